This design comes from an exercise in tuning for small area, a short achievable clock period and few clock cycles per item on the open sky130 flow, not from production work.
At most, simulation tests tie the RTL to the original design; equivalence was not proved.
Order is by start time. A run may have started before the one above it ended, and the first run may already hold edits.
Not every run is shown, and edits may drop behaviour that the tests do not exercise.
Function not checked in runs 2 to 4, 7 and 16: the RTL went through the layout flow alone.
Power and IR drop assume default switching activity.

`design.v`:
```
`timescale 1ns / 1ps
module summator(
input [16:0] a1,
input [16:0] b1,
output [16:0] res1
);
    assign res1 = a1 + b1;
endmodule
`timescale 1ns / 1ps
module multer (
    input clk_i ,
    input rst_i ,
    input [7:0] a_bi ,
    input [7:0] b_bi ,
    input start_i ,
    output wire ready,
    output busy_o ,
    output reg [15:0] y_bo
);
    localparam IDLE = 1'b0 ;
    localparam WORK = 1'b1 ;
    reg [2:0] ctr ;
    wire [2:0] end_step ;
    wire [7:0] part_sum ;
    wire [15:0] shifted_part_sum ;
    reg [7:0] a , b ;
    reg [15:0] part_res ;
    reg state ;
    reg ready_in ; 
    assign part_sum = a & { 8{ b [ ctr ] } } ;
    assign shifted_part_sum = part_sum << ctr ;
    assign end_step = ( ctr == 3'h7 ) ;
    assign busy_o = state ;
    assign ready = ready_in ;
    always @(posedge clk_i)
        if (rst_i) begin
            ctr <= 0 ;
            part_res <= 0 ;
            y_bo <= 0 ;
            state <= IDLE ;
            ready_in <= 1 ;
        end else begin
            case ( state )
                IDLE :
                    if (start_i) begin
                        state <= WORK;
                        a <= a_bi ;
                        b <= b_bi ;
                        ctr <= 0 ;
                        part_res <= 0 ;
                        ready_in <= 0 ;
                    end
                WORK:
                begin
                    if ( end_step ) begin
                        state <= IDLE ;
                        y_bo <= part_res + shifted_part_sum ;
                    end
                    part_res <= part_res + shifted_part_sum ;
                    ctr <= ctr + 1 ;
                end
            endcase
        end
endmodule
`timescale 1ns / 1ps
module sqrt (
    input clk_i ,
    input rst_i ,
    input [16:0] a_bi ,
    input start_i ,
    output wire ready,
    output busy_o ,
    output reg [8:0] y_bo,
    output wire [16:0] summator_reg1_sqrt,
    output wire [16:0] summator_reg2_sqrt,
    input wire [16:0] summator_result_sqrt
);
    localparam IDLE = 1'b0 ;
    localparam WORK = 1'b1 ;
    wire [2:0] end_step ;
    reg [16:0] a ;
    reg state ;
    reg ready_in ; 
    reg [16:0] m ;
    reg [16:0] y_or_m, y ;
    reg[16:0] y_temp, yw, mw;
    reg [16:0] aw, bw;
    assign busy_o = state ;
    assign end_step = (m == 0) ;
    assign ready = ready_in ;
    assign summator_reg1_sqrt = a;
    assign summator_reg2_sqrt = -bw;
    always @(posedge clk_i)
        if (rst_i) begin
            m <= 1 << 16 ;
            y_bo <= 0 ;
            y <= 0 ;
            state <= IDLE ;
            ready_in <= 1 ;
        end else begin
            case ( state )
                IDLE :
                    if (ready && start_i) begin
                        m <= 1 << 16 ;
                        y <= 0 ;
                        state <= WORK;
                        a <= a_bi ;
                        ready_in <= 0 ;
                    end
                WORK:
                begin
                    if (end_step) begin
                        state <= IDLE ;
                        ready_in <= 1 ;
                        y_bo <= y ;
                    end else begin
                        y_or_m <= bw;
                        a <= aw;
                        y <= yw;
                        m <= mw;
                    end
                end
            endcase
        end
        always @*
            begin
                bw = y | m ;
                yw = y >> 1 ;
                if (a >= bw) begin
                    aw = summator_result_sqrt ;  
                    yw = yw | m ;
                end else begin
                    aw = a;
                end
                mw = m >> 2 ;
            end
endmodule
`timescale 1ns / 1ps
module evaluator(
    input clk_i ,
    input rst_i ,
    input [7:0] a_bi ,
    input [7:0] b_bi ,
    input start_i ,
    output ready,
    output busy_o ,
    output reg [8:0] y_bo
);
    localparam IDLE = 2'h0 ;
    localparam WORK_MULT = 2'h1 ;
    localparam WORK_SQRT = 2'h2 ;
    reg [1:0] state ;
    reg ready_in;
    reg start_mult;
    reg start_sqrt;
    reg [15:0] a_res, b_res;
    wire [15:0] a_sq, b_sq;
    wire a_busy, b_busy, sqrt_busy;
    wire a_ready, b_ready, sqrt_ready;
    reg [16:0] sum;
    wire [8:0] res;
    reg a_rst;
    reg b_rst;
    reg sum_rst;
    assign ready = ready_in;
    assign busy_o = state > 0 ;
    wire [16:0] summator_reg1;
    wire [16:0] summator_reg2;
    wire [16:0] summator_result;
    wire [16:0] sqrt_operand1;
    wire [16:0] sqrt_operand2;
    assign summator_reg1 = (state == WORK_MULT) ? a_sq : sqrt_operand1;
    assign summator_reg2 = (state == WORK_MULT) ? b_sq : sqrt_operand2;
    summator main_summator(
        .a1(summator_reg1), .b1(summator_reg2),
        .res1(summator_result)
    );
    multer a_square(.clk_i(clk_i), .rst_i(a_rst), .ready(a_ready), 
                    .a_bi(a_bi), .b_bi(a_bi), .start_i(start_mult), 
                    .busy_o(a_busy), .y_bo(a_sq));
    multer b_square(.clk_i(clk_i), .rst_i(b_rst), .ready(b_ready), 
                    .a_bi(b_bi), .b_bi(b_bi), .start_i(start_mult), 
                    .busy_o(b_busy), .y_bo(b_sq));
    reg [16:0] sqrt_input;
    sqrt sqrt_res(.clk_i(clk_i), .rst_i(sum_rst), .ready(sqrt_ready),
                  .a_bi(sqrt_input), .start_i(start_sqrt), 
                  .busy_o(sqrt_busy), .y_bo(res), 
                  .summator_reg1_sqrt(sqrt_operand1), .summator_reg2_sqrt(sqrt_operand2), 
                  .summator_result_sqrt(summator_result)
                  );
    always @(posedge clk_i)
        if (rst_i) begin
            y_bo <= 0 ;
            state <= IDLE ;
            a_rst <= 1;
            b_rst <= 1;
            sum_rst <= 1;
            start_mult <= 0;
            start_sqrt <= 0;
            sum <= 0;
            ready_in <= 1;
        end else begin
            case ( state )
                IDLE :
                    if (start_i) begin
                        a_rst <= 0;
                        b_rst <= 0;
                        sum_rst <= 0;
                        state <= WORK_MULT ;
                        ready_in <= 0 ;
                        start_mult <= 1 ;
                    end
                WORK_MULT:
                    begin
                        if (start_mult) begin
                            start_mult <= 0;         
                        end else if (!a_busy && !b_busy) begin
                            a_res <= a_sq;
                            b_res <= b_sq;
                            sqrt_input <= summator_result;
                            start_sqrt <= 1;
                            state <= WORK_SQRT;
                        end
                    end
                WORK_SQRT:
                    begin
                        if (start_sqrt) begin
                            start_sqrt <= 0;
                        end else if (!sqrt_busy) begin
                            y_bo <= res;                        
                            ready_in <= 1 ;
                            state <= IDLE;
                        end
                    end
            endcase
        end
endmodule
```
`run.sh`:
```
#!/bin/bash
# synth_recipe.tcl (not shown) runs the flow's synth.tcl, then flattens the netlist and writes it again
# the make line also repeats each setting of config.mk as NAME=value (left out here)
make -C /OpenROAD-flow-scripts/flow DESIGN_CONFIG=/design/flow/config.mk WORK_HOME=/design/flow/orfs CLKGATE_MAP_FILE= SYNTH_SCRIPT=/design/flow/synth_recipe.tcl finish
```
`constraint.sdc`:
```
create_clock -name core_clock -period 4.0 [get_ports {clk_i}]
set_input_delay 0.8000 -clock core_clock [delete_from_list [all_inputs] [get_ports {clk_i}]]
set_output_delay 0.8000 -clock core_clock [all_outputs]
set_load 0.01 [all_outputs]
```
`config.mk`:
```
export PLATFORM = sky130hd
export DESIGN_NAME = evaluator
export DESIGN_NICKNAME = evaluator
export VERILOG_FILES = /design/flow/design.v
export SDC_FILE = /design/flow/constraint.sdc
export NUM_CORES = 4
export LEC_CHECK = 0
export CAP_MARGIN = 20
export CORE_MARGIN = 2
export CORE_UTILIZATION = 40
export SLEW_MARGIN = 20
```
==> summary.txt, run 1 <==
crit path from b_square.ctr[0]; critical path class register to register; Worst Clk Skew 0.0119 ns; synth cell count leaders nor2_1 (164), nand2_1 (147), dfxtp_1 (124); Fin. Hold Viols 0; HPWL Detailed 18300 µm; power density over the cells 422 mW/mm²; Post-synth top flop dfxtp_1; drt wl/cell 16.0 µm; maximum clock rate 271 MHz; part of the cycle the worst path needs 0.924; post-synthesis cell area 0.0103 mm²; Synth cell types 65; syn_nets 1291; die height 165 µm; Slew @ Worst Pin 0.814 ns; Post-Route WL 24600 µm; FILL cells 2517; TritonCTS clock tree yes; DP Area 0.0109 mm²; Clock Tree Root clkbuf_16; largest net degree at the start of global routing 71; I/O pins 30; cts repair resizes 0; layout cells sized above 1 0.0899; Max VDD drop 278 µV; crit path launch type register; Hold Startpoint y_bo[2]; WP data arrival 3.98 ns; Yosys warning total 3; Rows 58; CTS Buf Count 17; Final ANT Viol Nets 0; first-pass GRT wire length 40800 µm; Detailed Route Iter0 Violations 557; register area 0.00399 mm²; CP Capture Type register; Placeable Area 0.0253 mm²; Post-synth EDFFs 50; Post-Synthesis Cells 1196; routed vias 8345; die width 165 µm; Final Cell Area 0.0114 mm²; Tot GR Track Use 0.190; drt first pass iters 7; Setup TNS Final 0 ns; Max-slew headroom 0.456; Max Buffers Root-to-Sink 2; GRT overflow 0; Sink Count 174; Worst Hold Class register to register; postcts setup bufs 0; Vias/cell 5.41; Max Cap Viol 0; register area share after synthesis 0.387; top cells by area, synth dfxtp_1 (24%), edfxtp_1 (15%), ha_1 (8.9%); Yosys top cell area share 0.241; Tmin final 3.70 ns; unrepaired setup endpoints after global routing false; Synth async-reset ratio 0; Critical Path RT 4.28 ns; gpl congestion 0.870; final setup vio count 0; Nets 1295; Critical R2R Launch b_square.ctr[0]; initial antenna violation count 0; LEAKAGE 4.34 nW; PortBufs 29; most common cell in the synthesized netlist nor2_1; # H-tree levels 4; Die ar. 0.0271 mm²; #FFs+latches synth 174; # diodes 0; Initial Utilization 0.408; Post-route DRC 0; CTS clk-pin slew, worst paths 0.07 ns; clock latency at the later pin of the worst-skew pair 0.43 ns; Hold Buf Count CTS 0; Max FO, Critical Path 10; number of global-route vias before repair 7944; max-slew violation count 0; Yosys top cell by area dfxtp_1; Avg Cell Area, Syn 8.62 µm²; area grow syn2layout 11.1%; outcome timing/DRC/antenna clean; area of the multi-input gates 0.00594 mm²
==> logic make-up (layout without fill, tap and decap cells) <==
logic type      after synthesis  after routing  share of synthesized area
compound gates              293            293                      0.170
buf+inv                      98            115                     0.0382
simple gates                438            438                      0.194
xor+xnor                     52             52                     0.0442
mux                          65             65                     0.0731
flops                       174            174                      0.387
fa+ha+maj                    76             76                     0.0944
==> sequential cells by signal (all words and copies together) (netlist names), 2 cells and up <==
signal / flops
sqrt_res.y_bo: 9
sqrt_res.a: 17
a_square.part_res: 16
b_square.part_res: 16
a_square.ctr: 3
sqrt_input: 17
y_bo: 9
sqrt_res.m: 9
b_square.ctr: 3
b_square.y_bo: 16
b_square.a: 8
a_square.y_bo: 16
a_square.a: 8
state: 2
sqrt_res.y: 17
==> area by class of cell <==
| class | count | share of cell area |
|---|---|---|
| Timing Repair Buffer | 46 | 0.0365 |
| Multi-Input combinational cell | 924 | 0.519 |
| Clock inverter | 14 | 0.0101 |
| Sequential cell | 174 | 0.348 |
| Tap cell | 330 | 0.0361 |
| Inverter | 37 | 0.0121 |
| Clock buffer | 18 | 0.0384 |
==> where the power goes <==
part | switching (mW) | leakage (nW) | total [mW] | internal [mW]
registers | 0.123 | 1.46 | 2.08 | 1.96
logic | 0.724 | 2.60 | 1.14 | 0.418
clock network | 0.774 | 0.283 | 1.61 | 0.836
==> metal layers <==
| layer | part of all wire | global-route usage |
|---|---|---|
| met1 | 0.50 | 0.263 |
| met2 | 0.46 | 0.308 |
| met3 | 0.032 | 0.0334 |
| met4 | 0.016 | 0.0498 |
| met5 | 0 | 0 |
==> layout by cell type (no fill, tap or decap), drive strengths merged, types with 17 or more instances in the layout <==
| cell type | synthesis | final |
|---|---|---|
| clkdlybuf4s50 | 0 | 29 |
| mux2i | 19 | 19 |
| a21o | 18 | 18 |
| nand3 | 24 | 24 |
| a21oi | 123 | 123 |
| inv | 37 | 51 |
| a211oi | 18 | 18 |
| xor2 | 24 | 24 |
| o21ai | 66 | 66 |
| a22oi | 24 | 24 |
| dfxtp | 124 | 124 |
| mux2 | 42 | 42 |
| xnor2 | 28 | 28 |
| ha | 73 | 73 |
| nand2 | 148 | 148 |
| clkbuf | 42 | 18 |
| nor3b | 26 | 26 |
| edfxtp | 50 | 50 |
| buf | 19 | 17 |
| nor2 | 165 | 165 |
==> final timing paths <==
kind / endpoint / slack, ns / depth (start not counted)
hold / removal: y_bo[2] / 0.45 / 2
hold reg to reg: y_bo[2] / 0.45 / 2
setup reg to reg: b_square.y_bo[15] / 0.30 / 12
setup / recovery: b_square.y_bo[15] / 0.30 / 12
==> worst max-delay path, stage by stage, from the launching register on <==
cell	delay, ns
dfxtp_1	0.55
mux4_2	0.54
nand2_1	0.14
and2_1	0.27
a211oi_1	0.08
ha_1	0.35
a211oi_1	0.25
nor2_1	0.10
o41ai_1	0.56
o221ai_1	0.33
xor2_1	0.21
nand2_1	0.08
a21oi_1	0.07
==> metrics by stage <==
| step | power [mW] | hold WS, ns | util | std cells | setup slack (ns) |
|---|---|---|---|---|---|
| 6_report | 4.84 | 0.454 | 0.453 | 1543 | 0.303 |
| 5_1_grt | 5.09 | 0.475 | 0.453 | 1543 | 0.0340 |
| 4_1_cts | 4.87 | 0.458 | 0.453 | 1543 | 0.331 |
| 3_5_place_dp | 3.26 | 0.448 | 0.431 | 1511 | 0.394 |
| 3_3_place_gp | 3.25 | 0.443 | 0.431 | 1511 | 0.432 |
| 2_1_floorplan | 2.93 | 0.425 | - | 1196 | 0.362 |
Testbench counts, summed over its fixed seeds: cycles 36,808, items 1,600.
==> run 2: changes to the inputs <==
==> design.v (replaced) <==
module summator(
    input  [7:0]  a1,
    input  [7:0]  b1,
    output [16:0] res1
);
    wire t1, t2, t3, t4, t5, t6, t7, t8, t9, t10, t11, t12, t13, t14, t15, t16, t17, t18, t19, t20, t21, t22, t23, t24, t25, t26, t27, t28, t29, t30, t31, t32, t33, t34, t35, t36, t37, t38, t39, t40, t41, t42, t43, t44, t45, t46, t47, t48, t49, t50, t51, t52, t53, t54, t55, t56, t57, t58, t59, t60, t61, t62, t63, t64, t65, t66, t67, t68, t69, t70, t71, t72, t73, t74, t75, t76, t77, t78, t79, t80, t81, t82, t83, t84, t85, t86, t87, t88, t89, t90, t91, t92, t93, t94, t95, t96, t97, t98, t99, t100, t101, t102, t103, t104, t105, t106, t107, t108, t109, t110, t111, t112, t113, t114, t115, t116, t117, t118, t119, t120, t121, t122, t123, t124, t125, t126, t127, t128, t129, t130, t131, t132, t133, t134, t135, t136, t137, t138, t139, t140, t141, t142, t143, t144, t145, t146, t147, t148, t149, t150, t151, t152, t153, t154, t155, t156, t157, t158, t159, t160, t161, t162, t163, t164, t165, t166, t167, t168;
    wire [16:0] r0 = {t168, t166, t164, t162, t160, t158, t156, t154, t152, t150, t148, t146, t144, t119, t3, 1'b0, t1};
    wire [16:0] r1 = {1'b0, t167, t165, t163, t161, t159, t157, t155, t153, t151, t149, t147, t145, t143, t4, 1'b0, t2};
    assign t1 = a1[0];
    assign t2 = b1[0];
    assign t3 = (a1[1] & ~a1[0]);
    assign t4 = (b1[1] & ~b1[0]);
    assign t5 = (a1[0] & a1[1]);
    assign t6 = (a1[0] & a1[2]);
    assign t7 = (b1[0] & b1[1]);
    assign t8 = (b1[0] & b1[2]);
    assign t9 = (a1[2] & ~a1[1]);
    assign t10 = (a1[0] & a1[3]);
    assign t11 = (b1[2] & ~b1[1]);
    assign t12 = (b1[0] & b1[3]);
    assign t13 = (a1[1] & a1[2]);
    assign t14 = (a1[0] & a1[4]);
    assign t15 = (a1[1] & a1[3]);
    assign t16 = (b1[1] & b1[2]);
    assign t17 = (b1[0] & b1[4]);
    assign t18 = (b1[1] & b1[3]);
    assign t19 = (a1[3] & ~a1[2]);
    assign t20 = (a1[0] & a1[5]);
    assign t21 = (a1[1] & a1[4]);
    assign t22 = (b1[3] & ~b1[2]);
    assign t23 = (b1[0] & b1[5]);
    assign t24 = (b1[1] & b1[4]);
    assign t25 = (a1[2] & a1[3]);
    assign t26 = (a1[0] & a1[6]);
    assign t27 = (a1[1] & a1[5]);
    assign t28 = (a1[2] & a1[4]);
    assign t29 = (b1[2] & b1[3]);
    assign t30 = (b1[0] & b1[6]);
    assign t31 = (b1[1] & b1[5]);
    assign t32 = (b1[2] & b1[4]);
    assign t33 = (a1[4] & ~a1[3]);
    assign t34 = (a1[0] & a1[7]);
    assign t35 = (a1[1] & a1[6]);
    assign t36 = (a1[2] & a1[5]);
    assign t37 = (b1[4] & ~b1[3]);
    assign t38 = (b1[0] & b1[7]);
    assign t39 = (b1[1] & b1[6]);
    assign t40 = (b1[2] & b1[5]);
    assign t41 = (a1[3] & a1[4]);
    assign t42 = (a1[1] & a1[7]);
    assign t43 = (a1[2] & a1[6]);
    assign t44 = (a1[3] & a1[5]);
    assign t45 = (b1[3] & b1[4]);
    assign t46 = (b1[1] & b1[7]);
    assign t47 = (b1[2] & b1[6]);
    assign t48 = (b1[3] & b1[5]);
    assign t49 = (a1[5] & ~a1[4]);
    assign t50 = (a1[2] & a1[7]);
    assign t51 = (a1[3] & a1[6]);
    assign t52 = (b1[5] & ~b1[4]);
    assign t53 = (b1[2] & b1[7]);
    assign t54 = (b1[3] & b1[6]);
    assign t55 = (a1[4] & a1[5]);
    assign t56 = (a1[3] & a1[7]);
    assign t57 = (a1[4] & a1[6]);
    assign t58 = (b1[4] & b1[5]);
    assign t59 = (b1[3] & b1[7]);
    assign t60 = (b1[4] & b1[6]);
    assign t61 = (a1[6] & ~a1[5]);
    assign t62 = (a1[4] & a1[7]);
    assign t63 = (b1[6] & ~b1[5]);
    assign t64 = (b1[4] & b1[7]);
    assign t65 = (a1[5] & a1[6]);
    assign t66 = (a1[5] & a1[7]);
    assign t67 = (b1[5] & b1[6]);
    assign t68 = (b1[5] & b1[7]);
    assign t69 = (a1[7] & ~a1[6]);
    assign t70 = (b1[7] & ~b1[6]);
    assign t71 = (a1[6] & a1[7]);
    assign t72 = (b1[6] & b1[7]);
    assign t73 = t25 ^ t26 ^ t27;
    assign t74 = (t25 & t26) | (t25 & t27) | (t26 & t27);
    assign t75 = t33 ^ t34 ^ t35;
    assign t76 = (t33 & t34) | (t33 & t35) | (t34 & t35);
    assign t77 = t36 ^ t37;
    assign t78 = t36 & t37;
    assign t79 = t41 ^ t42 ^ t43;
    assign t80 = (t41 & t42) | (t41 & t43) | (t42 & t43);
    assign t81 = t44 ^ t45 ^ t46;
    assign t82 = (t44 & t45) | (t44 & t46) | (t45 & t46);
    assign t83 = t49 ^ t50 ^ t51;
    assign t84 = (t49 & t50) | (t49 & t51) | (t50 & t51);
    assign t85 = t55 ^ t56;
    assign t86 = t55 & t56;
    assign t87 = t13 ^ t14 ^ t15;
    assign t88 = (t13 & t14) | (t13 & t15) | (t14 & t15);
    assign t89 = t19 ^ t20 ^ t21;
    assign t90 = (t19 & t20) | (t19 & t21) | (t20 & t21);
    assign t91 = t22 ^ t23;
    assign t92 = t22 & t23;
    assign t93 = t28 ^ t29 ^ t30;
    assign t94 = (t28 & t29) | (t28 & t30) | (t29 & t30);
    assign t95 = t31 ^ t32 ^ t73;
    assign t96 = (t31 & t32) | (t31 & t73) | (t32 & t73);
    assign t97 = t38 ^ t39 ^ t40;
    assign t98 = (t38 & t39) | (t38 & t40) | (t39 & t40);
    assign t99 = t74 ^ t75 ^ t77;
    assign t100 = (t74 & t75) | (t74 & t77) | (t75 & t77);
    assign t101 = t47 ^ t48 ^ t76;
    assign t102 = (t47 & t48) | (t47 & t76) | (t48 & t76);
    assign t103 = t78 ^ t79 ^ t81;
    assign t104 = (t78 & t79) | (t78 & t81) | (t79 & t81);
    assign t105 = t52 ^ t53 ^ t54;
    assign t106 = (t52 & t53) | (t52 & t54) | (t53 & t54);
    assign t107 = t80 ^ t82 ^ t83;
    assign t108 = (t80 & t82) | (t80 & t83) | (t82 & t83);
    assign t109 = t57 ^ t58 ^ t59;
    assign t110 = (t57 & t58) | (t57 & t59) | (t58 & t59);
    assign t111 = t60 ^ t84 ^ t85;
    assign t112 = (t60 & t84) | (t60 & t85) | (t84 & t85);
    assign t113 = t61 ^ t62 ^ t63;
    assign t114 = (t61 & t62) | (t61 & t63) | (t62 & t63);
    assign t115 = t64 ^ t86;
    assign t116 = t64 & t86;
    assign t117 = t65 ^ t66 ^ t67;
    assign t118 = (t65 & t66) | (t65 & t67) | (t66 & t67);
    assign t119 = t5 ^ t6;
    assign t120 = t5 & t6;
    assign t121 = t9 ^ t10 ^ t11;
    assign t122 = (t9 & t10) | (t9 & t11) | (t10 & t11);
    assign t123 = t16 ^ t17 ^ t18;
    assign t124 = (t16 & t17) | (t16 & t18) | (t17 & t18);
    assign t125 = t24 ^ t88 ^ t89;
    assign t126 = (t24 & t88) | (t24 & t89) | (t88 & t89);
    assign t127 = t90 ^ t92 ^ t93;
    assign t128 = (t90 & t92) | (t90 & t93) | (t92 & t93);
    assign t129 = t94 ^ t96 ^ t97;
    assign t130 = (t94 & t96) | (t94 & t97) | (t96 & t97);
    assign t131 = t98 ^ t100 ^ t101;
    assign t132 = (t98 & t100) | (t98 & t101) | (t100 & t101);
    assign t133 = t102 ^ t104 ^ t105;
    assign t134 = (t102 & t104) | (t102 & t105) | (t104 & t105);
    assign t135 = t106 ^ t108 ^ t109;
    assign t136 = (t106 & t108) | (t106 & t109) | (t108 & t109);
    assign t137 = t110 ^ t112 ^ t113;
    assign t138 = (t110 & t112) | (t110 & t113) | (t112 & t113);
    assign t139 = t68 ^ t114 ^ t116;
    assign t140 = (t68 & t114) | (t68 & t116) | (t114 & t116);
    assign t141 = t69 ^ t70;
    assign t142 = t69 & t70;
    assign t143 = t7 ^ t8;
    assign t144 = t7 & t8;
    assign t145 = t12 ^ t120 ^ t121;
    assign t146 = (t12 & t120) | (t12 & t121) | (t120 & t121);
    assign t147 = t87 ^ t122 ^ t123;
    assign t148 = (t87 & t122) | (t87 & t123) | (t122 & t123);
    assign t149 = t91 ^ t124 ^ t125;
    assign t150 = (t91 & t124) | (t91 & t125) | (t124 & t125);
    assign t151 = t95 ^ t126 ^ t127;
    assign t152 = (t95 & t126) | (t95 & t127) | (t126 & t127);
    assign t153 = t99 ^ t128 ^ t129;
    assign t154 = (t99 & t128) | (t99 & t129) | (t128 & t129);
    assign t155 = t103 ^ t130 ^ t131;
    assign t156 = (t103 & t130) | (t103 & t131) | (t130 & t131);
    assign t157 = t107 ^ t132 ^ t133;
    assign t158 = (t107 & t132) | (t107 & t133) | (t132 & t133);
    assign t159 = t111 ^ t134 ^ t135;
    assign t160 = (t111 & t134) | (t111 & t135) | (t134 & t135);
    assign t161 = t115 ^ t136 ^ t137;
    assign t162 = (t115 & t136) | (t115 & t137) | (t136 & t137);
    assign t163 = t117 ^ t138 ^ t139;
    assign t164 = (t117 & t138) | (t117 & t139) | (t138 & t139);
    assign t165 = t118 ^ t140 ^ t141;
    assign t166 = (t118 & t140) | (t118 & t141) | (t140 & t141);
    assign t167 = t71 ^ t72 ^ t142;
    assign t168 = (t71 & t72) | (t71 & t142) | (t72 & t142);
    assign res1 = r0 + r1;
endmodule
module sqrt(
    input  [6:0] rem_i,
    input  [5:0] y_i,
    input  [5:0] x_i,
    output [6:0] rem_o,
    output [2:0] bits_o
);
    wire [8:0]  r1 = {rem_i, x_i[5:4]};
    wire [9:0]  t1 = {1'b0, r1} - {2'b00, y_i, 2'b01};
    wire        b1 = ~t1[9];
    wire [7:0]  q1 = b1 ? t1[7:0] : r1[7:0];
    wire [6:0]  y1 = {y_i, b1};
    wire [9:0]  r2 = {q1, x_i[3:2]};
    wire [10:0] t2 = {1'b0, r2} - {2'b00, y1, 2'b01};
    wire        b2 = ~t2[10];
    wire [8:0]  q2 = b2 ? t2[8:0] : r2[8:0];
    wire [7:0]  y2 = {y1, b2};
    wire [10:0] r3 = {q2, x_i[1:0]};
    wire [11:0] t3 = {1'b0, r3} - {2'b00, y2, 2'b01};
    wire        b3 = ~t3[11];
    wire [9:0]  q3 = b3 ? t3[9:0] : r3[9:0];
    assign rem_o  = q3[6:0];
    assign bits_o = {b1, b2, b3};
endmodule
module evaluator(
    input clk_i ,
    input rst_i ,
    input [7:0] a_bi ,
    input [7:0] b_bi ,
    input start_i ,
    output ready,
    output busy_o ,
    output reg [8:0] y_bo
);
    reg        busy;
    reg [1:0]  cnt;      
    reg [16:0] x;        
    reg [6:0]  rem;      
    wire [16:0] n;
    wire [6:0]  rem_nx;
    wire [2:0]  bits;
    wire        first = (cnt == 2'd0);
    wire [5:0]  x_sel = first          ? {1'b0, x[16:12]} :
                        (cnt == 2'd1)  ? x[11:6] : x[5:0];
    summator sq_sum(.a1(a_bi), .b1(b_bi), .res1(n));
    sqrt     rows(.rem_i(first ? 7'd0 : rem), .y_i(y_bo[5:0]),
                  .x_i(x_sel), .rem_o(rem_nx), .bits_o(bits));
    assign busy_o = busy;
    assign ready  = ~busy;
    always @(posedge clk_i) begin
        x   <= n;
        rem <= rem_nx;
    end
    always @(posedge clk_i)
        if (rst_i) begin
            busy <= 1'b0;
            cnt  <= 2'd0;
            y_bo <= 9'd0;
        end else if (busy) begin
            y_bo <= {y_bo[5:0], bits};
            cnt  <= (cnt == 2'd2) ? 2'd0 : cnt + 2'd1;
            if (cnt == 2'd2)
                busy <= 1'b0;
        end else if (start_i) begin
            busy <= 1'b1;
            y_bo <= 9'd0;
        end
endmodule
==> run 2 against run 1 <==
  * The layout now fails its checks (setup timing)
  * Die area shrank 55%
  * Sequential cell count down 138
  * Clock skew fell by 0.0054 ns
  * Sequential share of layout area shrank 24 points
  * Synthesized cell count shrank 56%
==> summary.txt, run 2 <==
outcome failed layout checks; violated checks setup timing; area grow syn2layout 50.3%; Final Cell Area 0.00673 mm² (-41%); clock latency at the later pin of the worst-skew pair 0.28 ns (-0.15 ns); CTS clk-pin slew, worst paths 0.07 ns (about the same); die height 110 µm (-33%); crit path launch type register; Tmin final 4.86 ns (+1.16 ns); drt wl/cell 14.3 µm (-10%); WP data arrival 5.04 ns (+1.06 ns); Final ANT Viol Nets 0 (unchanged); number of global-route vias before repair 4213 (-47%); Biggest register x; Initial Utilization 0.411 (+0.00314); Largest register FFs 17; Placed Cells incl. Taps 811 (-46%); Post-Route WL 12100 µm (-51%); Max Cap Viol 0 (unchanged); Max-slew headroom 0.629 (+0.173); FILL cells 887 (-65%); register area share after synthesis 0.161 (-0.226); most frequent cells in the layout buf_4 (143), inv_1 (73), nand2_1 (34), dfxtp_1 (34); Max FO, Critical Path 6 (-4); I/O pins 30 (unchanged); final setup vio count 8 (+8); cells on worst reg2reg path 24 (+12); # H-tree levels 2 (-2); Fin. Hold Viols 0 (unchanged); Worst Clk Skew 0.00652 ns (-0.00540 ns); first-pass GRT wire length 20200 µm (-50%); Worst Hold Class register to register; dpl ws -1.01 ns (-1.41 ns); most common cell in the synthesized netlist inv_1; drt first pass iters 4 (-3); top cells by area, synth fa_1 (19%), dfxtp_1 (16%), ha_1 (13%); layout cells sized above 1 0.413 (+0.323); register area 726 µm² (-82%); HPWL Detailed 9730 µm (-47%); Yosys warning total 1 (-2); Yosys top cell by area fa_1; syn_nets 633 (-51%); part of the cycle the worst path needs 1.21 (+0.291); synth cell count leaders inv_1 (82), ha_1 (46), and2_1 (43); RR Endpoint rem[6]; met2 usage 0.362 (+0.0542); area of the multi-input gates 0.00398 mm² (-33%); critical path endpoint rem[6]; Slew @ Worst Pin 0.550 ns (-0.264 ns); routed vias 4187 (-50%); post-synthesis cell area 0.00448 mm² (-57%); Sink Count 36 (-79%); PortBufs 29 (unchanged); crit path from cnt[0]; Critical Path RT 4.18 ns (-0.10 ns); maximum clock rate 206 MHz (-24%); max-slew violation count 0 (unchanged); met1 Track Usage GR 0.296 (+0.0328); DP Area 0.00609 mm² (-44%); Detailed Route Iter0 Violations 105 (-81%); GR peak layer met2; Vias/cell 4.96 (-8.3%); Tot GR Track Use 0.214 (+0.0237); commonest non-fill, non-tap cell in the layout buf_4; r2r setup slk -0.86 ns (-1.16 ns); Die ar. 0.0121 mm² (-55%); Post-Synthesis Cells 526 (-56%); Post-route DRC 0 (unchanged); initial antenna violation count 0 (unchanged); Top Registers x x17, y_bo x9, rem x7; Synth cell types 55 (-15%); Avg Cell Area, Syn 8.51 µm² (-1.2%); Max Buffers Root-to-Sink 2 (unchanged); #FFs+latches synth 36 (-79%); unrepaired setup endpoints after global routing true; GRT overflow 0 (unchanged); gpl congestion 0.882 (+1.3%); CTS Buf Count 5 (-12); Synth async-reset ratio 0 (unchanged); critical path class register to register; CP Capture Type register; # diodes 0 (unchanged); Critical R2R Launch cnt[0]; setup ws final -0.860 ns (-1.16 ns); Placeable Area 0.0109 mm² (-57%); Yosys top cell area share 0.188 (-0.0531); Rows 38 (-34%); worst hold stages 3 (+1); die width 110 µm (-33%); Nets 811 (-37%); Post-synth EDFFs 0 (-100%); global-route met3 utilization 0.0267 (-0.00673); largest net degree at the start of global routing 16 (-77%); post-route insts no fill 844 (-45%); Clock Tree Root clkbuf_8; TritonCTS clock tree yes; Post-synth top flop dfxtp_1
run 2: logic make-up (layout without fill, tap and decap cells):
kind of cell | after synthesis | in the layout | share of synthesized area
AND/OR/NAND/NOR | 172 | 172 | 0.205
flip-flops | 36 | 36 | 0.161
adder cells (fa/ha/maj) | 88 | 88 | 0.316
buffers and inverters | 92 | 270 | 0.0813
multiplexers | 20 | 20 | 0.0511
AO/OA/AOI/OAI | 87 | 87 | 0.125
XOR/XNOR | 31 | 31 | 0.0606
run 2: metal layers:
layer,wire [µm],part of all wire,up-vias
met3,277,0.023,13
met2,6040,0.50,37
met5,0,0,-
li1,-,-,2080
met4,131,0.011,0
met1,5630,0.47,2057
run 2: final cells by class:
class                           instances  share of cell area
Tap cell                              140              0.0260
Multi-Input combinational cell        398               0.591
Sequential cell                        36               0.108
Clock buffer                            7              0.0143
Inverter                               82              0.0457
Timing Repair Buffer                  181               0.215
run 2: worst max-delay path, stage by stage (launching register included):
cell and delay (ns):
dfxtp_4 0.37, or2_4 0.26, and2_4 0.18, ha_4 0.24
a21o_1 0.17, nand2_2 0.08, nand2_2 0.07, a21oi_4 0.16
buf_6 0.16, mux2i_4 0.28, ha_4 0.16, or4b_4 0.49
nand3b_4 0.10, nand4_1 0.16, nand2b_4 0.19, buf_6 0.15
mux2i_2 0.23, ha_1 0.30, buf_4 0.16, o21ai_0 0.07
nand2b_1 0.10, a21o_1 0.20, a21oi_2 0.13, xnor2_1 0.07
mux2_4 0.26
run 2: per-stage QoR:
step	TNS, ns	hold slack [ns]	util
2_1_floorplan	-5.14	0.516	-
3_3_place_gp	-12.53	0.566	0.560
3_5_place_dp	-13.57	0.592	0.560
4_1_cts	-6.21	0.615	0.598
5_1_grt	-8.28	0.632	0.618
6_report	-6.69	0.603	0.618
run 2: repair_timing:
action / in CTS / in global routing
buffers inserted: 19 / 7
pin swaps: 40 / 53
endpoints found under the setup margin: 16 / 11
hold buffers: 0 / 0
endpoints found under the hold margin: 0 / 0
gates cloned: 1 / 0
gates resized for setup: 105 / 61
run 2: how the worst min path moves through the flow:
stage / to / slack [ns] / startpoint
2_1_floorplan: rem[1] / 0.52 / x[1]
3_3_place_gp: rem[1] / 0.57 / x[1]
3_5_place_dp: y_bo[8] / 0.59 / y_bo[5]
4_1_cts: y_bo[3] / 0.62 / y_bo[0]
5_1_grt: y_bo[8] / 0.63 / y_bo[5]
6_report: y_bo[3] / 0.60 / y_bo[0]
Power of run 2 is not shown: the default activity estimate is doubtful for this run.
==> run 3: changes to the inputs <==
--- a/design.v
+++ b/design.v
@@ -177,27 +177,15 @@
     assign res1 = r0 + r1;
 endmodule
-module sqrt(
-    input  [6:0] rem_i,
-    input  [5:0] y_i,
-    input  [5:0] x_i,
-    output [6:0] rem_o,
-    output [2:0] bits_o
+module sqrt #(parameter RW = 4, parameter YW = 3) (
+    input  [RW-1:0] rem_i,
+    input  [YW-1:0] y_i,
+    input  [1:0]    x_i,
+    output [RW:0]   rem_o,
+    output          bit_o
 );
-    wire [8:0]  r1 = {rem_i, x_i[5:4]};
-    wire [9:0]  t1 = {1'b0, r1} - {2'b00, y_i, 2'b01};
-    wire        b1 = ~t1[9];
-    wire [7:0]  q1 = b1 ? t1[7:0] : r1[7:0];
-    wire [6:0]  y1 = {y_i, b1};
-    wire [9:0]  r2 = {q1, x_i[3:2]};
-    wire [10:0] t2 = {1'b0, r2} - {2'b00, y1, 2'b01};
-    wire        b2 = ~t2[10];
-    wire [8:0]  q2 = b2 ? t2[8:0] : r2[8:0];
-    wire [7:0]  y2 = {y1, b2};
-    wire [10:0] r3 = {q2, x_i[1:0]};
-    wire [11:0] t3 = {1'b0, r3} - {2'b00, y2, 2'b01};
-    wire        b3 = ~t3[11];
-    wire [9:0]  q3 = b3 ? t3[9:0] : r3[9:0];
-    assign rem_o  = q3[6:0];
-    assign bits_o = {b1, b2, b3};
+    wire [RW+1:0] r = {rem_i, x_i};
+    wire [RW+2:0] t = {1'b0, r} - {{(RW-YW+1){1'b0}}, y_i, 2'b01};
+    assign bit_o = ~t[RW+2];
+    assign rem_o = bit_o ? t[RW:0] : r[RW:0];
 endmodule
 module evaluator(
@@ -212,35 +200,47 @@
 );
     reg        busy;
-    reg [1:0]  cnt;      
+    reg [1:0]  ph;       
     reg [16:0] x;        
-    reg [6:0]  rem;      
+    reg [7:0]  rem;      
     wire [16:0] n;
-    wire [6:0]  rem_nx;
-    wire [2:0]  bits;
-    wire        first = (cnt == 2'd0);
-    wire [5:0]  x_sel = first          ? {1'b0, x[16:12]} :
-                        (cnt == 2'd1)  ? x[11:6] : x[5:0];
     summator sq_sum(.a1(a_bi), .b1(b_bi), .res1(n));
-    sqrt     rows(.rem_i(first ? 7'd0 : rem), .y_i(y_bo[5:0]),
-                  .x_i(x_sel), .rem_o(rem_nx), .bits_o(bits));
+    reg [2:0] yt;
+    reg [3:0] rt;
+    always @* begin
+        if      (x[16:12] >= 5'd25) yt = 3'd5;
+        else if (x[16:12] >= 5'd16) yt = 3'd4;
+        else if (x[16:12] >= 5'd9)  yt = 3'd3;
+        else if (x[16:12] >= 5'd4)  yt = 3'd2;
+        else if (x[16:12] >= 5'd1)  yt = 3'd1;
+        else                        yt = 3'd0;
+        rt = x[16:12] - yt * yt;
+    end
+    wire       p0 = (ph == 2'd0);
+    wire [7:0] rem_in = p0 ? {4'd0, rt} : rem;
+    wire [6:0] y_in   = p0 ? {4'd0, yt} : y_bo[6:0];
+    wire [3:0] x_in   = p0 ? x[11:8] : (ph == 2'd1) ? x[7:4] : x[3:0];
+    wire [8:0] r1; wire b1;
+    wire [9:0] r2; wire b2;
+    sqrt #(8, 7) row1(.rem_i(rem_in), .y_i(y_in), .x_i(x_in[3:2]), .rem_o(r1), .bit_o(b1));
+    sqrt #(9, 8) row2(.rem_i(r1), .y_i({y_in, b1}), .x_i(x_in[1:0]), .rem_o(r2), .bit_o(b2));
     assign busy_o = busy;
     assign ready  = ~busy;
     always @(posedge clk_i) begin
         x   <= n;
-        rem <= rem_nx;
+        rem <= r2[7:0];
     end
     always @(posedge clk_i)
         if (rst_i) begin
             busy <= 1'b0;
-            cnt  <= 2'd0;
+            ph   <= 2'd0;
             y_bo <= 9'd0;
         end else if (busy) begin
-            y_bo <= {y_bo[5:0], bits};
-            cnt  <= (cnt == 2'd2) ? 2'd0 : cnt + 2'd1;
-            if (cnt == 2'd2)
+            y_bo <= {y_in, b1, b2};
+            if (ph == 2'd2) begin
+                ph   <= 2'd0;
                 busy <= 1'b0;
-        end else if (start_i) begin
+            end else
+                ph <= ph + 2'd1;
+        end else if (start_i)
             busy <= 1'b1;
-            y_bo <= 9'd0;
-        end
 endmodule
==> run 3 against run 2 <==
  * Still fails the layout checks on setup timing
  * Hold slack worse by 0.14 ns
  * Via count decreased by 7.2%
  * Clock skew is 0.0021 ns lower
  * Global-route usage fell by 3.8 points
  * Cell count decreased by 5.7%
  * Fmax is 4.6% higher
==> summary.txt, run 3 <==
worst path bufs/invs 1 (-2); I/O pins 30 (unchanged); Tmin final 4.65 ns (-0.215 ns); die height 109 µm (-1.1%); Placed Cells incl. Taps 772 (-4.8%); synth cell count leaders inv_1 (77), nand2_1 (46), and2_1 (45); violated checks setup timing; Yosys top cell by area fa_1; Sink Count 37 (+2.8%); CTS clk-pin slew, worst paths 0.07 ns (about the same); Critical Path RT 4.18 ns (about the same); Worst Clk Skew 0.00440 ns (-0.00211 ns); Max Cap Viol 0 (unchanged); Rows 38 (unchanged); gpl congestion 0.807 (-8.5%); syn_nets 614 (-3.0%); met2 usage 0.367 (+0.00500); critical path class register to register; part of the cycle the worst path needs 1.16 (-0.0537); drt first pass iters 4 (unchanged); commonest non-fill, non-tap cell in the layout buf_4; Top Registers x x17, y_bo x9, rem x8; Post-Synthesis Cells 510 (-3.0%); Final ANT Viol Nets 0 (unchanged); Critical R2R Launch x[14]; Hold Startpoint y_bo[8]; post-route insts no fill 796 (-5.7%); final setup vio count 13 (+5); clock latency at the later pin of the worst-skew pair 0.29 ns (about the same); critical path's slowest cell a211o_4; Initial Utilization 0.407 (-0.00421); drt wl/cell 12.8 µm (-11%); Die ar. 0.0118 mm² (-2.2%); most frequent cells in the layout buf_4 (115), inv_1 (69), nand2_1 (42); PortBufs 29 (unchanged); Biggest register x; critical path, cell by cell nor2_4 -> nor2_1 -> ha_1 -> inv_2 -> ha_4 -> nor4bb_4 -> nor3_2 -> xnor2_1 -> o21ai_2 -> ha_4 -> a221oi_4 -> a31oi_4 -> nor2_4 -> mux2i_2 -> ha_1 -> and3_4 -> a32o_1 -> o31a_1 -> a211o_4 -> mux2_4; r2r setup slk -0.65 ns (+0.21 ns); post-synthesis cell area 0.00437 mm² (-2.3%); HPWL Detailed 8440 µm (-13%); Post-synth EDFFs 0 (unchanged); crit path launch type register; Post-Route WL 10200 µm (-16%); Max Buffers Root-to-Sink 2 (unchanged); GR peak layer met2; WP data arrival 4.83 ns (-0.21 ns); Post-synth top flop dfxtp_1; crit path from x[14]; Yosys warning total 1 (unchanged); Fin. Hold Viols 0 (unchanged); slowest stage delay, CP 0.39 ns (-0.10 ns); setup ws final -0.645 ns (+0.215 ns); largest net degree at the start of global routing 18 (+2); GRT overflow 0 (unchanged); first-pass GRT wire length 16700 µm (-18%); number of global-route vias before repair 3983 (-5.5%); Final Cell Area 0.00619 mm² (-8.0%); Nets 759 (-6.4%); #FFs+latches synth 37 (+2.8%); Tot GR Track Use 0.176 (-0.0375); # diodes 0 (unchanged); CTS Buf Count 5 (unchanged); Worst Hold Class register to register; maximum clock rate 215 MHz (+4.6%); Synth cell types 55 (unchanged); TritonCTS clock tree yes; Synth async-reset ratio 0 (unchanged); met1 Track Usage GR 0.180 (-0.115); Yosys top cell area share 0.192 (+0.00446); max-slew violation count 0 (unchanged); most common cell in the synthesized netlist inv_1; routed vias 3886 (-7.2%); Post-route DRC 0 (unchanged); Clock Tree Root clkbuf_8; top cells by area, synth fa_1 (19%), dfxtp_1 (17%), ha_1 (12%); # H-tree levels 2 (unchanged); Detailed Route Iter0 Violations 144 (+37%); global-route met3 utilization 0.0151 (-0.0116); die width 109 µm (-1.1%); unrepaired setup endpoints after global routing true; outcome failed layout checks; Largest register FFs 17 (unchanged); Slew @ Worst Pin 0.545 ns (-0.00483 ns); Max-slew headroom 0.636 (+0.00660); Max FO, Critical Path 6 (unchanged); Placeable Area 0.0107 mm² (-1.3%); Avg Cell Area, Syn 8.58 µm² (+0.75%); Vias/cell 4.88 (-1.6%); CP top delay family compound AO/OA/AOI/OAI gates; area grow syn2layout 41.5%; DP Area 0.00572 mm² (-6.1%); register area share after synthesis 0.169 (+0.00840); layout cells sized above 1 0.332 (-0.0810); CP Capture Type register; initial antenna violation count 0 (unchanged)
==> run 3: cell count changes after synthesis, sizes merged, moves of 3 or more <==
cell | before | now
a211oi | 0 | 6
ha | 46 | 43
mux2 | 11 | 7
nand2 | 42 | 46
xor2 | 12 | 8
or3b | 0 | 3
a21oi | 30 | 21
a31oi | 4 | 1
o211ai | 4 | 1
nor3 | 11 | 6
inv | 82 | 77
==> run 3: final cells by class <==
class                   instances  area [µm²]
clock buffers                   6        82.6
clock inverters                 2        36.3
fillers                       968        4560
inverters                      79         297
multi-input cells             384        3630
flip-flops and latches         37         756
well taps                     140         175
repair buffers                148        1210
==> run 3: repair_timing <==
item                                   in CTS  in global routing
hold buffers                                0                  0
endpoints found under the hold margin       0                  0
pin swaps                                  39                 34
gates resized for setup                   105                 17
setup endpoints to repair                  18                 15
buffers inserted                           10                  6
==> run 3: worst paths after layout <==
path,to,cells after the start
min reg2reg,y_bo[8],2
max,rem[5],20
min,y_bo[8],2
max reg2reg,rem[5],20
==> run 3: cell families (layout without fill, tap and decap cells) <==
logic type,Yosys count,count (layout),synth area share
AOI/OAI and AO/OA,81,81,0.119
xor gates and xnor gates,29,29,0.0581
adders and majority gates,85,85,0.315
buffers and inverters,89,235,0.0801
DFF,37,37,0.169
muxes,16,16,0.0495
and+or+nand+nor,173,173,0.209
==> run 3: routing by layer <==
layer | vias up | wire [µm]
met1 | 1860 | 3950
met2 | 56 | 5780
met4 | 0 | 229
met3 | 19 | 209
met5 | - | 0
li1 | 1951 | -
==> run 3: worst register-to-register path: cells and delay by family (launching register included) <==
kind                     cells  cell delay (ns)
AO/OA/AOI/OAI                6             1.50
adder cells (fa/ha/maj)      4             0.91
AND/OR/NAND/NOR              6             0.91
multiplexers                 2             0.59
flip-flops                   1             0.37
XOR/XNOR                     1             0.20
buffers and inverters        1             0.04
==> run 3: per-stage QoR <==
step / util / setup WS (ns) / hold WS [ns] / TNS (ns)
after floorplan: - / -0.593 / 0.490 / -4.85
after global placement: 0.532 / -0.907 / 0.454 / -12.32
after detailed placement: 0.532 / -0.960 / 0.457 / -13.36
after CTS: 0.565 / -0.570 / 0.469 / -5.35
after global routing: 0.576 / -0.884 / 0.498 / -8.70
final: 0.576 / -0.645 / 0.468 / -5.88
Power of run 3 is left out: the tool's default activity adds up to more than one toggle a clock period on the data nets, which glitch-free logic cannot reach.
==> run 4: changes to the inputs <==
--- a/design.v
+++ b/design.v
@@ -2,9 +2,10 @@
     input  [7:0]  a1,
     input  [7:0]  b1,
+    output [16:0] res0,
     output [16:0] res1
 );
     wire t1, t2, t3, t4, t5, t6, t7, t8, t9, t10, t11, t12, t13, t14, t15, t16, t17, t18, t19, t20, t21, t22, t23, t24, t25, t26, t27, t28, t29, t30, t31, t32, t33, t34, t35, t36, t37, t38, t39, t40, t41, t42, t43, t44, t45, t46, t47, t48, t49, t50, t51, t52, t53, t54, t55, t56, t57, t58, t59, t60, t61, t62, t63, t64, t65, t66, t67, t68, t69, t70, t71, t72, t73, t74, t75, t76, t77, t78, t79, t80, t81, t82, t83, t84, t85, t86, t87, t88, t89, t90, t91, t92, t93, t94, t95, t96, t97, t98, t99, t100, t101, t102, t103, t104, t105, t106, t107, t108, t109, t110, t111, t112, t113, t114, t115, t116, t117, t118, t119, t120, t121, t122, t123, t124, t125, t126, t127, t128, t129, t130, t131, t132, t133, t134, t135, t136, t137, t138, t139, t140, t141, t142, t143, t144, t145, t146, t147, t148, t149, t150, t151, t152, t153, t154, t155, t156, t157, t158, t159, t160, t161, t162, t163, t164, t165, t166, t167, t168;
-    wire [16:0] r0 = {t168, t166, t164, t162, t160, t158, t156, t154, t152, t150, t148, t146, t144, t119, t3, 1'b0, t1};
-    wire [16:0] r1 = {1'b0, t167, t165, t163, t161, t159, t157, t155, t153, t151, t149, t147, t145, t143, t4, 1'b0, t2};
+    assign res0 = {t168, t166, t164, t162, t160, t158, t156, t154, t152, t150, t148, t146, t144, t119, t3, 1'b0, t1};
+    assign res1 = {1'b0, t167, t165, t163, t161, t159, t157, t155, t153, t151, t149, t147, t145, t143, t4, 1'b0, t2};
     assign t1 = a1[0];
     assign t2 = b1[0];
@@ -175,5 +176,4 @@
     assign t167 = t71 ^ t72 ^ t142;
     assign t168 = (t71 & t72) | (t71 & t142) | (t72 & t142);
-    assign res1 = r0 + r1;
 endmodule
 module sqrt #(parameter RW = 4, parameter YW = 3) (
@@ -201,33 +201,33 @@
     reg        busy;
     reg [1:0]  ph;       
-    reg [16:0] x;        
+    reg [4:0]  top;      
+    reg        c12;      
+    reg [11:0] nlo;      
     reg [7:0]  rem;      
-    wire [16:0] n;
-    summator sq_sum(.a1(a_bi), .b1(b_bi), .res1(n));
-    reg [2:0] yt;
-    reg [3:0] rt;
-    always @* begin
-        if      (x[16:12] >= 5'd25) yt = 3'd5;
-        else if (x[16:12] >= 5'd16) yt = 3'd4;
-        else if (x[16:12] >= 5'd9)  yt = 3'd3;
-        else if (x[16:12] >= 5'd4)  yt = 3'd2;
-        else if (x[16:12] >= 5'd1)  yt = 3'd1;
-        else                        yt = 3'd0;
-        rt = x[16:12] - yt * yt;
+    wire [16:0] t0, t1;
+    summator sq_sum(.a1(a_bi), .b1(b_bi), .res0(t0), .res1(t1));
+    wire [12:0] lo_sum = t0[11:0] + t1[11:0];
+    always @(posedge clk_i) begin
+        top <= t0[16:12] + t1[16:12];
+        c12 <= lo_sum[12];
+        nlo <= lo_sum[11:0];
     end
-    wire       p0 = (ph == 2'd0);
-    wire [7:0] rem_in = p0 ? {4'd0, rt} : rem;
-    wire [6:0] y_in   = p0 ? {4'd0, yt} : y_bo[6:0];
-    wire [3:0] x_in   = p0 ? x[11:8] : (ph == 2'd1) ? x[7:4] : x[3:0];
-    wire [8:0] r1; wire b1;
-    wire [9:0] r2; wire b2;
-    sqrt #(8, 7) row1(.rem_i(rem_in), .y_i(y_in), .x_i(x_in[3:2]), .rem_o(r1), .bit_o(b1));
-    sqrt #(9, 8) row2(.rem_i(r1), .y_i({y_in, b1}), .x_i(x_in[1:0]), .rem_o(r2), .bit_o(b2));
+    reg  [2:0] yt;
+    reg  [3:0] rt;
+    localparam [447:0] ROOT_TABLE = 448'h015ab55ab52a53a74a951a342848911e3c68d162c4890e1c285060c080d9b356ad1a3366c993162c1824488d1a244850a040489112240800;
+    always @* {yt, rt} = ROOT_TABLE[{top, c12} * 7 +: 7];
+    wire [4:0] ra5; wire b5;
+    wire [5:0] ra4; wire b4;
+    sqrt #(4, 3) row5(.rem_i(rt), .y_i(yt), .x_i(nlo[11:10]), .rem_o(ra5), .bit_o(b5));
+    sqrt #(5, 4) row4(.rem_i(ra5), .y_i({yt, b5}), .x_i(nlo[9:8]), .rem_o(ra4), .bit_o(b4));
+    wire [3:0] xq = ph[0] ? nlo[7:4] : nlo[3:0];
+    wire [8:0] rb1; wire bb1;
+    wire [9:0] rb2; wire bb2;
+    sqrt #(8, 7) rowb1(.rem_i(rem), .y_i(y_bo[6:0]), .x_i(xq[3:2]), .rem_o(rb1), .bit_o(bb1));
+    sqrt #(9, 8) rowb2(.rem_i(rb1), .y_i({y_bo[6:0], bb1}), .x_i(xq[1:0]), .rem_o(rb2), .bit_o(bb2));
     assign busy_o = busy;
     assign ready  = ~busy;
-    always @(posedge clk_i) begin
-        x   <= n;
-        rem <= r2[7:0];
-    end
+    always @(posedge clk_i)
+        rem <= (ph == 2'd0) ? {2'b00, ra4} : rb2[7:0];
     always @(posedge clk_i)
         if (rst_i) begin
@@ -236,5 +236,8 @@
             y_bo <= 9'd0;
         end else if (busy) begin
-            y_bo <= {y_in, b1, b2};
+            if (ph == 2'd0)
+                y_bo <= {4'd0, yt, b5, b4};
+            else
+                y_bo <= {y_bo[6:0], bb1, bb2};
             if (ph == 2'd2) begin
                 ph   <= 2'd0;
==> run 4 against run 3 <==
  * Still fails the layout checks on setup timing
  * First-iteration DRC count is 33% higher
  * Utilization is 2.6 points lower
  * Synthesized cell count is 9.0% higher
  * Cell count is 2.3% higher
  * Sequential cell count is 1 higher
  * Count of clock-buffer cells in the layout is 1 lower
==> summary.txt, run 4 <==
Fin. Hold Viols 0 (unchanged); largest net degree at the start of global routing 18 (unchanged); post-synthesis cell area 0.00474 mm² (+8.4%); Setup TNS Final -0.453 ns (+5.42 ns); CP top delay family compound AO/OA/AOI/OAI gates; dpl ws -0.631 ns (+0.329 ns); Synth async-reset ratio 0 (unchanged); area grow syn2layout 33.5%; Die ar. 0.0127 mm² (+8.1%); drt wl/cell 14.3 µm (+12%); critical path, cell by cell inv_4 -> ha_4 -> mux2_2 -> a21oi_2 -> o21ai_1 -> ha_1 -> o21a_1 -> o31a_1 -> or3_4 -> mux2_4 -> ha_4 -> a21oi_4 -> o31ai_4 -> o21ai_2 -> nand2_2 -> buf_6 -> xnor2_2 -> o211ai_1; Synth cell types 67 (+22%); commonest non-fill, non-tap cell in the layout buf_4; Vias/cell 5.28 (+8.1%); routed vias 4297 (+11%); violated checks setup timing; die width 113 µm (+4.0%); final setup vio count 7 (-6); part of the cycle the worst path needs 1.04 (-0.122); Critical Path RT 4.19 ns (about the same); Initial Utilization 0.412 (+0.00459); slowest stage delay, CP 0.42 ns (+0.03 ns); Nets 784 (+3.3%); # H-tree levels 2 (unchanged); unrepaired setup endpoints after global routing true; worst hold stages 2 (unchanged); Post-synth top flop dfxtp_1; Post-synth EDFFs 0 (unchanged); synth cell count leaders inv_1 (71), ha_1 (52), nand2_1 (49); Avg Cell Area, Syn 8.53 µm² (-0.59%); Post-route DRC 0 (unchanged); Worst Hold Class register to register; Clock Tree Root clkbuf_16; Yosys top cell area share 0.182 (-0.0106); die height 113 µm (+4.0%); HPWL Detailed 8810 µm (+4.4%); final core occ 0.550 (-0.0263); CP Capture Type register; Sink Count 38 (+2.7%); critical path's slowest cell or3_4; syn_nets 670 (+9.1%); Hold Buf Count CTS 0 (unchanged); Yosys top cell by area fa_1; Max FO, Critical Path 5 (-1); hold slack 0.459 ns (-0.00821 ns); WP data arrival 4.35 ns (-0.48 ns); number of global-route vias before repair 4352 (+9.3%); Crit path depth 18 (-10%); CTS clk-pin slew, worst paths 0.06 ns (about the same); Worst Clk Skew 0.00613 ns (+0.00172 ns); crit path launch type register; # diodes 0 (unchanged); CP most frequent cell ha_4; Placeable Area 0.0115 mm² (+7.2%); initial antenna violation count 0 (unchanged); Max Cap Viol 0 (unchanged); critical path class register to register; Critical R2R Launch c12; Slew @ Worst Pin 0.870 ns (+0.325 ns); Detailed Route Iter0 Violations 192 (+33%); Largest register FFs 12 (-5); layout cells sized above 1 0.252 (-0.0805); Tot GR Track Use 0.182 (+0.00535); Max-slew headroom 0.418 (-0.218); RR Endpoint rem[0]; FILL cells 1032 (+6.6%); r2r setup slk -0.16 ns (+0.49 ns); #FFs+latches synth 38 (+2.7%); Yosys warning total 1 (unchanged); Hold Startpoint y_bo[8]; top cells by area, synth fa_1 (18%), dfxtp_1 (16%), ha_1 (14%); setup ws final -0.157 ns (+0.488 ns); GRT overflow 0 (unchanged); I/O pins 30 (unchanged); Post-Route WL 11600 µm (+14%); drt first pass iters 21 (+17); Final ANT Viol Nets 0 (unchanged); cells on worst reg2reg path 18 (-10%); most common cell in the synthesized netlist inv_1; max-slew violation count 0 (unchanged); clock latency at the later pin of the worst-skew pair 0.28 ns (about the same); first-pass GRT wire length 19200 µm (+15%); register area share after synthesis 0.160 (-0.00887); maximum clock rate 241 MHz (+12%); Rows 39 (+2.6%); Top Registers nlo x12, y_bo x9, rem x8; outcome failed layout checks; Tmin final 4.16 ns (-0.488 ns); gpl congestion 0.856 (+6.1%); Post-Synthesis Cells 556 (+9.0%); CTS Buf Count 5 (unchanged); hold endpoint y_bo[8]; Max Buffers Root-to-Sink 2 (unchanged); Biggest register nlo; TritonCTS clock tree yes; worst path bufs/invs 2 (+1); PortBufs 29 (unchanged); most frequent cells in the layout buf_4 (91), inv_1 (68), nand2_1 (45)
==> run 4: metrics by stage <==
step                cell area, µm²  instances
finish                        6330        814
global route                  6330        814
CTS                           6210        810
detailed placement            5660        778
global placement              5660        778
floorplan                     4770        556
==> run 4: timing repair <==
action                                  4_1_cts  5_1_grt
endpoints found under the setup margin       14       13
pin swaps                                    18       21
cloned                                        0        0
gates resized for setup                      50       42
setup buffers                                25        4
==> run 4: worst min-delay path, cell delays in order, from the launching register on <==
cell	delay (ns)
dfxtp_1	0.30
nand2_1	0.06
a21oi_1	0.05
==> run 4: how the worst max path moves through the flow <==
stage | from | end | slack [ns]
after floorplan | a_bi[4] | nlo[11] | 0.06
after global placement | a_bi[4] | nlo[11] | -0.53
after detailed placement | a_bi[4] | nlo[11] | -0.63
after CTS | c12 | rem[4] | -0.02
after global routing | c12 | rem[0] | -0.32
final | c12 | rem[0] | -0.16
==> run 4: kinds of logic after synthesis <==
logic type / share of synthesized area
fa+ha+maj: 0.319
buf+inv: 0.0702
mux: 0.0333
compound gates: 0.179
simple gates: 0.187
flops: 0.160
xor+xnor: 0.0517
==> run 4: layout make-up <==
cell class,count,area [µm²],share of cell area
Multi-Input combinational cell,431,3930,0.621
Timing Repair Buffer,121,975,0.154
Sequential cell,38,771,0.122
Inverter,73,279,0.0441
Tap cell,143,179,0.0283
Clock buffer,5,125,0.0198
Clock inverter,3,68.8,0.0109
==> run 4: metal layers <==
metal | part of all wire | wire length [µm] | up-vias | GRT usage
met2 | 0.52 | 5980 | 128 | 0.349
met3 | 0.046 | 532 | 22 | 0.0204
met1 | 0.42 | 4830 | 2039 | 0.208
met4 | 0.022 | 255 | 0 | 0.0618
met5 | 0 | 0 | - | 0
li1 | - | - | 2108 | -
Power of run 4 is left out for the same reason.
==> run 5: changes to the inputs <==
--- a/design.v
+++ b/design.v
@@ -213,12 +213,10 @@
         nlo <= lo_sum[11:0];
     end
-    reg  [2:0] yt;
-    reg  [3:0] rt;
-    localparam [447:0] ROOT_TABLE = 448'h015ab55ab52a53a74a951a342848911e3c68d162c4890e1c285060c080d9b356ad1a3366c993162c1824488d1a244850a040489112240800;
-    always @* {yt, rt} = ROOT_TABLE[{top, c12} * 7 +: 7];
-    wire [4:0] ra5; wire b5;
+    reg  [3:0] yt;
+    reg  [4:0] rt;
+    localparam [2303:0] ROOT_TABLE = 2304'h110844000b3596c963b3596c963b1586c154b1586c154a9d4aa350a9d4aa350a7d3a9b4ca7d3a9b4ca5d2a9348a5d2a9348a3d1a8b44a3d1a8b44a1d0a8340a1d0a8340994c6612f994c6612f974b6592b974b6592b954a65127954a6512793496492393496492391486411091486411087c3a1b0c87c3a1b0c85c2a130885c2a130883c1a0b0483c1a0b0481c0a030081c0a0300773b5d8eb773b5d8eb753a5d0e7753a5d0e773395c8e373395c8e371385c0cc71385c0cc65b2992c865b2992c863b198ac463b198ac461b0982c061b0982c0552a550a7552a550a75329548a35329548a351285408851285408843a190a8443a190a8441a09028041a09028033194c86333194c86331184c04431184c044219088240219088240110844000;
+    always @* {yt, rt} = ROOT_TABLE[{top, c12, nlo[11:10]} * 9 +: 9];
     wire [5:0] ra4; wire b4;
-    sqrt #(4, 3) row5(.rem_i(rt), .y_i(yt), .x_i(nlo[11:10]), .rem_o(ra5), .bit_o(b5));
-    sqrt #(5, 4) row4(.rem_i(ra5), .y_i({yt, b5}), .x_i(nlo[9:8]), .rem_o(ra4), .bit_o(b4));
+    sqrt #(5, 4) row4(.rem_i(rt), .y_i(yt), .x_i(nlo[9:8]), .rem_o(ra4), .bit_o(b4));
     wire [3:0] xq = ph[0] ? nlo[7:4] : nlo[3:0];
     wire [8:0] rb1; wire bb1;
@@ -237,5 +235,5 @@
         end else if (busy) begin
             if (ph == 2'd0)
-                y_bo <= {4'd0, yt, b5, b4};
+                y_bo <= {4'd0, yt, b4};
             else
                 y_bo <= {y_bo[6:0], bb1, bb2};
==> run 5 against run 4 <==
  * Now clean on timing, DRC and antenna
  * Setup slack better by 0.28 ns
  * Hold slack gained 0.0080 ns
  * Sequential share of layout area shrank 0.91 points
  * Final area increased by 7.4%
  * Critical endpoint is now nlo[11]
  * Via count increased by 24%
  * Cell count rose by 19%
  * Sequential cell count stayed put
  * Die area grew 17%
  * Synthesized area grew 18%
  * Critical path type is now input port to register
==> summary.txt, run 5 <==
outcome timing/DRC/antenna clean; Max Buffers Root-to-Sink 2 (unchanged); Setup TNS Final 0 ns (+0.453 ns); PortBufs 29 (unchanged); Worst Hold Class register to register; Post-synth top flop dfxtp_1; TritonCTS clock tree yes; synth cell count leaders inv_1 (74), nand2_1 (57), a21oi_1 (53); Detailed Route Iter0 Violations 348 (+81%); CTS clk-pin slew, worst paths 0.05 ns (about the same); CP Capture Type register; Clock Tree Root clkbuf_16; Sink Count 38 (unchanged); register area share after synthesis 0.136 (-0.0240); Post-route DRC 0 (unchanged); Worst Clk Skew 0.00461 ns (-0.00152 ns); Final Cell Area 0.00680 mm² (+7.4%); Vias/cell 5.50 (+4.1%); largest net degree at the start of global routing 52 (+34); Yosys warning total 1 (unchanged); Max FO, Critical Path 5 (unchanged); Post-synth EDFFs 0 (unchanged); Tmin final 3.88 ns (-0.275 ns); DP Area 0.00658 mm² (+16%); Max-slew headroom 0.543 (+0.126); r2r setup slk 0.23 ns (+0.39 ns); setup ws final 0.118 ns (+0.275 ns); Synth cell types 71 (+6.0%); Synth async-reset ratio 0 (unchanged); syn_nets 819 (+22%); first-pass GRT wire length 24600 µm (+28%); hold endpoint y_bo[7]; Max Cap Viol 0 (unchanged); drt wl/cell 15.0 µm (+5.6%); Avg Cell Area, Syn 7.88 µm² (-7.5%); worst hold stages 2 (unchanged); routed vias 5321 (+24%); part of the cycle the worst path needs 0.970 (-0.0688); Slew @ Worst Pin 0.684 ns (-0.186 ns); unrepaired setup endpoints after global routing false; gpl congestion 0.921 (+7.7%); Tot GR Track Use 0.202 (+0.0201); post-synthesis cell area 0.00557 mm² (+18%); Placeable Area 0.0137 mm² (+19%); Fin. Hold Viols 0 (unchanged); Final ANT Viol Nets 0 (unchanged); most common cell in the synthesized netlist inv_1; #FFs+latches synth 38 (unchanged); top cells by area, synth fa_1 (15%), dfxtp_1 (14%), ha_1 (11%); area grow syn2layout 21.9%; cells on worst reg2reg path 15 (-3); layout cells sized above 1 0.174 (-0.0780); critical path class input port to register; dpl ws -0.609 ns (+0.0216 ns); initial antenna violation count 0 (unchanged); Initial Utilization 0.406 (-0.00538); Top Registers nlo x12, y_bo x9, rem x8; Nets 899 (+15%); Yosys top cell area share 0.154 (-0.0271); Post-Route WL 14600 µm (+26%); crit path launch type input port; Die ar. 0.0149 mm² (+17%); max-slew violation count 0 (unchanged); Post-Synthesis Cells 707 (+27%); GRT overflow 0 (unchanged); Critical Path RT 4.23 ns (+0.04 ns); Largest register FFs 12 (unchanged); die height 122 µm (+8.1%); clock latency at the later pin of the worst-skew pair 0.29 ns (about the same); maximum clock rate 258 MHz (+7.1%); # H-tree levels 2 (unchanged); WP data arrival 4.11 ns (-0.24 ns); HPWL Detailed 11700 µm (+32%); # diodes 0 (unchanged); final setup vio count 0 (-7); Hold Buf Count CTS 0 (unchanged); Hold Startpoint y_bo[7]; Biggest register nlo; I/O pins 30 (unchanged); number of global-route vias before repair 5378 (+24%); Critical R2R Launch y_bo[0]; most frequent cells in the layout buf_4 (79), inv_1 (70), nand2_1 (57); commonest non-fill, non-tap cell in the layout buf_4; drt first pass iters 7 (-67%); Yosys top cell by area fa_1; crit path from a_bi[6]; RR Endpoint rem[3]; Rows 43 (+10%); CTS Buf Count 5 (unchanged); die width 122 µm (+8.1%)
[run 5: cell types whose count changed after synthesis, moves of 9 or more]
cell      previous run  this run
nor2_1              22        39
nand2b_1             6        15
a21oi_1             31        53
nand3_1             10        23
buf_2                2        14
[run 5: worst max-delay path: stages]
cell	delay (ns)
buf_4	0.13
and2_4	0.13
fa_1	0.55
inv_2	0.05
fa_2	0.36
inv_2	0.07
fa_1	0.43
fa_1	0.56
ha_4	0.22
a21oi_2	0.14
o21ai_2	0.07
or4b_4	0.53
nand3_2	0.08
[run 5: worst max path at each step]
stage / to / slack (ns) / cells after the start
2_1_floorplan: nlo[11] / 0.009 / 12
3_3_place_gp: nlo[11] / -0.53 / 13
3_5_place_dp: nlo[11] / -0.61 / 13
4_1_cts: nlo[11] / 0.0004 / 13
5_1_grt: nlo[11] / 0.001 / 13
6_report: nlo[11] / 0.12 / 13
[run 5: metrics by stage]
step | hold WS (ns) | std cells | util
after floorplan | 0.480 | 707 | -
after global placement | 0.449 | 959 | 0.479
after detailed placement | 0.465 | 959 | 0.479
after CTS | 0.474 | 968 | 0.491
after global routing | 0.492 | 968 | 0.495
final | 0.467 | 968 | 0.495
[run 5: metal layers]
metal | global-route usage | vias to the layer above | wire length [µm]
met5 | 0 | - | 0
met4 | 0.0654 | 0 | 255
met3 | 0.0239 | 25 | 761
met2 | 0.357 | 173 | 7330
met1 | 0.255 | 2489 | 6220
li1 | - | 2634 | -
[run 5: final cells by class]
| class | count | area, µm² |
|---|---|---|
| Multi-Input combinational cell | 556 | 4480 |
| Timing Repair Buffer | 109 | 892 |
| Sequential cell | 38 | 766 |
| Clock inverter | 1 | 5.00 |
| Clock buffer | 7 | 143 |
| Inverter | 77 | 289 |
| Fill cell | 1325 | 6920 |
| Tap cell | 180 | 225 |
[run 5: cell families after synthesis]
kind of cell    Yosys count  synth area share
buf+inv                 113            0.0806
simple gates            228             0.212
fa+ha+maj                93             0.267
mux                      16            0.0316
xor+xnor                 25            0.0393
compound gates          194             0.233
flops                    38             0.136
[run 5: repair_timing]
| action | 4_1_cts | 5_1_grt |
|---|---|---|
| pin swaps | 2 | 14 |
| endpoints found under the setup margin | 6 | 14 |
| resized for setup | 22 | 40 |
| setup buffers | 1 | 0 |
| hold endpoints to repair | 0 | 0 |
Testbench counts for the RTL of run 5, summed over its fixed seeds: cycles 6,408, items 1,600.
Power of run 5 is not shown: the default activity estimate is doubtful for this run.
==> run 6: changes to the inputs <==
--- a/design.v
+++ b/design.v
@@ -205,4 +205,5 @@
     reg [11:0] nlo;      
     reg [7:0]  rem;      
+    reg [3:0]  xq;       
     wire [16:0] t0, t1;
     summator sq_sum(.a1(a_bi), .b1(b_bi), .res0(t0), .res1(t1));
@@ -213,11 +214,16 @@
         nlo <= lo_sum[11:0];
     end
-    reg  [3:0] yt;
-    reg  [4:0] rt;
-    localparam [2303:0] ROOT_TABLE = 2304'h110844000b3596c963b3596c963b1586c154b1586c154a9d4aa350a9d4aa350a7d3a9b4ca7d3a9b4ca5d2a9348a5d2a9348a3d1a8b44a3d1a8b44a1d0a8340a1d0a8340994c6612f994c6612f974b6592b974b6592b954a65127954a6512793496492393496492391486411091486411087c3a1b0c87c3a1b0c85c2a130885c2a130883c1a0b0483c1a0b0481c0a030081c0a0300773b5d8eb773b5d8eb753a5d0e7753a5d0e773395c8e373395c8e371385c0cc71385c0cc65b2992c865b2992c863b198ac463b198ac461b0982c061b0982c0552a550a7552a550a75329548a35329548a351285408851285408843a190a8443a190a8441a09028041a09028033194c86333194c86331184c04431184c044219088240219088240110844000;
-    always @* {yt, rt} = ROOT_TABLE[{top, c12, nlo[11:10]} * 9 +: 9];
+    reg  [2:0] yt;
+    reg  [3:0] rt;
+    reg        pos, zero;
+    reg  [2:0] e1, e0;
+    localparam [959:0] ROOT_TABLE = 960'h00815a22b445540aa815002a005300a60148029005100a201400280048a391471e6a3cd46918d2316222c4444088810c0218042008401040208040008000da69b4d35916b22d221a4433406680c80190031006200c001800249149228e211c4224044808401080200040004a209441140228040008000040;
+    always @* {yt, rt, pos, zero, e1, e0} = ROOT_TABLE[{top, c12} * 15 +: 15];
+    wire [1:0] n5 = nlo[11:10];
+    wire       b5 = pos | (zero & (n5 != 2'd0));
+    wire [4:0] ra5 = !b5          ? {rt[2:0], n5} :
+                     (n5 != 2'd0) ? {e1, n5 - 2'd1} : {e0, 2'b11};
     wire [5:0] ra4; wire b4;
-    sqrt #(5, 4) row4(.rem_i(rt), .y_i(yt), .x_i(nlo[9:8]), .rem_o(ra4), .bit_o(b4));
-    wire [3:0] xq = ph[0] ? nlo[7:4] : nlo[3:0];
+    sqrt #(5, 4) row4(.rem_i(ra5), .y_i({yt, b5}), .x_i(nlo[9:8]), .rem_o(ra4), .bit_o(b4));
     wire [8:0] rb1; wire bb1;
     wire [9:0] rb2; wire bb2;
@@ -226,6 +232,8 @@
     assign busy_o = busy;
     assign ready  = ~busy;
-    always @(posedge clk_i)
+    always @(posedge clk_i) begin
         rem <= (ph == 2'd0) ? {2'b00, ra4} : rb2[7:0];
+        xq  <= (ph == 2'd0) ? nlo[7:4] : nlo[3:0];
+    end
     always @(posedge clk_i)
         if (rst_i) begin
@@ -235,5 +243,5 @@
         end else if (busy) begin
             if (ph == 2'd0)
-                y_bo <= {4'd0, yt, b4};
+                y_bo <= {4'd0, yt, b5, b4};
             else
                 y_bo <= {y_bo[6:0], bb1, bb2};
==> run 6 against run 5 <==
  * Still clean on timing, DRC and antenna
  * Sequential cell count is 4 higher
  * Setup slack gained 0.020 ns
  * Utilization increased by 1.9 points
  * Clock skew is 0.0019 ns higher
  * Count of clock-buffer cells in the layout decreased by 1
  * Sequential share of layout area up 2.4 points
  * Wire length fell by 24%
  * Cell count is 11% lower
  * Global-route usage fell by 2.5 points
  * Via count down 18%
  * Critical path type is now register to register
  * Critical endpoint is now rem[5]
==> summary.txt, run 6 <==
Synth async-reset ratio 0 (unchanged); Top Registers nlo x12, y_bo x9, rem x8; critical path's slowest cell dfxtp_2; commonest non-fill, non-tap cell in the layout inv_1; Sink Count 42 (+11%); Max Cap Viol 0 (unchanged); slowest stage delay, CP 0.50 ns (-0.06 ns); HPWL Detailed 9180 µm (-21%); GRT overflow 0 (unchanged); RR Endpoint rem[5]; Hold Buf Count CTS 0 (unchanged); area grow syn2layout 25.5%; Biggest register nlo; register area share after synthesis 0.171 (+0.0342); TritonCTS clock tree yes; Initial Utilization 0.410 (+0.00392); Post-synth EDFFs 0 (unchanged); Yosys top cell area share 0.175 (+0.0203); # diodes 0 (unchanged); CTS Buf Count 5 (unchanged); critical path endpoint rem[5]; Post-Synthesis Cells 618 (-13%); post-synthesis cell area 0.00493 mm² (-12%); Tmin final 3.86 ns (-0.0199 ns); drt wl/cell 12.9 µm (-15%); Final ANT Viol Nets 0 (unchanged); Largest register FFs 12 (unchanged); initial antenna violation count 0 (unchanged); final setup vio count 0 (unchanged); I/O pins 30 (unchanged); Avg Cell Area, Syn 7.97 µm² (+1.1%); r2r setup slk 0.14 ns (-0.09 ns); max-slew violation count 0 (unchanged); Rows 40 (-7.0%); outcome timing/DRC/antenna clean; largest net degree at the start of global routing 25 (-52%); Critical Path RT 4.24 ns (about the same); Tot GR Track Use 0.177 (-0.0250); Worst Clk Skew 0.00651 ns (+0.00191 ns); Clock Tree Root clkbuf_16; Crit path depth 14 (+1); CTS clk-pin slew, worst paths 0.06 ns (about the same); Post-synth top flop dfxtp_1; crit path from top[4]; most frequent cells in the layout inv_1 (87), buf_4 (83), nand2_1 (71); PortBufs 29 (unchanged); critical path class register to register; FILL cells 1150 (-13%); Post-route DRC 0 (unchanged); Vias/cell 5.06 (-8.0%); Synth cell types 65 (-8.5%); Yosys top cell by area fa_1; critical path, cell by cell nand2b_1 -> a32o_1 -> a2111o_1 -> nand2_1 -> nand2_1 -> buf_4 -> mux2i_1 -> ha_1 -> a221o_1 -> a31o_1 -> buf_4 -> a21o_2 -> a221oi_1 -> o21a_1; Detailed Route Iter0 Violations 207 (-41%); CP Capture Type register; first-pass GRT wire length 19300 µm (-22%); cells on worst reg2reg path 14 (-1); Worst Hold Class register to register; Yosys warning total 1 (unchanged); number of global-route vias before repair 4363 (-19%); Fin. Hold Viols 0 (unchanged); worst path bufs/invs 2 (-1); routed vias 4369 (-18%); part of the cycle the worst path needs 0.965 (-0.00497); top cells by area, synth fa_1 (17%), dfxtp_1 (17%), ha_1 (12%); Die ar. 0.0132 mm² (-11%); Max-slew headroom 0.604 (+0.0610); crit path launch type register; Max FO, Critical Path 13 (+8); synth cell count leaders inv_1 (88), nand2_1 (71), ha_1 (46); drt first pass iters 4 (-3); syn_nets 726 (-11%); CP top delay family compound AO/OA/AOI/OAI gates; Critical R2R Launch top[4]; gpl congestion 0.884 (-4.0%); Hold Startpoint nlo[4]; die height 115 µm (-5.8%); WP data arrival 4.10 ns (about the same); # H-tree levels 2 (unchanged); Max Buffers Root-to-Sink 2 (unchanged); Post-Route WL 11100 µm (-24%); Slew @ Worst Pin 0.593 ns (-0.0916 ns); hold slack 0.414 ns (-0.0537 ns); layout cells sized above 1 0.173 (-0.000915); #FFs+latches synth 42 (+11%); Nets 824 (-8.3%); most common cell in the synthesized netlist inv_1; maximum clock rate 259 MHz (+0.52%); die width 115 µm (-5.8%); clock latency at the later pin of the worst-skew pair 0.29 ns (about the same); Placeable Area 0.0120 mm² (-12%)
-- run 6: layout make-up --
cell class | count | area [µm²] | share of cell area
clock buffers | 6 | 129 | 0.0208
multi-input cells | 464 | 3750 | 0.606
repair buffers | 112 | 900 | 0.146
inverters | 91 | 342 | 0.0553
well taps | 147 | 184 | 0.0298
flip-flops and latches | 42 | 843 | 0.136
clock inverters | 2 | 37.5 | 0.00607
-- run 6: worst min-delay path by stage --
| stage | endpoint | slack [ns] | cells past startpoint |
|---|---|---|---|
| finish | xq[0] | 0.41 | 2 |
| global route | xq[0] | 0.44 | 2 |
| CTS | xq[0] | 0.42 | 2 |
| detailed placement | xq[0] | 0.40 | 2 |
| global placement | xq[3] | 0.40 | 2 |
| floorplan | xq[0] | 0.39 | 2 |
-- run 6: worst register-to-register path, cell delays in order, from the launching register on --
cell,delay [ns]
dfxtp_2,0.50
nand2b_1,0.15
a32o_1,0.28
a2111o_1,0.44
nand2_1,0.11
nand2_1,0.09
buf_4,0.18
mux2i_1,0.22
ha_1,0.33
a221o_1,0.34
a31o_1,0.21
buf_4,0.14
a21o_2,0.20
a221oi_1,0.45
o21a_1,0.17
-- run 6: cell families after synthesis --
group / count (synthesis) / share of synthesized area
buffers and inverters: 112 / 0.0881
multiplexers: 12 / 0.0259
AND/OR/NAND/NOR: 213 / 0.211
flip-flops: 42 / 0.171
XOR/XNOR: 26 / 0.0462
AO/OA/AOI/OAI: 124 / 0.167
adder cells (fa/ha/maj): 89 / 0.292
-- run 6: through the flow --
step	area, µm²	std cells	TNS, ns	utilization	setup slack (ns)
after global routing	6180	864	-0.0141	0.515	-0.0133
after floorplan	4930	618	0	-	0.0453
after global placement	5920	855	-2.13	0.493	-0.368
final	6180	864	0	0.515	0.138
after detailed placement	5920	855	-2.60	0.493	-0.442
after CTS	6090	863	0	0.507	0.0124
-- run 6: layer usage --
layer | track usage | up-vias | routed length [µm]
met4 | 0.0410 | 0 | 125
met3 | 0.0169 | 8 | 338
met2 | 0.328 | 83 | 5600
met5 | 0 | - | 0
li1 | - | 2242 | -
met1 | 0.221 | 2036 | 5040
-- run 6: timing repair --
action / in CTS / in global routing
pin swaps: 6 / 4
endpoints found under the setup margin: 5 / 13
gates resized for setup: 15 / 22
setup buffers: 0 / 1
Testbench counts for the RTL of run 6, summed over its fixed seeds: cycles 6,408, items 1,600.
Power of run 6 is not shown: the default activity estimate is doubtful for this run.
==> run 7: changes to the inputs <==
--- a/design.v
+++ b/design.v
@@ -199,9 +199,10 @@
     output reg [8:0] y_bo
 );
-    reg        busy;
-    reg [1:0]  ph;       
+    reg [1:0]  st;       
+    wire       busy = (st != 2'd0);
+    wire       p1   = (st == 2'd1);
     reg [4:0]  top;      
     reg        c12;      
-    reg [11:0] nlo;      
+    reg [11:8] nlo;      
     reg [7:0]  rem;      
     reg [3:0]  xq;       
@@ -212,5 +213,5 @@
         top <= t0[16:12] + t1[16:12];
         c12 <= lo_sum[12];
-        nlo <= lo_sum[11:0];
+        nlo <= lo_sum[11:8];
     end
     reg  [2:0] yt;
@@ -233,23 +234,18 @@
     assign ready  = ~busy;
     always @(posedge clk_i) begin
-        rem <= (ph == 2'd0) ? {2'b00, ra4} : rb2[7:0];
-        xq  <= (ph == 2'd0) ? nlo[7:4] : nlo[3:0];
+        rem <= p1 ? {2'b00, ra4} : rb2[7:0];
+        xq  <= p1 ? lo_sum[7:4] : lo_sum[3:0];
     end
     always @(posedge clk_i)
         if (rst_i) begin
-            busy <= 1'b0;
-            ph   <= 2'd0;
+            st   <= 2'd0;
             y_bo <= 9'd0;
         end else if (busy) begin
-            if (ph == 2'd0)
-                y_bo <= {4'd0, yt, b5, b4};
+            if (p1)
+                y_bo <= {3'd0, yt, b5, b4};
             else
                 y_bo <= {y_bo[6:0], bb1, bb2};
-            if (ph == 2'd2) begin
-                ph   <= 2'd0;
-                busy <= 1'b0;
-            end else
-                ph <= ph + 2'd1;
+            st <= st + 2'd1;
         end else if (start_i)
-            busy <= 1'b1;
+            st <= 2'd1;
 endmodule
==> run 7 against run 6 <==
  * Hold slack improved by 0.074 ns
  * Synthesized area fell by 0.48%
  * Wire length rose by 0.81%
  * Non-clock buffer count fell by 10
  * Critical endpoint is now nlo[11]
  * Still clean
  * Register-to-register slack improved by 0.03 ns
  * Count of clock-buffer cells in the layout rose by 2
==> summary.txt, run 7 <==
syn_nets 706 (-2.8%); largest net degree at the start of global routing 29 (+16%); Fin. Hold Viols 0 (unchanged); Post-Synthesis Cells 596 (-3.6%); Yosys top cell by area fa_1; Post-route DRC 0 (unchanged); WP data arrival 4.04 ns (-0.06 ns); critical path class input port to register; commonest non-fill, non-tap cell in the layout inv_1; Largest register FFs 9 (-3); post-synthesis cell area 0.00490 mm² (-0.48%); Tmin final 3.89 ns (+0.0313 ns); Critical Path RT 4.15 ns (-0.09 ns); outcome timing/DRC/antenna clean; Slew @ Worst Pin 0.574 ns (-0.0183 ns); HPWL Detailed 8940 µm (-2.6%); die height 115 µm (-0.23%); maximum clock rate 257 MHz (-0.80%); synth cell count leaders inv_1 (84), ha_1 (48), nand2_1 (46); Detailed Route Iter0 Violations 150 (-28%); top cells by area, synth fa_1 (18%), dfxtp_1 (13%), ha_1 (12%); clock latency at the later pin of the worst-skew pair 0.28 ns (about the same); area grow syn2layout 25.3%; Top Registers y_bo x9, rem x8, top x5; Initial Utilization 0.408 (-0.00198); Rows 40 (unchanged); Final ANT Viol Nets 0 (unchanged); #FFs+latches synth 33 (-21%); CTS Buf Count 5 (unchanged); Worst Hold Class register to register; drt wl/cell 13.5 µm (+4.7%); number of global-route vias before repair 4318 (-1.0%); CP Capture Type register; FILL cells 1130 (-1.7%); Setup TNS Final 0 ns (unchanged); initial antenna violation count 0 (unchanged); register area 663 µm² (-21%); Sink Count 33 (-21%); area of the multi-input gates 0.00402 mm² (+7.2%); Max-slew headroom 0.614 (+0.00944); Max Buffers Root-to-Sink 2 (unchanged); most common cell in the synthesized netlist inv_1; gpl congestion 0.845 (-4.5%); Tot GR Track Use 0.173 (-0.00419); Nets 794 (-3.6%); Post-synth top flop dfxtp_1; PortBufs 29 (unchanged); routed vias 4310 (-1.4%); max-slew violation count 0 (unchanged); final setup vio count 0 (unchanged); Max FO, Critical Path 4 (-9); I/O pins 30 (unchanged); Worst Clk Skew 0.00215 ns (-0.00436 ns); final core occ 0.511 (-0.00333); Clock Tree Root clkbuf_16; crit path launch type input port; part of the cycle the worst path needs 0.973 (+0.00783); Hold Buf Count CTS 0 (unchanged); # H-tree levels 2 (unchanged); drt first pass iters 4 (unchanged); Yosys top cell area share 0.176 (+0.000847); Placeable Area 0.0120 mm² (unchanged); Synth async-reset ratio 0 (unchanged); Avg Cell Area, Syn 8.23 µm² (+3.2%); layout cells sized above 1 0.191 (+0.0183); # diodes 0 (unchanged); most frequent cells in the layout inv_1 (80), buf_4 (70), nand2_1 (46); CTS clk-pin slew, worst paths 0.05 ns (about the same); TritonCTS clock tree yes; Post-synth EDFFs 0 (unchanged); Max Cap Viol 0 (unchanged); Post-Route WL 11200 µm (+0.81%); GRT overflow 0 (unchanged); Synth cell types 64 (-1.5%); Vias/cell 5.18 (+2.4%); Die ar. 0.0132 mm² (-0.46%); first-pass GRT wire length 18900 µm (-2.3%); Biggest register y_bo; register area share after synthesis 0.135 (-0.0359); Yosys warning total 1 (unchanged); die width 115 µm (-0.23%)
## run 7: path summary, 6_finish.rpt
path	endpoint	slack, ns	from	depth (start not counted)
max	nlo[11]	0.11	b_bi[3]	13
min	y_bo[7]	0.49	y_bo[7]	2
max reg2reg	rem[2]	0.17	top[0]	16
min reg2reg	y_bo[7]	0.49	y_bo[7]	2
## run 7: critical path, stage by stage
cell	delay (ns)
clkdlybuf4s50_1	0.42
and2_4	0.17
fa_1	0.46
fa_1	0.37
inv_1	0.07
fa_1	0.42
fa_1	0.45
inv_2	0.08
ha_4	0.15
nand2b_1	0.14
nor3_1	0.08
a2111oi_4	0.31
o211ai_1	0.12
## run 7: cell type report
cell class / count / area share
flip-flops and latches: 33 / 0.108
multi-input cells: 458 / 0.654
repair buffers: 102 / 0.135
clock buffers: 8 / 0.0222
well taps: 147 / 0.0299
inverters: 84 / 0.0513
## run 7: repair_timing
action                                  in CTS  in global routing
setup buffers                                0                 11
gates cloned                                 0                  1
pin swaps                                    4                 14
resized for setup                           14                 46
endpoints found under the setup margin       6                 12
## run 7: stage by stage
| step | instance area (µm²) | std cells | setup WS (ns) | hold slack, ns |
|---|---|---|---|---|
| floorplan | 4920 | 596 | 0.0316 | 0.474 |
| global placement | 5750 | 812 | -0.430 | 0.470 |
| detailed placement | 5750 | 812 | -0.505 | 0.483 |
| CTS | 5880 | 820 | 0.0173 | 0.495 |
| global route | 6140 | 832 | -0.0206 | 0.522 |
| finish | 6140 | 832 | 0.107 | 0.488 |
## run 7: routing by layer
layer  routed length [µm]  global-route usage  share of wire  up-vias
li1                     -                   -              -     2200
met1                 4910               0.207           0.44     2005
met2                 5680               0.321           0.51       87
met3                  358              0.0201          0.032       18
met4                  244              0.0538          0.022        0
met5                    0                   0              0        -
## run 7: logic make-up (layout without fill, tap and decap cells)
family / count (synthesis) / in the layout / synth area share
AOI/OAI and AO/OA: 124 / 124 / 0.180
and+or+nand+nor: 198 / 198 / 0.213
muxes: 21 / 21 / 0.0467
xor gates and xnor gates: 24 / 24 / 0.0429
buffers and inverters: 105 / 194 / 0.0852
adders and majority gates: 91 / 91 / 0.298
DFF: 33 / 33 / 0.135
Power of run 7 is not shown: the default activity estimate is doubtful for this run.
==> run 8: changes to the inputs <==
--- a/design.v
+++ b/design.v
@@ -199,10 +199,9 @@
     output reg [8:0] y_bo
 );
-    reg [1:0]  st;       
-    wire       busy = (st != 2'd0);
-    wire       p1   = (st == 2'd1);
+    reg        busy;
+    reg [1:0]  ph;       
     reg [4:0]  top;      
     reg        c12;      
-    reg [11:8] nlo;      
+    reg [11:0] nlo;      
     reg [7:0]  rem;      
     reg [3:0]  xq;       
@@ -213,5 +212,5 @@
         top <= t0[16:12] + t1[16:12];
         c12 <= lo_sum[12];
-        nlo <= lo_sum[11:8];
+        nlo <= lo_sum[11:0];
     end
     reg  [2:0] yt;
@@ -234,18 +233,23 @@
     assign ready  = ~busy;
     always @(posedge clk_i) begin
-        rem <= p1 ? {2'b00, ra4} : rb2[7:0];
-        xq  <= p1 ? lo_sum[7:4] : lo_sum[3:0];
+        rem <= (ph == 2'd0) ? {2'b00, ra4} : rb2[7:0];
+        xq  <= (ph == 2'd0) ? nlo[7:4] : nlo[3:0];
     end
     always @(posedge clk_i)
         if (rst_i) begin
-            st   <= 2'd0;
+            busy <= 1'b0;
+            ph   <= 2'd0;
             y_bo <= 9'd0;
         end else if (busy) begin
-            if (p1)
-                y_bo <= {3'd0, yt, b5, b4};
+            if (ph == 2'd0)
+                y_bo <= {4'd0, yt, b5, b4};
             else
                 y_bo <= {y_bo[6:0], bb1, bb2};
-            st <= st + 2'd1;
+            if (ph == 2'd2) begin
+                ph   <= 2'd0;
+                busy <= 1'b0;
+            end else
+                ph <= ph + 2'd1;
         end else if (start_i)
-            st <= 2'd1;
+            busy <= 1'b1;
 endmodule
--- a/config.mk
+++ b/config.mk
@@ -9,3 +9,4 @@
 export CORE_MARGIN = 2
 export CORE_UTILIZATION = 40
+export GPL_TIMING_DRIVEN = 0
 export SLEW_MARGIN = 20
==> run 8 against run 7 <==
  * Global-route usage shrank 0.095 points
  * First-iteration DRC count is 4.0% higher
  * Cell count shrank 2.6%
  * Utilization is 3.0 points lower
  * Count of clock-buffer cells in the layout shrank 3
  * Clock skew increased by 0.0068 ns
  * Register-to-register slack worse by 0.02 ns
  * Wire length fell by 2.6%
  * Setup slack better by 0.041 ns
  * Fmax is 1.1% higher
  * Critical endpoint is now rem[2]
==> summary.txt, run 8 <==
outcome timing/DRC/antenna clean; Critical Path RT 4.18 ns (+0.03 ns); CP most frequent cell a31o_1; Hold Startpoint nlo[7]; most frequent cells in the layout inv_1 (88), nand2_1 (68), nor2_1 (43); FILL cells 1195 (+5.8%); Synth cell types 65 (+1.6%); Worst Clk Skew 0.00890 ns (+0.00675 ns); Placeable Area 0.0120 mm² (unchanged); RR Endpoint rem[2]; Post-synth EDFFs 0 (unchanged); #FFs+latches synth 42 (+27%); final setup vio count 0 (unchanged); slowest stage delay, CP 0.41 ns (-0.05 ns); area grow syn2layout 17.3%; PortBufs 26 (-10%); crit path launch type register; Biggest register nlo; critical path, cell by cell buf_2 -> nand2_2 -> o22ai_1 -> a21boi_2 -> a31o_1 -> nand2_4 -> mux2i_4 -> ha_4 -> a21oi_1 -> inv_1 -> a221o_1 -> a31o_4 -> a21oi_4 -> mux2_4 -> o32a_1 -> a31o_1; Post-Synthesis Cells 618 (+3.7%); gpl congestion 0.883 (+4.5%); Max FO, Critical Path 10 (+6); largest net degree at the start of global routing 16 (-45%); GRT overflow 0 (unchanged); critical path class register to register; Hold Buf Count CTS 0 (unchanged); Synth async-reset ratio 0 (unchanged); most common cell in the synthesized netlist inv_1; Die ar. 0.0132 mm² (+0.46%); number of global-route vias before repair 4119 (-4.6%); post-synthesis cell area 0.00493 mm² (+0.48%); Avg Cell Area, Syn 7.97 µm² (-3.1%); Yosys warning total 1 (unchanged); Tmin final 3.85 ns (-0.0413 ns); Worst Hold Class register to register; Post-route DRC 0 (unchanged); top cells by area, synth fa_1 (17%), dfxtp_1 (17%), ha_1 (12%); Max Cap Viol 0 (unchanged); r2r setup slk 0.15 ns (-0.02 ns); drt wl/cell 13.5 µm (about the same); TritonCTS clock tree yes; Largest register FFs 12 (+3); initial antenna violation count 0 (unchanged); # diodes 0 (unchanged); Top Registers nlo x12, y_bo x9, rem x8; worst hold stages 2 (unchanged); CTS clk-pin slew, worst paths 0.06 ns (about the same); crit path from top[1]; layout cells sized above 1 0.115 (-0.0766); maximum clock rate 260 MHz (+1.1%); Nets 770 (-3.0%); register area share after synthesis 0.171 (+0.0359); critical path's slowest cell dfxtp_1; clock latency at the later pin of the worst-skew pair 0.29 ns (about the same); HPWL Detailed 8600 µm (-3.9%); Max-slew headroom 0.575 (-0.0386); Final ANT Viol Nets 0 (unchanged); commonest non-fill, non-tap cell in the layout inv_1; # H-tree levels 2 (unchanged); hold endpoint xq[3]; Detailed Route Iter0 Violations 156 (+4.0%); Slew @ Worst Pin 0.635 ns (+0.0605 ns); hold slack 0.418 ns (-0.0695 ns); Fin. Hold Viols 0 (unchanged); WP data arrival 4.03 ns (about the same); Vias/cell 5.27 (+1.7%); die width 115 µm (+0.23%); synth cell count leaders inv_1 (88), nand2_1 (71), ha_1 (46); Initial Utilization 0.410 (+0.00198); Rows 40 (unchanged); routed vias 4269 (-0.95%); part of the cycle the worst path needs 0.963 (-0.0103); Post-synth top flop dfxtp_1; max-slew violation count 0 (unchanged); I/O pins 30 (unchanged); Tot GR Track Use 0.172 (-0.000947); Sink Count 42 (+27%); Yosys top cell area share 0.175 (-0.000847); Post-Route WL 10900 µm (-2.6%); first-pass GRT wire length 18800 µm (-0.55%); CP Capture Type register; die height 115 µm (+0.23%); drt first pass iters 4 (unchanged); Critical R2R Launch top[1]; Clock Tree Root clkbuf_16; Yosys top cell by area fa_1; syn_nets 726 (+2.8%); cells on worst reg2reg path 16 (unchanged); Max Buffers Root-to-Sink 2 (unchanged); CTS Buf Count 5 (unchanged)
## run 8: cell types whose count changed after synthesis, moves of 6 or more
cell     before  now
nand2_1      46   71
dfxtp_1      33   42
a21oi_1      27   35
a21o_1       15    8
nand3_1       5   11
nor2_1       37   43
## run 8: layout make-up
class                      instances  area, µm²  share of cell area
clock inverter                     3       23.8             0.00411
sequential                        42        843               0.146
buffer                            21        104              0.0180
inverter                          91        347              0.0600
multi-input combinational        464       3830               0.664
tap                              147        184              0.0318
timing repair buffer              37        317              0.0548
clock buffer                       5        125              0.0217
## run 8: metrics by stage
stage | util | setup WS, ns | cells | instance area, µm² | setup TNS, ns
6_report | 0.481 | 0.148 | 810 | 5780 | 0
5_1_grt | 0.481 | -0.0364 | 810 | 5780 | -0.107
4_1_cts | 0.469 | 0.00324 | 801 | 5640 | 0
3_5_place_dp | 0.447 | -0.799 | 791 | 5370 | -9.12
3_3_place_gp | 0.447 | -0.800 | 791 | 5370 | -8.73
2_1_floorplan | - | 0.0453 | 618 | 4930 | 0
## run 8: critical path, delay by kind of cell (launching register included)
kind	cells	cell delay (ns)
compound gates	9	1.85
mux	2	0.60
flops	1	0.41
buf+inv	2	0.32
simple gates	2	0.32
fa+ha+maj	1	0.23
## run 8: cell families after synthesis
| logic type | count (synthesis) | synth area share |
|---|---|---|
| muxes | 12 | 0.0259 |
| DFF | 42 | 0.171 |
| buffers and inverters | 112 | 0.0881 |
| xor gates and xnor gates | 26 | 0.0462 |
| and+or+nand+nor | 213 | 0.211 |
| adders and majority gates | 89 | 0.292 |
| AOI/OAI and AO/OA | 124 | 0.167 |
## run 8: per-layer routing
layer / up-vias / global-route usage / routed length [µm]
li1: 2128 / - / -
met1: 2021 / 0.223 / 5140
met2: 94 / 0.301 / 5110
met3: 26 / 0.0200 / 332
met4: 0 / 0.0498 / 318
met5: - / 0 / 0
## run 8: timing repair
action                     CTS  global route
buffers inserted             2             9
pin swaps                    3             5
gates resized for setup     37            37
setup endpoints to repair   14            13
## run 8: worst max-delay path by stage
stage          endpoint  slack (ns)  cells past startpoint
5_1_grt          rem[3]       -0.04                     17
6_report         rem[2]        0.15                     16
3_5_place_dp     rem[1]       -0.80                     19
4_1_cts          rem[3]       0.003                     17
2_1_floorplan    rem[2]        0.05                     17
3_3_place_gp     rem[1]       -0.80                     19
Testbench counts for the RTL of run 8, summed over its fixed seeds: cycles 6,408, items 1,600.
Power of run 8 is not shown: the default activity estimate is doubtful for this run.
==> run 9: changes to the inputs <==
--- a/design.v
+++ b/design.v
@@ -214,10 +214,23 @@
         nlo <= lo_sum[11:0];
     end
-    reg  [2:0] yt;
-    reg  [3:0] rt;
-    reg        pos, zero;
-    reg  [2:0] e1, e0;
-    localparam [959:0] ROOT_TABLE = 960'h00815a22b445540aa815002a005300a60148029005100a201400280048a391471e6a3cd46918d2316222c4444088810c0218042008401040208040008000da69b4d35916b22d221a4433406680c80190031006200c001800249149228e211c4224044808401080200040004a209441140228040008000040;
-    always @* {yt, rt, pos, zero, e1, e0} = ROOT_TABLE[{top, c12} * 15 +: 15];
+    wire [2:0] yt;
+    wire [3:0] rt;
+    wire       pos, zero;
+    wire [2:0] e1, e0;
+    assign yt[0] = (c12 & ~top[2] & top[3]) | (~c12 & top[0] & top[3]) | (~top[0] & top[2] & top[3]) | (~c12 & top[1] & ~top[2] & ~top[4]) | (top[0] & ~top[1] & top[3]) | (c12 & ~top[0] & ~top[2] & ~top[4]) | (top[0] & ~top[1] & ~top[2] & ~top[4]) | (top[1] & ~top[2] & top[3]);
+    assign yt[1] = (~top[2] & top[3] & ~top[4]) | (top[2] & ~top[3] & ~top[4]) | (~top[0] & top[3] & ~top[4]) | (~top[1] & top[2] & ~top[4]) | (~c12 & top[2] & ~top[4]) | (c12 & top[0] & top[1] & ~top[2] & ~top[4]);
+    assign yt[2] = (~top[3] & top[4]) | (~top[1] & top[4]) | (~top[0] & top[4]) | (~c12 & top[4]) | (~top[2] & top[4]) | (c12 & top[0] & top[1] & top[2] & top[3] & ~top[4]);
+    assign rt[0] = (~c12 & ~top[0] & top[1] & top[3]) | (c12 & top[0] & ~top[2] & top[3]) | (~c12 & top[0] & top[2] & ~top[3]) | (c12 & ~top[0] & ~top[3] & top[4]) | (~c12 & ~top[0] & top[2] & top[3]) | (~c12 & top[0] & ~top[3] & top[4]) | (c12 & ~top[0] & top[2] & ~top[3]) | (c12 & top[0] & ~top[1] & top[3]) | (~c12 & ~top[0] & top[1] & ~top[2] & ~top[4]) | (c12 & top[0] & ~top[1] & ~top[2] & ~top[4]);
+    assign rt[1] = (c12 & ~top[0] & top[1]) | (~c12 & top[0] & top[1]) | (~top[0] & top[1] & top[2] & ~top[3]) | (top[0] & top[1] & ~top[2] & top[3]) | (c12 & top[0] & ~top[1] & ~top[3] & top[4]) | (~c12 & ~top[0] & ~top[1] & top[2] & top[3]) | (~c12 & top[1] & ~top[3] & top[4]) | (c12 & top[0] & ~top[1] & top[2] & ~top[3]);
+    assign rt[2] = (c12 & ~top[0] & top[2] & top[4]) | (top[0] & ~top[1] & top[2] & top[3]) | (~c12 & top[2] & ~top[3] & top[4]) | (~c12 & top[1] & top[2] & top[3]) | (c12 & ~top[0] & top[2] & top[3]) | (~top[1] & top[2] & ~top[3] & top[4]) | (~c12 & ~top[0] & ~top[1] & ~top[2] & top[3] & ~top[4]) | (c12 & top[0] & top[1] & top[2] & ~top[3] & ~top[4]) | (c12 & top[0] & top[1] & ~top[2] & ~top[3] & top[4]);
+    assign rt[3] = (c12 & top[0] & top[1] & top[2] & ~top[3] & top[4]) | (~c12 & ~top[0] & ~top[1] & ~top[2] & top[3] & top[4]);
+    assign pos = (top[0] & top[1] & top[2] & ~top[3]) | (c12 & ~top[0] & top[1] & top[2]) | (c12 & top[2] & ~top[3] & top[4]) | (~c12 & top[0] & top[1] & top[2]) | (top[0] & ~top[1] & top[2] & top[3] & ~top[4]) | (~c12 & ~top[0] & ~top[1] & ~top[2] & top[3]) | (top[1] & top[2] & ~top[3] & top[4]) | (top[0] & top[2] & ~top[3] & top[4]) | (~top[0] & top[1] & top[2] & top[3] & ~top[4]) | (c12 & ~top[0] & top[1] & ~top[3] & ~top[4]) | (~c12 & top[0] & top[1] & ~top[3] & ~top[4]) | (c12 & ~top[1] & top[2] & top[3] & ~top[4]);
+    assign zero = (c12 & top[0] & ~top[1] & ~top[3] & ~top[4]) | (~c12 & ~top[0] & ~top[2] & ~top[3] & ~top[4]) | (c12 & top[0] & top[2] & top[3] & top[4]) | (~c12 & ~top[0] & top[1] & ~top[3] & ~top[4]) | (c12 & top[0] & top[1] & ~top[2] & top[3] & ~top[4]) | (~c12 & ~top[0] & ~top[1] & top[2] & ~top[3] & top[4]) | (~c12 & ~top[0] & ~top[1] & top[2] & top[3] & ~top[4]) | (~c12 & ~top[0] & top[1] & top[2] & top[3] & top[4]) | (c12 & top[0] & top[1] & ~top[2] & ~top[3] & top[4]);
+    assign e1[0] = (c12 & ~top[0] & top[1] & top[2]) | (~c12 & top[0] & top[1] & top[2]) | (c12 & ~top[0] & top[2] & ~top[3] & top[4]) | (c12 & ~top[0] & top[1] & ~top[3] & ~top[4]) | (~c12 & top[0] & top[2] & top[3] & ~top[4]) | (~c12 & top[0] & top[2] & ~top[3] & top[4]) | (~c12 & top[0] & top[1] & ~top[3] & ~top[4]) | (c12 & ~top[0] & top[2] & top[3] & ~top[4]);
+    assign e1[1] = (~top[0] & top[1] & top[2] & ~top[3] & top[4]) | (~top[0] & top[1] & top[2] & top[3] & ~top[4]) | (~c12 & top[1] & top[2] & ~top[3] & top[4]) | (~c12 & top[1] & top[2] & top[3] & ~top[4]) | (~c12 & ~top[0] & ~top[1] & ~top[2] & top[3] & ~top[4]) | (c12 & top[0] & top[1] & top[2] & ~top[3] & ~top[4]) | (c12 & top[0] & ~top[1] & top[2] & ~top[3] & top[4]) | (c12 & top[0] & ~top[1] & top[2] & top[3] & ~top[4]);
+    assign e1[2] = (c12 & top[0] & top[1] & top[2] & ~top[3] & top[4]) | (~c12 & ~top[0] & ~top[1] & ~top[2] & top[3] & top[4]);
+    assign e0[0] = (c12 & top[0] & top[1] & top[2] & ~top[3]) | (~c12 & ~top[0] & ~top[1] & ~top[2] & top[3]) | (c12 & top[0] & top[2] & ~top[3] & top[4]) | (c12 & top[0] & ~top[1] & top[2] & top[3] & ~top[4]) | (~c12 & ~top[0] & top[1] & top[2] & ~top[3] & top[4]) | (~c12 & ~top[0] & top[1] & top[2] & top[3] & ~top[4]);
+    assign e0[1] = (c12 & top[1] & top[2] & ~top[3] & top[4]) | (top[0] & top[1] & top[2] & ~top[3] & top[4]) | (~c12 & ~top[0] & ~top[1] & ~top[2] & top[3] & top[4]) | (c12 & ~top[0] & top[1] & top[2] & top[3] & ~top[4]) | (~c12 & top[0] & top[1] & top[2] & top[3] & ~top[4]);
+    assign e0[2] = 1'b0;
     wire [1:0] n5 = nlo[11:10];
     wire       b5 = pos | (zero & (n5 != 2'd0));
--- a/config.mk
+++ b/config.mk
@@ -9,4 +9,3 @@
 export CORE_MARGIN = 2
 export CORE_UTILIZATION = 40
-export GPL_TIMING_DRIVEN = 0
 export SLEW_MARGIN = 20
==> run 9 against run 8 <==
  * Largest cell class unchanged
  * Utilization is 0.78 points higher
  * Synthesized cell count decreased by 1.8%
  * First-iteration DRC count increased by 25%
  * Still clean
  * Via count decreased by 3.2%
  * Highest routed layer unchanged
  * Register-to-register slack improved by 0.09 ns
  * Non-clock buffer count rose by 17
  * Sequential share of layout area decreased by 0.31 points
==> summary.txt, run 9 <==
Synth async-reset ratio 0 (unchanged); critical path's slowest cell fa_2; Setup TNS Final 0 ns (unchanged); Avg Cell Area, Syn 8.15 µm² (+2.3%); Critical Path RT 4.20 ns (+0.02 ns); max-slew violation count 0 (unchanged); Vias/cell 4.94 (-6.3%); post-synthesis cell area 0.00495 mm² (+0.43%); routed vias 4133 (-3.2%); Post-Synthesis Cells 607 (-1.8%); layout cells sized above 1 0.127 (+0.0124); maximum clock rate 258 MHz (-0.61%); PortBufs 29 (+12%); Final Cell Area 0.00590 mm² (+2.0%); HPWL Detailed 8580 µm (-0.17%); drt first pass iters 4 (unchanged); Tot GR Track Use 0.167 (-0.00487); worst path bufs/invs 5 (+3); Post-synth top flop dfxtp_1; Slew @ Worst Pin 0.602 ns (-0.0329 ns); Tmin final 3.88 ns (+0.0237 ns); area of the multi-input gates 0.00371 mm² (-3.4%); Max Cap Viol 0 (unchanged); part of the cycle the worst path needs 0.969 (+0.00592); die height 115 µm (+0.21%); crit path launch type input port; Max-slew headroom 0.598 (+0.0229); WP data arrival 4.08 ns (+0.05 ns); critical path class input port to register; CP Capture Type register; CTS clk-pin slew, worst paths 0.06 ns (about the same); number of global-route vias before repair 4085 (-0.83%); Placeable Area 0.0121 mm² (+0.42%); top cells by area, synth fa_1 (17%), dfxtp_1 (17%), ha_1 (11%); slowest stage delay, CP 0.56 ns (+0.15 ns); I/O pins 30 (unchanged); Initial Utilization 0.410 (about the same); # H-tree levels 2 (unchanged); Clock Tree Root clkbuf_16; Detailed Route Iter0 Violations 195 (+25%); DP Area 0.00566 mm² (+5.4%); register area share after synthesis 0.170 (-0.000733); Rows 40 (unchanged); critical path, cell by cell dlygate4sd2_1 -> nor2b_2 -> fa_2 -> inv_1 -> fa_2 -> fa_2 -> fa_1 -> inv_1 -> ha_1 -> inv_1 -> fa_2 -> inv_1 -> a21o_1 -> a21oi_1 -> xnor2_1; Worst Hold Class register to register; clock latency at the later pin of the worst-skew pair 0.28 ns (about the same); register area 842 µm² (-0.15%); Final ANT Viol Nets 0 (unchanged); GRT overflow 0 (unchanged); Yosys top cell by area fa_1; Max Buffers Root-to-Sink 2 (unchanged); largest net degree at the start of global routing 21 (+5); final setup vio count 0 (unchanged); TritonCTS clock tree yes; outcome timing/DRC/antenna clean; Post-Route WL 10400 µm (-4.8%); first-pass GRT wire length 18400 µm (-2.0%); dpl ws -0.656 ns (+0.143 ns); die width 115 µm (+0.21%); gpl congestion 0.899 (+1.8%); Max FO, Critical Path 4 (-6); drt wl/cell 12.4 µm (-7.9%); commonest non-fill, non-tap cell in the layout inv_1; Post-route DRC 0 (unchanged); CP top delay family adder cells; most common cell in the synthesized netlist inv_1; most frequent cells in the layout inv_1 (81), nand2_1 (69), buf_4 (45); syn_nets 713 (-1.8%); area grow syn2layout 19.1%; Post-synth EDFFs 0 (unchanged); # diodes 0 (unchanged); #FFs+latches synth 42 (unchanged); final core occ 0.489 (+0.00775); Die ar. 0.0133 mm² (+0.42%); synth cell count leaders inv_1 (82), nand2_1 (69), ha_1 (44); Yosys top cell area share 0.174 (-0.000751); CTS Buf Count 5 (unchanged); Biggest register nlo; initial antenna violation count 0 (unchanged); Top Registers nlo x12, y_bo x9, rem x8; Yosys warning total 1 (unchanged); Largest register FFs 12 (unchanged); Synth cell types 66 (+1.5%); setup ws final 0.125 ns (-0.0237 ns); Worst Clk Skew 0.00334 ns (-0.00556 ns); Fin. Hold Viols 0 (unchanged); Sink Count 42 (unchanged); FILL cells 1211 (+1.3%); Nets 774 (+0.52%)
## run 9: cells by family after synthesis
group | Yosys count | synth area share
simple gates | 211 | 0.216
compound gates | 125 | 0.171
buf+inv | 104 | 0.0880
fa+ha+maj | 87 | 0.285
flops | 42 | 0.170
xor+xnor | 27 | 0.0478
mux | 11 | 0.0228
## run 9: timing repair
item,in CTS,in global routing
pin swaps,0,4
hold buffers,0,0
endpoints found under the hold margin,0,0
resized for setup,17,31
buffers inserted,0,1
endpoints found under the setup margin,7,13
## run 9: layout make-up
| class | instances | share of cell area |
|---|---|---|
| clock buffers | 6 | 0.0236 |
| clock inverters | 2 | 0.0102 |
| inverters | 83 | 0.0528 |
| multi-input cells | 461 | 0.629 |
| flip-flops and latches | 42 | 0.143 |
| well taps | 168 | 0.0357 |
| repair buffers | 75 | 0.106 |
## run 9: worst reg2reg max path: stages (launching register included)
cell,delay [ns]
dfxtp_2,0.36
inv_1,0.08
ha_1,0.33
nor2b_1,0.16
o31a_1,0.28
o211ai_1,0.27
and2_1,0.19
buf_4,0.18
buf_4,0.14
nand2_1,0.04
o21ai_0,0.10
ha_1,0.29
a21o_1,0.16
a21oi_1,0.14
o21ai_0,0.09
a21oi_1,0.15
o211ai_2,0.15
buf_4,0.20
a211o_1,0.28
o21ai_0,0.09
## run 9: layer usage
metal / global-route usage / share of wire / wire, µm
met1: 0.215 / 0.46 / 4780
met2: 0.305 / 0.50 / 5150
met3: 0.0169 / 0.032 / 327
met4: 0.0305 / 0.011 / 112
met5: 0 / 0 / 0
## run 9: worst paths after layout
| check | endpoint | startpoint | slack (ns) | cells after the start |
|---|---|---|---|---|
| setup / recovery | top[4] | a_bi[5] | 0.12 | 15 |
| setup reg to reg | rem[3] | y_bo[0] | 0.24 | 19 |
| hold / removal | xq[0] | nlo[4] | 0.41 | 2 |
| hold reg to reg | xq[0] | nlo[4] | 0.41 | 2 |
## run 9: through the flow
step	hold WS, ns	std cells
6_report	0.415	837
5_1_grt	0.434	837
4_1_cts	0.414	836
3_5_place_dp	0.398	828
3_3_place_gp	0.401	828
2_1_floorplan	0.392	607
Testbench counts for the RTL of run 9, summed over its fixed seeds: cycles 6,408, items 1,600.
Power of run 9 is not shown: the default activity estimate is doubtful for this run.
==> run 10: changes to the inputs <==
--- a/design.v
+++ b/design.v
@@ -177,15 +177,21 @@
     assign t168 = (t71 & t72) | (t71 & t142) | (t72 & t142);
 endmodule
-module sqrt #(parameter RW = 4, parameter YW = 3) (
+module sqrt #(parameter RW = 5, parameter YW = 4, parameter UW = 6, parameter W = 10) (
     input  [RW-1:0] rem_i,
     input  [YW-1:0] y_i,
-    input  [1:0]    x_i,
-    output [RW:0]   rem_o,
-    output          bit_o
+    input  [UW-1:0] u_i,
+    input  [3:0]    q_i,
+    output [1:0]    d_o,
+    output [W-2:0]  rem_o
 );
-    wire [RW+1:0] r = {rem_i, x_i};
-    wire [RW+2:0] t = {1'b0, r} - {{(RW-YW+1){1'b0}}, y_i, 2'b01};
-    assign bit_o = ~t[RW+2];
-    assign rem_o = bit_o ? t[RW:0] : r[RW:0];
+    wire [W-1:0] r  = {{(W-RW-4){1'b0}}, rem_i, q_i};
+    wire [W-1:0] d1 = r - {{(W-YW-3){1'b0}}, y_i, 3'b001};
+    wire [W-1:0] d2 = r - {{(W-YW-4){1'b0}}, y_i, 4'b0100};
+    wire [W-1:0] d3 = r - {{(W-UW-3){1'b0}}, u_i, 3'b001};
+    wire ge1 = ~d1[W-1];
+    wire ge2 = ~d2[W-1];
+    wire ge3 = ~d3[W-1];
+    assign d_o   = ge3 ? 2'd3 : ge2 ? 2'd2 : ge1 ? 2'd1 : 2'd0;
+    assign rem_o = ge3 ? d3[W-2:0] : ge2 ? d2[W-2:0] : ge1 ? d1[W-2:0] : r[W-2:0];
 endmodule
 module evaluator(
@@ -199,11 +205,11 @@
     output reg [8:0] y_bo
 );
-    reg        busy;
-    reg [1:0]  ph;       
+    reg [1:0]  st;       
+    wire       busy = st[0] | st[1];
     reg [4:0]  top;      
     reg        c12;      
     reg [11:0] nlo;      
-    reg [7:0]  rem;      
-    reg [3:0]  xq;       
+    reg [6:0]  rem;      
+    reg [7:0]  u;        
     wire [16:0] t0, t1;
     summator sq_sum(.a1(a_bi), .b1(b_bi), .res0(t0), .res1(t1));
@@ -218,4 +224,5 @@
     wire       pos, zero;
     wire [2:0] e1, e0;
+    wire [5:0] u0m, u0, u0p, u1m, u1, u1p;
     assign yt[0] = (c12 & ~top[2] & top[3]) | (~c12 & top[0] & top[3]) | (~top[0] & top[2] & top[3]) | (~c12 & top[1] & ~top[2] & ~top[4]) | (top[0] & ~top[1] & top[3]) | (c12 & ~top[0] & ~top[2] & ~top[4]) | (top[0] & ~top[1] & ~top[2] & ~top[4]) | (top[1] & ~top[2] & top[3]);
     assign yt[1] = (~top[2] & top[3] & ~top[4]) | (top[2] & ~top[3] & ~top[4]) | (~top[0] & top[3] & ~top[4]) | (~top[1] & top[2] & ~top[4]) | (~c12 & top[2] & ~top[4]) | (c12 & top[0] & top[1] & ~top[2] & ~top[4]);
@@ -233,36 +240,82 @@
     assign e0[1] = (c12 & top[1] & top[2] & ~top[3] & top[4]) | (top[0] & top[1] & top[2] & ~top[3] & top[4]) | (~c12 & ~top[0] & ~top[1] & ~top[2] & top[3] & top[4]) | (c12 & ~top[0] & top[1] & top[2] & top[3] & ~top[4]) | (~c12 & top[0] & top[1] & top[2] & top[3] & ~top[4]);
     assign e0[2] = 1'b0;
+    assign u0m[0] = 1'b0;
+    assign u0m[1] = (c12 & ~top[2] & top[3]) | (~c12 & top[0] & top[3]) | (~top[0] & top[2] & top[3]) | (~c12 & top[1] & ~top[2] & ~top[4]) | (top[0] & ~top[1] & top[3]) | (c12 & ~top[0] & ~top[2] & ~top[4]) | (top[0] & ~top[1] & ~top[2] & ~top[4]) | (top[1] & ~top[2] & top[3]);
+    assign u0m[2] = (top[2] & ~top[3] & ~top[4]) | (c12 & ~top[3] & ~top[4]) | (c12 & ~top[1] & top[3] & top[4]) | (~c12 & top[2] & top[3] & top[4]) | (top[1] & ~top[2] & top[3] & top[4]) | (top[0] & ~top[3] & ~top[4]) | (top[1] & ~top[3] & ~top[4]) | (top[0] & ~top[1] & top[3] & top[4]) | (c12 & ~top[0] & top[3] & top[4]) | (~c12 & ~top[0] & ~top[1] & ~top[2] & top[3] & ~top[4]);
+    assign u0m[3] = (~top[3] & top[4]) | (~top[1] & top[4]) | (top[2] & ~top[3]) | (~c12 & top[4]) | (~top[2] & top[4]) | (~top[0] & top[4]) | (c12 & top[0] & top[1] & ~top[3]) | (~c12 & ~top[0] & ~top[1] & ~top[2] & top[3]) | (c12 & top[0] & top[1] & top[2] & ~top[4]);
+    assign u0m[4] = (~top[2] & top[4]) | (~top[0] & top[4]) | (top[1] & top[3] & ~top[4]) | (top[0] & ~top[1] & top[3]) | (~top[3] & top[4]) | (top[2] & top[3] & ~top[4]) | (~c12 & top[4]) | (c12 & ~top[2] & top[3]);
+    assign u0m[5] = 1'b0;
+    assign u0[0] = 1'b1;
+    assign u0[1] = (c12 & ~top[2] & top[3]) | (~c12 & top[0] & top[3]) | (~top[0] & top[2] & top[3]) | (~c12 & top[1] & ~top[2] & ~top[4]) | (top[0] & ~top[1] & top[3]) | (c12 & ~top[0] & ~top[2] & ~top[4]) | (top[0] & ~top[1] & ~top[2] & ~top[4]) | (top[1] & ~top[2] & top[3]);
+    assign u0[2] = (top[2] & ~top[3] & ~top[4]) | (c12 & ~top[3] & ~top[4]) | (c12 & ~top[1] & top[3] & top[4]) | (~c12 & top[2] & top[3] & top[4]) | (top[1] & ~top[2] & top[3] & top[4]) | (top[0] & ~top[3] & ~top[4]) | (top[1] & ~top[3] & ~top[4]) | (top[0] & ~top[1] & top[3] & top[4]) | (c12 & ~top[0] & top[3] & top[4]) | (~c12 & ~top[0] & ~top[1] & ~top[2] & top[3] & ~top[4]);
+    assign u0[3] = (~top[3] & top[4]) | (~top[1] & top[4]) | (top[2] & ~top[3]) | (~c12 & top[4]) | (~top[2] & top[4]) | (~top[0] & top[4]) | (c12 & top[0] & top[1] & ~top[3]) | (~c12 & ~top[0] & ~top[1] & ~top[2] & top[3]) | (c12 & top[0] & top[1] & top[2] & ~top[4]);
+    assign u0[4] = (~top[2] & top[4]) | (~top[0] & top[4]) | (top[1] & top[3] & ~top[4]) | (top[0] & ~top[1] & top[3]) | (~top[3] & top[4]) | (top[2] & top[3] & ~top[4]) | (~c12 & top[4]) | (c12 & ~top[2] & top[3]);
+    assign u0[5] = 1'b0;
+    assign u0p[0] = 1'b0;
+    assign u0p[1] = (~top[3] & top[4]) | (top[2] & ~top[3]) | (~c12 & ~top[0] & ~top[1] & ~top[2]) | (c12 & top[0] & top[1] & top[2]) | (c12 & top[0] & top[1] & ~top[3]);
+    assign u0p[2] = (~top[2] & top[3] & ~top[4]) | (top[2] & ~top[3] & ~top[4]) | (~top[0] & top[3] & ~top[4]) | (~top[1] & top[2] & ~top[4]) | (~c12 & top[2] & ~top[4]) | (c12 & top[0] & top[1] & ~top[2] & ~top[4]);
+    assign u0p[3] = (~top[3] & top[4]) | (c12 & ~top[3]) | (top[0] & ~top[3]) | (top[2] & ~top[3]) | (~c12 & ~top[0] & ~top[1] & ~top[2] & top[3]) | (top[1] & ~top[3]) | (c12 & top[0] & top[1] & top[2] & ~top[4]);
+    assign u0p[4] = (~top[3] & top[4]) | (top[1] & top[3] & ~top[4]) | (top[2] & top[3] & ~top[4]) | (c12 & top[3] & ~top[4]) | (top[0] & top[3] & ~top[4]) | (~c12 & ~top[0] & ~top[1] & ~top[2] & top[4]);
+    assign u0p[5] = (c12 & ~top[1] & top[3] & top[4]) | (~c12 & top[2] & top[3] & top[4]) | (top[1] & ~top[2] & top[3] & top[4]) | (c12 & ~top[0] & top[3] & top[4]) | (top[0] & ~top[1] & top[3] & top[4]);
+    assign u1m[0] = 1'b1;
+    assign u1m[1] = (~top[3] & top[4]) | (top[2] & ~top[3]) | (~c12 & ~top[0] & ~top[1] & ~top[2]) | (c12 & top[0] & top[1] & top[2]) | (c12 & top[0] & top[1] & ~top[3]);
+    assign u1m[2] = (~top[2] & top[3] & ~top[4]) | (top[2] & ~top[3] & ~top[4]) | (~top[0] & top[3] & ~top[4]) | (~top[1] & top[2] & ~top[4]) | (~c12 & top[2] & ~top[4]) | (c12 & top[0] & top[1] & ~top[2] & ~top[4]);
+    assign u1m[3] = (~top[3] & top[4]) | (c12 & ~top[3]) | (top[0] & ~top[3]) | (top[2] & ~top[3]) | (~c12 & ~top[0] & ~top[1] & ~top[2] & top[3]) | (top[1] & ~top[3]) | (c12 & top[0] & top[1] & top[2] & ~top[4]);
+    assign u1m[4] = (~top[3] & top[4]) | (top[1] & top[3] & ~top[4]) | (top[2] & top[3] & ~top[4]) | (c12 & top[3] & ~top[4]) | (top[0] & top[3] & ~top[4]) | (~c12 & ~top[0] & ~top[1] & ~top[2] & top[4]);
+    assign u1m[5] = (c12 & ~top[1] & top[3] & top[4]) | (~c12 & top[2] & top[3] & top[4]) | (top[1] & ~top[2] & top[3] & top[4]) | (c12 & ~top[0] & top[3] & top[4]) | (top[0] & ~top[1] & top[3] & top[4]);
+    assign u1[0] = 1'b0;
+    assign u1[1] = (c12 & ~top[2] & top[3]) | (~c12 & top[0] & top[3]) | (~top[0] & top[2] & top[3]) | (~c12 & top[1] & ~top[2] & ~top[4]) | (top[0] & ~top[1] & top[3]) | (c12 & ~top[0] & ~top[2] & ~top[4]) | (top[0] & ~top[1] & ~top[2] & ~top[4]) | (top[1] & ~top[2] & top[3]);
+    assign u1[2] = (~top[3] & top[4]) | (top[1] & top[3] & ~top[4]) | (top[2] & top[3] & ~top[4]) | (top[0] & top[3] & ~top[4]) | (c12 & top[3] & ~top[4]) | (~c12 & ~top[0] & ~top[1] & ~top[2] & ~top[3]) | (c12 & top[0] & top[1] & top[2] & top[4]) | (~c12 & ~top[0] & ~top[1] & ~top[2] & top[4]);
+    assign u1[3] = (~top[3] & top[4]) | (top[0] & ~top[1] & ~top[2] & ~top[3]) | (c12 & ~top[0] & ~top[2] & ~top[3]) | (~c12 & top[1] & ~top[2] & ~top[3]) | (~c12 & ~top[0] & ~top[1] & ~top[2] & top[4]) | (c12 & top[0] & top[1] & top[2] & top[3] & ~top[4]);
+    assign u1[4] = (~top[3] & top[4]) | (top[2] & ~top[4]) | (top[3] & ~top[4]) | (c12 & top[0] & top[1] & ~top[3]) | (~c12 & ~top[0] & ~top[1] & ~top[2] & top[3]);
+    assign u1[5] = (c12 & ~top[1] & top[3] & top[4]) | (~c12 & top[2] & top[3] & top[4]) | (top[1] & ~top[2] & top[3] & top[4]) | (c12 & ~top[0] & top[3] & top[4]) | (top[0] & ~top[1] & top[3] & top[4]);
+    assign u1p[0] = 1'b1;
+    assign u1p[1] = (c12 & ~top[2] & top[3]) | (~c12 & top[0] & top[3]) | (~top[0] & top[2] & top[3]) | (~c12 & top[1] & ~top[2] & ~top[4]) | (top[0] & ~top[1] & top[3]) | (c12 & ~top[0] & ~top[2] & ~top[4]) | (top[0] & ~top[1] & ~top[2] & ~top[4]) | (top[1] & ~top[2] & top[3]);
+    assign u1p[2] = (~top[3] & top[4]) | (top[1] & top[3] & ~top[4]) | (top[2] & top[3] & ~top[4]) | (top[0] & top[3] & ~top[4]) | (c12 & top[3] & ~top[4]) | (~c12 & ~top[0] & ~top[1] & ~top[2] & ~top[3]) | (c12 & top[0] & top[1] & top[2] & top[4]) | (~c12 & ~top[0] & ~top[1] & ~top[2] & top[4]);
+    assign u1p[3] = (~top[3] & top[4]) | (top[0] & ~top[1] & ~top[2] & ~top[3]) | (c12 & ~top[0] & ~top[2] & ~top[3]) | (~c12 & top[1] & ~top[2] & ~top[3]) | (~c12 & ~top[0] & ~top[1] & ~top[2] & top[4]) | (c12 & top[0] & top[1] & top[2] & top[3] & ~top[4]);
+    assign u1p[4] = (~top[3] & top[4]) | (top[2] & ~top[4]) | (top[3] & ~top[4]) | (c12 & top[0] & top[1] & ~top[3]) | (~c12 & ~top[0] & ~top[1] & ~top[2] & top[3]);
+    assign u1p[5] = (c12 & ~top[1] & top[3] & top[4]) | (~c12 & top[2] & top[3] & top[4]) | (top[1] & ~top[2] & top[3] & top[4]) | (c12 & ~top[0] & top[3] & top[4]) | (top[0] & ~top[1] & top[3] & top[4]);
     wire [1:0] n5 = nlo[11:10];
     wire       b5 = pos | (zero & (n5 != 2'd0));
     wire [4:0] ra5 = !b5          ? {rt[2:0], n5} :
                      (n5 != 2'd0) ? {e1, n5 - 2'd1} : {e0, 2'b11};
-    wire [5:0] ra4; wire b4;
-    sqrt #(5, 4) row4(.rem_i(ra5), .y_i({yt, b5}), .x_i(nlo[9:8]), .rem_o(ra4), .bit_o(b4));
-    wire [8:0] rb1; wire bb1;
-    wire [9:0] rb2; wire bb2;
-    sqrt #(8, 7) rowb1(.rem_i(rem), .y_i(y_bo[6:0]), .x_i(xq[3:2]), .rem_o(rb1), .bit_o(bb1));
-    sqrt #(9, 8) rowb2(.rem_i(rb1), .y_i({y_bo[6:0], bb1}), .x_i(xq[1:0]), .rem_o(rb2), .bit_o(bb2));
+    wire [3:0] y5 = {yt, b5};
+    wire [5:0] u5 = b5 ? u1 : u0;
+    wire [1:0] da; wire [8:0] ra;
+    sqrt #(5, 4, 6, 10) step_a(.rem_i(ra5), .y_i(y5), .u_i(u5), .q_i(nlo[9:6]),
+                               .d_o(da), .rem_o(ra));
+    wire [5:0] u5m = b5 ? u1m : u0m;
+    wire [5:0] u5p = b5 ? u1p : u0p;
+    reg  [7:0] ua;
+    always @*
+        case (da)
+            2'd0: ua = {u5m, 2'b01};
+            2'd1: ua = {u5, 2'b00};
+            2'd2: ua = {u5, 2'b11};
+            default: ua = {u5p, 2'b10};
+        endcase
+    wire [1:0] db; wire [10:0] rb;
+    sqrt #(7, 6, 8, 12) step_b(.rem_i(rem), .y_i(y_bo[5:0]), .u_i(u), .q_i(nlo[5:2]),
+                               .d_o(db), .rem_o(rb));
+    wire [7:0]  yb = {y_bo[5:0], db};
+    wire [11:0] r0 = {rb[9:0], nlo[1:0]} - {2'b00, yb, 2'b01};
+    wire        b0 = ~r0[11];
     assign busy_o = busy;
     assign ready  = ~busy;
     always @(posedge clk_i) begin
-        rem <= (ph == 2'd0) ? {2'b00, ra4} : rb2[7:0];
-        xq  <= (ph == 2'd0) ? nlo[7:4] : nlo[3:0];
+        rem <= ra[6:0];
+        u   <= ua;
     end
     always @(posedge clk_i)
         if (rst_i) begin
-            busy <= 1'b0;
-            ph   <= 2'd0;
+            st   <= 2'd0;
             y_bo <= 9'd0;
-        end else if (busy) begin
-            if (ph == 2'd0)
-                y_bo <= {4'd0, yt, b5, b4};
-            else
-                y_bo <= {y_bo[6:0], bb1, bb2};
-            if (ph == 2'd2) begin
-                ph   <= 2'd0;
-                busy <= 1'b0;
-            end else
-                ph <= ph + 2'd1;
+        end else if (st[0]) begin
+            y_bo <= {3'd0, y5, da};
+            st   <= 2'd2;
+        end else if (st[1]) begin
+            y_bo <= {yb, b0};
+            st   <= 2'd0;
         end else if (start_i)
-            busy <= 1'b1;
+            st <= 2'd1;
 endmodule
--- a/config.mk
+++ b/config.mk
@@ -9,3 +9,4 @@
 export CORE_MARGIN = 2
 export CORE_UTILIZATION = 40
+export GPL_TIMING_DRIVEN = 0
 export SLEW_MARGIN = 20
==> run 10 against run 9 <==
  * Sequential share of layout area is 2.2 points lower
  * Critical endpoint is now u[4]
  * Wire length increased by 57%
  * Still clean on timing, DRC and antenna
  * Via count increased by 40%
  * Fmax increased by 0.40%
  * Largest cell class unchanged
  * Register-to-register slack worse by 0.10 ns
  * Highest routed layer unchanged
  * Critical path depth up 1
  * Die area grew 26%
==> summary.txt, run 10 <==
outcome timing/DRC/antenna clean; Top Registers nlo x12, y_bo x9, u x8; # H-tree levels 2 (unchanged); hold endpoint rem[1]; area of the multi-input gates 0.00529 mm² (+43%); Die ar. 0.0167 mm² (+26%); Largest register FFs 12 (unchanged); met2 usage 0.353 (+0.0482); synth cell count leaders inv_1 (92), ha_1 (66), nand2_1 (64); first-pass GRT wire length 27000 µm (+47%); syn_nets 920 (+29%); Placed Cells incl. Taps 1031 (+25%); Synth cell types 79 (+20%); post-synthesis cell area 0.00628 mm² (+27%); Final ANT Viol Nets 0 (unchanged); unrepaired setup endpoints after global routing true; CP Capture Type register; drt first pass iters 5 (+1); Slew @ Worst Pin 0.769 ns (+0.167 ns); Max-slew headroom 0.474 (-0.124); Yosys top cell area share 0.140 (-0.0337); die width 129 µm (+12%); worst hold stages 2 (unchanged); Biggest register nlo; PortBufs 28 (-3.4%); Fin. Hold Viols 0 (unchanged); Critical Path RT 4.18 ns (-0.02 ns); global-route met3 utilization 0.0161 (-0.000766); Setup TNS Final 0 ns (unchanged); area grow syn2layout 19.9%; Hold Buf Count CTS 0 (unchanged); RR Endpoint u[4]; # diodes 0 (unchanged); GR peak layer met2; FILL cells 1535 (+27%); Hold Startpoint nlo[7]; commonest non-fill, non-tap cell in the layout inv_1; register area share after synthesis 0.140 (-0.0296); Post-route DRC 0 (unchanged); slowest stage delay, CP 0.40 ns (-0.16 ns); CTS Buf Count 5 (unchanged); drt wl/cell 15.5 µm (+25%); Post-Route WL 16300 µm (+57%); CTS clk-pin slew, worst paths 0.06 ns (about the same); Yosys top cell by area dfxtp_1; routed vias 5787 (+40%); GRT overflow 0 (unchanged); Detailed Route Iter0 Violations 528 (+170%); Worst Hold Class register to register; Post-synth top flop dfxtp_1; critical path class register to register; cells on worst reg2reg path 16 (-3); WP data arrival 4.04 ns (-0.04 ns); Clock Tree Root clkbuf_16; layout cells sized above 1 0.168 (+0.0410); critical path, cell by cell buf_6 -> nor4bb_2 -> o21ai_1 -> a31oi_2 -> a21o_4 -> inv_2 -> a221o_1 -> ha_1 -> o21a_1 -> o21ai_0 -> a31oi_1 -> nor2_2 -> nand2_1 -> or3_4 -> o211a_1 -> a311oi_1; Worst Clk Skew 0.00293 ns (-0.000412 ns); Initial Utilization 0.411 (+0.00121); Max Buffers Root-to-Sink 2 (unchanged); Critical R2R Launch c12; r2r setup slk 0.14 ns (-0.10 ns); max-slew violation count 0 (unchanged); register area 911 µm² (+8.2%); Synth async-reset ratio 0 (unchanged); Vias/cell 5.51 (+12%); maximum clock rate 259 MHz (+0.40%); HPWL Detailed 12800 µm (+49%); gpl congestion 0.918 (+2.1%); largest net degree at the start of global routing 14 (-33%); clock latency at the later pin of the worst-skew pair 0.28 ns (about the same); Tmin final 3.86 ns (-0.0154 ns); top cells by area, synth dfxtp_1 (14%), fa_1 (14%), ha_1 (13%); Post-synth EDFFs 0 (unchanged); Nets 967 (+25%); Max FO, Critical Path 10 (+6); Placeable Area 0.0153 mm² (+27%); #FFs+latches synth 44 (+4.8%); Tot GR Track Use 0.198 (+0.0314); Max Cap Viol 0 (unchanged); part of the cycle the worst path needs 0.965 (-0.00386); Rows 45 (+13%); post-route insts no fill 1050 (+25%); met1 Track Usage GR 0.266 (+0.0508); critical path's slowest cell nor4bb_2; TritonCTS clock tree yes; I/O pins 30 (unchanged); hold slack 0.491 ns (+0.0757 ns); crit path launch type register; Post-Synthesis Cells 792 (+30%); initial antenna violation count 0 (unchanged); worst path bufs/invs 2 (-3); most frequent cells in the layout inv_1 (86), nand2_1 (64), ha_1 (50); Yosys warning total 1 (unchanged); Avg Cell Area, Syn 7.93 µm² (-2.8%); CP top delay family compound AO/OA/AOI/OAI gates; final setup vio count 0 (unchanged); number of global-route vias before repair 5526 (+35%); most common cell in the synthesized netlist inv_1; die height 129 µm (+12%); Sink Count 44 (+4.8%)
==> run 10: changes by cell type in the layout (fill, tap and decap cells not counted), sizes merged, moves of 7 or more <==
| cell | delta |
|---|---|
| clkbuf | +19 |
| inv | +11 |
| o21ai | +11 |
| xnor2 | +20 |
| nor3 | +11 |
| nor2 | +18 |
| xor2 | -7 |
| a21oi | +14 |
| nand3 | -7 |
| a211oi | +13 |
| ha | +22 |
| buf | -21 |
==> run 10: metal layers <==
| metal | up-vias | wire [µm] |
|---|---|---|
| met3 | 24 | 459 |
| li1 | 2892 | - |
| met4 | 0 | 270 |
| met1 | 2759 | 7550 |
| met5 | - | 0 |
| met2 | 112 | 8000 |
==> run 10: metrics by stage <==
step	area [µm²]	worst slack, ns	util
after floorplan	6280	0.124	-
after global placement	6830	-0.714	0.448
after detailed placement	6830	-0.691	0.448
after CTS	7160	-0.0129	0.469
after global routing	7530	-0.0645	0.493
final	7530	0.140	0.493
==> run 10: cell type report <==
class,instances,share of cell area
Multi-Input combinational cell,625,0.703
Inverter,93,0.0464
Clock buffer,5,0.0166
Sequential cell,44,0.121
Clock inverter,2,0.00798
Tap cell,211,0.0351
Buffer,27,0.0209
Timing Repair Buffer,43,0.0494
==> run 10: worst max-delay path by stage <==
stage                     startpoint       to  slack, ns  cells past startpoint
after floorplan              y_bo[5]  y_bo[0]       0.12                     19
final                            c12     u[4]       0.14                     16
after global placement        top[4]     u[4]      -0.71                     19
after global routing          rem[4]  y_bo[0]      -0.06                     18
after CTS                    y_bo[1]  y_bo[0]      -0.01                     18
after detailed placement     a_bi[5]   top[4]      -0.69                     15
==> run 10: timing repair <==
| action | 4_1_cts | 5_1_grt |
|---|---|---|
| setup buffers | 4 | 11 |
| gates resized for setup | 68 | 98 |
| pin swaps | 4 | 25 |
| endpoints found under the setup margin | 25 | 21 |
==> run 10: worst reg2reg max path: cells and delay by family (launching register included) <==
kind	cells	cell delay, ns
compound gates	9	1.85
simple gates	4	1.00
fa+ha+maj	1	0.35
flops	1	0.34
buf+inv	2	0.21
==> run 10: logic make-up (layout without fill, tap and decap cells) <==
family	count (synthesis)	after routing	synth area share
AOI/OAI and AO/OA	210	210	0.231
xor gates and xnor gates	40	40	0.0558
adders and majority gates	109	109	0.269
buffers and inverters	123	170	0.0759
DFF	44	44	0.140
muxes	11	11	0.0183
and+or+nand+nor	255	255	0.210
Power of run 10 is left out: the tool's default activity adds up to more than one toggle a clock period on the data nets, which glitch-free logic cannot reach.
==> run 11: changes to the inputs <==
==> design.v: back to that of run 9 <==
--- a/config.mk
+++ b/config.mk
@@ -8,5 +8,6 @@
 export CAP_MARGIN = 20
 export CORE_MARGIN = 2
-export CORE_UTILIZATION = 40
+export CORE_UTILIZATION = 60
 export GPL_TIMING_DRIVEN = 0
+export SETUP_SLACK_MARGIN = 0.3
 export SLEW_MARGIN = 20
==> run 11 against run 10 <==
  * Wire length shrank 33%
  * Count of clock-buffer cells in the layout is the same
  * Critical path type is now input port to register
  * Hold slack lost 0.069 ns
  * Setup slack gained 0.21 ns
  * Largest cell class unchanged
  * Synthesized area shrank 21%
  * Die area shrank 46%
  * Still clean
  * Critical endpoint is now top[4]
  * Final area shrank 23%
  * Clock skew grew 0.0091 ns
  * Sequential share of layout area grew 2.5 points
  * Utilization grew 22 points
  * Synthesized cell count shrank 23%
  * Critical path depth shrank 1
==> summary.txt, run 11 <==
Post-synth EDFFs 0 (unchanged); Tmin final 3.65 ns (-0.205 ns); Worst Clk Skew 0.0120 ns (+0.00908 ns); die height 94.8 µm (-27%); most common cell in the synthesized netlist inv_1; Clock Tree Root clkbuf_8; most frequent cells in the layout inv_1 (78), nand2_1 (69), fa_1 (37), dfxtp_1 (37); CTS clk-pin slew, worst paths 0.09 ns (+0.03 ns); Nets 763 (-21%); gpl congestion 0.922 (+0.46%); HPWL Detailed 8400 µm (-34%); Final Cell Area 0.00581 mm² (-23%); Worst Hold Class register to register; global-route met3 utilization 0.0208 (+0.00465); part of the cycle the worst path needs 0.914 (-0.0513); Yosys top cell by area fa_1; final setup vio count 0 (unchanged); Critical Path RT 4.20 ns (+0.02 ns); Critical R2R Launch y_bo[0]; Post-Route WL 10900 µm (-33%); Die ar. 0.00899 mm² (-46%); Max Buffers Root-to-Sink 2 (unchanged); Biggest register nlo; largest net degree at the start of global routing 16 (+2); Yosys warning total 1 (unchanged); critical path class input port to register; met2 usage 0.466 (+0.113); commonest non-fill, non-tap cell in the layout inv_1; maximum clock rate 274 MHz (+5.6%); simple-gate share of the synthesized area 0.216 (+0.00523); GRT overflow 0 (unchanged); routed vias 4329 (-25%); crit path launch type input port; Detailed Route Iter0 Violations 197 (-63%); Fin. Hold Viols 0 (unchanged); register area share after synthesis 0.170 (+0.0296); Post-Synthesis Cells 607 (-23%); WP data arrival 3.85 ns (-0.19 ns); #FFs+latches synth 42 (-4.5%); top cells by area, synth fa_1 (17%), dfxtp_1 (17%), ha_1 (11%); # diodes 0 (unchanged); Initial Utilization 0.611 (+0.200); post-synthesis compound-gate area fraction 0.171 (-0.0599); Max Cap Viol 0 (unchanged); Slew @ Worst Pin 0.689 ns (-0.0807 ns); unrepaired setup endpoints after global routing true; drt first pass iters 5 (unchanged); PortBufs 29 (+3.6%); Rows 33 (-27%); crit path from a_bi[2]; Yosys top cell area share 0.174 (+0.0337); Sink Count 42 (-4.5%); largest family of logic cells by synthesized area adder cells; Tot GR Track Use 0.251 (+0.0529); first-pass GRT wire length 18200 µm (-33%); Placeable Area 0.00809 mm² (-47%); Vias/cell 5.67 (+2.9%); Max FO, Critical Path 8 (-2); CTS Buf Count 5 (unchanged); max-slew violation count 0 (unchanged); Avg Cell Area, Syn 8.15 µm² (+2.8%); post-synthesis cell area 0.00495 mm² (-21%); Adder-Cell Fraction of Synth Area 0.285 (+0.0166); CP Capture Type register; DP Area 0.00540 mm² (-21%); Synth async-reset ratio 0 (unchanged); initial antenna violation count 0 (unchanged); area grow syn2layout 17.5%; drt wl/cell 14.3 µm (-8.1%); number of global-route vias before repair 4131 (-25%); GR peak layer met2; I/O pins 30 (unchanged); Synth cell types 66 (-16%); die width 94.8 µm (-27%); # H-tree levels 2 (unchanged); Post-route DRC 0 (unchanged); layout cells sized above 1 0.167 (-0.000884); TritonCTS clock tree yes; met1 Track Usage GR 0.313 (+0.0465); multiplexer share of the synthesized area 0.0228 (+0.00442); outcome timing/DRC/antenna clean; Post-synth top flop dfxtp_1; Top Registers nlo x12, y_bo x9, rem x8; Largest register FFs 12 (unchanged); syn_nets 713 (-23%); Max-slew headroom 0.539 (+0.0654); clock latency at the later pin of the worst-skew pair 0.31 ns (+0.03 ns); Final ANT Viol Nets 0 (unchanged); Hold Buf Count CTS 0 (unchanged); Hold Startpoint nlo[7]; synth cell count leaders inv_1 (82), nand2_1 (69), ha_1 (44); Synth Area in XOR/XNOR 0.0478 (-0.00801)
-- run 11: what timing repair did --
item,CTS,global route
buffers inserted,6,7
gates resized for setup,83,63
pin swaps,17,23
setup endpoints to repair,18,13
cloned,1,0
-- run 11: worst paths after layout --
| kind | slack, ns | endpoint | depth (start not counted) |
|---|---|---|---|
| worst max-delay path | 0.35 | top[4] | 15 |
| worst min-delay path | 0.42 | xq[3] | 2 |
| worst max register to register | 0.38 | rem[7] | 17 |
| worst min register to register | 0.42 | xq[3] | 2 |
-- run 11: critical path, stage by stage --
cell and delay, ns:
buf_12 0.11, and2_4 0.15, fa_2 0.39, fa_2 0.36
fa_1 0.56, inv_1 0.06, fa_1 0.44, inv_1 0.07
ha_2 0.18, inv_2 0.04, fa_2 0.36, inv_2 0.05
a21o_1 0.11, a21oi_2 0.05, xnor2_1 0.11
-- run 11: cell families (layout without fill, tap and decap cells) --
logic type                 after synthesis  count (layout)
and+or+nand+nor                        211             211
AOI/OAI and AO/OA                      125             125
buffers and inverters                  104             155
adders and majority gates               87              87
DFF                                     42              42
xor gates and xnor gates                27              27
muxes                                   11              11
-- run 11: cell type report --
cell class / count / area (µm²)
sequential: 42 / 850
fill: 645 / 2280
multi-input combinational: 461 / 3910
timing repair buffer: 43 / 369
tap: 105 / 131
buffer: 21 / 144
clock buffer: 5 / 68.8
clock inverter: 3 / 25.0
inverter: 83 / 314
-- run 11: through the flow --
step / setup TNS, ns / utilization / instances / hold WS [ns] / worst slack (ns)
2_1_floorplan: 0 / - / 607 / 0.392 / 0.287
3_3_place_gp: -3.63 / 0.667 / 741 / 0.398 / -0.523
3_5_place_dp: -4.99 / 0.667 / 741 / 0.404 / -0.542
4_1_cts: 0 / 0.693 / 756 / 0.427 / 0.305
5_1_grt: 0 / 0.718 / 763 / 0.440 / 0.184
6_report: 0 / 0.718 / 763 / 0.422 / 0.345
-- run 11: metal layers --
metal | vias up | wire length (µm) | share of wire
met5 | - | 0 | 0
met4 | 0 | 160 | 0.015
met3 | 12 | 414 | 0.038
met2 | 114 | 5630 | 0.52
met1 | 2088 | 4670 | 0.43
li1 | 2115 | - | -
Testbench counts for the RTL of run 11, summed over its fixed seeds: cycles 6,408, items 1,600.
Power of run 11 is not shown: the default activity estimate is doubtful for this run.
==> run 12: changes to the inputs <==
--- a/config.mk
+++ b/config.mk
@@ -10,4 +10,3 @@
 export CORE_UTILIZATION = 60
 export GPL_TIMING_DRIVEN = 0
-export SETUP_SLACK_MARGIN = 0.3
 export SLEW_MARGIN = 20
==> run 12 against run 11 <==
  * Sequential share of layout area up 0.70 points
  * Clock skew down 0.0022 ns
  * Critical endpoint is now c12
  * Synthesized cell count is the same
  * Still clean
==> summary.txt, run 12 <==
GRT overflow 0 (unchanged); drt first pass iters 5 (unchanged); gpl congestion 0.945 (+2.4%); area grow syn2layout 11.1%; register area share after synthesis 0.170 (unchanged); FILL cells 715 (+11%); Max FO, Critical Path 9 (+1); routed vias 4179 (-3.5%); met1 Track Usage GR 0.311 (-0.00196); Critical Path RT 4.19 ns (about the same); DP Area 0.00537 mm² (-0.58%); WP data arrival 4.06 ns (+0.21 ns); TritonCTS clock tree yes; Top Registers nlo x12, y_bo x9, rem x8; most frequent cells in the layout inv_1 (82), nand2_1 (69), ha_1 (44); largest net degree at the start of global routing 16 (unchanged); Max-slew headroom 0.587 (+0.0478); HPWL Detailed 8360 µm (-0.42%); I/O pins 30 (unchanged); Max Buffers Root-to-Sink 2 (unchanged); layout cells sized above 1 0.0929 (-0.0743); Synth async-reset ratio 0 (unchanged); cells on worst reg2reg path 18 (+1); Post-route DRC 0 (unchanged); maximum clock rate 259 MHz (-5.5%); setup ws final 0.133 ns (-0.213 ns); worst hold stages 2 (unchanged); dpl ws -0.691 ns (-0.149 ns); CTS clk-pin slew, worst paths 0.09 ns (about the same); Yosys warning total 1 (unchanged); initial antenna violation count 0 (unchanged); Synth cell types 66 (unchanged); final setup vio count 0 (unchanged); Avg Cell Area, Syn 8.15 µm² (unchanged); CP Capture Type register; Tot GR Track Use 0.246 (-0.00481); commonest non-fill, non-tap cell in the layout inv_1; Yosys top cell area share 0.174 (unchanged); first-pass GRT wire length 18000 µm (-1.2%); synth cell count leaders inv_1 (82), nand2_1 (69), ha_1 (44); Detailed Route Iter0 Violations 163 (-17%); Yosys top cell by area fa_1; global-route met3 utilization 0.0295 (+0.00878); # H-tree levels 2 (unchanged); Post-Synthesis Cells 607 (unchanged); Clock Tree Root clkbuf_8; # diodes 0 (unchanged); Initial Utilization 0.611 (unchanged); Rows 33 (unchanged); #FFs+latches synth 42 (unchanged); unrepaired setup endpoints after global routing false; part of the cycle the worst path needs 0.967 (+0.0532); Worst Hold Class register to register; max-slew violation count 0 (unchanged); die height 94.8 µm (unchanged); Nets 751 (-1.6%); Fin. Hold Viols 0 (unchanged); Worst Clk Skew 0.00982 ns (-0.00218 ns); number of global-route vias before repair 4015 (-2.8%); outcome timing/DRC/antenna clean; Post-synth top flop dfxtp_1; Final Cell Area 0.00550 mm² (-5.4%); drt wl/cell 13.6 µm (-4.6%); Final ANT Viol Nets 0 (unchanged); die width 94.8 µm (unchanged); Sink Count 42 (unchanged); Max Cap Viol 0 (unchanged); CTS Buf Count 5 (unchanged); syn_nets 713 (unchanged); critical path class input port to register; Post-synth EDFFs 0 (unchanged); Hold Buf Count CTS 0 (unchanged); top cells by area, synth fa_1 (17%), dfxtp_1 (17%), ha_1 (11%); PortBufs 29 (unchanged); Biggest register nlo; GR peak layer met2; met2 usage 0.441 (-0.0248); Die ar. 0.00899 mm² (unchanged); most common cell in the synthesized netlist inv_1; Placeable Area 0.00809 mm² (unchanged); crit path launch type input port; Slew @ Worst Pin 0.620 ns (-0.0691 ns); Tmin final 3.87 ns (+0.213 ns); Vias/cell 5.56 (-1.9%); clock latency at the later pin of the worst-skew pair 0.30 ns (about the same); Largest register FFs 12 (unchanged); post-synthesis cell area 0.00495 mm² (unchanged); Post-Route WL 10200 µm (-6.1%)
-- run 12: kinds of logic after synthesis --
group                      count (synthesis)  synth area share
AOI/OAI and AO/OA                        125             0.171
xor gates and xnor gates                  27            0.0478
adders and majority gates                 87             0.285
buffers and inverters                    104            0.0880
DFF                                       42             0.170
muxes                                     11            0.0228
and+or+nand+nor                          211             0.216
-- run 12: routing by layer --
metal / routed length [µm] / vias up
li1: - / 2101
met1: 4450 / 1953
met2: 5130 / 109
met3: 449 / 16
met4: 186 / 0
met5: 0 / -
-- run 12: layout make-up --
| cell class | count | area (µm²) | area share |
|---|---|---|---|
| Multi-Input combinational cell | 461 | 3720 | 0.676 |
| Sequential cell | 42 | 842 | 0.153 |
| Inverter | 83 | 312 | 0.0567 |
| Timing Repair Buffer | 32 | 278 | 0.0505 |
| Tap cell | 105 | 131 | 0.0239 |
| Buffer | 20 | 125 | 0.0228 |
| Clock buffer | 5 | 68.8 | 0.0125 |
| Clock inverter | 3 | 25.0 | 0.00455 |
-- run 12: per-stage QoR --
| stage | hold slack [ns] | setup TNS, ns | std cells | util |
|---|---|---|---|---|
| finish | 0.425 | 0 | 751 | 0.679 |
| global route | 0.454 | 0 | 751 | 0.679 |
| CTS | 0.427 | 0 | 749 | 0.677 |
| detailed placement | 0.404 | -5.94 | 741 | 0.664 |
| global placement | 0.397 | -4.69 | 741 | 0.664 |
| floorplan | 0.392 | 0 | 607 | - |
-- run 12: what timing repair did --
action | in CTS | in global routing
resized for setup | 31 | 36
setup buffers | 0 | 3
endpoints found under the hold margin | 0 | 0
pin swaps | 0 | 3
setup endpoints to repair | 16 | 13
-- run 12: worst paths after layout --
kind                            endpoint  slack [ns]  startpoint
worst max register to register    rem[2]        0.32     y_bo[0]
worst min-delay path               xq[1]        0.42      nlo[5]
worst min register to register     xq[1]        0.42      nlo[5]
worst max-delay path                 c12        0.13     a_bi[3]
-- run 12: worst max-delay path, stage by stage --
cell             delay, ns
clkdlybuf4s15_2       0.26
nand2_1               0.10
fa_1                  0.50
fa_1                  0.37
inv_1                 0.08
fa_1                  0.43
fa_1                  0.45
ha_1                  0.32
a21boi_1              0.16
o21ai_1               0.13
nand2b_1              0.10
a21o_1                0.19
a21o_1                0.16
Power of run 12 is not shown: the default activity estimate is doubtful for this run.
==> run 13: changes to the inputs <==
--- a/design.v
+++ b/design.v
@@ -199,9 +199,10 @@
     output reg [8:0] y_bo
 );
-    reg        busy;
-    reg [1:0]  ph;       
+    reg [1:0]  st;       
+    wire       busy = (st != 2'd0);
+    wire       p1   = (st == 2'd1);
     reg [4:0]  top;      
     reg        c12;      
-    reg [11:0] nlo;      
+    reg [11:8] nlo;      
     reg [7:0]  rem;      
     reg [3:0]  xq;       
@@ -212,5 +213,5 @@
         top <= t0[16:12] + t1[16:12];
         c12 <= lo_sum[12];
-        nlo <= lo_sum[11:0];
+        nlo <= lo_sum[11:8];
     end
     wire [2:0] yt;
@@ -246,23 +247,18 @@
     assign ready  = ~busy;
     always @(posedge clk_i) begin
-        rem <= (ph == 2'd0) ? {2'b00, ra4} : rb2[7:0];
-        xq  <= (ph == 2'd0) ? nlo[7:4] : nlo[3:0];
+        rem <= p1 ? {2'b00, ra4} : rb2[7:0];
+        xq  <= p1 ? lo_sum[7:4] : lo_sum[3:0];
     end
     always @(posedge clk_i)
         if (rst_i) begin
-            busy <= 1'b0;
-            ph   <= 2'd0;
+            st   <= 2'd0;
             y_bo <= 9'd0;
         end else if (busy) begin
-            if (ph == 2'd0)
-                y_bo <= {4'd0, yt, b5, b4};
+            if (p1)
+                y_bo <= {3'd0, yt, b5, b4};
             else
                 y_bo <= {y_bo[6:0], bb1, bb2};
-            if (ph == 2'd2) begin
-                ph   <= 2'd0;
-                busy <= 1'b0;
-            end else
-                ph <= ph + 2'd1;
+            st <= st + 2'd1;
         end else if (start_i)
-            busy <= 1'b1;
+            st <= 2'd1;
 endmodule
==> run 13 against run 12 <==
  * Critical endpoint is now top[4]
  * Final area fell by 1.3%
  * Fmax is 0.52% higher
  * Critical path depth increased by 2
  * Still clean
  * Largest cell class unchanged
  * Critical path type unchanged
==> summary.txt, run 13 <==
Slew @ Worst Pin 0.599 ns (-0.0211 ns); Placeable Area 0.00773 mm² (-4.5%); gpl congestion 0.880 (-6.9%); Detailed Route Iter0 Violations 204 (+25%); Yosys top cell by area fa_1; Synth cell types 73 (+11%); FILL cells 629 (-12%); setup ws final 0.153 ns (+0.0200 ns); routed vias 4113 (-1.6%); Max Buffers Root-to-Sink 2 (unchanged); TritonCTS clock tree yes; maximum clock rate 260 MHz (+0.52%); Max-slew headroom 0.595 (+0.00841); commonest non-fill, non-tap cell in the layout inv_1; GRT overflow 0 (unchanged); Clock Tree Root clkbuf_8; max-slew violation count 0 (unchanged); Post-synth EDFFs 0 (unchanged); area of the multi-input gates 0.00385 mm² (+3.5%); Tmin final 3.85 ns (-0.0200 ns); Post-Route WL 10300 µm (+0.70%); Die ar. 0.00867 mm² (-3.5%); r2r setup slk 0.20 ns (-0.12 ns); die height 93.1 µm (-1.8%); Final ANT Viol Nets 0 (unchanged); # H-tree levels 2 (unchanged); CTS clk-pin slew, worst paths 0.07 ns (-0.02 ns); critical path, cell by cell clkdlybuf4s15_2 -> and2_1 -> fa_2 -> inv_1 -> fa_2 -> fa_2 -> fa_1 -> inv_1 -> ha_1 -> inv_1 -> fa_2 -> inv_1 -> a21o_1 -> a21oi_2 -> xnor2_1; dpl ws -0.721 ns (-0.0302 ns); register area share after synthesis 0.139 (-0.0313); register area 662 µm² (-21%); Tot GR Track Use 0.249 (+0.00277); I/O pins 30 (unchanged); Vias/cell 5.66 (+1.7%); slowest stage delay, CP 0.53 ns (+0.03 ns); Max Cap Viol 0 (unchanged); first-pass GRT wire length 17800 µm (-0.73%); drt wl/cell 14.1 µm (+4.0%); outcome timing/DRC/antenna clean; clock latency at the later pin of the worst-skew pair 0.28 ns (-0.02 ns); critical path class input port to register; number of global-route vias before repair 4069 (+1.3%); syn_nets 690 (-3.2%); Critical Path RT 4.21 ns (+0.02 ns); Final Cell Area 0.00543 mm² (-1.3%); most frequent cells in the layout inv_1 (81), and2_1 (41), ha_1 (39); Yosys top cell area share 0.181 (+0.00667); Placed Cells incl. Taps 713 (-3.8%); HPWL Detailed 8290 µm (-0.90%); die width 93.1 µm (-1.8%); largest net degree at the start of global routing 11 (-5); Worst Clk Skew 0.00248 ns (-0.00734 ns); Fin. Hold Viols 0 (unchanged); Yosys warning total 1 (unchanged); cells on worst reg2reg path 19 (+1); Hold Buf Count CTS 0 (unchanged); Nets 732 (-2.5%); Sink Count 33 (-21%); #FFs+latches synth 33 (-21%); Max FO, Critical Path 8 (-1); RR Endpoint rem[4]; Biggest register y_bo; post-synthesis cell area 0.00477 mm² (-3.7%); top cells by area, synth fa_1 (18%), dfxtp_1 (14%), ha_1 (12%); synth cell count leaders inv_1 (82), ha_1 (46), fa_1 (43); Post-route DRC 0 (unchanged); worst hold stages 2 (unchanged); DP Area 0.00518 mm² (-3.5%); WP data arrival 4.06 ns (about the same); Largest register FFs 9 (-3); final setup vio count 0 (unchanged); PortBufs 29 (unchanged); crit path launch type input port; Avg Cell Area, Syn 8.19 µm² (+0.45%); layout cells sized above 1 0.115 (+0.0223); # diodes 0 (unchanged); part of the cycle the worst path needs 0.962 (-0.00499); most common cell in the synthesized netlist inv_1; Synth async-reset ratio 0 (unchanged); Initial Utilization 0.617 (+0.00527); Post-synth top flop dfxtp_1; drt first pass iters 5 (unchanged); critical path's slowest cell fa_2; area grow syn2layout 13.8%; Rows 32 (-3.0%); Worst Hold Class register to register; initial antenna violation count 0 (unchanged); CTS Buf Count 5 (unchanged); CP Capture Type register; Post-Synthesis Cells 582 (-4.1%); post-route insts no fill 727 (-3.2%); Critical R2R Launch y_bo[0]; Top Registers y_bo x9, rem x8, top x5; Hold Startpoint y_bo[8]; hold endpoint y_bo[8]
run 13: layout make-up:
| class | instances | area share |
|---|---|---|
| Tap cell | 102 | 0.0235 |
| Sequential cell | 33 | 0.122 |
| Timing Repair Buffer | 35 | 0.0554 |
| Multi-Input combinational cell | 448 | 0.709 |
| Inverter | 82 | 0.0567 |
| Buffer | 19 | 0.0182 |
| Clock inverter | 2 | 0.00185 |
| Clock buffer | 6 | 0.0134 |
run 13: metrics by stage:
step	hold WS, ns	utilization	setup TNS (ns)
floorplan	0.474	-	0
global placement	0.467	0.671	-4.81
detailed placement	0.476	0.671	-6.03
CTS	0.493	0.687	0
global route	0.553	0.702	-0.000128
finish	0.490	0.702	0
run 13: timing repair:
| item | 4_1_cts | 5_1_grt |
|---|---|---|
| pin swaps | 2 | 7 |
| setup buffers | 5 | 1 |
| endpoints found under the setup margin | 17 | 11 |
| gates resized for setup | 42 | 37 |
run 13: cells by family (layout without fill, tap and decap cells):
kind of cell / count (synthesis) / count (layout) / synth area share
multiplexers: 15 / 15 / 0.0333
adder cells (fa/ha/maj): 89 / 89 / 0.301
flip-flops: 33 / 33 / 0.139
buffers and inverters: 101 / 144 / 0.0838
AND/OR/NAND/NOR: 190 / 190 / 0.213
AO/OA/AOI/OAI: 128 / 128 / 0.182
XOR/XNOR: 26 / 26 / 0.0478
run 13: worst max-delay path: cells and delay by family:
kind	cells	cell delay [ns]
xor gates and xnor gates	1	0.13
AOI/OAI and AO/OA	2	0.29
buffers and inverters	5	0.44
adders and majority gates	6	2.19
and+or+nand+nor	1	0.20
run 13: per-layer routing:
| layer | vias up | routed length, µm | global-route usage | part of all wire |
|---|---|---|---|---|
| met5 | - | 0 | 0 | 0 |
| met4 | 0 | 167 | 0.0527 | 0.016 |
| met3 | 17 | 299 | 0.0274 | 0.029 |
| met2 | 82 | 5350 | 0.484 | 0.52 |
| met1 | 1965 | 4470 | 0.294 | 0.43 |
| li1 | 2049 | - | - | - |
run 13: how the worst max path moves through the flow:
stage                       start     end  slack, ns  cells past startpoint
after floorplan           y_bo[0]  rem[4]       0.06                     18
after global placement    a_bi[2]     c12      -0.68                     13
after detailed placement  a_bi[2]     c12      -0.72                     13
after CTS                 y_bo[0]  rem[4]      0.001                     19
after global routing      y_bo[0]  rem[4]    -0.0001                     19
final                     a_bi[7]  top[4]       0.15                     15
Testbench counts for the RTL of run 13, summed over its fixed seeds: cycles 6,408, items 1,600.
Power of run 13 is not shown: the default activity estimate is doubtful for this run.
==> run 14: changes to the inputs <==
--- a/design.v
+++ b/design.v
@@ -177,15 +177,43 @@
     assign t168 = (t71 & t72) | (t71 & t142) | (t72 & t142);
 endmodule
-module sqrt #(parameter RW = 4, parameter YW = 3) (
+module sqrt #(parameter RW = 5, parameter YW = 4, parameter UW = 6, parameter W = 10) (
     input  [RW-1:0] rem_i,
     input  [YW-1:0] y_i,
-    input  [1:0]    x_i,
-    output [RW:0]   rem_o,
-    output          bit_o
+    input  [UW-1:0] u_i,
+    input  [3:0]    q_i,
+    output [1:0]    d_o,
+    output [W-2:0]  rem_o
 );
-    wire [RW+1:0] r = {rem_i, x_i};
-    wire [RW+2:0] t = {1'b0, r} - {{(RW-YW+1){1'b0}}, y_i, 2'b01};
-    assign bit_o = ~t[RW+2];
-    assign rem_o = bit_o ? t[RW:0] : r[RW:0];
+    wire [W-1:0] r  = {{(W-RW-4){1'b0}}, rem_i, q_i};
+    wire [W-1:0] d1 = r - {{(W-YW-3){1'b0}}, y_i, 3'b001};
+    wire [W-1:0] d2 = r - {{(W-YW-4){1'b0}}, y_i, 4'b0100};
+    wire [W-1:0] d3 = r - {{(W-UW-3){1'b0}}, u_i, 3'b001};
+    wire ge1 = ~d1[W-1];
+    wire ge2 = ~d2[W-1];
+    wire ge3 = ~d3[W-1];
+    assign d_o   = ge3 ? 2'd3 : ge2 ? 2'd2 : ge1 ? 2'd1 : 2'd0;
+    assign rem_o = ge3 ? d3[W-2:0] : ge2 ? d2[W-2:0] : ge1 ? d1[W-2:0] : r[W-2:0];
+endmodule
+module sqrt_last #(parameter RW = 7, parameter YW = 6, parameter UW = 8, parameter W = 12) (
+    input  [RW-1:0] rem_i,
+    input  [YW-1:0] y_i,
+    input  [UW-1:0] u_i,
+    input  [5:0]    q_i,
+    output [2:0]    bits_o
+);
+    wire [W-1:0] r  = {{(W-RW-4){1'b0}}, rem_i, q_i[5:2]};
+    wire [W-1:0] d1 = r - {{(W-YW-3){1'b0}}, y_i, 3'b001};
+    wire [W-1:0] d2 = r - {{(W-YW-4){1'b0}}, y_i, 4'b0100};
+    wire [W-1:0] d3 = r - {{(W-UW-3){1'b0}}, u_i, 3'b001};
+    wire ge1 = ~d1[W-1];
+    wire ge2 = ~d2[W-1];
+    wire ge3 = ~d3[W-1];
+    wire [W+1:0] t0 = {r, q_i[1:0]}  - {{(W-YW-3){1'b0}}, y_i, 2'd0, 2'b01};
+    wire [W+1:0] t1 = {d1, q_i[1:0]} - {{(W-YW-3){1'b0}}, y_i, 2'd1, 2'b01};
+    wire [W+1:0] t2 = {d2, q_i[1:0]} - {{(W-YW-3){1'b0}}, y_i, 2'd2, 2'b01};
+    wire [W+1:0] t3 = {d3, q_i[1:0]} - {{(W-YW-3){1'b0}}, y_i, 2'd3, 2'b01};
+    assign bits_o = ge3 ? {2'd3, ~t3[W+1]} :
+                    ge2 ? {2'd2, ~t2[W+1]} :
+                    ge1 ? {2'd1, ~t1[W+1]} : {2'd0, ~t0[W+1]};
 endmodule
 module evaluator(
@@ -200,11 +228,10 @@
 );
     reg [1:0]  st;       
-    wire       busy = (st != 2'd0);
-    wire       p1   = (st == 2'd1);
+    wire       busy = st[0] | st[1];
     reg [4:0]  top;      
     reg        c12;      
-    reg [11:8] nlo;      
-    reg [7:0]  rem;      
-    reg [3:0]  xq;       
+    reg [11:0] nlo;      
+    reg [6:0]  rem;      
+    reg [7:0]  u;        
     wire [16:0] t0, t1;
     summator sq_sum(.a1(a_bi), .b1(b_bi), .res0(t0), .res1(t1));
@@ -213,5 +240,5 @@
         top <= t0[16:12] + t1[16:12];
         c12 <= lo_sum[12];
-        nlo <= lo_sum[11:8];
+        nlo <= lo_sum[11:0];
     end
     wire [2:0] yt;
@@ -238,15 +265,36 @@
     wire [4:0] ra5 = !b5          ? {rt[2:0], n5} :
                      (n5 != 2'd0) ? {e1, n5 - 2'd1} : {e0, 2'b11};
-    wire [5:0] ra4; wire b4;
-    sqrt #(5, 4) row4(.rem_i(ra5), .y_i({yt, b5}), .x_i(nlo[9:8]), .rem_o(ra4), .bit_o(b4));
-    wire [8:0] rb1; wire bb1;
-    wire [9:0] rb2; wire bb2;
-    sqrt #(8, 7) rowb1(.rem_i(rem), .y_i(y_bo[6:0]), .x_i(xq[3:2]), .rem_o(rb1), .bit_o(bb1));
-    sqrt #(9, 8) rowb2(.rem_i(rb1), .y_i({y_bo[6:0], bb1}), .x_i(xq[1:0]), .rem_o(rb2), .bit_o(bb2));
+    wire [3:0] y5 = {yt, b5};
+    localparam [287:0] SIX = {6'd47, 6'd46, 6'd45, 6'd44, 6'd43, 6'd42,
+                              6'd41, 6'd40, 6'd39, 6'd38, 6'd37, 6'd36,
+                              6'd35, 6'd34, 6'd33, 6'd32, 6'd31, 6'd30,
+                              6'd29, 6'd28, 6'd27, 6'd26, 6'd25, 6'd24,
+                              6'd23, 6'd22, 6'd21, 6'd20, 6'd19, 6'd18,
+                              6'd17, 6'd16, 6'd15, 6'd14, 6'd13, 6'd12,
+                              6'd11, 6'd10, 6'd9,  6'd8,  6'd7,  6'd6,
+                              6'd5,  6'd4,  6'd3,  6'd2,  6'd1,  6'd0};
+    wire [35:0] six = SIX[yt * 36 +: 36];    
+    wire [5:0] u5  = b5 ? six[29:24] : six[11:6];
+    wire [5:0] u5m = b5 ? six[23:18] : six[5:0];
+    wire [5:0] u5p = b5 ? six[35:30] : six[17:12];
+    wire [1:0] da; wire [8:0] ra;
+    sqrt #(5, 4, 6, 10) step_a(.rem_i(ra5), .y_i(y5), .u_i(u5), .q_i(nlo[9:6]),
+                               .d_o(da), .rem_o(ra));
+    reg  [7:0] ua;
+    always @*
+        case (da)
+            2'd0: ua = {u5m, 2'b01};
+            2'd1: ua = {u5, 2'b00};
+            2'd2: ua = {u5, 2'b11};
+            default: ua = {u5p, 2'b10};
+        endcase
+    wire [2:0] bl;
+    sqrt_last #(7, 6, 8, 12) step_b(.rem_i(rem), .y_i(y_bo[5:0]), .u_i(u), .q_i(nlo[5:0]),
+                                    .bits_o(bl));
     assign busy_o = busy;
     assign ready  = ~busy;
     always @(posedge clk_i) begin
-        rem <= p1 ? {2'b00, ra4} : rb2[7:0];
-        xq  <= p1 ? lo_sum[7:4] : lo_sum[3:0];
+        rem <= ra[6:0];
+        u   <= ua;
     end
     always @(posedge clk_i)
@@ -254,10 +302,10 @@
             st   <= 2'd0;
             y_bo <= 9'd0;
-        end else if (busy) begin
-            if (p1)
-                y_bo <= {3'd0, yt, b5, b4};
-            else
-                y_bo <= {y_bo[6:0], bb1, bb2};
-            st <= st + 2'd1;
+        end else if (st[0]) begin
+            y_bo <= {3'd0, y5, da};
+            st   <= 2'd2;
+        end else if (st[1]) begin
+            y_bo <= {y_bo[5:0], bl};
+            st   <= 2'd0;
         end else if (start_i)
             st <= 2'd1;
--- a/config.mk
+++ b/config.mk
@@ -10,3 +10,4 @@
 export CORE_UTILIZATION = 60
 export GPL_TIMING_DRIVEN = 0
+export SETUP_SLACK_MARGIN = 0.2
 export SLEW_MARGIN = 20
==> run 14 against run 13 <==
  * Still clean on timing, DRC and antenna
  * Utilization increased by 1.3 points
  * Clock skew up 0.011 ns
  * Wire length up 47%
  * Count of clock-buffer cells in the layout fell by 1
  * Global-route usage up 1.8 points
  * Sequential share of layout area shrank 0.22 points
  * Fmax grew 3.0%
  * First-iteration DRC count increased by 53%
  * Critical path type is now register to register
  * Critical endpoint is now u[4]
  * Highest routed layer unchanged
==> summary.txt, run 14 <==
# H-tree levels 2 (unchanged); syn_nets 920 (+33%); Fin. Hold Viols 0 (unchanged); part of the cycle the worst path needs 0.934 (-0.0278); maximum clock rate 268 MHz (+3.0%); TritonCTS clock tree yes; PortBufs 29 (unchanged); Post-route DRC 0 (unchanged); final setup vio count 0 (unchanged); most common cell in the synthesized netlist inv_1; r2r setup slk 0.26 ns (+0.06 ns); Final ANT Viol Nets 0 (unchanged); Synth cell types 81 (+11%); Critical Path RT 4.24 ns (+0.03 ns); critical path class register to register; largest net degree at the start of global routing 16 (+5); hold slack 0.497 ns (+0.00663 ns); crit path launch type register; Yosys top cell area share 0.173 (-0.00804); gpl congestion 0.926 (+5.3%); Clock Tree Root clkbuf_8; Yosys top cell by area ha_1; Synth async-reset ratio 0 (unchanged); Worst Hold Class register to register; CTS clk-pin slew, worst paths 0.10 ns (+0.03 ns); Max Buffers Root-to-Sink 2 (unchanged); initial antenna violation count 0 (unchanged); FILL cells 837 (+33%); Sink Count 44 (+33%); synth cell count leaders inv_1 (90), ha_1 (89), a21oi_1 (49); routed vias 5692 (+38%); number of global-route vias before repair 5738 (+41%); I/O pins 30 (unchanged); Post-synth top flop dfxtp_1; drt first pass iters 5 (unchanged); Detailed Route Iter0 Violations 312 (+53%); die width 108 µm (+16%); top cells by area, synth ha_1 (17%), dfxtp_1 (14%), fa_1 (13%); Post-synth EDFFs 0 (unchanged); Vias/cell 5.94 (+4.9%); die height 108 µm (+16%); CP Capture Type register; Max-slew headroom 0.591 (-0.00463); Biggest register nlo; Rows 37 (+16%); Largest register FFs 12 (+3); area grow syn2layout 14.9%; CTS Buf Count 5 (unchanged); clock latency at the later pin of the worst-skew pair 0.31 ns (+0.03 ns); final core occ 0.715 (+0.0128); Avg Cell Area, Syn 8.39 µm² (+2.5%); first-pass GRT wire length 25500 µm (+43%); Nets 973 (+33%); Slew @ Worst Pin 0.609 ns (+0.0107 ns); setup ws final 0.264 ns (+0.111 ns); Placeable Area 0.0104 mm² (+34%); Max Cap Viol 0 (unchanged); unrepaired setup endpoints after global routing true; layout cells sized above 1 0.159 (+0.0440); Post-Synthesis Cells 769 (+32%); dpl ws -0.661 ns (+0.0596 ns); drt wl/cell 15.7 µm (+11%); most frequent cells in the layout inv_1 (84), ha_1 (84), nand2_1 (44); Tot GR Track Use 0.267 (+0.0181); Hold Buf Count CTS 0 (unchanged); Tmin final 3.74 ns (-0.111 ns); post-synthesis cell area 0.00645 mm² (+35%); GRT overflow 0 (unchanged); Post-Route WL 15100 µm (+47%); Worst Clk Skew 0.0130 ns (+0.0105 ns); Initial Utilization 0.622 (+0.00548); WP data arrival 3.97 ns (-0.09 ns); register area share after synthesis 0.137 (-0.00211); # diodes 0 (unchanged); Setup TNS Final 0 ns (unchanged); Top Registers nlo x12, y_bo x9, u x8; Yosys warning total 1 (unchanged); HPWL Detailed 11500 µm (+38%); #FFs+latches synth 44 (+33%); outcome timing/DRC/antenna clean; Max FO, Critical Path 10 (+2); Die ar. 0.0116 mm² (+34%); max-slew violation count 0 (unchanged)
==> run 14: cell families after synthesis <==
logic type               count (synthesis)  share of synthesized area
multiplexers                            13                     0.0206
XOR/XNOR                                49                     0.0665
flip-flops                              44                      0.137
AO/OA/AOI/OAI                          190                      0.208
AND/OR/NAND/NOR                        226                      0.189
buffers and inverters                  115                     0.0731
adder cells (fa/ha/maj)                132                      0.306
==> run 14: worst paths after layout <==
check | cells after the start | to | from
worst max-delay path | 17 | u[4] | top[1]
worst min-delay path | 1 | rem[0] | nlo[6]
worst max register to register | 17 | u[4] | top[1]
worst min register to register | 1 | rem[0] | nlo[6]
==> run 14: metrics by stage <==
| stage | cells | area, µm² |
|---|---|---|
| floorplan | 769 | 6480 |
| global placement | 934 | 6940 |
| detailed placement | 934 | 6940 |
| CTS | 951 | 7220 |
| global route | 959 | 7410 |
| finish | 959 | 7410 |
==> run 14: what timing repair did <==
action	4_1_cts	5_1_grt
pin swaps	6	23
resized for setup	82	74
setup endpoints to repair	25	18
setup buffers	8	8
cloned	1	0
==> run 14: final cells by class <==
cell class,instances,area (µm²),share of cell area
clock inverter,3,46.3,0.00624
tap,136,170,0.0230
buffer,22,171,0.0231
clock buffer,5,68.8,0.00928
multi-input combinational,610,5350,0.722
inverter,93,352,0.0474
timing repair buffer,46,363,0.0489
sequential,44,888,0.120
==> run 14: critical path, stage by stage, from the launching register on <==
cell,delay [ns]
dfxtp_2,0.38
or3b_4,0.41
a2111oi_4,0.37
a211oi_2,0.10
o31ai_4,0.09
buf_6,0.15
buf_4,0.13
nor2_2,0.05
a21oi_4,0.21
ha_1,0.31
or2_2,0.31
a21oi_2,0.18
a21oi_2,0.08
a31o_4,0.31
buf_4,0.18
mux2i_1,0.16
o31ai_1,0.09
a31oi_1,0.14
==> run 14: routing by layer <==
metal / vias up / GRT usage / share of wire
met2: 134 / 0.506 / 0.53
li1: 2777 / - / -
met4: 0 / 0.0870 / 0.026
met1: 2751 / 0.310 / 0.42
met5: - / 0 / 0
met3: 30 / 0.0309 / 0.032
Testbench counts for the RTL of run 14, summed over its fixed seeds: cycles 4,808, items 1,600.
Power of run 14 is not shown: default switching activity piles up to over one toggle a cycle in this logic, so the estimate is an artifact.
==> run 15: changes to the inputs <==
--- a/design.v
+++ b/design.v
@@ -6,84 +6,84 @@
 );
     wire t1, t2, t3, t4, t5, t6, t7, t8, t9, t10, t11, t12, t13, t14, t15, t16, t17, t18, t19, t20, t21, t22, t23, t24, t25, t26, t27, t28, t29, t30, t31, t32, t33, t34, t35, t36, t37, t38, t39, t40, t41, t42, t43, t44, t45, t46, t47, t48, t49, t50, t51, t52, t53, t54, t55, t56, t57, t58, t59, t60, t61, t62, t63, t64, t65, t66, t67, t68, t69, t70, t71, t72, t73, t74, t75, t76, t77, t78, t79, t80, t81, t82, t83, t84, t85, t86, t87, t88, t89, t90, t91, t92, t93, t94, t95, t96, t97, t98, t99, t100, t101, t102, t103, t104, t105, t106, t107, t108, t109, t110, t111, t112, t113, t114, t115, t116, t117, t118, t119, t120, t121, t122, t123, t124, t125, t126, t127, t128, t129, t130, t131, t132, t133, t134, t135, t136, t137, t138, t139, t140, t141, t142, t143, t144, t145, t146, t147, t148, t149, t150, t151, t152, t153, t154, t155, t156, t157, t158, t159, t160, t161, t162, t163, t164, t165, t166, t167, t168;
-    assign res0 = {t168, t166, t164, t162, t160, t158, t156, t154, t152, t150, t148, t146, t144, t119, t3, 1'b0, t1};
-    assign res1 = {1'b0, t167, t165, t163, t161, t159, t157, t155, t153, t151, t149, t147, t145, t143, t4, 1'b0, t2};
-    assign t1 = a1[0];
-    assign t2 = b1[0];
-    assign t3 = (a1[1] & ~a1[0]);
-    assign t4 = (b1[1] & ~b1[0]);
-    assign t5 = (a1[0] & a1[1]);
-    assign t6 = (a1[0] & a1[2]);
-    assign t7 = (b1[0] & b1[1]);
-    assign t8 = (b1[0] & b1[2]);
-    assign t9 = (a1[2] & ~a1[1]);
-    assign t10 = (a1[0] & a1[3]);
-    assign t11 = (b1[2] & ~b1[1]);
-    assign t12 = (b1[0] & b1[3]);
-    assign t13 = (a1[1] & a1[2]);
-    assign t14 = (a1[0] & a1[4]);
-    assign t15 = (a1[1] & a1[3]);
-    assign t16 = (b1[1] & b1[2]);
-    assign t17 = (b1[0] & b1[4]);
-    assign t18 = (b1[1] & b1[3]);
-    assign t19 = (a1[3] & ~a1[2]);
-    assign t20 = (a1[0] & a1[5]);
-    assign t21 = (a1[1] & a1[4]);
-    assign t22 = (b1[3] & ~b1[2]);
-    assign t23 = (b1[0] & b1[5]);
-    assign t24 = (b1[1] & b1[4]);
-    assign t25 = (a1[2] & a1[3]);
-    assign t26 = (a1[0] & a1[6]);
-    assign t27 = (a1[1] & a1[5]);
-    assign t28 = (a1[2] & a1[4]);
-    assign t29 = (b1[2] & b1[3]);
-    assign t30 = (b1[0] & b1[6]);
-    assign t31 = (b1[1] & b1[5]);
-    assign t32 = (b1[2] & b1[4]);
-    assign t33 = (a1[4] & ~a1[3]);
-    assign t34 = (a1[0] & a1[7]);
-    assign t35 = (a1[1] & a1[6]);
-    assign t36 = (a1[2] & a1[5]);
-    assign t37 = (b1[4] & ~b1[3]);
-    assign t38 = (b1[0] & b1[7]);
-    assign t39 = (b1[1] & b1[6]);
-    assign t40 = (b1[2] & b1[5]);
-    assign t41 = (a1[3] & a1[4]);
-    assign t42 = (a1[1] & a1[7]);
-    assign t43 = (a1[2] & a1[6]);
-    assign t44 = (a1[3] & a1[5]);
-    assign t45 = (b1[3] & b1[4]);
-    assign t46 = (b1[1] & b1[7]);
-    assign t47 = (b1[2] & b1[6]);
-    assign t48 = (b1[3] & b1[5]);
-    assign t49 = (a1[5] & ~a1[4]);
-    assign t50 = (a1[2] & a1[7]);
-    assign t51 = (a1[3] & a1[6]);
-    assign t52 = (b1[5] & ~b1[4]);
-    assign t53 = (b1[2] & b1[7]);
-    assign t54 = (b1[3] & b1[6]);
-    assign t55 = (a1[4] & a1[5]);
-    assign t56 = (a1[3] & a1[7]);
-    assign t57 = (a1[4] & a1[6]);
-    assign t58 = (b1[4] & b1[5]);
-    assign t59 = (b1[3] & b1[7]);
-    assign t60 = (b1[4] & b1[6]);
-    assign t61 = (a1[6] & ~a1[5]);
-    assign t62 = (a1[4] & a1[7]);
-    assign t63 = (b1[6] & ~b1[5]);
-    assign t64 = (b1[4] & b1[7]);
-    assign t65 = (a1[5] & a1[6]);
-    assign t66 = (a1[5] & a1[7]);
-    assign t67 = (b1[5] & b1[6]);
-    assign t68 = (b1[5] & b1[7]);
-    assign t69 = (a1[7] & ~a1[6]);
-    assign t70 = (b1[7] & ~b1[6]);
-    assign t71 = (a1[6] & a1[7]);
-    assign t72 = (b1[6] & b1[7]);
+    assign res0 = ~{t168, t166, t164, t162, t160, t158, t156, t154, t152, t150, t148, t146, t144, t119, t3, 1'b1, t1};
+    assign res1 = ~{1'b1, t167, t165, t163, t161, t159, t157, t155, t153, t151, t149, t147, t145, t143, t4, 1'b1, t2};
+    assign t1 = ~a1[0];
+    assign t2 = ~b1[0];
+    assign t3 = ~(a1[1] & ~a1[0]);
+    assign t4 = ~(b1[1] & ~b1[0]);
+    assign t5 = ~(a1[0] & a1[1]);
+    assign t6 = ~(a1[0] & a1[2]);
+    assign t7 = ~(b1[0] & b1[1]);
+    assign t8 = ~(b1[0] & b1[2]);
+    assign t9 = ~(a1[2] & ~a1[1]);
+    assign t10 = ~(a1[0] & a1[3]);
+    assign t11 = ~(b1[2] & ~b1[1]);
+    assign t12 = ~(b1[0] & b1[3]);
+    assign t13 = ~(a1[1] & a1[2]);
+    assign t14 = ~(a1[0] & a1[4]);
+    assign t15 = ~(a1[1] & a1[3]);
+    assign t16 = ~(b1[1] & b1[2]);
+    assign t17 = ~(b1[0] & b1[4]);
+    assign t18 = ~(b1[1] & b1[3]);
+    assign t19 = ~(a1[3] & ~a1[2]);
+    assign t20 = ~(a1[0] & a1[5]);
+    assign t21 = ~(a1[1] & a1[4]);
+    assign t22 = ~(b1[3] & ~b1[2]);
+    assign t23 = ~(b1[0] & b1[5]);
+    assign t24 = ~(b1[1] & b1[4]);
+    assign t25 = ~(a1[2] & a1[3]);
+    assign t26 = ~(a1[0] & a1[6]);
+    assign t27 = ~(a1[1] & a1[5]);
+    assign t28 = ~(a1[2] & a1[4]);
+    assign t29 = ~(b1[2] & b1[3]);
+    assign t30 = ~(b1[0] & b1[6]);
+    assign t31 = ~(b1[1] & b1[5]);
+    assign t32 = ~(b1[2] & b1[4]);
+    assign t33 = ~(a1[4] & ~a1[3]);
+    assign t34 = ~(a1[0] & a1[7]);
+    assign t35 = ~(a1[1] & a1[6]);
+    assign t36 = ~(a1[2] & a1[5]);
+    assign t37 = ~(b1[4] & ~b1[3]);
+    assign t38 = ~(b1[0] & b1[7]);
+    assign t39 = ~(b1[1] & b1[6]);
+    assign t40 = ~(b1[2] & b1[5]);
+    assign t41 = ~(a1[3] & a1[4]);
+    assign t42 = ~(a1[1] & a1[7]);
+    assign t43 = ~(a1[2] & a1[6]);
+    assign t44 = ~(a1[3] & a1[5]);
+    assign t45 = ~(b1[3] & b1[4]);
+    assign t46 = ~(b1[1] & b1[7]);
+    assign t47 = ~(b1[2] & b1[6]);
+    assign t48 = ~(b1[3] & b1[5]);
+    assign t49 = ~(a1[5] & ~a1[4]);
+    assign t50 = ~(a1[2] & a1[7]);
+    assign t51 = ~(a1[3] & a1[6]);
+    assign t52 = ~(b1[5] & ~b1[4]);
+    assign t53 = ~(b1[2] & b1[7]);
+    assign t54 = ~(b1[3] & b1[6]);
+    assign t55 = ~(a1[4] & a1[5]);
+    assign t56 = ~(a1[3] & a1[7]);
+    assign t57 = ~(a1[4] & a1[6]);
+    assign t58 = ~(b1[4] & b1[5]);
+    assign t59 = ~(b1[3] & b1[7]);
+    assign t60 = ~(b1[4] & b1[6]);
+    assign t61 = ~(a1[6] & ~a1[5]);
+    assign t62 = ~(a1[4] & a1[7]);
+    assign t63 = ~(b1[6] & ~b1[5]);
+    assign t64 = ~(b1[4] & b1[7]);
+    assign t65 = ~(a1[5] & a1[6]);
+    assign t66 = ~(a1[5] & a1[7]);
+    assign t67 = ~(b1[5] & b1[6]);
+    assign t68 = ~(b1[5] & b1[7]);
+    assign t69 = ~(a1[7] & ~a1[6]);
+    assign t70 = ~(b1[7] & ~b1[6]);
+    assign t71 = ~(a1[6] & a1[7]);
+    assign t72 = ~(b1[6] & b1[7]);
     assign t73 = t25 ^ t26 ^ t27;
     assign t74 = (t25 & t26) | (t25 & t27) | (t26 & t27);
     assign t75 = t33 ^ t34 ^ t35;
     assign t76 = (t33 & t34) | (t33 & t35) | (t34 & t35);
-    assign t77 = t36 ^ t37;
-    assign t78 = t36 & t37;
+    assign t77 = ~(t36 ^ t37);
+    assign t78 = t36 | t37;
     assign t79 = t41 ^ t42 ^ t43;
     assign t80 = (t41 & t42) | (t41 & t43) | (t42 & t43);
@@ -92,12 +92,12 @@
     assign t83 = t49 ^ t50 ^ t51;
     assign t84 = (t49 & t50) | (t49 & t51) | (t50 & t51);
-    assign t85 = t55 ^ t56;
-    assign t86 = t55 & t56;
+    assign t85 = ~(t55 ^ t56);
+    assign t86 = t55 | t56;
     assign t87 = t13 ^ t14 ^ t15;
     assign t88 = (t13 & t14) | (t13 & t15) | (t14 & t15);
     assign t89 = t19 ^ t20 ^ t21;
     assign t90 = (t19 & t20) | (t19 & t21) | (t20 & t21);
-    assign t91 = t22 ^ t23;
-    assign t92 = t22 & t23;
+    assign t91 = ~(t22 ^ t23);
+    assign t92 = t22 | t23;
     assign t93 = t28 ^ t29 ^ t30;
     assign t94 = (t28 & t29) | (t28 & t30) | (t29 & t30);
@@ -122,10 +122,10 @@
     assign t113 = t61 ^ t62 ^ t63;
     assign t114 = (t61 & t62) | (t61 & t63) | (t62 & t63);
-    assign t115 = t64 ^ t86;
-    assign t116 = t64 & t86;
+    assign t115 = ~(t64 ^ t86);
+    assign t116 = t64 | t86;
     assign t117 = t65 ^ t66 ^ t67;
     assign t118 = (t65 & t66) | (t65 & t67) | (t66 & t67);
-    assign t119 = t5 ^ t6;
-    assign t120 = t5 & t6;
+    assign t119 = ~(t5 ^ t6);
+    assign t120 = t5 | t6;
     assign t121 = t9 ^ t10 ^ t11;
     assign t122 = (t9 & t10) | (t9 & t11) | (t10 & t11);
@@ -148,8 +148,8 @@
     assign t139 = t68 ^ t114 ^ t116;
     assign t140 = (t68 & t114) | (t68 & t116) | (t114 & t116);
-    assign t141 = t69 ^ t70;
-    assign t142 = t69 & t70;
-    assign t143 = t7 ^ t8;
-    assign t144 = t7 & t8;
+    assign t141 = ~(t69 ^ t70);
+    assign t142 = t69 | t70;
+    assign t143 = ~(t7 ^ t8);
+    assign t144 = t7 | t8;
     assign t145 = t12 ^ t120 ^ t121;
     assign t146 = (t12 & t120) | (t12 & t121) | (t120 & t121);
@@ -177,43 +177,15 @@
     assign t168 = (t71 & t72) | (t71 & t142) | (t72 & t142);
 endmodule
-module sqrt #(parameter RW = 5, parameter YW = 4, parameter UW = 6, parameter W = 10) (
+module sqrt #(parameter RW = 4, parameter YW = 3) (
     input  [RW-1:0] rem_i,
     input  [YW-1:0] y_i,
-    input  [UW-1:0] u_i,
-    input  [3:0]    q_i,
-    output [1:0]    d_o,
-    output [W-2:0]  rem_o
+    input  [1:0]    x_i,
+    output [RW:0]   rem_o,
+    output          bit_o
 );
-    wire [W-1:0] r  = {{(W-RW-4){1'b0}}, rem_i, q_i};
-    wire [W-1:0] d1 = r - {{(W-YW-3){1'b0}}, y_i, 3'b001};
-    wire [W-1:0] d2 = r - {{(W-YW-4){1'b0}}, y_i, 4'b0100};
-    wire [W-1:0] d3 = r - {{(W-UW-3){1'b0}}, u_i, 3'b001};
-    wire ge1 = ~d1[W-1];
-    wire ge2 = ~d2[W-1];
-    wire ge3 = ~d3[W-1];
-    assign d_o   = ge3 ? 2'd3 : ge2 ? 2'd2 : ge1 ? 2'd1 : 2'd0;
-    assign rem_o = ge3 ? d3[W-2:0] : ge2 ? d2[W-2:0] : ge1 ? d1[W-2:0] : r[W-2:0];
-endmodule
-module sqrt_last #(parameter RW = 7, parameter YW = 6, parameter UW = 8, parameter W = 12) (
-    input  [RW-1:0] rem_i,
-    input  [YW-1:0] y_i,
-    input  [UW-1:0] u_i,
-    input  [5:0]    q_i,
-    output [2:0]    bits_o
-);
-    wire [W-1:0] r  = {{(W-RW-4){1'b0}}, rem_i, q_i[5:2]};
-    wire [W-1:0] d1 = r - {{(W-YW-3){1'b0}}, y_i, 3'b001};
-    wire [W-1:0] d2 = r - {{(W-YW-4){1'b0}}, y_i, 4'b0100};
-    wire [W-1:0] d3 = r - {{(W-UW-3){1'b0}}, u_i, 3'b001};
-    wire ge1 = ~d1[W-1];
-    wire ge2 = ~d2[W-1];
-    wire ge3 = ~d3[W-1];
-    wire [W+1:0] t0 = {r, q_i[1:0]}  - {{(W-YW-3){1'b0}}, y_i, 2'd0, 2'b01};
-    wire [W+1:0] t1 = {d1, q_i[1:0]} - {{(W-YW-3){1'b0}}, y_i, 2'd1, 2'b01};
-    wire [W+1:0] t2 = {d2, q_i[1:0]} - {{(W-YW-3){1'b0}}, y_i, 2'd2, 2'b01};
-    wire [W+1:0] t3 = {d3, q_i[1:0]} - {{(W-YW-3){1'b0}}, y_i, 2'd3, 2'b01};
-    assign bits_o = ge3 ? {2'd3, ~t3[W+1]} :
-                    ge2 ? {2'd2, ~t2[W+1]} :
-                    ge1 ? {2'd1, ~t1[W+1]} : {2'd0, ~t0[W+1]};
+    wire [RW+1:0] r = {rem_i, x_i};
+    wire [RW+2:0] t = {1'b0, r} - {{(RW-YW+1){1'b0}}, y_i, 2'b01};
+    assign bit_o = ~t[RW+2];
+    assign rem_o = bit_o ? t[RW:0] : r[RW:0];
 endmodule
 module evaluator(
@@ -228,10 +200,11 @@
 );
     reg [1:0]  st;       
-    wire       busy = st[0] | st[1];
+    wire       busy = (st != 2'd0);
+    wire       p1   = (st == 2'd1);
     reg [4:0]  top;      
     reg        c12;      
-    reg [11:0] nlo;      
-    reg [6:0]  rem;      
-    reg [7:0]  u;        
+    reg [11:8] nlo;      
+    reg [7:0]  rem;      
+    reg [3:0]  xq;       
     wire [16:0] t0, t1;
     summator sq_sum(.a1(a_bi), .b1(b_bi), .res0(t0), .res1(t1));
@@ -240,5 +213,5 @@
         top <= t0[16:12] + t1[16:12];
         c12 <= lo_sum[12];
-        nlo <= lo_sum[11:0];
+        nlo <= lo_sum[11:8];
     end
     wire [2:0] yt;
@@ -265,36 +238,15 @@
     wire [4:0] ra5 = !b5          ? {rt[2:0], n5} :
                      (n5 != 2'd0) ? {e1, n5 - 2'd1} : {e0, 2'b11};
-    wire [3:0] y5 = {yt, b5};
-    localparam [287:0] SIX = {6'd47, 6'd46, 6'd45, 6'd44, 6'd43, 6'd42,
-                              6'd41, 6'd40, 6'd39, 6'd38, 6'd37, 6'd36,
-                              6'd35, 6'd34, 6'd33, 6'd32, 6'd31, 6'd30,
-                              6'd29, 6'd28, 6'd27, 6'd26, 6'd25, 6'd24,
-                              6'd23, 6'd22, 6'd21, 6'd20, 6'd19, 6'd18,
-                              6'd17, 6'd16, 6'd15, 6'd14, 6'd13, 6'd12,
-                              6'd11, 6'd10, 6'd9,  6'd8,  6'd7,  6'd6,
-                              6'd5,  6'd4,  6'd3,  6'd2,  6'd1,  6'd0};
-    wire [35:0] six = SIX[yt * 36 +: 36];    
-    wire [5:0] u5  = b5 ? six[29:24] : six[11:6];
-    wire [5:0] u5m = b5 ? six[23:18] : six[5:0];
-    wire [5:0] u5p = b5 ? six[35:30] : six[17:12];
-    wire [1:0] da; wire [8:0] ra;
-    sqrt #(5, 4, 6, 10) step_a(.rem_i(ra5), .y_i(y5), .u_i(u5), .q_i(nlo[9:6]),
-                               .d_o(da), .rem_o(ra));
-    reg  [7:0] ua;
-    always @*
-        case (da)
-            2'd0: ua = {u5m, 2'b01};
-            2'd1: ua = {u5, 2'b00};
-            2'd2: ua = {u5, 2'b11};
-            default: ua = {u5p, 2'b10};
-        endcase
-    wire [2:0] bl;
-    sqrt_last #(7, 6, 8, 12) step_b(.rem_i(rem), .y_i(y_bo[5:0]), .u_i(u), .q_i(nlo[5:0]),
-                                    .bits_o(bl));
+    wire [5:0] ra4; wire b4;
+    sqrt #(5, 4) row4(.rem_i(ra5), .y_i({yt, b5}), .x_i(nlo[9:8]), .rem_o(ra4), .bit_o(b4));
+    wire [8:0] rb1; wire bb1;
+    wire [9:0] rb2; wire bb2;
+    sqrt #(8, 7) rowb1(.rem_i(rem), .y_i(y_bo[6:0]), .x_i(xq[3:2]), .rem_o(rb1), .bit_o(bb1));
+    sqrt #(9, 8) rowb2(.rem_i(rb1), .y_i({y_bo[6:0], bb1}), .x_i(xq[1:0]), .rem_o(rb2), .bit_o(bb2));
     assign busy_o = busy;
     assign ready  = ~busy;
     always @(posedge clk_i) begin
-        rem <= ra[6:0];
-        u   <= ua;
+        rem <= p1 ? {2'b00, ra4} : rb2[7:0];
+        xq  <= p1 ? lo_sum[7:4] : lo_sum[3:0];
     end
     always @(posedge clk_i)
@@ -302,10 +254,10 @@
             st   <= 2'd0;
             y_bo <= 9'd0;
-        end else if (st[0]) begin
-            y_bo <= {3'd0, y5, da};
-            st   <= 2'd2;
-        end else if (st[1]) begin
-            y_bo <= {y_bo[5:0], bl};
-            st   <= 2'd0;
+        end else if (busy) begin
+            if (p1)
+                y_bo <= {3'd0, yt, b5, b4};
+            else
+                y_bo <= {y_bo[6:0], bb1, bb2};
+            st <= st + 2'd1;
         end else if (start_i)
             st <= 2'd1;
--- a/config.mk
+++ b/config.mk
@@ -10,4 +10,3 @@
 export CORE_UTILIZATION = 60
 export GPL_TIMING_DRIVEN = 0
-export SETUP_SLACK_MARGIN = 0.2
 export SLEW_MARGIN = 20
==> run 15 against run 14 <==
  * Clock skew down 0.011 ns
  * Global-route usage down 2.1 points
  * Die area down 26%
  * Sequential cell count down 11
  * Via count down 27%
  * Setup slack worse by 0.15 ns
  * Critical path depth down 3
  * Cell count down 24%
  * Critical path type is now input port to register
==> summary.txt, run 15 <==
simple-gate share of the synthesized area 0.215 (+0.0259); max-slew violation count 0 (unchanged); post-synthesis cell area 0.00469 mm² (-27%); Met1 Routed Length 4420 µm (-30%); die width 92.4 µm (-14%); Max Buffers Root-to-Sink 2 (unchanged); routed wl met3 405 µm (-17%); Max FO, Critical Path 9 (-1); Tot GR Track Use 0.246 (-0.0210); layout cells sized above 1 0.104 (-0.0553); number of global-route vias before repair 4031 (-30%); Hold Buf Count CTS 0 (unchanged); Worst Hold Class register to register; HPWL Detailed 8000 µm (-30%); Yosys top cell by area fa_1; Adder-Cell Fraction of Synth Area 0.306 (about the same); Synth cell types 59 (-27%); Synth Area in XOR/XNOR 0.0467 (-0.0198); Worst Clk Skew 0.00201 ns (-0.0110 ns); # diodes 0 (unchanged); first-pass GRT wire length 17300 µm (-32%); GRT overflow 0 (unchanged); # H-tree levels 2 (unchanged); commonest non-fill, non-tap cell in the layout inv_1; Nets 733 (-25%); gpl congestion 0.881 (-4.9%); largest net degree at the start of global routing 11 (-5); Fin. Hold Viols 0 (unchanged); Post-route DRC 0 (unchanged); Post-synth EDFFs 0 (unchanged); CP Capture Type register; Detailed Route Iter0 Violations 220 (-29%); Max-slew headroom 0.636 (+0.0453); post-synthesis compound-gate area fraction 0.179 (-0.0292); Die ar. 0.00854 mm² (-26%); drt wl/cell 14.2 µm (-9.9%); clock latency at the later pin of the worst-skew pair 0.29 ns (-0.02 ns); uppermost routed layer met4; area grow syn2layout 14.1%; Avg Cell Area, Syn 8.02 µm² (-4.4%); synth cell count leaders inv_1 (76), nand2_1 (66), ha_1 (46); top cells by area, synth fa_1 (18%), dfxtp_1 (14%), ha_1 (12%); Placeable Area 0.00765 mm² (-26%); Post-synth top flop dfxtp_1; PortBufs 29 (unchanged); WP data arrival 4.07 ns (+0.10 ns); unrepaired setup endpoints after global routing true; Final ANT Viol Nets 0 (unchanged); largest family of logic cells by synthesized area adder cells; CTS Buf Count 5 (unchanged); part of the cycle the worst path needs 0.972 (+0.0378); initial antenna violation count 0 (unchanged); critical path class input port to register; Top Registers y_bo x9, rem x8, top x5; drt first pass iters 7 (+2); most frequent cells in the layout inv_1 (76), nand2_1 (66), ha_1 (43); Critical Path RT 4.18 ns (-0.06 ns); r2r setup slk 0.19 ns (-0.07 ns); outcome timing/DRC/antenna clean; Vias/cell 5.72 (-3.7%); Tmin final 3.89 ns (+0.151 ns); routed vias 4161 (-27%); die height 92.4 µm (-14%); I/O pins 30 (unchanged); Setup TNS Final 0 ns (unchanged); Biggest register y_bo; crit path from a_bi[3]; RR Endpoint rem[4]; Critical R2R Launch y_bo[4]; crit path launch type input port; Yosys top cell area share 0.184 (+0.0109); Clock Tree Root clkbuf_8; Sink Count 33 (-25%); #FFs+latches synth 33 (-25%); Initial Utilization 0.613 (-0.00884); Max Cap Viol 0 (unchanged); FILL cells 635 (-24%); register area share after synthesis 0.141 (+0.00432); maximum clock rate 257 MHz (-3.9%); most common cell in the synthesized netlist inv_1; final setup vio count 0 (unchanged); Post-Route WL 10300 µm (-32%); hold slack 0.474 ns (-0.0230 ns); Slew @ Worst Pin 0.546 ns (-0.0633 ns); Synth async-reset ratio 0 (unchanged); Rows 32 (-14%); CTS clk-pin slew, worst paths 0.07 ns (-0.03 ns); cells on worst reg2reg path 16 (-1); syn_nets 693 (-25%); Post-Synthesis Cells 585 (-24%); multiplexer share of the synthesized area 0.0301 (+0.00959); Largest register FFs 9 (-3); TritonCTS clock tree yes; WL met2 5330 µm (-33%); critical path endpoint c12; Yosys warning total 1 (unchanged)
run 15: routing by layer:
layer  up-vias  GRT usage
li1       2042          -
met1      1981      0.304
met2       117      0.452
met3        21     0.0269
met4         0     0.0734
met5         -          0
run 15: worst min path at each step:
stage	from	end	cells past startpoint
finish	st[0]	st[0]	2
global route	y_bo[0]	y_bo[0]	2
CTS	st[0]	st[0]	2
detailed placement	st[0]	st[0]	2
global placement	y_bo[0]	y_bo[0]	2
floorplan	st[0]	st[0]	2
run 15: cells by family (layout without fill, tap and decap cells):
logic type / after synthesis / count (layout)
buffers and inverters: 95 / 136
adder cells (fa/ha/maj): 89 / 89
AND/OR/NAND/NOR: 204 / 204
multiplexers: 13 / 13
AO/OA/AOI/OAI: 126 / 126
flip-flops: 33 / 33
XOR/XNOR: 25 / 25
run 15: final cells by class:
class / instances / area (µm²) / share of cell area
Sequential cell: 33 / 661 / 0.123
Multi-Input combinational cell: 457 / 3770 / 0.704
Tap cell: 102 / 128 / 0.0238
Timing Repair Buffer: 35 / 309 / 0.0577
Inverter: 77 / 289 / 0.0540
Clock buffer: 7 / 96.3 / 0.0180
Buffer: 16 / 97.6 / 0.0182
Clock inverter: 1 / 5.00 / 0.000935
run 15: through the flow:
stage	worst slack [ns]	std cells	area, µm²	utilization
3_3_place_gp	-0.745	716	5110	0.668
2_1_floorplan	0.109	585	4690	-
5_1_grt	-0.0278	728	5350	0.700
3_5_place_dp	-0.826	716	5110	0.668
6_report	0.113	728	5350	0.700
4_1_cts	0.000743	726	5250	0.687
run 15: critical path, cell delays in order:
cell             delay, ns
clkdlybuf4s15_2       0.24
and2_1                0.20
fa_1                  0.54
inv_1                 0.06
fa_2                  0.34
fa_1                  0.50
inv_1                 0.05
fa_1                  0.52
ha_4                  0.21
a21boi_2              0.16
o21ai_1               0.13
nand2b_1              0.10
a21oi_1               0.16
o21bai_1              0.07
run 15: what timing repair did:
action                                  in CTS  in global routing
endpoints found under the setup margin      15                 14
gates cloned                                 0                  0
buffers inserted                             2                  4
gates resized for setup                     35                 47
pin swaps                                    3                  7
Testbench counts for the RTL of run 15, summed over its fixed seeds: cycles 6,408, items 1,600.
Power of run 15 is not shown: the default activity estimate is doubtful for this run.
==> run 16: changes to the inputs <==
--- a/design.v
+++ b/design.v
@@ -177,15 +177,43 @@
     assign t168 = (t71 & t72) | (t71 & t142) | (t72 & t142);
 endmodule
-module sqrt #(parameter RW = 4, parameter YW = 3) (
+module sqrt #(parameter RW = 5, parameter YW = 4, parameter UW = 6, parameter W = 10) (
     input  [RW-1:0] rem_i,
     input  [YW-1:0] y_i,
-    input  [1:0]    x_i,
-    output [RW:0]   rem_o,
-    output          bit_o
+    input  [UW-1:0] u_i,
+    input  [3:0]    q_i,
+    output [1:0]    d_o,
+    output [W-2:0]  rem_o
 );
-    wire [RW+1:0] r = {rem_i, x_i};
-    wire [RW+2:0] t = {1'b0, r} - {{(RW-YW+1){1'b0}}, y_i, 2'b01};
-    assign bit_o = ~t[RW+2];
-    assign rem_o = bit_o ? t[RW:0] : r[RW:0];
+    wire [W-1:0] r  = {{(W-RW-4){1'b0}}, rem_i, q_i};
+    wire [W-1:0] d1 = r - {{(W-YW-3){1'b0}}, y_i, 3'b001};
+    wire [W-1:0] d2 = r - {{(W-YW-4){1'b0}}, y_i, 4'b0100};
+    wire [W-1:0] d3 = r - {{(W-UW-3){1'b0}}, u_i, 3'b001};
+    wire ge1 = ~d1[W-1];
+    wire ge2 = ~d2[W-1];
+    wire ge3 = ~d3[W-1];
+    assign d_o   = ge3 ? 2'd3 : ge2 ? 2'd2 : ge1 ? 2'd1 : 2'd0;
+    assign rem_o = ge3 ? d3[W-2:0] : ge2 ? d2[W-2:0] : ge1 ? d1[W-2:0] : r[W-2:0];
+endmodule
+module sqrt_last #(parameter RW = 7, parameter YW = 6, parameter UW = 8, parameter W = 12) (
+    input  [RW-1:0] rem_i,
+    input  [YW-1:0] y_i,
+    input  [UW-1:0] u_i,
+    input  [5:0]    q_i,
+    output [2:0]    bits_o
+);
+    wire [W-1:0] r  = {{(W-RW-4){1'b0}}, rem_i, q_i[5:2]};
+    wire [W-1:0] d1 = r - {{(W-YW-3){1'b0}}, y_i, 3'b001};
+    wire [W-1:0] d2 = r - {{(W-YW-4){1'b0}}, y_i, 4'b0100};
+    wire [W-1:0] d3 = r - {{(W-UW-3){1'b0}}, u_i, 3'b001};
+    wire ge1 = ~d1[W-1];
+    wire ge2 = ~d2[W-1];
+    wire ge3 = ~d3[W-1];
+    wire [W+1:0] t0 = {r, q_i[1:0]}  - {{(W-YW-3){1'b0}}, y_i, 2'd0, 2'b01};
+    wire [W+1:0] t1 = {d1, q_i[1:0]} - {{(W-YW-3){1'b0}}, y_i, 2'd1, 2'b01};
+    wire [W+1:0] t2 = {d2, q_i[1:0]} - {{(W-YW-3){1'b0}}, y_i, 2'd2, 2'b01};
+    wire [W+1:0] t3 = {d3, q_i[1:0]} - {{(W-YW-3){1'b0}}, y_i, 2'd3, 2'b01};
+    assign bits_o = ge3 ? {2'd3, ~t3[W+1]} :
+                    ge2 ? {2'd2, ~t2[W+1]} :
+                    ge1 ? {2'd1, ~t1[W+1]} : {2'd0, ~t0[W+1]};
 endmodule
 module evaluator(
@@ -200,11 +228,10 @@
 );
     reg [1:0]  st;       
-    wire       busy = (st != 2'd0);
-    wire       p1   = (st == 2'd1);
+    wire       busy = st[0] | st[1];
     reg [4:0]  top;      
     reg        c12;      
-    reg [11:8] nlo;      
-    reg [7:0]  rem;      
-    reg [3:0]  xq;       
+    reg [11:0] nlo;      
+    reg [6:0]  rem;      
+    reg [7:0]  u;        
     wire [16:0] t0, t1;
     summator sq_sum(.a1(a_bi), .b1(b_bi), .res0(t0), .res1(t1));
@@ -213,5 +240,5 @@
         top <= t0[16:12] + t1[16:12];
         c12 <= lo_sum[12];
-        nlo <= lo_sum[11:8];
+        nlo <= lo_sum[11:0];
     end
     wire [2:0] yt;
@@ -238,15 +265,36 @@
     wire [4:0] ra5 = !b5          ? {rt[2:0], n5} :
                      (n5 != 2'd0) ? {e1, n5 - 2'd1} : {e0, 2'b11};
-    wire [5:0] ra4; wire b4;
-    sqrt #(5, 4) row4(.rem_i(ra5), .y_i({yt, b5}), .x_i(nlo[9:8]), .rem_o(ra4), .bit_o(b4));
-    wire [8:0] rb1; wire bb1;
-    wire [9:0] rb2; wire bb2;
-    sqrt #(8, 7) rowb1(.rem_i(rem), .y_i(y_bo[6:0]), .x_i(xq[3:2]), .rem_o(rb1), .bit_o(bb1));
-    sqrt #(9, 8) rowb2(.rem_i(rb1), .y_i({y_bo[6:0], bb1}), .x_i(xq[1:0]), .rem_o(rb2), .bit_o(bb2));
+    wire [3:0] y5 = {yt, b5};
+    localparam [287:0] SIX = {6'd47, 6'd46, 6'd45, 6'd44, 6'd43, 6'd42,
+                              6'd41, 6'd40, 6'd39, 6'd38, 6'd37, 6'd36,
+                              6'd35, 6'd34, 6'd33, 6'd32, 6'd31, 6'd30,
+                              6'd29, 6'd28, 6'd27, 6'd26, 6'd25, 6'd24,
+                              6'd23, 6'd22, 6'd21, 6'd20, 6'd19, 6'd18,
+                              6'd17, 6'd16, 6'd15, 6'd14, 6'd13, 6'd12,
+                              6'd11, 6'd10, 6'd9,  6'd8,  6'd7,  6'd6,
+                              6'd5,  6'd4,  6'd3,  6'd2,  6'd1,  6'd0};
+    wire [35:0] six = SIX[yt * 36 +: 36];    
+    wire [5:0] u5  = b5 ? six[29:24] : six[11:6];
+    wire [5:0] u5m = b5 ? six[23:18] : six[5:0];
+    wire [5:0] u5p = b5 ? six[35:30] : six[17:12];
+    wire [1:0] da; wire [8:0] ra;
+    sqrt #(5, 4, 6, 10) step_a(.rem_i(ra5), .y_i(y5), .u_i(u5), .q_i(nlo[9:6]),
+                               .d_o(da), .rem_o(ra));
+    reg  [7:0] ua;
+    always @*
+        case (da)
+            2'd0: ua = {u5m, 2'b01};
+            2'd1: ua = {u5, 2'b00};
+            2'd2: ua = {u5, 2'b11};
+            default: ua = {u5p, 2'b10};
+        endcase
+    wire [2:0] bl;
+    sqrt_last #(7, 6, 8, 12) step_b(.rem_i(rem), .y_i(y_bo[5:0]), .u_i(u), .q_i(nlo[5:0]),
+                                    .bits_o(bl));
     assign busy_o = busy;
     assign ready  = ~busy;
     always @(posedge clk_i) begin
-        rem <= p1 ? {2'b00, ra4} : rb2[7:0];
-        xq  <= p1 ? lo_sum[7:4] : lo_sum[3:0];
+        rem <= ra[6:0];
+        u   <= ua;
     end
     always @(posedge clk_i)
@@ -254,10 +302,10 @@
             st   <= 2'd0;
             y_bo <= 9'd0;
-        end else if (busy) begin
-            if (p1)
-                y_bo <= {3'd0, yt, b5, b4};
-            else
-                y_bo <= {y_bo[6:0], bb1, bb2};
-            st <= st + 2'd1;
+        end else if (st[0]) begin
+            y_bo <= {3'd0, y5, da};
+            st   <= 2'd2;
+        end else if (st[1]) begin
+            y_bo <= {y_bo[5:0], bl};
+            st   <= 2'd0;
         end else if (start_i)
             st <= 2'd1;
--- a/config.mk
+++ b/config.mk
@@ -10,3 +10,4 @@
 export CORE_UTILIZATION = 60
 export GPL_TIMING_DRIVEN = 0
+export SETUP_SLACK_MARGIN = 0.2
 export SLEW_MARGIN = 20
==> run 16 against run 15 <==
  * The layout now fails its checks (setup timing)
  * Wire length grew 64%
  * Utilization grew 5.3 points
  * Count of clock-buffer cells in the layout shrank 2
  * Register-to-register slack lost 0.35 ns
  * Die area grew 34%
  * Final area grew 45%
  * Setup slack lost 0.27 ns
  * Hold slack gained 0.033 ns
  * Sequential cell count grew 11
  * Via count grew 45%
  * Fmax shrank 6.5%
  * Critical endpoint is now rem[4]
  * Largest cell class unchanged
==> summary.txt, run 16 <==
outcome failed layout checks; violated checks setup timing; PortBufs 29 (unchanged); critical path class register to register; largest net degree at the start of global routing 16 (+5); Hold Buf Count CTS 0 (unchanged); Synth cell types 68 (+15%); Tot GR Track Use 0.286 (+0.0392); part of the cycle the worst path needs 1.04 (+0.0672); Synth async-reset ratio 0 (unchanged); CTS clk-pin slew, worst paths 0.10 ns (+0.03 ns); Yosys warning total 1 (unchanged); Max Buffers Root-to-Sink 2 (unchanged); post-synthesis compound-gate area fraction 0.199 (+0.0202); unrepaired setup endpoints after global routing true; # H-tree levels 2 (unchanged); Synth Area in XOR/XNOR 0.0618 (+0.0151); most common cell in the synthesized netlist inv_1; CP Capture Type register; FILL cells 733 (+15%); Post-synth EDFFs 0 (unchanged); drt wl/cell 16.9 µm (+19%); r2r setup slk -0.16 ns (-0.35 ns); Nets 1013 (+38%); Post-Synthesis Cells 785 (+34%); I/O pins 30 (unchanged); Tmin final 4.16 ns (+0.269 ns); HPWL Detailed 11700 µm (+46%); initial antenna violation count 0 (unchanged); max-slew violation count 0 (unchanged); die width 107 µm (+16%); GRT overflow 0 (unchanged); top cells by area, synth ha_1 (17%), dfxtp_1 (14%), fa_1 (14%); die height 107 µm (+16%); Fin. Hold Viols 0 (unchanged); Post-route DRC 0 (unchanged); area of the multi-input gates 0.00547 mm² (+45%); Adder-Cell Fraction of Synth Area 0.308 (+0.00154); Die ar. 0.0115 mm² (+34%); Post-synth top flop dfxtp_1; simple-gate share of the synthesized area 0.193 (-0.0214); Yosys top cell by area ha_1; multiplexer share of the synthesized area 0.0212 (-0.00894); register area share after synthesis 0.138 (-0.00266); critical path endpoint rem[4]; Hold Startpoint nlo[6]; #FFs+latches synth 44 (+33%); first-pass GRT wire length 26800 µm (+55%); Clock Tree Root clkbuf_8; most frequent cells in the layout inv_1 (94), ha_1 (76), nand2_1 (51); synth cell count leaders inv_1 (98), ha_1 (88), nand2_1 (55); layout cells sized above 1 0.199 (+0.0952); dpl ws -0.720 ns (+0.105 ns); setup ws final -0.156 ns (-0.269 ns); CTS Buf Count 5 (unchanged); Rows 37 (+16%); commonest non-fill, non-tap cell in the layout inv_1; Worst Clk Skew 0.0110 ns (+0.00894 ns); Critical Path RT 4.20 ns (+0.02 ns); drt first pass iters 8 (+1); largest family of logic cells by synthesized area adder cells; syn_nets 935 (+35%); TritonCTS clock tree yes; Avg Cell Area, Syn 8.12 µm² (+1.3%); Sink Count 44 (+33%); maximum clock rate 241 MHz (-6.5%); Worst Hold Class register to register; RR Endpoint rem[4]; # diodes 0 (unchanged); Slew @ Worst Pin 0.896 ns (+0.350 ns); routed vias 6020 (+45%); WP data arrival 4.35 ns (+0.28 ns); cells on worst reg2reg path 20 (+4); crit path from top[3]; crit path launch type register; Detailed Route Iter0 Violations 505 (+130%); Largest register FFs 12 (+3); clock latency at the later pin of the worst-skew pair 0.31 ns (+0.02 ns); Placeable Area 0.0103 mm² (+35%); area grow syn2layout 22.0%; Max Cap Viol 0 (unchanged); Final ANT Viol Nets 0 (unchanged); Vias/cell 6.02 (+5.3%); final setup vio count 11 (+11); Top Registers nlo x12, y_bo x9, u x8; number of global-route vias before repair 5842 (+45%); Critical R2R Launch top[3]; Max FO, Critical Path 10 (+1); Initial Utilization 0.618 (+0.00412); post-synthesis cell area 0.00637 mm² (+36%); Yosys top cell area share 0.173 (-0.0108); register area 883 µm² (+34%); Post-Route WL 16900 µm (+64%); Biggest register nlo; gpl congestion 0.948 (+7.6%); Max-slew headroom 0.398 (-0.238)
-- run 16: layout make-up --
cell class | count | share of cell area
repair buffers | 70 | 0.0703
clock buffers | 5 | 0.00885
well taps | 136 | 0.0219
inverters | 100 | 0.0489
flip-flops and latches | 44 | 0.114
plain buffers | 25 | 0.0273
clock inverters | 3 | 0.00595
multi-input cells | 617 | 0.703
-- run 16: worst min path at each step --
stage          slack, ns     end  cells after the start
6_report            0.51  rem[0]                      1
5_1_grt             0.53  rem[0]                      1
4_1_cts             0.49  rem[1]                      2
3_5_place_dp        0.49  rem[0]                      1
3_3_place_gp        0.47  rem[1]                      2
2_1_floorplan       0.45  rem[1]                      2
-- run 16: routing by layer --
metal | up-vias | wire length [µm] | part of all wire | GRT usage
met1 | 2907 | 6850 | 0.40 | 0.340
met5 | - | 0 | 0 | 0
met3 | 50 | 744 | 0.044 | 0.0286
met2 | 191 | 8780 | 0.52 | 0.541
li1 | 2872 | - | - | -
met4 | 0 | 541 | 0.032 | 0.0779
-- run 16: cell families (layout without fill, tap and decap cells) --
group | after synthesis | count (layout)
adders and majority gates | 131 | 131
xor gates and xnor gates | 45 | 45
DFF | 44 | 44
muxes | 13 | 13
AOI/OAI and AO/OA | 188 | 189
and+or+nand+nor | 239 | 239
buffers and inverters | 125 | 203
-- run 16: timing repair --
| action | CTS | global route |
|---|---|---|
| endpoints found under the setup margin | 26 | 20 |
| pin swaps | 17 | 29 |
| gates resized for setup | 109 | 86 |
| cloned | 1 | 0 |
| buffers inserted | 18 | 23 |
| hold endpoints to repair | 0 | 0 |
-- run 16: through the flow --
step / util / instances / TNS, ns / instance area, µm² / hold slack [ns]
floorplan: - / 785 / 0 / 6440 / 0.448
global placement: 0.668 / 950 / -11.11 / 6900 / 0.470
detailed placement: 0.668 / 950 / -11.90 / 6900 / 0.487
CTS: 0.720 / 977 / -0.284 / 7430 / 0.491
global route: 0.753 / 1000 / -3.16 / 7780 / 0.525
finish: 0.753 / 1000 / -0.901 / 7780 / 0.507
-- run 16: critical path, stage by stage, from the launching register on --
cell and delay (ns):
dfxtp_1 0.33, clkbuf_4 0.19, xor2_1 0.23, o211a_1 0.16, a211o_1 0.30, or2_1 0.24, buf_6 0.12, buf_8 0.11
buf_8 0.12, nor2_4 0.07, a21oi_2 0.04, ha_1 0.28, clkbuf_8 0.15, a21oi_2 0.12, nor2b_1 0.08, o31a_1 0.35
nor4_4 0.22, buf_4 0.19, nand3_4 0.08, o31a_1 0.31, o311a_1 0.33
Power of run 16 is not shown: default switching activity piles up to over one toggle a cycle in this logic, so the estimate is an artifact.
==> run 17: changes to the inputs <==
==> design.v: back to that of run 15 <==
--- a/config.mk
+++ b/config.mk
@@ -6,8 +6,8 @@
 export NUM_CORES = 4
 export LEC_CHECK = 0
+export ABC_AREA = 1
 export CAP_MARGIN = 20
 export CORE_MARGIN = 2
 export CORE_UTILIZATION = 60
 export GPL_TIMING_DRIVEN = 0
-export SETUP_SLACK_MARGIN = 0.2
 export SLEW_MARGIN = 20
==> run 17 against run 16 <==
  * Now clean on timing, DRC and antenna
  * Wire length decreased by 34%
  * Clock skew decreased by 0.0010 ns
  * Fmax increased by 8.3%
  * Synthesized area decreased by 21%
  * Hold slack improved by 0.0034 ns
  * Via count decreased by 23%
  * Die area decreased by 20%
  * Critical endpoint is now nlo[10]
  * Largest cell class unchanged
==> summary.txt, run 17 <==
initial antenna violation count 0 (unchanged); final core occ 0.678 (-0.0750); crit path launch type input port; Crit path depth 16 (-20%); PortBufs 15 (-48%); Avg Cell Area, Syn 6.79 µm² (-16%); Placeable Area 0.00818 mm² (-21%); synth cell count leaders nand2_1 (164), inv_1 (157), nor2_1 (53); GRT overflow 0 (unchanged); Synth async-reset ratio 0 (unchanged); HPWL Detailed 9420 µm (-19%); top cells by area, synth fa_1 (17%), dfxtp_1 (13%), nand2_1 (12%); worst path bufs/invs 6 (unchanged); slowest stage delay, CP 0.53 ns (+0.18 ns); Detailed Route Iter0 Violations 245 (-51%); die width 95.7 µm (-11%); Max Cap Viol 0 (unchanged); Critical Path RT 4.22 ns (+0.02 ns); critical path, cell by cell buf_2 -> nand2_1 -> inv_1 -> fa_1 -> inv_1 -> fa_2 -> fa_1 -> inv_1 -> fa_1 -> ha_4 -> inv_2 -> nor2_2 -> nor2_1 -> o21bai_1 -> buf_4 -> xor2_1; commonest non-fill, non-tap cell in the layout nand2_1; Nets 875 (-14%); layout cells sized above 1 0.111 (-0.0884); Vias/cell 5.29 (-12%); routed vias 4616 (-23%); TritonCTS clock tree yes; critical path's slowest cell fa_1; Initial Utilization 0.618 (about the same); Post-Synthesis Cells 744 (-5.2%); # H-tree levels 2 (unchanged); Max-slew headroom 0.606 (+0.208); max-slew violation count 0 (unchanged); critical path class input port to register; CTS Buf Count 5 (unchanged); drt wl/cell 12.8 µm (-25%); Largest register FFs 9 (-3); die height 95.7 µm (-11%); Tot GR Track Use 0.264 (-0.0217); worst hold stages 2 (+1); clock latency at the later pin of the worst-skew pair 0.29 ns (-0.02 ns); CP top delay family adder cells; setup ws final 0.164 ns (+0.320 ns); Slew @ Worst Pin 0.583 ns (-0.313 ns); dpl ws -0.674 ns (+0.0465 ns); #FFs+latches synth 33 (-25%); first-pass GRT wire length 19500 µm (-27%); Sink Count 33 (-25%); number of global-route vias before repair 4577 (-22%); maximum clock rate 261 MHz (+8.3%); Tmin final 3.84 ns (-0.320 ns); post-synthesis cell area 0.00505 mm² (-21%); most frequent cells in the layout nand2_1 (162), inv_1 (156), nor2_1 (51); most common cell in the synthesized netlist nand2_1; Post-synth top flop dfxtp_1; register area share after synthesis 0.131 (-0.00732); Max FO, Critical Path 9 (-1); Post-route DRC 0 (unchanged); area grow syn2layout 9.86%; gpl congestion 0.987 (+4.1%); Yosys warning total 1 (unchanged); syn_nets 852 (-8.9%); outcome timing/DRC/antenna clean; Synth cell types 45 (-34%); part of the cycle the worst path needs 0.959 (-0.0800); Worst Hold Class register to register; Yosys top cell area share 0.171 (-0.00221); Fin. Hold Viols 0 (unchanged); final setup vio count 0 (-11); CP Capture Type register; Worst Clk Skew 0.00995 ns (-0.00101 ns); WP data arrival 4.05 ns (-0.30 ns); Yosys top cell by area fa_1; FILL cells 749 (+2.2%); Final ANT Viol Nets 0 (unchanged); cells on worst reg2reg path 20 (unchanged); Clock Tree Root clkbuf_8; Biggest register y_bo; Die ar. 0.00916 mm² (-20%); Max Buffers Root-to-Sink 2 (unchanged); # diodes 0 (unchanged); I/O pins 30 (unchanged); Post-synth EDFFs 0 (unchanged); Rows 33 (-11%); CTS clk-pin slew, worst paths 0.07 ns (-0.03 ns); largest net degree at the start of global routing 11 (-5); Top Registers y_bo x9, rem x8, top x5; drt first pass iters 5 (-3); Post-Route WL 11100 µm (-34%)
## run 17: cell types whose count changed in the layout (fill, tap and decap cells not counted), sizes merged, moves of 14 or more
cell / change
nand2: +120
inv: +68
buf: -52
ha: -42
and2: -37
nand3: +35
nor2b: -25
xnor2: -21
a21oi: -15
nor2: +15
nor3: -14
## run 17: path summary, 6_finish.rpt
path,from,to,slack (ns)
setup / recovery,a_bi[3],nlo[10],0.16
setup reg to reg,y_bo[3],rem[1],0.34
hold / removal,st[0],st[0],0.51
hold reg to reg,st[0],st[0],0.51
## run 17: routing by layer
metal	global-route usage	wire, µm	up-vias
li1	-	-	2363
met1	0.333	4860	2126
met2	0.483	5660	113
met3	0.0235	443	14
met4	0.0679	169	0
met5	0	0	-
## run 17: timing repair
item | 4_1_cts | 5_1_grt
pin swaps | 0 | 10
resized for setup | 5 | 32
buffers inserted | 0 | 3
endpoints found under the setup margin | 5 | 12
hold buffers | 0 | 0
## run 17: final cells by class
| type | instances | area, µm² | share of cell area |
|---|---|---|---|
| Buffer | 26 | 155 | 0.0280 |
| Clock buffer | 7 | 86.3 | 0.0156 |
| Clock inverter | 1 | 30.0 | 0.00541 |
| Inverter | 170 | 646 | 0.116 |
| Multi-Input combinational cell | 513 | 3670 | 0.661 |
| Sequential cell | 33 | 661 | 0.119 |
| Tap cell | 105 | 131 | 0.0237 |
| Timing Repair Buffer | 18 | 170 | 0.0307 |
## run 17: logic make-up after synthesis
group	synth area share
simple gates	0.277
buf+inv	0.157
compound gates	0.112
fa+ha+maj	0.285
flops	0.131
xor+xnor	0.0364
mux	0.00198
## run 17: metrics by stage
step / setup TNS, ns / cells / hold WS, ns / area (µm²)
finish: 0 / 873 / 0.510 / 5550
global route: -0.0829 / 873 / 0.531 / 5550
CTS: 0 / 870 / 0.507 / 5450
detailed placement: -3.35 / 864 / 0.496 / 5340
global placement: -3.03 / 864 / 0.480 / 5340
floorplan: 0 / 744 / 0.456 / 5060
## run 17: worst reg2reg max path, cell delays in order (launching register included)
cell      delay, ns
dfxtp_1        0.39
inv_1          0.10
ha_1           0.37
nand2_1        0.12
o21ai_0        0.26
nand2_1        0.10
nand3_2        0.14
inv_1          0.12
clkbuf_4       0.20
nand2_1        0.06
o21ai_0        0.12
ha_1           0.25
a21oi_1        0.23
nor2_1         0.07
a211oi_1       0.18
nand2_1        0.14
nand3_1        0.12
nand2_2        0.11
buf_4          0.19
o211ai_1       0.20
nand2_1        0.07
Testbench counts for the RTL of run 17, summed over its fixed seeds: cycles 6,408, items 1,600.
Power of run 17 is not shown: the default activity estimate is doubtful for this run.
==> run 18: changes to the inputs <==
--- a/config.mk
+++ b/config.mk
@@ -6,8 +6,8 @@
 export NUM_CORES = 4
 export LEC_CHECK = 0
-export ABC_AREA = 1
 export CAP_MARGIN = 20
 export CORE_MARGIN = 2
 export CORE_UTILIZATION = 60
+export CTS_BUF_LIST = sky130_fd_sc_hd__clkbuf_2 sky130_fd_sc_hd__clkbuf_4
 export GPL_TIMING_DRIVEN = 0
 export SLEW_MARGIN = 20
==> run 18 against run 17 <==
  * Via count is 11% lower
  * Register-to-register slack lost 0.19 ns
  * Cell count decreased by 17%
  * Count of clock-buffer cells in the layout shrank 2
  * Synthesized cell count shrank 21%
  * Largest cell class unchanged
  * Sequential cell count did not move
  * Still clean
  * Sequential share of layout area grew 0.56 points
  * Critical endpoint is now nlo[11]
  * First-iteration DRC count down 39%
==> summary.txt, run 18 <==
GRT overflow 0 (unchanged); Sink Count 33 (unchanged); Nets 733 (-16%); first-pass GRT wire length 17300 µm (-12%); critical path class input port to register; CP Capture Type register; HPWL Detailed 8000 µm (-15%); Vias/cell 5.67 (+7.2%); outcome timing/DRC/antenna clean; most common cell in the synthesized netlist inv_1; RR Endpoint rem[4]; Max Buffers Root-to-Sink 2 (unchanged); part of the cycle the worst path needs 0.967 (+0.00792); CTS Buf Count 5 (unchanged); Tot GR Track Use 0.245 (-0.0190); Synth async-reset ratio 0 (unchanged); Post-synth EDFFs 0 (unchanged); drt wl/cell 14.0 µm (+9.4%); Biggest register y_bo; Final ANT Viol Nets 0 (unchanged); initial antenna violation count 0 (unchanged); Worst Clk Skew 0.00677 ns (-0.00318 ns); TritonCTS clock tree yes; post-synthesis cell area 0.00469 mm² (-7.1%); clock latency at the later pin of the worst-skew pair 0.35 ns (+0.06 ns); max-slew violation count 0 (unchanged); die width 92.4 µm (-3.5%); cells on worst reg2reg path 16 (-20%); Placeable Area 0.00765 mm² (-6.5%); Largest register FFs 9 (unchanged); Rows 32 (-3.0%); CTS clk-pin slew, worst paths 0.10 ns (+0.03 ns); Post-route DRC 0 (unchanged); final setup vio count 0 (unchanged); Hold Startpoint st[0]; drt first pass iters 5 (unchanged); Worst Hold Class register to register; Avg Cell Area, Syn 8.02 µm² (+18%); synth cell count leaders inv_1 (76), nand2_1 (66), ha_1 (46); worst hold stages 2 (unchanged); # H-tree levels 2 (unchanged); gpl congestion 0.881 (-11%); Max Cap Viol 0 (unchanged); Top Registers y_bo x9, rem x8, top x5; die height 92.4 µm (-3.5%); Max-slew headroom 0.625 (+0.0193); Critical R2R Launch y_bo[4]; most frequent cells in the layout inv_1 (76), nand2_1 (66), ha_1 (43); Post-Synthesis Cells 585 (-21%); Slew @ Worst Pin 0.562 ns (-0.0213 ns); unrepaired setup endpoints after global routing true; Post-synth top flop dfxtp_1; WP data arrival 4.10 ns (+0.05 ns); layout cells sized above 1 0.0895 (-0.0212); #FFs+latches synth 33 (unchanged); Yosys warning total 1 (unchanged); Tmin final 3.87 ns (+0.0317 ns); Fin. Hold Viols 0 (unchanged); Detailed Route Iter0 Violations 150 (-39%); Critical Path RT 4.23 ns (about the same); Hold Buf Count CTS 0 (unchanged); maximum clock rate 259 MHz (-0.82%); hold endpoint st[0]; area grow syn2layout 13.0%; Post-Route WL 10200 µm (-8.8%); Max FO, Critical Path 9 (unchanged); syn_nets 693 (-19%); Synth cell types 59 (+31%); Clock Tree Root clkbuf_4; largest net degree at the start of global routing 11 (unchanged); # diodes 0 (unchanged); I/O pins 30 (unchanged); crit path launch type input port; routed vias 4128 (-11%); PortBufs 29 (+14); Initial Utilization 0.613 (-0.00416); Yosys top cell by area fa_1; top cells by area, synth fa_1 (18%), dfxtp_1 (14%), ha_1 (12%); setup ws final 0.132 ns (-0.0317 ns); register area share after synthesis 0.141 (+0.00998); dpl ws -0.826 ns (-0.152 ns); Yosys top cell area share 0.184 (+0.0130); Die ar. 0.00854 mm² (-6.8%); r2r setup slk 0.15 ns (-0.19 ns); number of global-route vias before repair 4015 (-12%); commonest non-fill, non-tap cell in the layout inv_1
## run 18: cell count changes after synthesis, sizes merged, moves of 19 or more
cell   previous run  this run
nor2             59        35
nand2           175        66
and2              0        42
inv             169        76
nor2b             0        19
nand3            50         7
## run 18: layer usage
layer  part of all wire  track usage  up-vias
met5                  0            0        -
met4              0.015       0.0622        0
met3              0.037       0.0260       14
met2               0.52        0.455      100
met1               0.43        0.301     1966
li1                   -            -     2048
## run 18: logic make-up (layout without fill, tap and decap cells)
| group | after synthesis | count (layout) | share of synthesized area |
|---|---|---|---|
| XOR/XNOR | 25 | 25 | 0.0467 |
| buffers and inverters | 95 | 136 | 0.0822 |
| flip-flops | 33 | 33 | 0.141 |
| multiplexers | 13 | 13 | 0.0301 |
| AND/OR/NAND/NOR | 204 | 204 | 0.215 |
| adder cells (fa/ha/maj) | 89 | 89 | 0.306 |
| AO/OA/AOI/OAI | 126 | 126 | 0.179 |
## run 18: worst max path at each step
stage,start,cells past startpoint,slack [ns],to
2_1_floorplan,a_bi[3],11,0.11,nlo[11]
3_3_place_gp,y_bo[0],17,-0.75,rem[4]
3_5_place_dp,y_bo[0],17,-0.83,rem[4]
4_1_cts,b_bi[2],14,0.002,c12
5_1_grt,y_bo[4],16,-0.04,rem[6]
6_report,b_bi[1],12,0.13,nlo[11]
## run 18: critical path, cell delays in order
cell,delay (ns)
dlygate4sd2_1,0.32
and2_1,0.21
fa_1,0.47
inv_1,0.05
fa_1,0.39
fa_1,0.51
inv_1,0.05
fa_1,0.54
ha_4,0.23
nor2b_1,0.14
a221oi_1,0.26
o311ai_1,0.13
## run 18: repair_timing
item	CTS	global route
pin swaps	2	5
gates resized for setup	29	41
buffers inserted	2	4
endpoints found under the setup margin	14	13
## run 18: area by class of cell
| type | instances | area [µm²] |
|---|---|---|
| buffer | 16 | 97.6 |
| clock buffer | 5 | 37.5 |
| clock inverter | 3 | 12.5 |
| fill | 643 | 2350 |
| inverter | 77 | 289 |
| multi-input combinational | 457 | 3750 |
| sequential | 33 | 661 |
| tap | 102 | 128 |
| timing repair buffer | 35 | 322 |
## run 18: per-stage QoR
step / instance area [µm²] / instances / TNS [ns] / utilization / hold WS (ns)
finish: 5300 / 728 / 0 / 0.693 / 0.479
global route: 5300 / 728 / -0.0556 / 0.693 / 0.524
CTS: 5200 / 726 / 0 / 0.680 / 0.479
detailed placement: 5110 / 716 / -10.71 / 0.668 / 0.467
global placement: 5110 / 716 / -9.66 / 0.668 / 0.459
floorplan: 4690 / 585 / 0 / - / 0.443
Power of run 18 is not shown: the default activity estimate is doubtful for this run.
==> run 19: changes to the inputs <==
--- a/config.mk
+++ b/config.mk
@@ -6,8 +6,8 @@
 export NUM_CORES = 4
 export LEC_CHECK = 0
-export CAP_MARGIN = 20
+export CAP_MARGIN = 0
 export CORE_MARGIN = 2
 export CORE_UTILIZATION = 60
 export CTS_BUF_LIST = sky130_fd_sc_hd__clkbuf_2 sky130_fd_sc_hd__clkbuf_4
 export GPL_TIMING_DRIVEN = 0
-export SLEW_MARGIN = 20
+export SLEW_MARGIN = 0
==> run 19 against run 18 <==
  * Count of clock-buffer cells in the layout unchanged
  * Via count unchanged
  * Critical endpoint unchanged
  * Wire length unchanged
  * Final area unchanged
  * Cell count unchanged
  * Sequential cell count unchanged
==> summary.txt, run 19 <==
Post-Route WL 10200 µm (unchanged); hold endpoint st[0]; # diodes 0 (unchanged); Slew @ Worst Pin 0.562 ns (unchanged); Synth async-reset ratio 0 (unchanged); Max FO, Critical Path 9 (unchanged); maximum clock rate 259 MHz (unchanged); DP Area 0.00511 mm² (unchanged); Hold Startpoint st[0]; cells on worst reg2reg path 16 (unchanged); Vias/cell 5.67 (unchanged); commonest non-fill, non-tap cell in the layout inv_1; Sink Count 33 (unchanged); Post-route DRC 0 (unchanged); register area 661 µm² (unchanged); first-pass GRT wire length 17300 µm (unchanged); Post-synth top flop dfxtp_1; most common cell in the synthesized netlist inv_1; Fin. Hold Viols 0 (unchanged); Placeable Area 0.00765 mm² (unchanged); Tmin final 3.87 ns (unchanged); RR Endpoint rem[4]; TritonCTS clock tree yes; Yosys top cell by area fa_1; die width 92.4 µm (unchanged); #FFs+latches synth 33 (unchanged); gpl congestion 0.881 (unchanged); layout cells sized above 1 0.0895 (unchanged); Biggest register y_bo; Max Cap Viol 0 (unchanged); register area share after synthesis 0.141 (unchanged); crit path launch type input port; Max Buffers Root-to-Sink 2 (unchanged); Yosys warning total 1 (unchanged); Final ANT Viol Nets 0 (unchanged); Critical Path RT 4.23 ns (about the same); number of global-route vias before repair 4015 (unchanged); Worst Hold Class register to register; initial antenna violation count 0 (unchanged); Synth cell types 59 (unchanged); Initial Utilization 0.613 (unchanged); Top Registers y_bo x9, rem x8, top x5; outcome timing/DRC/antenna clean; largest net degree at the start of global routing 11 (unchanged); Setup TNS Final 0 ns (unchanged); Final Cell Area 0.00530 mm² (unchanged); post-synthesis cell area 0.00469 mm² (unchanged); HPWL Detailed 8000 µm (unchanged); Nets 733 (unchanged); area grow syn2layout 13.0% (unchanged); clock latency at the later pin of the worst-skew pair 0.35 ns (about the same); GRT overflow 0 (unchanged); WP data arrival 4.10 ns (about the same); synth cell count leaders inv_1 (76), nand2_1 (66), ha_1 (46); Critical R2R Launch y_bo[4]; Detailed Route Iter0 Violations 150 (unchanged); critical path class input port to register; Clock Tree Root clkbuf_4; worst hold stages 2 (unchanged); drt first pass iters 5 (unchanged); I/O pins 30 (unchanged); Avg Cell Area, Syn 8.02 µm² (unchanged); CP Capture Type register; max-slew violation count 0 (unchanged); final setup vio count 0 (unchanged); Die ar. 0.00854 mm² (unchanged); unrepaired setup endpoints after global routing true; Post-Synthesis Cells 585 (unchanged); routed vias 4128 (unchanged); most frequent cells in the layout inv_1 (76), nand2_1 (66), ha_1 (43); Worst Clk Skew 0.00677 ns (unchanged); Largest register FFs 9 (unchanged); Yosys top cell area share 0.184 (unchanged); Hold Buf Count CTS 0 (unchanged); part of the cycle the worst path needs 0.967 (unchanged); Max-slew headroom 0.625 (unchanged); r2r setup slk 0.15 ns (about the same); syn_nets 693 (unchanged); # H-tree levels 2 (unchanged); CTS clk-pin slew, worst paths 0.10 ns (about the same); Post-synth EDFFs 0 (unchanged); PortBufs 29 (unchanged); area of the multi-input gates 0.00375 mm² (unchanged); top cells by area, synth fa_1 (18%), dfxtp_1 (14%), ha_1 (12%); Tot GR Track Use 0.245 (unchanged); drt wl/cell 14.0 µm (unchanged); Rows 32 (unchanged); CTS Buf Count 5 (unchanged); FILL cells 643 (unchanged); die height 92.4 µm (unchanged)
==> run 19: logic make-up (layout without fill, tap and decap cells) <==
logic type                 after synthesis  after routing  synth area share
xor gates and xnor gates                25             25            0.0467
buffers and inverters                   95            136            0.0822
DFF                                     33             33             0.141
and+or+nand+nor                        204            204             0.215
muxes                                   13             13            0.0301
AOI/OAI and AO/OA                      126            126             0.179
adders and majority gates               89             89             0.306
==> run 19: metal layers <==
metal  track usage  share of wire  vias to the layer above
li1              -              -                     2048
met1         0.301           0.43                     1966
met2         0.455           0.52                      100
met3        0.0260          0.037                       14
met4        0.0622          0.015                        0
met5             0              0                        -
==> run 19: stage by stage <==
step / worst slack [ns] / hold slack [ns] / util / std cells
5_1_grt: -0.0351 / 0.524 / 0.693 / 728
6_report: 0.132 / 0.479 / 0.693 / 728
3_3_place_gp: -0.745 / 0.459 / 0.668 / 716
3_5_place_dp: -0.826 / 0.467 / 0.668 / 716
2_1_floorplan: 0.109 / 0.443 / - / 585
4_1_cts: 0.00235 / 0.479 / 0.680 / 726
==> run 19: worst max-delay path by stage <==
stage / start / endpoint / slack [ns] / depth (start not counted)
finish: b_bi[1] / nlo[11] / 0.13 / 12
global route: y_bo[4] / rem[6] / -0.04 / 16
CTS: b_bi[2] / c12 / 0.002 / 14
detailed placement: y_bo[0] / rem[4] / -0.83 / 17
global placement: y_bo[0] / rem[4] / -0.75 / 17
floorplan: a_bi[3] / nlo[11] / 0.11 / 11
==> run 19: layout make-up <==
class,count,share of cell area
Sequential cell,33,0.125
Inverter,77,0.0545
Multi-Input combinational cell,457,0.708
Timing Repair Buffer,35,0.0607
Buffer,16,0.0184
Clock buffer,5,0.00708
Clock inverter,3,0.00236
Tap cell,102,0.0241
==> run 19: critical path, stage by stage <==
cell and delay (ns):
dlygate4sd2_1 0.32, and2_1 0.21, fa_1 0.47, inv_1 0.05, fa_1 0.39, fa_1 0.51
inv_1 0.05, fa_1 0.54, ha_4 0.23, nor2b_1 0.14, a221oi_1 0.26, o311ai_1 0.13
==> run 19: what timing repair did <==
action,4_1_cts,5_1_grt
gates resized for setup,29,41
endpoints found under the setup margin,14,13
setup buffers,2,4
pin swaps,2,5
Power of run 19 is not shown: the default activity estimate is doubtful for this run.
==> run 20: changes to the inputs <==
--- a/config.mk
+++ b/config.mk
@@ -6,8 +6,8 @@
 export NUM_CORES = 4
 export LEC_CHECK = 0
-export CAP_MARGIN = 0
+export CAP_MARGIN = 20
 export CORE_MARGIN = 2
-export CORE_UTILIZATION = 60
+export CORE_UTILIZATION = 50
 export CTS_BUF_LIST = sky130_fd_sc_hd__clkbuf_2 sky130_fd_sc_hd__clkbuf_4
 export GPL_TIMING_DRIVEN = 0
-export SLEW_MARGIN = 0
+export SLEW_MARGIN = 20
==> run 20 against run 19 <==
  * Count of clock-buffer cells in the layout is 1 higher
  * Via count shrank 2.2%
  * Fmax fell by 1.3%
  * Hold slack improved by 0.0095 ns
  * Sequential cell count is the same
  * First-iteration DRC count increased by 6.0%
  * Setup slack got worse by 0.049 ns
  * Clock skew up 0.0025 ns
  * Sequential share of layout area increased by 0.050 points
  * Global-route usage fell by 3.1 points
  * Non-clock buffer count shrank 1
  * Synthesized cell count did not move
==> summary.txt, run 20 <==
Initial Utilization 0.513 (-0.101); Hold Startpoint y_bo[0]; HPWL Detailed 8230 µm (+2.9%); Clock Tree Root clkbuf_4; slowest stage delay, CP 0.51 ns (-0.03 ns); Synth cell types 59 (unchanged); drt first pass iters 4 (-1); Post-Route WL 10100 µm (-0.60%); Post-synth top flop dfxtp_1; Synth Area in XOR/XNOR 0.0467 (unchanged); Fin. Hold Viols 0 (unchanged); Worst Hold Class register to register; multiplexer share of the synthesized area 0.0301 (unchanged); register area 661 µm² (unchanged); Final ANT Viol Nets 0 (unchanged); largest family of logic cells by synthesized area adder cells; die width 101 µm (+9.1%); GRT overflow 0 (unchanged); Post-Synthesis Cells 585 (unchanged); Yosys top cell area share 0.184 (unchanged); max-slew violation count 0 (unchanged); Crit path depth 12 (unchanged); Post-synth EDFFs 0 (unchanged); hold slack 0.488 ns (+0.00946 ns); commonest non-fill, non-tap cell in the layout inv_1; Max-slew headroom 0.618 (-0.00707); Detailed Route Iter0 Violations 159 (+6.0%); hold endpoint y_bo[0]; critical path class input port to register; part of the cycle the worst path needs 0.979 (+0.0123); layout cells sized above 1 0.0849 (-0.00452); Slew @ Worst Pin 0.573 ns (+0.0106 ns); # diodes 0 (unchanged); Avg Cell Area, Syn 8.02 µm² (unchanged); Critical R2R Launch y_bo[0]; most common cell in the synthesized netlist inv_1; Post-route DRC 0 (unchanged); Max FO, Critical Path 9 (unchanged); #FFs+latches synth 33 (unchanged); CP most frequent cell fa_1; Vias/cell 5.49 (-3.1%); number of global-route vias before repair 4001 (-0.35%); area grow syn2layout 12.5%; PortBufs 29 (unchanged); largest net degree at the start of global routing 11 (unchanged); r2r setup slk 0.20 ns (+0.05 ns); maximum clock rate 255 MHz (-1.3%); Synth async-reset ratio 0 (unchanged); first-pass GRT wire length 17800 µm (+3.1%); register area share after synthesis 0.141 (unchanged); Sink Count 33 (unchanged); unrepaired setup endpoints after global routing true; WP data arrival 4.13 ns (+0.03 ns); Die ar. 0.0102 mm² (+19%); Largest register FFs 9 (unchanged); synth cell count leaders inv_1 (76), nand2_1 (66), ha_1 (46); die height 101 µm (+9.1%); CTS clk-pin slew, worst paths 0.10 ns (about the same); Top Registers y_bo x9, rem x8, top x5; I/O pins 30 (unchanged); Biggest register y_bo; Tot GR Track Use 0.214 (-0.0307); Worst Clk Skew 0.00930 ns (+0.00253 ns); CTS Buf Count 5 (unchanged); routed vias 4037 (-2.2%); critical path, cell by cell dlygate4sd2_1 -> and2_1 -> fa_1 -> inv_1 -> fa_1 -> fa_1 -> inv_1 -> fa_1 -> ha_4 -> nor2b_1 -> a221oi_2 -> o311ai_2; syn_nets 693 (unchanged); clock latency at the later pin of the worst-skew pair 0.34 ns (about the same); initial antenna violation count 0 (unchanged); Placeable Area 0.00915 mm² (+20%); RR Endpoint rem[6]; outcome timing/DRC/antenna clean; simple-gate share of the synthesized area 0.215 (unchanged); drt wl/cell 13.7 µm (-1.5%); worst hold stages 2 (unchanged); worst path bufs/invs 3 (unchanged); crit path launch type input port; Tmin final 3.92 ns (+0.0492 ns); CP top delay family adder cells; area of the multi-input gates 0.00373 mm² (-0.70%); post-synthesis cell area 0.00469 mm² (unchanged); Max Buffers Root-to-Sink 2 (unchanged); critical path's slowest cell fa_1; final setup vio count 0 (unchanged); Rows 35 (+9.4%); # H-tree levels 2 (unchanged); post-synthesis compound-gate area fraction 0.179 (unchanged); FILL cells 878 (+37%); gpl congestion 0.861 (-2.3%); most frequent cells in the layout inv_1 (76), nand2_1 (66), ha_1 (44); Max Cap Viol 0 (unchanged); CP Capture Type register; Nets 732 (-0.14%); Yosys warning total 1 (unchanged); cells on worst reg2reg path 16 (unchanged); top cells by area, synth fa_1 (18%), dfxtp_1 (14%), ha_1 (12%); Adder-Cell Fraction of Synth Area 0.306 (unchanged); TritonCTS clock tree yes; Critical Path RT 4.21 ns (-0.02 ns); Yosys top cell by area fa_1
[run 20: cell count changes in the layout (fill, tap and decap cells not counted), sizes merged]
cell / before / now
buf: 13 / 11
dlymetal6s2s: 3 / 2
clkinv: 4 / 2
clkdlybuf4s50: 14 / 13
dlygate4sd2: 2 / 6
[run 20: tightest hold or removal path, stage by stage (launching register included)]
cell	delay, ns
dfxtp_1	0.34
nand2_1	0.06
a21oi_1	0.05
[run 20: logic make-up after synthesis]
family                   count (synthesis)
AO/OA/AOI/OAI                          126
AND/OR/NAND/NOR                        204
multiplexers                            13
XOR/XNOR                                25
buffers and inverters                   95
flip-flops                              33
adder cells (fa/ha/maj)                 89
[run 20: layout make-up]
cell class	instances	area share
Tap cell	111	0.0263
Buffer	16	0.0185
Timing Repair Buffer	34	0.0600
Sequential cell	33	0.125
Clock inverter	1	0.000711
Multi-Input combinational cell	457	0.706
Clock buffer	6	0.00853
Inverter	77	0.0548
[run 20: worst max path at each step]
stage,start,endpoint,slack (ns)
2_1_floorplan,a_bi[3],nlo[11],0.11
3_3_place_gp,y_bo[0],rem[4],-0.87
3_5_place_dp,y_bo[0],rem[6],-0.87
4_1_cts,b_bi[5],top[4],0.01
5_1_grt,y_bo[0],rem[4],-0.03
6_report,b_bi[3],nlo[11],0.08
[run 20: timing repair]
item,in CTS,in global routing
resized for setup,30,34
endpoints found under the setup margin,14,14
buffers inserted,3,2
hold buffers,0,0
pin swaps,1,3
[run 20: layer usage]
| layer | GRT usage | share of wire | vias to the layer above |
|---|---|---|---|
| met1 | 0.266 | 0.45 | 1908 |
| met3 | 0.0222 | 0.028 | 12 |
| li1 | - | - | 2047 |
| met5 | 0 | 0 | - |
| met4 | 0.0569 | 0.016 | 0 |
| met2 | 0.393 | 0.50 | 70 |
[run 20: per-stage QoR]
step | setup WS, ns | TNS [ns] | utilization | std cells | cell area, µm²
after global placement | -0.871 | -10.87 | 0.559 | 725 | 5120
after CTS | 0.00996 | 0 | 0.570 | 734 | 5220
after global routing | -0.0266 | -0.0269 | 0.577 | 735 | 5280
final | 0.0830 | 0 | 0.577 | 735 | 5280
after detailed placement | -0.866 | -11.20 | 0.559 | 725 | 5120
after floorplan | 0.109 | 0 | - | 585 | 4690
Power of run 20 is not shown: the default activity estimate is doubtful for this run.
==> run 21: changes to the inputs <==
--- a/config.mk
+++ b/config.mk
@@ -8,5 +8,5 @@
 export CAP_MARGIN = 20
 export CORE_MARGIN = 2
-export CORE_UTILIZATION = 50
+export CORE_UTILIZATION = 67
 export CTS_BUF_LIST = sky130_fd_sc_hd__clkbuf_2 sky130_fd_sc_hd__clkbuf_4
 export GPL_TIMING_DRIVEN = 0
==> run 21 against run 20 <==
  * Count of clock-buffer cells in the layout unchanged
  * Via count up 4.2%
  * Utilization up 20 points
  * Die area down 24%
  * Non-clock buffer count down 1
  * Register-to-register slack about the same
  * Hold slack better by 0.0072 ns
  * Fmax up 1.2%
  * Setup slack better by 0.048 ns
  * Critical path type unchanged
==> summary.txt, run 21 <==
r2r setup slk 0.20 ns (about the same); Critical R2R Launch y_bo[0]; GRT overflow 0 (unchanged); Sink Count 33 (unchanged); clock latency at the later pin of the worst-skew pair 0.34 ns (about the same); cells on worst reg2reg path 16 (unchanged); layout cells sized above 1 0.106 (+0.0208); Vias/cell 5.84 (+6.4%); outcome timing/DRC/antenna clean; Largest register FFs 9 (unchanged); Max FO, Critical Path 9 (unchanged); die width 87.7 µm (-13%); Avg Cell Area, Syn 8.02 µm² (unchanged); Yosys top cell area share 0.184 (unchanged); RR Endpoint rem[6]; Post-Route WL 10600 µm (+4.6%); die height 87.7 µm (-13%); Tmin final 3.87 ns (-0.0477 ns); #FFs+latches synth 33 (unchanged); initial antenna violation count 0 (unchanged); Post-synth top flop dfxtp_1; Worst Clk Skew 0.0152 ns (+0.00587 ns); WP data arrival 4.13 ns (about the same); Final ANT Viol Nets 0 (unchanged); synth cell count leaders inv_1 (76), nand2_1 (66), ha_1 (46); I/O pins 30 (unchanged); Setup TNS Final 0 ns (unchanged); Max-slew headroom 0.639 (+0.0212); largest net degree at the start of global routing 11 (unchanged); post-route insts no fill 720 (-2.0%); Biggest register y_bo; critical path class input port to register; Max Buffers Root-to-Sink 2 (unchanged); most frequent cells in the layout inv_1 (76), nand2_1 (66), ha_1 (44); gpl congestion 0.923 (+7.2%); maximum clock rate 258 MHz (+1.2%); most common cell in the synthesized netlist inv_1; Die ar. 0.00769 mm² (-24%); routed vias 4206 (+4.2%); Synth cell types 59 (unchanged); final core occ 0.779 (+0.202); Tot GR Track Use 0.280 (+0.0658); area grow syn2layout 12.8%; CP Capture Type register; Top Registers y_bo x9, rem x8, top x5; CTS Buf Count 5 (unchanged); worst hold stages 2 (unchanged); Synth async-reset ratio 0 (unchanged); # diodes 0 (unchanged); crit path launch type input port; CTS clk-pin slew, worst paths 0.11 ns (about the same); Post-route DRC 0 (unchanged); Placed Cells incl. Taps 710 (-2.1%); Post-synth EDFFs 0 (unchanged); register area share after synthesis 0.141 (unchanged); Worst Hold Class register to register; Placeable Area 0.00679 mm² (-26%); global-route met3 utilization 0.0330 (+0.0108); max-slew violation count 0 (unchanged); met2 usage 0.537 (+0.143); final setup vio count 0 (unchanged); Hold Startpoint y_bo[0]; Initial Utilization 0.690 (+0.178); Nets 731 (-0.14%); post-synthesis cell area 0.00469 mm² (unchanged); TritonCTS clock tree yes; GR peak layer met2; Rows 30 (-14%); Slew @ Worst Pin 0.534 ns (-0.0386 ns); first-pass GRT wire length 17400 µm (-2.3%); Hold Buf Count CTS 0 (unchanged); drt first pass iters 5 (+1); Yosys top cell by area fa_1; HPWL Detailed 8340 µm (+1.3%); hold endpoint y_bo[0]; number of global-route vias before repair 3965 (-0.90%); Post-Synthesis Cells 585 (unchanged); unrepaired setup endpoints after global routing false; # H-tree levels 2 (unchanged); syn_nets 693 (unchanged); part of the cycle the worst path needs 0.967 (-0.0119); top cells by area, synth fa_1 (18%), dfxtp_1 (14%), ha_1 (12%); Yosys warning total 1 (unchanged); Max Cap Viol 0 (unchanged); commonest non-fill, non-tap cell in the layout inv_1; drt wl/cell 14.7 µm (+6.8%); Clock Tree Root clkbuf_4; hold slack 0.495 ns (+0.00716 ns); Fin. Hold Viols 0 (unchanged); PortBufs 29 (unchanged); met1 Track Usage GR 0.330 (+0.0645); Detailed Route Iter0 Violations 292 (+84%); Critical Path RT 4.27 ns (+0.06 ns)
-- run 21: cell count changes in the layout (fill, tap and decap cells not counted), sizes merged --
cell,change
clkbuf,+3
clkdlybuf4s15,-2
dlygate4sd2,-4
buf,+2
bufinv,+1
-- run 21: per-stage QoR --
stage	setup slack, ns	instance area [µm²]
6_report	0.131	5290
5_1_grt	0.00285	5290
4_1_cts	0.00155	5230
3_5_place_dp	-0.816	5100
3_3_place_gp	-0.661	5100
2_1_floorplan	0.109	4690
-- run 21: worst max path at each step --
stage | start | to | slack (ns) | cells after the start
final | a_bi[2] | top[4] | 0.13 | 15
after global routing | y_bo[0] | rem[6] | 0.003 | 19
after CTS | b_bi[2] | nlo[11] | 0.002 | 12
after detailed placement | y_bo[0] | rem[4] | -0.82 | 17
after global placement | y_bo[0] | rem[4] | -0.66 | 17
after floorplan | a_bi[3] | nlo[11] | 0.11 | 11
-- run 21: routing by layer --
metal	routed length, µm	vias to the layer above
met5	0	-
met4	137	0
met3	361	14
met2	5630	117
met1	4440	2034
li1	-	2041
-- run 21: layout make-up --
class                           count  area, µm²
Buffer                             16       97.6
Clock buffer                        6       45.0
Clock inverter                      2       33.8
Fill cell                         520       1500
Inverter                           77        289
Multi-Input combinational cell    457       3760
Sequential cell                    33        661
Tap cell                           96        120
Timing Repair Buffer               33        282
-- run 21: worst max-delay path, cell delays in order --
cell	delay (ns)
clkdlybuf4s15_2	0.25
and2_4	0.17
fa_1	0.38
inv_1	0.08
fa_1	0.17
inv_1	0.06
fa_1	0.50
inv_1	0.06
fa_1	0.50
inv_1	0.05
ha_1	0.22
fa_2	0.36
a21o_1	0.17
a21oi_1	0.17
xor2_1	0.19
-- run 21: logic make-up (layout without fill, tap and decap cells) --
| logic type | count (synthesis) | in the layout | share of synthesized area |
|---|---|---|---|
| adders and majority gates | 89 | 89 | 0.306 |
| buffers and inverters | 95 | 134 | 0.0822 |
| DFF | 33 | 33 | 0.141 |
| AOI/OAI and AO/OA | 126 | 126 | 0.179 |
| and+or+nand+nor | 204 | 204 | 0.215 |
| muxes | 13 | 13 | 0.0301 |
| xor gates and xnor gates | 25 | 25 | 0.0467 |
-- run 21: what timing repair did --
action / CTS / global route
setup buffers: 2 / 2
resized for setup: 35 / 47
endpoints found under the setup margin: 15 / 13
pin swaps: 1 / 8
Power of run 21 is not shown: the default activity estimate is doubtful for this run.

## re-timing with driven ports
How much do the figures lean on ideal ports? The routed layouts below were timed once more, with nothing changed but the port constraints. Step 1: set_driving_cell puts a clkbuf_16 on clk_i and a buf_2 on each other input, an assumption about the parent block. Step 2 moves the port delays by t, midway between the first and last clock arrival at a register: inputs arrive t later, outputs are due t later. That takes back most of the time a late clock gives input paths. a / b / c = ideal / step 1 / step 2; a / b = the first two.
| run | t, ns | slack for setup (ns) | worst setup path after step 2 | slew at the worst register clock pin (ns) | pins driven straight from the clock port |
|---|---|---|---|---|---|
| run 1 | 0.473 | 0.303 / 0.303 / 0.303 | register to register | 0.07 / 0.07 | 1 |
| run 2 | 0.316 | -0.860 / -0.860 / -0.860 | register to register | 0.07 / 0.07 | 1 |
| run 3 | 0.318 | -0.645 / -0.645 / -0.645 | register to register | 0.07 / 0.07 | 1 |
| run 4 | 0.316 | -0.157 / -0.157 / -0.157 | register to register | 0.06 / 0.06 | 1 |
| run 5 | 0.321 | 0.118 / 0.133 / -0.188 | input to register | 0.05 / 0.05 | 1 |
| run 6 | 0.321 | 0.138 / 0.138 / -0.121 | input to register | 0.06 / 0.06 | 1 |
| run 7 | 0.313 | 0.107 / 0.121 / -0.192 | input to register | 0.05 / 0.05 | 1 |
| run 8 | 0.324 | 0.148 / 0.148 / -0.150 | input to register | 0.07 / 0.07 | 1 |
| run 9 | 0.318 | 0.125 / 0.147 / -0.171 | input to register | 0.06 / 0.06 | 1 |
| run 10 | 0.318 | 0.140 / 0.140 / -0.123 | input to register | 0.06 / 0.06 | 1 |
| run 11 | 0.336 | 0.345 / 0.334 / -0.002 | input to register | 0.09 / 0.09 | 1 |
| run 12 | 0.326 | 0.133 / 0.142 / -0.184 | input to register | 0.09 / 0.09 | 1 |
| run 13 | 0.308 | 0.153 / 0.161 / -0.147 | input to register | 0.07 / 0.07 | 1 |
| run 14 | 0.342 | 0.264 / 0.264 / 0.024 | input to register | 0.10 / 0.10 | 1 |
| run 15 | 0.321 | 0.113 / 0.125 / -0.196 | input to register | 0.07 / 0.07 | 1 |
| run 16 | 0.346 | -0.156 / -0.156 / -0.156 | register to register | 0.10 / 0.10 | 1 |
| run 17 | 0.312 | 0.164 / 0.175 / -0.137 | input to register | 0.07 / 0.07 | 1 |
| run 18 | 0.375 | 0.132 / 0.142 / -0.233 | input to register | 0.11 / 0.11 | 1 |
| run 19 | 0.375 | 0.132 / 0.142 / -0.233 | input to register | 0.11 / 0.11 | 1 |
| run 20 | 0.363 | 0.083 / 0.098 / -0.265 | input to register | 0.10 / 0.10 | 1 |
| run 21 | 0.367 | 0.131 / 0.136 / -0.232 | input to register | 0.11 / 0.11 | 1 |
With both steps, setup timing fails in 15 of these runs, where it was met with ideal ports.
